What follows belongs to an exercise in optimizing a design on an open flow for small area; a production flow would make more cautious choices. Where RTL was checked, it was by simulation tests only, not by an equivalence proof against the original. The runs stand in the order in which they began. Some may have run side by side, so a run need not build on the results above it, and the first need not be the original design. The series may have gaps, and a smaller design here may also do less where the tests do not look. No functional check of the RTL was part of runs 4, 9 and 17. In runs 12 to 19 the design's own scripts or RTL, not TritonCTS, make the clock network. The clock input has no modelled driver; a real chip could not lean on it and would need a root buffer or a full tree. No activity file was given, so power comes from the tool's default toggle rates.

--- flow/design.v ---
`timescale 1ns / 1ps
module display(
    input   wire        clk,         
    input   wire        rstn,        
    input   wire[31:0]  vga_pos,     
    output   wire       hsync,       
    output   wire       vsync,       
    output   wire[3:0]  red,         
    output   wire[3:0]  green,       
    output   wire[3:0]  blue         
    );
    reg reg_h;
    reg reg_v;
    reg[3:0] reg_red;
    reg[3:0] reg_green;
    reg[3:0] reg_blue;
    assign hsync = reg_h;
    assign vsync = reg_v;
    assign red = reg_red;
    assign green = reg_green;
    assign blue = reg_blue;
    reg[9:0] h_count;
    reg[9:0] v_count;
    always @(posedge clk) begin
        if (!rstn) begin
            h_count <= 10'b0;
            v_count <= 10'b0;
        end
        else begin
            if (h_count == 10'd800 - 1) begin
                h_count <= 10'b0;
                if (v_count == 10'd525 - 1) begin
                    v_count <= 10'b0;
                end
                else begin
                    v_count <= v_count + 1'b1;
                end
            end
            else begin
                h_count <= h_count + 1'b1;
            end
        end
    end
    always @(posedge clk) begin
        if (h_count < 10'd96) begin
            reg_h <= 1'b0;
        end
        else begin
            reg_h <= 1'b1;
        end
    end
    always @(posedge clk) begin
        if (v_count < 10'd2) begin
            reg_v <= 1'b0;
        end
        else begin
            reg_v <= 1'b1;
        end
    end
    wire[9:0] x, y;
    assign x = vga_pos % 10'd800;
    assign y = vga_pos / 10'd800;
    wire[9:0] top = y - 10'd15;
    wire[9:0] bottom = y + 10'd15;
    wire[9:0] left = x - 10'd15;
    wire[9:0] right = x + 10'd15;
    always @(posedge clk) begin
        if (h_count>left && h_count<right && v_count>top && v_count<bottom) begin
            if(v_count>top+10'd6 && v_count<top+10'd12) begin
                if((h_count>left+10'd3 && h_count<left+10'd12) || (h_count>right-10'd12 && h_count<right-10'd3)) begin   
                    reg_red   <= 4'b0;
                    reg_green <= 4'b0;
                    reg_blue  <= 4'b0;
                end
                else begin    
                    reg_red   <= 4'b0100;
                    reg_green <= 4'b0010;
                    reg_blue  <= 4'b0001;
                end
            end
            else if(h_count>left+10'd10 && h_count<right-10'd10 && v_count>bottom-10'd10 && v_count<bottom-10'd4) begin  
                reg_red     <= 4'b1000;
                reg_green   <= 4'b0001;
                reg_blue    <= 4'b0001;
            end
            else begin   
                reg_red   <= 4'b0100;
                reg_green <= 4'b0010;
                reg_blue  <= 4'b0001;
            end
        end
        else begin   
                reg_red   <= 4'b0;
                reg_green <= 4'b0;
                reg_blue  <= 4'b0;
        end
    end
endmodule
--- flow/run.sh ---
#!/bin/bash
# synth_recipe.tcl (not shown) runs the flow's synth.tcl, then flattens the netlist and writes it again
# the make line also repeats each setting of config.mk as NAME=value (left out here)
make -C /OpenROAD-flow-scripts/flow DESIGN_CONFIG=/design/flow/config.mk WORK_HOME=/design/flow/orfs CLKGATE_MAP_FILE= SYNTH_SCRIPT=/design/flow/synth_recipe.tcl finish
--- flow/config.mk ---
export PLATFORM = sky130hd
export DESIGN_NAME = display
export DESIGN_NICKNAME = display
export VERILOG_FILES = /design/flow/design.v
export SDC_FILE = /design/flow/constraint.sdc
export NUM_CORES = 4
export LEC_CHECK = 0
export CAP_MARGIN = 20
export CORE_MARGIN = 2
export CORE_UTILIZATION = 40
export SLEW_MARGIN = 20
--- flow/constraint.sdc ---
create_clock -name core_clock -period 40.0 [get_ports {clk}]
set_input_delay 8.0000 -clock core_clock [delete_from_list [all_inputs] [get_ports {clk}]]
set_output_delay 8.0000 -clock core_clock [all_outputs]
set_load 0.01 [all_outputs]
==> key figures, run 1 <==
Outcome
  • Status: no timing/DRC/antenna violations

Global routing
  • First-pass GRT wire length: between 50,000 and 60,000 um
  • Gr usage total: 0.210
  • Vias in the first global route: between 10,000 and 15,000
  • Initial antenna violation count: 0
  • Pin count of the biggest net entering global routing: 26
  • Total grt overflow: 0

Route
  • Total wire length: 34,200 um
  • Routed WL per cell: 16.9 um
  • Initial DRT Pass Iterations: 5
  • Vias/cell: approximately 6.2
  • Iteration-0 DRC Markers: a little under 800
  • Via count: roughly 13,000
  • Residual DRC: 0
  • Remaining antenna violation count: 0

Die
  • Die Area: ~0.032 mm2
  • Die Ht: roughly 180 um
  • Core Area: slightly above 0.03 mm2
  • Rows: between 60 and 70
  • Initial Util: 0.404
  • Die span in x: around 180 um
  • Num ports: between 40 and 50

Critical path
  • Reg-to-reg setup timing slack: around 37 ns
  • CP max stage cell: clkdlybuf4s50_1
  • Req. time, crit path: around 40 ns
  • Crit end category: flip-flop
  • CP arrival: ~28 ns
  • CP peak stage delay: between 0.9 and 1 ns
  • Top cell by count, worst path: o2111ai_1
  • Critical path launch point type: primary input
  • Crit path kind: primary input to flip-flop
  • Worst Path Max Fanout: 25

Synth
  • Synth area leaders: ha_1 15%, xnor2_1 5.7%, dfxtp_1 4.1%
  • Post-synth top area cell: ha_1
  • Synth Area per Inst: between 7 and 8 um2
  • Cell Area, Synth: about 0.012 mm2
  • Synth top area share: 0.153
  • EDFF count, synth: 0
  • Synth top cells by count: 150 x ha_1, 130 x nor2_1, 96 x nand2_1, 95 x a21oi_1, 80 x xnor2_1
  • Synth Instances: 1,648
  • Ys Warns: 1
  • Number of synthesized register bits: 25
  • Ys async rst share: 0
  • Synth cell types: 129
  • Sequential share of the synthesized area: 0.0408
  • Most frequent cell after synthesis: ha_1
  • Primary FF master, synth: dfxtp_1

CTS
  • Maximum clock insertion buffer count: 2
  • Clock-pin slew on the worst setup and hold paths: around 0.060 ns
  • CTS root buf: clkbuf_16
  • CTS tree: built
  • Hold-fix buffers, CTS: 0
  • CTS HTree Levels: 1
  • Clock latency (worst-skew pair): approximately 0.26 ns
  • PostCTS Resize Cnt: 0
  • CTS sink count: 25
  • Setup bufs post-CTS: 0
  • CTS buffer count: 3

Timing
  • Worst Clk Skew: about 0.0038 ns
  • Fin crit period: roughly 28 ns
  • Unrepaired setup endpoints after global routing: false
  • Fmax: 35.8 MHz
  • Final hold violations: 0
  • Final Cycle Share: 0.699
  • Max-slew headroom: 0.279
  • Final setup TNS: 0 ns
  • Worst slew pin tran: between 1 and 1.5 ns
  • Slack of the critical path: between 10 and 15 ns
  • Final Max Slew Viols: 0
  • # setup viols final: 0

Cells and area
  • Multi-input gate area: ~0.011 mm2
  • # diodes: 0
  • Net count, final: between 1,500 and 2,000
  • Area Overhead vs Synth: 5.60%
  • Layout cell share with drive strength beyond 1: 0.0829
  • # fillers: approximately 3,100
  • Sequential cell area: 500 um2

Placed design
  • Gpl congestion: 0.926
  • Pre-CTS setup slack: ~12 ns
  • DPL Wire Length: approximately 27,000 um
  • Port bufs: 40

Hold path
  • Tightest Hold Check Type: flip-flop to flip-flop

Run
  • Max cap viols: 0
layer usage:
| metal | global-route usage | share of wire |
|---|---|---|
| met1 | 0.286 | 0.47 |
| met2 | 0.367 | 0.47 |
| met3 | 0.0144 | 0.046 |
| met4 | 0.0318 | 0.011 |
| met5 | 0 | 0 |
cell usage in the layout (no fill, tap or decap), types with 34 or more instances in the layout:
| cell type | synthesis | final |
|---|---|---|
| ha_1 | 150 | 150 |
| nor2_1 | 130 | 130 |
| nand2_1 | 96 | 96 |
| a21oi_1 | 95 | 94 |
| xnor2_1 | 80 | 80 |
| inv_1 | 72 | 72 |
| o21ai_0 | 69 | 69 |
| nand3_1 | 49 | 49 |
| nor3_1 | 46 | 46 |
| clkdlybuf4s50_1 | 0 | 40 |
| xor2_1 | 38 | 38 |
| a21o_1 | 36 | 36 |
| a31oi_1 | 34 | 34 |
critical path, delay by kind of cell:
kind,cells,cell delay (ns)
AOI/OAI and AO/OA,33,10.49
and+or+nand+nor,21,5.99
buffers and inverters,3,1.39
xor gates and xnor gates,3,0.86
adders and majority gates,3,0.76
muxes,1,0.58
cells by family after synthesis:
family                   count (synthesis)  share of synthesized area
AO/OA/AOI/OAI                          576                      0.361
XOR/XNOR                               130                      0.102
adder cells (fa/ha/maj)                157                      0.159
buffers and inverters                  151                     0.0519
flip-flops                              25                     0.0408
multiplexers                            37                     0.0325
other                                    1                   0.000306
AND/OR/NAND/NOR                        571                      0.252
through the flow:
| stage | utilization | std cells | cell area [um2] | hold WS [ns] |
|---|---|---|---|---|
| after detailed placement | 0.424 | 2021 | 12900 | 0.471 |
| final | 0.426 | 2025 | 12900 | 0.484 |
| after CTS | 0.426 | 2025 | 12900 | 0.483 |
| after global routing | 0.426 | 2025 | 12900 | 0.499 |
| after floorplan | - | 1654 | 12300 | 0.441 |
| after global placement | 0.424 | 2021 | 12900 | 0.460 |
worst paths after layout:
check                                  from      endpoint  cells after the start
worst max-delay path            vga_pos[31]    reg_red[3]                     64
worst min-delay path             h_count[0]    h_count[0]                      1
worst max register to register   v_count[1]  reg_green[1]                     14
worst min register to register   h_count[0]    h_count[0]                      1
registers in the layout, indices dropped and copies added, names as in the netlist:
register   cells
reg_red        1
reg_h          1
v_count       10
h_count       10
reg_blue       1
reg_green      1
reg_v          1
area by class of cell:
| cell class | instances | share of cell area |
|---|---|---|
| Clock inverter | 1 | 0.000387 |
| Timing Repair Buffer | 43 | 0.0327 |
| Tap cell | 396 | 0.0383 |
| Inverter | 79 | 0.0229 |
| Multi-Input combinational cell | 1478 | 0.861 |
| Sequential cell | 25 | 0.0387 |
| Clock buffer | 3 | 0.00580 |
Power of run 1 is not shown: default switching activity piles up to over one toggle a cycle in this logic, so the estimate is an artifact.
==> run 2: changes to the inputs <==
==> flow/design.v (replaced) <==
`timescale 1ns / 1ps
module display(
    input   wire        clk,         
    input   wire        rstn,        
    input   wire[31:0]  vga_pos,     
    output   wire       hsync,       
    output   wire       vsync,       
    output   wire[3:0]  red,         
    output   wire[3:0]  green,       
    output   wire[3:0]  blue         
    );
    function [9:0] add10(input [9:0] a, input [9:0] b, input cin);
        integer i;
        reg c;
        begin
            c = cin;
            for (i = 0; i < 10; i = i + 1) begin
                add10[i] = a[i] ^ b[i] ^ c;
                c = (a[i] & b[i]) | (a[i] & c) | (b[i] & c);
            end
        end
    endfunction
    function [9:0] inc10(input [9:0] a);
        integer i;
        reg c;
        begin
            c = 1'b1;
            for (i = 0; i < 10; i = i + 1) begin
                inc10[i] = a[i] ^ c;
                c = a[i] & c;
            end
        end
    endfunction
    reg [9:0] hx;
    reg [9:0] vy;
    wire h_wrap = (hx == 10'd800 + 10'd14);
    wire v_wrap = (vy == 10'd525 + 10'd14);
    always @(posedge clk) begin
        if (!rstn) begin
            hx <= 10'd14;
            vy <= 10'd15;
        end
        else begin
            if (h_wrap) begin
                hx <= 10'd15;
                if (v_wrap)
                    vy <= 10'd15;
                else
                    vy <= inc10(vy);
            end
            else begin
                hx <= inc10(hx);
            end
        end
    end
    assign hsync = hx >= 10'd96 + 10'd15;
    assign vsync = vy >= 10'd2 + 10'd15;
    wire [4:0] s = hx[4:0];
    wire [31:0] pbits = {vga_pos[5], vga_pos[5], vga_pos[5], vga_pos[5], vga_pos[5],
                         vga_pos[5], vga_pos[6], vga_pos[7], vga_pos[8], vga_pos[9],
                         vga_pos[10], vga_pos[11], vga_pos[12], vga_pos[13], vga_pos[14],
                         vga_pos[15], vga_pos[16], vga_pos[17], vga_pos[18], vga_pos[19],
                         vga_pos[20], vga_pos[21], vga_pos[22], vga_pos[23], vga_pos[24],
                         vga_pos[25], vga_pos[26], vga_pos[27], vga_pos[28], vga_pos[29],
                         vga_pos[30], vga_pos[31]};
    wire pbit = pbits[s];
    reg [4:0] r_w;       
    reg [4:0] r_q;       
    wire [4:0] r_in = (s == 5'd0) ? 5'd0 : r_w;
    wire [5:0] t = {r_in, pbit};
    wire t_ge = (t >= 6'd25);
    wire [5:0] t_sub = t - 6'd25;
    always @(posedge clk) begin
        r_w <= t_ge ? t_sub[4:0] : t[4:0];
        if (s == 5'd27)
            r_q <= r_w;
    end
    wire [9:0] x = {r_q, vga_pos[4:0]};
    wire [9:0] d = add10(vga_pos[14:5], {5'b11111, ~r_q}, 1'b1);    
    wire [9:0] y = add10(add10(d, {d[6:0], 3'b000}, 1'b0), {d[4:0], 5'b00000}, 1'b0);
    wire [9:0] dh = add10(hx, ~x, 1'b1);
    wire [9:0] dv = add10(vy, ~y, 1'b1);
    wire in_h = (dh[9:5] == 5'd0) && (dh[4:0] != 5'd0) && (dh[4:0] <= 5'd29) && (x >= 10'd15);
    wire in_v = (dv[9:5] == 5'd0) && (dv[4:0] != 5'd0) && (dv[4:0] <= 5'd29) &&
                (y >= 10'd15) && (y <= 10'd1008);
    wire [4:0] ch = dh[4:0];
    wire [4:0] cv = dv[4:0];
    wire eye_row = (cv >= 5'd7) && (cv <= 5'd11);
    wire eye_col = ((ch >= 5'd4) && (ch <= 5'd11)) || ((ch >= 5'd19) && (ch <= 5'd26));
    wire mouth_row = (cv >= 5'd21) && (cv <= 5'd25);
    wire mouth_col = (ch >= 5'd11) && (ch <= 5'd19);
    wire inbox = in_h && in_v;
    wire mouth = inbox && mouth_row && mouth_col;
    wire face = inbox && !(eye_row && eye_col) && !mouth;
    assign red = {mouth, face, 2'b00};
    assign green = {2'b00, face, mouth};
    assign blue = {3'b000, face | mouth};
endmodule
==> key figures, run 2 <==
Timing
  • Worst Clk Skew: 0.00802 ns (+0.00419 ns)
  • Max-slew headroom: 0.459 (+0.179)
  • Slack of the critical path: 16.91 ns (+4.88 ns)
  • Final Max Slew Viols: 0 (unchanged)
  • Fin crit period: 23.09 ns (-4.88 ns)
  • Unrepaired setup endpoints after global routing: false
  • Worst slew pin tran: 0.811 ns (-0.256 ns)
  • Final hold violations: 0 (unchanged)
  • Final setup TNS: 0 ns (unchanged)
  • # setup viols final: 0 (unchanged)
  • Final Cycle Share: 0.577 (-0.122)
  • Fmax: 43.3 MHz (+21%)

Critical path
  • Crit Reg-Reg Startpoint: hx[1]
  • Crit-path cells: clkdlybuf4s50_1 > inv_1 > ha_1 > inv_1 > fa_1 > fa_1 > fa_1 > inv_1 > fa_1 > inv_1 > maj3_1 > a21oi_1 > fa_1 > fa_1 > fa_1 > fa_1 > fa_1 > nor4bb_1 > nand4_1 > a2111oi_4 > o2111ai_1 > a21boi_0 > clkdlybuf4s50_1
  • Top cell by count, worst path: fa_1
  • Critical path launch point type: primary input
  • Req. time, crit path: 32.00 ns (-8.16 ns)
  • CP Launch Point: vga_pos[5]
  • Crit path kind: primary input to output port
  • Worst Path Max Fanout: 4 (-84%)
  • Crit end category: output port
  • CP max stage cell: fa_1
  • CP peak stage delay: 0.60 ns (-0.37 ns)
  • CP arrival: 15.09 ns (-13.03 ns)

Route
  • Vias/cell: 5.12 (-18%)
  • Iteration-0 DRC Markers: 51 (-93%)
  • Total wire length: 6670 um (-81%)
  • Initial DRT Pass Iterations: 4 (-1)
  • Routed WL per cell: 14.8 um (-13%)
  • Via count: 2,311 (-82%)
  • Remaining antenna violation count: 0 (unchanged)
  • Residual DRC: 0 (unchanged)

Cells and area
  • Top flop regs: hx: 10 flops, vy: 10 flops
  • Layout cell share with drive strength beyond 1: 0.0625 (-0.0204)
  • Net count, final: 442 (-76%)
  • Non-filler cells, final: 451 (-78%)
  • # diodes: 0 (unchanged)
  • Area Overhead vs Synth: 17.4%
  • Most common cell after layout, fill and taps aside: inv_1
  • Commonest cells after routing, fill and taps aside: 42 x inv_1, 40 x clkdlybuf4s50_1, 33 x ha_1, 25 x dfxtp_1, 24 x fa_1

Synth
  • Synth top cells by count: 42 x inv_1, 33 x ha_1, 25 x dfxtp_1, 24 x fa_1, 17 x nor2_1
  • Most frequent cell after synthesis: inv_1
  • Cell Area, Synth: 0.00305 mm2 (-75%)
  • Ys async rst share: 0 (unchanged)
  • Ys Warns: 1 (unchanged)
  • Synth top area share: 0.164 (+0.0109)
  • Sequential share of the synthesized area: 0.213 (+0.172)
  • Synth cell types: 63 (-51%)
  • Post-synth top area cell: dfxtp_1
  • Synth Area per Inst: 9.75 um2 (+31%)
  • Number of synthesized register bits: 30 (+20%)
  • Synth area leaders: dfxtp_1 16%, fa_1 16%, ha_1 14%
  • Synth Instances: 313 (-81%)
  • EDFF count, synth: 5 (+5)
  • Primary FF master, synth: dfxtp_1

CTS
  • CTS buffer count: 5 (+2)
  • Setup bufs post-CTS: 0 (unchanged)
  • PostCTS Resize Cnt: 0 (unchanged)
  • CTS tree: built
  • Maximum clock insertion buffer count: 2 (unchanged)
  • Clock latency (worst-skew pair): 0.28 ns (+0.02 ns)
  • CTS HTree Levels: 2 (+1)
  • Hold-fix buffers, CTS: 0 (unchanged)
  • Clock-pin slew on the worst setup and hold paths: 0.06 ns (about the same)
  • CTS root buf: clkbuf_8
  • CTS sink count: 30 (+20%)

Global routing
  • Top Usage Layer GRT: met2
  • M2 GR Usage: 0.277 (-0.0906)
  • Total grt overflow: 0 (unchanged)
  • Pin count of the biggest net entering global routing: 16 (-38%)
  • M3 GR Usage: 0.0199 (+0.00550)
  • First-pass GRT wire length: 11,500 um (-80%)
  • Initial antenna violation count: 0 (unchanged)
  • GR Util met1: 0.244 (-0.0422)
  • Vias in the first global route: 2,337 (-80%)
  • Gr usage total: 0.170 (-0.0395)

Placed design
  • DPL Wire Length: 5470 um (-80%)
  • Port bufs: 40 (unchanged)
  • Pre-CTS setup slack: 16.90 ns (+5.02 ns)
  • Gpl congestion: 0.787 (-15%)
  • Dpl cells: 443 (-78%)

Hold path
  • Hold_sp: r_w[0]
  • Tightest Hold Check Type: flip-flop to flip-flop

Die
  • Die span in x: 91.3 um (-49%)
  • Die Ht: 91.3 um (-49%)
  • Initial Util: 0.416 (+0.0123)
  • Core Area: 0.00733 mm2 (-76%)
  • Num ports: 48 (unchanged)
  • Die Area: 0.00834 mm2 (-74%)
  • Rows: 31 (-52%)

Run
  • Max cap viols: 0 (unchanged)

Power
  • Peak supply drop: 25.8 uV
  • Leak pwr: ~1.6 nW
  • P per Cell Area: approximately 35 mW/mm2

Outcome
  • Status: no timing/DRC/antenna violations
[run 2: cell count changes after synthesis, moves of 33 or more]
| cell | previous run | this run |
|---|---|---|
| nor3_1 | 46 | 6 |
| clkbuf_1 | 40 | 1 |
| xnor2_1 | 80 | 8 |
| a21o_1 | 36 | 2 |
| xor2_1 | 38 | 5 |
| ha_1 | 150 | 33 |
| nand2_1 | 96 | 13 |
| nand3_1 | 49 | 2 |
| nor2_1 | 130 | 17 |
| a21oi_1 | 95 | 10 |
| o21ai_0 | 69 | 11 |
[run 2: layer usage]
metal	part of all wire	vias to the layer above	routed length (um)
li1	-	1156	-
met5	0	-	0
met2	0.47	28	3160
met4	0.0085	0	57
met1	0.50	1122	3330
met3	0.019	5	124
[run 2: cells by family after synthesis]
group,Yosys count,share of synthesized area
AND/OR/NAND/NOR,87,0.168
buffers and inverters,59,0.0947
adder cells (fa/ha/maj),58,0.296
AO/OA/AOI/OAI,52,0.125
flip-flops,30,0.213
XOR/XNOR,15,0.0529
multiplexers,11,0.0484
other,1,0.00123
[run 2: path summary, 6_finish.rpt]
kind / endpoint / slack (ns) / cells past startpoint
hold / removal: r_q[0] / 0.52 / 0
hold reg to reg: r_q[0] / 0.52 / 0
setup / recovery: green[1] / 16.91 / 23
setup reg to reg: r_w[2] / 36.78 / 11
[run 2: critical path, delay by kind of cell]
family,cells,cell delay (ns)
adder cells (fa/ha/maj),11,4.38
AND/OR/NAND/NOR,2,0.45
AO/OA/AOI/OAI,4,0.93
buffers and inverters,6,1.32
[run 2: through the flow]
step | util | hold WS (ns) | total power, mW | cell area (um2)
finish | 0.488 | 0.517 | 0.126 | 3580
global route | 0.488 | 0.542 | 0.137 | 3580
detailed placement | 0.474 | 0.499 | 0.0996 | 3480
global placement | 0.474 | 0.498 | 0.0985 | 3480
CTS | 0.488 | 0.511 | 0.127 | 3580
floorplan | - | 0.453 | 0.0855 | 3070
[run 2: layout make-up]
class / count / area (um2)
repair buffers: 41 / 408
flip-flops and latches: 30 / 651
clock inverters: 2 / 10.0
fillers: 705 / 3750
inverters: 43 / 161
multi-input cells: 230 / 2130
well taps: 99 / 124
clock buffers: 6 / 93.8
[run 2: report_power, final]
part	switching (mW)	total (mW)	leakage (nW)	internal [mW]
clock network	0.0118	0.0276	0.0561	0.0158
logic	0.0288	0.0571	1.31	0.0283
registers	0.00652	0.0415	0.250	0.0350
==> run 3: changes to the inputs <==
==> flow/flow/run.sh (new file) <==
#!/bin/bash
# Standard ORFS layout, with two changes that only pick smaller cells:
#  - port buffers are buf_1 instead of the resizer's default choice;
#  - the clock tree uses small clock buffers and no dummy loads.
set -euo pipefail
bash standard.sh synth > synth.log 2>&1
bash standard.sh \
  "BUFFER_PORTS_ARGS=-buffer_cell sky130_fd_sc_hd__buf_1" \
  "CTS_ARGS=-sink_clustering_enable -repair_clock_nets -dont_use_dummy_load -buf_list sky130_fd_sc_hd__clkbuf_4 -root_buf sky130_fd_sc_hd__clkbuf_4" \
  finish > layout.log 2>&1
==> flow/standard.sh (new file) <==
#!/bin/bash
# synth_recipe.tcl (not shown) runs the flow's synth.tcl, then flattens the netlist and writes it again
# the make line also repeats each setting of config.mk as NAME=value (left out here)
make -C /OpenROAD-flow-scripts/flow DESIGN_CONFIG=/design/flow/config.mk WORK_HOME=/design/flow/orfs CLKGATE_MAP_FILE= SYNTH_SCRIPT=/design/flow/synth_recipe.tcl "${@:-finish}"
removed: flow/run.sh
==> key figures, run 3 <==
Outcome
  • Status: no timing/DRC/antenna violations

Cells and area
  • Layout cell share with drive strength beyond 1: 0.0544 (-0.00806)
  • Net count, final: 442 (unchanged)
  • Area Overhead vs Synth: 7.01%
  • Most common cell after layout, fill and taps aside: inv_1
  • Non-filler cells, final: 448 (-0.67%)
  • Post-route cell area: 0.00326 mm2 (-8.8%)
  • Commonest cells after routing, fill and taps aside: 42 x inv_1, 40 x buf_1, 33 x ha_1, 25 x dfxtp_1, 24 x fa_1
  • # fillers: 724 (+2.7%)
  • # diodes: 0 (unchanged)
  • Top flop regs: hx: 10 flops, vy: 10 flops

Timing
  • Worst slew pin tran: 0.709 ns (-0.101 ns)
  • Final hold violations: 0 (unchanged)
  • Final Cycle Share: 0.556 (-0.0213)
  • # setup viols final: 0 (unchanged)
  • Fmax: 45.0 MHz (+3.8%)
  • Final Max Slew Viols: 0 (unchanged)
  • Worst Clk Skew: 0.0200 ns (+0.0120 ns)
  • Final setup TNS: 0 ns (unchanged)
  • Fin crit period: 22.24 ns (-0.853 ns)
  • Max-slew headroom: 0.526 (+0.0677)
  • Unrepaired setup endpoints after global routing: false

Die
  • Die Area: 0.00834 mm2 (unchanged)
  • Num ports: 48 (unchanged)
  • Initial Util: 0.416 (unchanged)
  • Die Ht: 91.3 um (unchanged)
  • Rows: 31 (unchanged)
  • Core Area: 0.00733 mm2 (unchanged)
  • Die span in x: 91.3 um (unchanged)

CTS
  • CTS root buf: clkbuf_4
  • CTS tree: built
  • CTS sink count: 30 (unchanged)
  • Setup bufs post-CTS: 0 (unchanged)
  • Clock latency (worst-skew pair): 0.32 ns (+0.04 ns)
  • Hold-fix buffers, CTS: 0 (unchanged)
  • Maximum clock insertion buffer count: 2 (unchanged)
  • PostCTS Resize Cnt: 0 (unchanged)
  • Clock-pin slew on the worst setup and hold paths: 0.10 ns (+0.04 ns)
  • CTS buffer count: 5 (unchanged)
  • CTS HTree Levels: 2 (unchanged)

Synth
  • Synth top cells by count: 42 x inv_1, 33 x ha_1, 25 x dfxtp_1, 24 x fa_1, 17 x nor2_1
  • Synth cell types: 63 (unchanged)
  • Cell Area, Synth: 0.00305 mm2 (unchanged)
  • Most frequent cell after synthesis: inv_1
  • Number of synthesized register bits: 30 (unchanged)
  • Ys Warns: 1 (unchanged)
  • Synth area leaders: dfxtp_1 16%, fa_1 16%, ha_1 14%
  • Post-synth top area cell: dfxtp_1
  • Ys async rst share: 0 (unchanged)
  • EDFF count, synth: 5 (unchanged)
  • Sequential share of the synthesized area: 0.213 (unchanged)
  • Synth top area share: 0.164 (unchanged)
  • Synth Instances: 313 (unchanged)
  • Primary FF master, synth: dfxtp_1
  • Synth Area per Inst: 9.75 um2 (unchanged)

Global routing
  • Initial antenna violation count: 0 (unchanged)
  • Pin count of the biggest net entering global routing: 16 (unchanged)
  • Total grt overflow: 0 (unchanged)
  • First-pass GRT wire length: 10,900 um (-5.2%)
  • Gr usage total: 0.162 (-0.00797)
  • Vias in the first global route: 2,361 (+1.0%)

Critical path
  • Req. time, crit path: 32.00 ns (about the same)
  • CP max stage cell: fa_1
  • Crit end category: output port
  • Worst Path Max Fanout: 4 (unchanged)
  • Top delay family on crit path: adder cells
  • Crit path kind: primary input to output port
  • Crit-path cells: buf_1 > inv_1 > ha_1 > inv_1 > fa_1 > fa_1 > fa_1 > inv_1 > fa_1 > inv_1 > maj3_1 > a21oi_1 > fa_1 > fa_1 > fa_1 > fa_1 > fa_1 > nor4bb_1 > nand4_1 > a2111oi_4 > o2111ai_1 > a21boi_0 > buf_1
  • CP arrival: 14.24 ns (-0.85 ns)
  • Critical path launch point type: primary input
  • CP peak stage delay: 0.59 ns (about the same)
  • Crit Reg-Reg Startpoint: hx[0]
  • Reg-to-reg setup timing slack: 36.80 ns (+0.02 ns)
  • Top cell by count, worst path: fa_1
  • Worst path bufs/invs: 6 (unchanged)
  • CP Launch Point: vga_pos[5]

Hold path
  • Tightest Hold Check Type: flip-flop to flip-flop
  • Hold_sp: vy[0]

Power
  • Leak pwr: 1.48 nW (-8.6%)
  • P per Cell Area: 34.3 mW/mm2 (-2.6%)
  • Peak supply drop: 24.6 uV (-4.5%)

Placed design
  • Dpl cells: 443 (unchanged)
  • DPL Wire Length: 5330 um (-2.6%)
  • Gpl congestion: 0.789 (+0.27%)
  • Area post-placement: 0.00323 mm2 (-7.2%)
  • Port bufs: 40 (unchanged)

Route
  • Initial DRT Pass Iterations: 4 (unchanged)
  • Residual DRC: 0 (unchanged)
  • Iteration-0 DRC Markers: 69 (+35%)
  • Routed WL per cell: 14.3 um (-3.7%)
  • Total wire length: 6390 um (-4.3%)
  • Via count: 2,307 (-0.17%)
  • Vias/cell: 5.15 (+0.50%)
  • Remaining antenna violation count: 0 (unchanged)

Run
  • Max cap viols: 0 (unchanged)
-- run 3: cell types whose count changed in the layout (fill, tap and decap cells not counted), sizes merged --
cell	delta
buf	+40
clkbuf	-1
clkdlybuf4s50	-40
clkinv	-2
-- run 3: layout make-up --
type | instances | area (um2) | share of cell area
well taps | 99 | 124 | 0.0379
flip-flops and latches | 30 | 651 | 0.199
repair buffers | 41 | 158 | 0.0483
multi-input cells | 230 | 2130 | 0.654
inverters | 43 | 161 | 0.0494
clock buffers | 5 | 37.5 | 0.0115
-- run 3: per-layer routing --
| metal | GRT usage | routed length (um) | up-vias |
|---|---|---|---|
| met3 | 0.0307 | 148 | 11 |
| met4 | 0.0417 | 93 | 0 |
| met5 | 0 | 0 | - |
| met1 | 0.211 | 3040 | 1105 |
| met2 | 0.278 | 3110 | 27 |
| li1 | - | - | 1164 |
-- run 3: power breakdown --
part / internal [mW] / switching (mW)
clock: 0.00586 / 0.00946
sequential: 0.0350 / 0.00628
combinational: 0.0262 / 0.0293
total: 0.0670 / 0.0451
-- run 3: logic make-up (layout without fill, tap and decap cells) --
family / count (synthesis) / in the layout / share of synthesized area
adders and majority gates: 58 / 58 / 0.296
DFF: 30 / 30 / 0.213
AOI/OAI and AO/OA: 52 / 52 / 0.125
xor gates and xnor gates: 15 / 15 / 0.0529
muxes: 11 / 11 / 0.0484
other: 1 / 7 / 0.00123
and+or+nand+nor: 87 / 87 / 0.168
buffers and inverters: 59 / 89 / 0.0947
-- run 3: worst paths after layout --
check | cells past startpoint | end
max | 23 | red[2]
min | 1 | vy[0]
max reg2reg | 11 | r_w[2]
min reg2reg | 1 | vy[0]
-- run 3: stage by stage --
step | utilization | setup WS, ns | hold slack (ns) | power [mW]
2_1_floorplan | - | 18.16 | 0.453 | 0.0855
3_3_place_gp | 0.440 | 17.85 | 0.494 | 0.0963
3_5_place_dp | 0.440 | 17.73 | 0.496 | 0.0978
4_1_cts | 0.445 | 17.73 | 0.520 | 0.114
5_1_grt | 0.445 | 17.31 | 0.542 | 0.124
6_report | 0.445 | 17.77 | 0.516 | 0.112
==> run 4: changes to the inputs <==
--- a/flow/design.v
+++ b/flow/design.v
@@ -21,9 +21,9 @@
         end
     endfunction
-    function [9:0] inc10(input [9:0] a);
+    function [9:0] inc10(input [9:0] a, input cin);
         integer i;
         reg c;
         begin
-            c = 1'b1;
+            c = cin;
             for (i = 0; i < 10; i = i + 1) begin
                 inc10[i] = a[i] ^ c;
@@ -42,14 +42,6 @@
         end
         else begin
-            if (h_wrap) begin
-                hx <= 10'd15;
-                if (v_wrap)
-                    vy <= 10'd15;
-                else
-                    vy <= inc10(vy);
-            end
-            else begin
-                hx <= inc10(hx);
-            end
+            hx <= h_wrap ? 10'd15 : inc10(hx, 1'b1);
+            vy <= (h_wrap && v_wrap) ? 10'd15 : inc10(vy, h_wrap);
         end
     end
@@ -66,19 +58,24 @@
     wire pbit = pbits[s];
     reg [4:0] r_w;       
-    reg [4:0] r_q;       
+    reg [4:0] r_qn;      
+    reg [9:0] y_n;       
     wire [4:0] r_in = (s == 5'd0) ? 5'd0 : r_w;
     wire [5:0] t = {r_in, pbit};
-    wire t_ge = (t >= 6'd25);
+    wire q = (t >= 6'd25);
     wire [5:0] t_sub = t - 6'd25;
+    integer k;
     always @(posedge clk) begin
-        r_w <= t_ge ? t_sub[4:0] : t[4:0];
+        r_w <= q ? t_sub[4:0] : t[4:0];
         if (s == 5'd27)
-            r_q <= r_w;
+            r_qn <= ~r_w;
+        for (k = 0; k < 10; k = k + 1)
+            if (s == 5'd26 - k)
+                y_n[k] <= ~q;
     end
-    wire [9:0] x = {r_q, vga_pos[4:0]};
-    wire [9:0] d = add10(vga_pos[14:5], {5'b11111, ~r_q}, 1'b1);    
-    wire [9:0] y = add10(add10(d, {d[6:0], 3'b000}, 1'b0), {d[4:0], 5'b00000}, 1'b0);
-    wire [9:0] dh = add10(hx, ~x, 1'b1);
-    wire [9:0] dv = add10(vy, ~y, 1'b1);
+    wire [9:0] x_n = {r_qn, ~vga_pos[4:0]};
+    wire [9:0] x = ~x_n;
+    wire [9:0] y = ~y_n;
+    wire [9:0] dh = add10(hx, x_n, 1'b1);
+    wire [9:0] dv = add10(vy, y_n, 1'b1);
     wire in_h = (dh[9:5] == 5'd0) && (dh[4:0] != 5'd0) && (dh[4:0] <= 5'd29) && (x >= 10'd15);
     wire in_v = (dv[9:5] == 5'd0) && (dv[4:0] != 5'd0) && (dv[4:0] <= 5'd29) &&
==> flow/flow/run.sh (replaced) <==
#!/bin/bash
# The standard ORFS layout with changes that only pick smaller cells:
#  - synthesis: the same ORFS synthesis script, but the combinational logic is
#    mapped by ABC with an area-oriented script (flow/abc.script) and without
#    Yosys's separate full-adder extraction, so ABC sees all of the logic;
#    registers are mapped exactly as in the standard synthesis;
#  - port buffers are buf_1 instead of the resizer's default choice;
#  - the clock tree uses small clock buffers and no dummy loads.
set -euo pipefail
HERE=$(pwd)
rm -rf "$HERE/scripts_mod"
cp -r "$FLOW_HOME/scripts" "$HERE/scripts_mod"
cp "$HERE/flow/abc.script" "$HERE/scripts_mod/abc_speed.script"
bash standard.sh "SCRIPTS_DIR=$HERE/scripts_mod" "ADDER_MAP_FILE=" synth > synth.log 2>&1
bash standard.sh \
  "BUFFER_PORTS_ARGS=-buffer_cell sky130_fd_sc_hd__buf_1" \
  "CTS_ARGS=-sink_clustering_enable -repair_clock_nets -dont_use_dummy_load -buf_list {sky130_fd_sc_hd__clkbuf_4 sky130_fd_sc_hd__clkbuf_8} -root_buf sky130_fd_sc_hd__clkbuf_8" \
  finish > layout.log 2>&1
==> flow/flow/abc.script (new file) <==
strash
&get -n
&deepsyn -T 30
&dch -f
&nf -R 1000
&put
==> key figures, run 4 <==
Route
  • Remaining antenna violation count: 0 (unchanged)
  • Residual DRC: 0 (unchanged)
  • Vias/cell: 5.36 (+4.1%)
  • Iteration-0 DRC Markers: 140 (+100%)
  • Routed WL per cell: 13.6 um (-4.9%)
  • Initial DRT Pass Iterations: 4 (unchanged)
  • Total wire length: 5730 um (-10%)
  • Via count: 2,267 (-1.7%)

Die
  • Num ports: 48 (unchanged)
  • Initial Util: 0.415 (-0.00120)
  • Die span in x: 82.6 um (-9.6%)
  • Core Area: 0.00596 mm2 (-19%)
  • Die Ht: 82.6 um (-9.6%)
  • Die Area: 0.00682 mm2 (-18%)
  • Rows: 28 (-9.7%)

Power
  • Sw power: 0.0296 mW (-34%)
  • Share of power burned in registers: 0.531 (+0.163)
  • Clock network power share: 0.247 (+0.110)
  • Leak pwr: 0.925 nW (-38%)
  • Int Pwr: 0.0687 mW (+2.6%)
  • P per Cell Area: 36.1 mW/mm2 (+5.1%)
  • Peak supply drop: 23.4 uV (-4.9%)
  • Sw Share: 0.301 (-0.102)
  • Logic pwr share: 0.222 (-0.273)
  • Total power: 0.0983 mW (-12%)

Timing
  • Worst slew pin tran: 0.623 ns (-0.0862 ns)
  • Final hold violations: 0 (unchanged)
  • Worst Clk Skew: 0.0148 ns (-0.00526 ns)
  • Slack of the critical path: 22.08 ns (+4.31 ns)
  • Final Cycle Share: 0.448 (-0.108)
  • Fin crit period: 17.92 ns (-4.31 ns)
  • Unrepaired setup endpoints after global routing: false
  • Max-slew headroom: 0.579 (+0.0527)
  • # setup viols final: 0 (unchanged)
  • Fmax: 55.8 MHz (+24%)
  • Final Max Slew Viols: 0 (unchanged)
  • Final setup TNS: 0 ns (unchanged)

CTS
  • Maximum clock insertion buffer count: 2 (unchanged)
  • CTS HTree Levels: 2 (unchanged)
  • Hold-fix buffers, CTS: 0 (unchanged)
  • Setup bufs post-CTS: 0 (unchanged)
  • CTS sink count: 40 (+33%)
  • CTS buffer count: 5 (unchanged)
  • CTS tree: built
  • Clock latency (worst-skew pair): 0.29 ns (-0.03 ns)
  • PostCTS Resize Cnt: 0 (unchanged)
  • Clock-pin slew on the worst setup and hold paths: 0.08 ns (-0.02 ns)
  • CTS root buf: clkbuf_8

Cells and area
  • Non-filler cells, final: 423 (-5.6%)
  • Final Core Density: 0.457 (+0.0121)
  • Top flop regs: hx: 10 flops, vy: 10 flops, y_n: 10 flops
  • # fillers: 619 (-15%)
  • Layout cell share with drive strength beyond 1: 0.0144 (-0.0401)
  • Commonest cells after routing, fill and taps aside: 45 x nor2_1, 40 x buf_1, 26 x nand2_1, 25 x dfxtp_1, 21 x o21ai_0
  • Net count, final: 384 (-13%)
  • Most common cell after layout, fill and taps aside: nor2_1
  • Area Overhead vs Synth: 10.2%
  • # diodes: 0 (unchanged)

Hold path
  • Tightest Hold Check Type: flip-flop to flip-flop
  • Worst hold path depth: 2 (+1)

Synth
  • EDFF count, synth: 15 (+10)
  • Synth top area share: 0.203 (+0.0385)
  • Synth Area per Inst: 8.02 um2 (-18%)
  • Primary FF master, synth: dfxtp_1
  • Post-synth top area cell: dfxtp_1
  • Synth top cells by count: 45 x nor2_1, 26 x nand2_1, 25 x dfxtp_1, 21 x o21ai_0, 20 x xnor2_1
  • Synth cell types: 45 (-29%)
  • Number of synthesized register bits: 40 (+33%)
  • Synth area leaders: dfxtp_1 20%, edfxtp_1 18%, xnor2_1 7.1%
  • Most frequent cell after synthesis: nor2_1
  • Synth Instances: 308 (-1.6%)
  • Ys Warns: 1 (unchanged)
  • Cell Area, Synth: 0.00247 mm2 (-19%)
  • Sequential share of the synthesized area: 0.385 (+0.172)
  • Ys async rst share: 0 (unchanged)

Placed design
  • Port bufs: 40 (unchanged)
  • Pre-CTS setup slack: 22.12 ns (+4.40 ns)
  • DPL Wire Length: 4570 um (-14%)
  • Dpl cells: 418 (-5.6%)
  • Gpl congestion: 0.830 (+5.2%)

Global routing
  • Vias in the first global route: 2,002 (-15%)
  • Total grt overflow: 0 (unchanged)
  • Gr usage total: 0.182 (+0.0195)
  • Pin count of the biggest net entering global routing: 14 (-2)
  • Initial antenna violation count: 0 (unchanged)
  • First-pass GRT wire length: 9670 um (-11%)

Critical path
  • Worst Path Max Fanout: 4 (unchanged)
  • Req. time, crit path: 32.00 ns (about the same)
  • CP arrival: 9.92 ns (-4.32 ns)
  • Crit path kind: primary input to output port
  • Reg2reg path depth: 10 (-1)
  • Crit end category: output port
  • Critical path launch point type: primary input

Run
  • Max cap viols: 0 (unchanged)

Outcome
  • Status: no timing/DRC/antenna violations
run 4: changes by cell type in the layout (fill, tap and decap cells not counted), sizes merged, moves of 8 or more:
cell    before  now
inv         43    0
xnor2        8   20
clkinv       0   13
nor2        17   45
o21ai       11   21
ha          33    0
edfxtp       5   15
nand2       13   26
nand3        2   10
nor3         6   19
o22ai        0    8
fa          24    0
run 4: through the flow:
| step | area (um2) | hold WS, ns |
|---|---|---|
| global placement | 2660 | 0.443 |
| floorplan | 2490 | 0.425 |
| CTS | 2720 | 0.453 |
| global route | 2720 | 0.471 |
| finish | 2720 | 0.453 |
| detailed placement | 2660 | 0.441 |
run 4: cell families (layout without fill, tap and decap cells):
group | Yosys count | in the layout | synth area share
buffers and inverters | 24 | 58 | 0.0532
XOR/XNOR | 24 | 24 | 0.0851
flip-flops | 40 | 40 | 0.385
AO/OA/AOI/OAI | 74 | 74 | 0.190
multiplexers | 1 | 1 | 0.00405
AND/OR/NAND/NOR | 144 | 144 | 0.282
other | 1 | 7 | 0.00152
run 4: final timing paths:
| kind | start | to | slack [ns] |
|---|---|---|---|
| hold / removal | r_w[3] | r_w[4] | 0.45 |
| hold reg to reg | r_w[3] | r_w[4] | 0.45 |
| setup / recovery | vga_pos[2] | green[1] | 22.08 |
| setup reg to reg | hx[0] | y_n[2] | 36.98 |
run 4: power groups by stage:
stage	Combinational, mW	Clock [mW]	Sequential [mW]
after floorplan	0.0170	0	0.0522
after global placement	0.0213	0	0.0531
after detailed placement	0.0219	0	0.0531
after CTS	0.0220	0.0246	0.0521
after global routing	0.0250	0.0257	0.0527
final	0.0218	0.0243	0.0521
run 4: final cells by class:
class | instances | area (um2) | share of cell area
Inverter | 13 | 48.8 | 0.0179
Tap cell | 75 | 93.8 | 0.0345
Clock buffer | 5 | 68.8 | 0.0253
Multi-Input combinational cell | 250 | 1410 | 0.518
Timing Repair Buffer | 40 | 150 | 0.0551
Sequential cell | 40 | 951 | 0.349
run 4: routing by layer:
| layer | part of all wire | track usage |
|---|---|---|
| met1 | 0.50 | 0.259 |
| met2 | 0.44 | 0.288 |
| met3 | 0.051 | 0.0293 |
| met4 | 0.0085 | 0.0443 |
| met5 | 0 | 0 |
run 4: critical path: stages:
cell and delay (ns):
buf_1 0.14, nand2b_1 0.17, nand3_1 0.09, a311oi_1 0.30, a21oi_1 0.09, nor2_1 0.11, a21oi_1 0.05, nor4_1 0.18
nand4_1 0.17, a311oi_1 0.29, o21a_1 0.18, buf_1 0.15
==> run 5: changes to the inputs <==
--- a/flow/design.v
+++ b/flow/design.v
@@ -34,6 +34,6 @@
     reg [9:0] hx;
     reg [9:0] vy;
-    wire h_wrap = (hx == 10'd800 + 10'd14);
-    wire v_wrap = (vy == 10'd525 + 10'd14);
+    wire h_wrap = hx[9] & hx[8] & hx[5] & ~hx[4] & hx[3] & hx[2] & hx[1] & ~hx[0];   
+    wire v_wrap = vy[9] & vy[4] & vy[3] & vy[1] & vy[0];                            
     always @(posedge clk) begin
         if (!rstn) begin
--- a/flow/flow/run.sh
+++ b/flow/flow/run.sh
@@ -6,5 +6,5 @@
 #    registers are mapped exactly as in the standard synthesis;
 #  - port buffers are buf_1 instead of the resizer's default choice;
-#  - the clock tree uses small clock buffers and no dummy loads.
+#  - the clock tree uses clkbuf_8 buffers only and no dummy loads.
 set -euo pipefail
 HERE=$(pwd)
@@ -14,5 +14,5 @@
 bash standard.sh "SCRIPTS_DIR=$HERE/scripts_mod" "ADDER_MAP_FILE=" synth > synth.log 2>&1
 bash standard.sh \
-  "BUFFER_PORTS_ARGS=-buffer_cell sky130_fd_sc_hd__buf_1" \
-  "CTS_ARGS=-sink_clustering_enable -repair_clock_nets -dont_use_dummy_load -buf_list {sky130_fd_sc_hd__clkbuf_4 sky130_fd_sc_hd__clkbuf_8} -root_buf sky130_fd_sc_hd__clkbuf_8" \
+  "SKIP_REPAIR_TIE_FANOUT=1" "BUFFER_PORTS_ARGS=-buffer_cell sky130_fd_sc_hd__buf_1" \
+  "CTS_ARGS=-sink_clustering_enable -repair_clock_nets -dont_use_dummy_load -sink_clustering_size 50 -sink_clustering_max_diameter 300 -buf_list sky130_fd_sc_hd__clkbuf_16 -root_buf sky130_fd_sc_hd__clkbuf_16" \
   finish > layout.log 2>&1
==> flow/flow/abc.script (replaced) <==
strash
&get -n
&deepsyn -J 100 -T 100 -S 3
&dch -f
&nf -R 1000
&put
==> key figures, run 5 <==
Outcome
  • Status: no timing/DRC/antenna violations

Hold path
  • Hold_sp: r_w[1]
  • Tightest Hold Check Type: flip-flop to flip-flop
  • Worst hold path depth: 1 (-1)
  • Hold EP: r_qn[1]

Global routing
  • Initial antenna violation count: 0 (unchanged)
  • Vias in the first global route: 2,042 (+2.0%)
  • Total grt overflow: 0 (unchanged)
  • Gr usage total: 0.179 (-0.00296)
  • Pin count of the biggest net entering global routing: 17 (+3)
  • First-pass GRT wire length: 9290 um (-3.8%)

Critical path
  • Reg-to-reg setup timing slack: 37.16 ns (+0.18 ns)
  • Crit path kind: primary input to output port
  • Critical path launch point type: primary input
  • CP peak stage delay: 0.40 ns (+0.10 ns)
  • CP max stage cell: or3_1
  • CP arrival: 10.42 ns (+0.50 ns)
  • Top delay family on crit path: simple AND/OR/NAND/NOR gates
  • Worst Path Max Fanout: 5 (+1)
  • Reg2reg path depth: 15 (+5)
  • Worst path bufs/invs: 3 (+1)
  • Crit end category: output port
  • Crit Reg-Reg Startpoint: hx[0]
  • Reg2reg end: r_w[2]
  • Crit-path cells: buf_1 > nand2b_1 > a31oi_1 > nand2b_1 > o21ai_0 > xnor2_1 > clkinv_1 > or3_1 > and3_1 > a211oi_1 > a21boi_0 > and2_0 > buf_1
  • Req. time, crit path: 32.00 ns (about the same)

Synth
  • Synth cell types: 41 (-8.9%)
  • EDFF count, synth: 15 (unchanged)
  • Synth Area per Inst: 8.24 um2 (+2.7%)
  • Synth top cells by count: 41 x nor2_1, 27 x o21ai_0, 25 x dfxtp_1, 20 x a21oi_1, 18 x xnor2_1
  • Ys Warns: 1 (unchanged)
  • Sequential share of the synthesized area: 0.387 (+0.00255)
  • Cell Area, Synth: 0.00245 mm2 (-0.66%)
  • Most frequent cell after synthesis: nor2_1
  • Synth area leaders: dfxtp_1 20%, edfxtp_1 18%, xnor2_1 6.4%
  • Ys async rst share: 0 (unchanged)
  • Synth top area share: 0.204 (+0.00134)
  • Post-synth top area cell: dfxtp_1
  • Synth Instances: 298 (-3.2%)
  • Primary FF master, synth: dfxtp_1
  • Number of synthesized register bits: 40 (unchanged)

Cells and area
  • Sequential cell area: 951 um2 (unchanged)
  • Top flop regs: hx: 10 flops, vy: 10 flops, y_n: 10 flops
  • Most common cell after layout, fill and taps aside: nor2_1
  • Multi-input gate area: 0.00139 mm2 (-1.4%)
  • Layout cell share with drive strength beyond 1: 0.0210 (+0.00659)
  • Commonest cells after routing, fill and taps aside: 41 x nor2_1, 40 x buf_1, 27 x o21ai_0, 25 x dfxtp_1, 20 x a21oi_1
  • # fillers: 611 (-1.3%)
  • # diodes: 0 (unchanged)
  • Area Overhead vs Synth: 12.3%
  • Net count, final: 370 (-3.6%)

Die
  • Rows: 28 (unchanged)
  • Core Area: 0.00592 mm2 (-0.59%)
  • Die Ht: 82.3 um (-0.31%)
  • Die span in x: 82.3 um (-0.31%)
  • Die Area: 0.00678 mm2 (-0.63%)
  • Initial Util: 0.415 (about the same)
  • Num ports: 48 (unchanged)

CTS
  • Clock-pin slew on the worst setup and hold paths: 0.06 ns (-0.02 ns)
  • CTS tree: built
  • CTS buffer count: 5 (unchanged)
  • Clock latency (worst-skew pair): 0.28 ns (about the same)
  • CTS sink count: 40 (unchanged)
  • CTS root buf: clkbuf_16
  • Setup bufs post-CTS: 0 (unchanged)
  • PostCTS Resize Cnt: 0 (unchanged)
  • Hold-fix buffers, CTS: 0 (unchanged)
  • Maximum clock insertion buffer count: 2 (unchanged)
  • CTS HTree Levels: 2 (unchanged)

Timing
  • Final setup TNS: 0 ns (unchanged)
  • Max-slew headroom: 0.627 (+0.0475)
  • Final Cycle Share: 0.461 (+0.0125)
  • Worst slew pin tran: 0.559 ns (-0.0639 ns)
  • Unrepaired setup endpoints after global routing: false
  • # setup viols final: 0 (unchanged)
  • Worst Clk Skew: 0.0144 ns (-0.000327 ns)
  • Final Max Slew Viols: 0 (unchanged)
  • Final hold violations: 0 (unchanged)
  • Fmax: 54.3 MHz (-2.7%)
  • Slack of the critical path: 21.58 ns (-0.501 ns)
  • Fin crit period: 18.42 ns (+0.501 ns)

Power
  • Clock network power share: 0.320 (+0.073)
  • Logic pwr share: 0.212 (-0.010)
  • P per Cell Area: 40.5 mW/mm2 (+12%)
  • Leak pwr: 0.941 nW (+1.8%)
  • Sw Share: 0.280 (-0.0207)
  • Peak supply drop: 33.6 uV (+44%)
  • Int Pwr: 0.0803 mW (+17%)
  • Sw power: 0.0312 mW (+5.7%)
  • Share of power burned in registers: 0.468 (-0.063)

Placed design
  • Port bufs: 40 (unchanged)
  • Gpl congestion: 0.827 (-0.43%)
  • DPL Wire Length: 4130 um (-9.7%)
  • Pre-CTS setup slack: 21.55 ns (-0.576 ns)

Route
  • Routed WL per cell: 13.0 um (-3.8%)
  • Initial DRT Pass Iterations: 4 (unchanged)
  • Vias/cell: 5.30 (-1.1%)
  • Residual DRC: 0 (unchanged)
  • Total wire length: 5330 um (-7.0%)
  • Remaining antenna violation count: 0 (unchanged)
  • Iteration-0 DRC Markers: 80 (-43%)
  • Via count: 2,168 (-4.4%)

Run
  • Max cap viols: 0 (unchanged)
run 5: worst reg2reg max path, cell delays in order (launching register included):
cell and delay [ns]:
dfxtp_1 0.47, nand2b_1 0.46, o22ai_1 0.16, nor3_1 0.13
o21ai_0 0.10, o21ai_0 0.09, a21oi_1 0.09, o2bb2ai_1 0.19
nand3_1 0.13, nand2_1 0.09, nor2_1 0.12, o21ai_0 0.09
buf_4 0.19, nand2b_1 0.18, nor2_1 0.13, xnor2_1 0.13
run 5: routing by layer:
| metal | vias to the layer above | wire length, um | global-route usage |
|---|---|---|---|
| met5 | - | 0 | 0 |
| met4 | 0 | 25 | 0.0400 |
| met3 | 2 | 150 | 0.0435 |
| met2 | 28 | 2550 | 0.308 |
| met1 | 994 | 2610 | 0.226 |
| li1 | 1144 | - | - |
run 5: power groups by stage:
stage / registers, mW / logic (mW) / clock network (mW)
after floorplan: 0.0522 / 0.0180 / 0
after global placement: 0.0529 / 0.0235 / 0
after detailed placement: 0.0530 / 0.0238 / 0
after CTS: 0.0522 / 0.0240 / 0.0367
after global routing: 0.0529 / 0.0278 / 0.0382
final: 0.0522 / 0.0236 / 0.0357
run 5: cell families (layout without fill, tap and decap cells):
kind of cell	count (synthesis)	count (layout)	share of synthesized area
XOR/XNOR	31	31	0.111
buffers and inverters	19	55	0.0459
multiplexers	1	1	0.00408
AO/OA/AOI/OAI	75	75	0.179
other	1	1	0.00153
AND/OR/NAND/NOR	128	128	0.259
adder cells (fa/ha/maj)	3	3	0.0122
flip-flops	40	40	0.387
run 5: worst max path at each step:
stage | startpoint | end | slack, ns | depth (start not counted)
floorplan | vga_pos[1] | green[1] | 21.74 | 12
global placement | vga_pos[1] | red[2] | 21.64 | 13
detailed placement | vga_pos[1] | green[1] | 21.55 | 13
CTS | vga_pos[1] | green[1] | 21.55 | 13
global route | vga_pos[1] | red[2] | 21.09 | 13
finish | vga_pos[1] | green[1] | 21.58 | 13
run 5: cell type report:
type                    count  area share
clock buffers               5      0.0454
repair buffers             42      0.0599
inverters                   8      0.0109
flip-flops and latches     40       0.345
multi-input cells         239       0.505
well taps                  75      0.0340
run 5: metrics by stage:
step / util / hold WS, ns / cell area, um2 / power (mW) / cells
floorplan: - / 0.435 / 2450 / 0.0701 / 298
finish: 0.466 / 0.460 / 2760 / 0.112 / 409
detailed placement: 0.444 / 0.449 / 2630 / 0.0768 / 404
global placement: 0.444 / 0.446 / 2630 / 0.0764 / 404
global route: 0.466 / 0.473 / 2760 / 0.119 / 409
CTS: 0.466 / 0.462 / 2760 / 0.113 / 409
==> run 6: changes to the inputs <==
--- a/flow/flow/run.sh
+++ b/flow/flow/run.sh
@@ -14,5 +14,5 @@
 bash standard.sh "SCRIPTS_DIR=$HERE/scripts_mod" "ADDER_MAP_FILE=" synth > synth.log 2>&1
 bash standard.sh \
-  "SKIP_REPAIR_TIE_FANOUT=1" "BUFFER_PORTS_ARGS=-buffer_cell sky130_fd_sc_hd__buf_1" \
-  "CTS_ARGS=-sink_clustering_enable -repair_clock_nets -dont_use_dummy_load -sink_clustering_size 50 -sink_clustering_max_diameter 300 -buf_list sky130_fd_sc_hd__clkbuf_16 -root_buf sky130_fd_sc_hd__clkbuf_16" \
+  "BUFFER_PORTS_ARGS=-buffer_cell sky130_fd_sc_hd__buf_1" \
+  "CTS_ARGS=-sink_clustering_enable -repair_clock_nets -dont_use_dummy_load -buf_list sky130_fd_sc_hd__clkbuf_8 -root_buf sky130_fd_sc_hd__clkbuf_8" \
   finish > layout.log 2>&1
==> key figures, run 6 <==
Outcome
  • Status: no timing/DRC/antenna violations

Hold path
  • Worst hold path depth: 1 (unchanged)
  • Tightest Hold Check Type: flip-flop to flip-flop

CTS
  • Clock latency (worst-skew pair): 0.29 ns (about the same)
  • CTS HTree Levels: 2 (unchanged)
  • CTS buffer count: 5 (unchanged)
  • Hold-fix buffers, CTS: 0 (unchanged)
  • CTS root buf: clkbuf_8
  • CTS sink count: 40 (unchanged)
  • Setup bufs post-CTS: 0 (unchanged)
  • PostCTS Resize Cnt: 0 (unchanged)
  • CTS tree: built
  • Clock-pin slew on the worst setup and hold paths: 0.07 ns (about the same)
  • Maximum clock insertion buffer count: 2 (unchanged)

Critical path
  • Reg-to-reg setup timing slack: 37.11 ns (-0.05 ns)
  • Worst Path Max Fanout: 5 (unchanged)
  • Crit end category: output port
  • Reg2reg end: vy[8]
  • Req. time, crit path: 32.00 ns (about the same)
  • Crit path kind: primary input to output port
  • Critical path launch point type: primary input
  • CP arrival: 10.45 ns (+0.03 ns)
  • CP Launch Point: vga_pos[1]
  • Reg2reg path depth: 8 (-7)
  • Crit path to: green[1]
  • Crit Reg-Reg Startpoint: hx[2]

Timing
  • Hold WS: 0.460 ns (+0.000163 ns)
  • Max-slew headroom: 0.528 (-0.0985)
  • Final Cycle Share: 0.461 (+0.000655)
  • # setup viols final: 0 (unchanged)
  • Fmax: 54.2 MHz (-0.14%)
  • Slack of the critical path: 21.55 ns (-0.0262 ns)
  • Unrepaired setup endpoints after global routing: false
  • Worst Clk Skew: 0.0236 ns (+0.00917 ns)
  • Final Max Slew Viols: 0 (unchanged)
  • Final hold violations: 0 (unchanged)
  • Final setup TNS: 0 ns (unchanged)
  • Worst slew pin tran: 0.702 ns (+0.143 ns)
  • Fin crit period: 18.45 ns (+0.0262 ns)

Synth
  • Synth Area per Inst: 8.24 um2 (unchanged)
  • Synth cell types: 41 (unchanged)
  • Most frequent cell after synthesis: nor2_1
  • Synth top cells by count: 41 x nor2_1, 27 x o21ai_0, 25 x dfxtp_1, 20 x a21oi_1, 18 x xnor2_1
  • Synth area leaders: dfxtp_1 20%, edfxtp_1 18%, xnor2_1 6.4%
  • Number of synthesized register bits: 40 (unchanged)
  • Synth Instances: 298 (unchanged)
  • Ys async rst share: 0 (unchanged)
  • Synth top area share: 0.204 (unchanged)
  • Post-synth top area cell: dfxtp_1
  • Sequential share of the synthesized area: 0.387 (unchanged)
  • Ys Warns: 1 (unchanged)
  • EDFF count, synth: 15 (unchanged)
  • Cell Area, Synth: 0.00245 mm2 (unchanged)
  • Primary FF master, synth: dfxtp_1

Die
  • Die span in x: 82.3 um (unchanged)
  • Die Area: 0.00678 mm2 (unchanged)
  • Core Area: 0.00592 mm2 (unchanged)
  • Initial Util: 0.415 (unchanged)
  • Die Ht: 82.3 um (unchanged)
  • Num ports: 48 (unchanged)
  • Rows: 28 (unchanged)

Route
  • Via count: 2,183 (+0.69%)
  • Vias/cell: 5.27 (-0.52%)
  • Routed WL per cell: 13.1 um (+0.46%)
  • Initial DRT Pass Iterations: 4 (unchanged)
  • Remaining antenna violation count: 0 (unchanged)
  • Total wire length: 5420 um (+1.7%)
  • Residual DRC: 0 (unchanged)
  • Iteration-0 DRC Markers: 72 (-10%)

Cells and area
  • Top flop regs: hx: 10 flops, vy: 10 flops, y_n: 10 flops
  • Net count, final: 375 (+1.4%)
  • Final Core Density: 0.459 (-0.00697)
  • Non-filler cells, final: 414 (+1.2%)
  • Area Overhead vs Synth: 10.6%
  • Multi-input gate area: 0.00141 mm2 (+1.6%)
  • # fillers: 594 (-2.8%)
  • Layout cell share with drive strength beyond 1: 0.0177 (-0.00326)
  • Sequential cell area: 951 um2 (unchanged)
  • # diodes: 0 (unchanged)
  • Most common cell after layout, fill and taps aside: nor2_1
  • Commonest cells after routing, fill and taps aside: 41 x nor2_1, 40 x buf_1, 27 x o21ai_0, 25 x dfxtp_1, 20 x a21oi_1

Placed design
  • Pre-CTS setup slack: 21.55 ns (+0.00120 ns)
  • Dpl cells: 409 (+1.2%)
  • Gpl congestion: 0.799 (-3.3%)
  • DPL Wire Length: 4120 um (about the same)
  • Port bufs: 40 (unchanged)

Run
  • Max cap viols: 0 (unchanged)

Global routing
  • First-pass GRT wire length: 9140 um (-1.7%)
  • Pin count of the biggest net entering global routing: 17 (unchanged)
  • Gr usage total: 0.176 (-0.00316)
  • Vias in the first global route: 2,032 (-0.49%)
  • Total grt overflow: 0 (unchanged)
  • Initial antenna violation count: 0 (unchanged)

Power
  • P per Cell Area: 36.6 mW/mm2 (-9.5%)
  • Leak pwr: 0.930 nW (-1.2%)
  • Peak supply drop: 28.1 uV (-16%)
## run 6: cell counts after synthesis
No cell type changed its count.
## run 6: kinds of logic (layout without fill, tap and decap cells)
| logic type | Yosys count | count (layout) | synth area share |
|---|---|---|---|
| simple gates | 128 | 128 | 0.259 |
| flops | 40 | 40 | 0.387 |
| buf+inv | 19 | 54 | 0.0459 |
| other cells | 1 | 7 | 0.00153 |
| fa+ha+maj | 3 | 3 | 0.0122 |
| xor+xnor | 31 | 31 | 0.111 |
| compound gates | 75 | 75 | 0.179 |
| mux | 1 | 1 | 0.00408 |
## run 6: worst max-delay path: stages
cell,delay [ns]
buf_1,0.09
nand2b_1,0.20
a31oi_1,0.25
nand2b_1,0.13
o21ai_0,0.15
xnor2_1,0.25
clkinv_1,0.15
or3_1,0.40
and3_1,0.19
a211oi_1,0.20
a21boi_0,0.13
and2_0,0.19
buf_1,0.13
## run 6: metrics by stage
| step | power, mW | area [um2] |
|---|---|---|
| CTS | 0.100 | 2720 |
| global placement | 0.0763 | 2650 |
| finish | 0.0994 | 2720 |
| global route | 0.107 | 2720 |
| detailed placement | 0.0767 | 2650 |
| floorplan | 0.0701 | 2480 |
## run 6: how the worst min path moves through the flow
stage	slack, ns	start	endpoint
2_1_floorplan	0.43	r_w[4]	r_qn[4]
6_report	0.46	r_w[1]	r_qn[1]
4_1_cts	0.46	r_w[1]	r_qn[1]
3_3_place_gp	0.45	r_w[3]	r_qn[3]
3_5_place_dp	0.45	r_w[2]	r_qn[2]
5_1_grt	0.48	r_w[1]	r_qn[1]
## run 6: layout make-up
class                           count  share of cell area
Inverter                            8              0.0111
Multi-Input combinational cell    245               0.521
Clock buffer                        5              0.0253
Tap cell                           75              0.0346
Timing Repair Buffer               41              0.0581
Sequential cell                    40               0.350
## run 6: power breakdown
group	leakage (nW)	total, mW	internal [mW]	switching, mW
clock network	0.0359	0.0237	0.0112	0.0124
logic	0.554	0.0237	0.00964	0.0141
registers	0.340	0.0520	0.0486	0.00338
total	0.930	0.0994	0.0695	0.0299
## run 6: routing by layer
layer	share of wire	global-route usage	vias up	wire length, um
li1	-	-	1145	-
met1	0.49	0.215	1002	2640
met2	0.48	0.305	31	2590
met3	0.027	0.0500	5	149
met4	0.0074	0.0400	0	40
met5	0	0	-	0
==> run 7: changes to the inputs <==
--- a/flow/flow/run.sh
+++ b/flow/flow/run.sh
@@ -14,5 +14,5 @@
 bash standard.sh "SCRIPTS_DIR=$HERE/scripts_mod" "ADDER_MAP_FILE=" synth > synth.log 2>&1
 bash standard.sh \
-  "BUFFER_PORTS_ARGS=-buffer_cell sky130_fd_sc_hd__buf_1" \
-  "CTS_ARGS=-sink_clustering_enable -repair_clock_nets -dont_use_dummy_load -buf_list sky130_fd_sc_hd__clkbuf_8 -root_buf sky130_fd_sc_hd__clkbuf_8" \
+  "SKIP_REPAIR_TIE_FANOUT=1" "BUFFER_PORTS_ARGS=-buffer_cell sky130_fd_sc_hd__buf_1" \
+  "CTS_ARGS=-sink_clustering_enable -repair_clock_nets -dont_use_dummy_load -buf_list sky130_fd_sc_hd__clkbuf_4 -root_buf sky130_fd_sc_hd__clkbuf_4" \
   finish > layout.log 2>&1
--- a/flow/config.mk
+++ b/flow/config.mk
@@ -6,6 +6,6 @@
 export NUM_CORES = 4
 export LEC_CHECK = 0
-export CAP_MARGIN = 20
+export CAP_MARGIN = 0
 export CORE_MARGIN = 2
-export CORE_UTILIZATION = 40
-export SLEW_MARGIN = 20
+export CORE_UTILIZATION = 70
+export SLEW_MARGIN = 0
==> key figures, run 7 <==
Critical path
  • CP peak stage delay: 0.40 ns (about the same)
  • Crit-path cells: buf_1 > nand2b_1 > a31oi_1 > nand2b_1 > o21ai_0 > xnor2_1 > clkinv_1 > or3_1 > and3_1 > a211oi_1 > a21boi_0 > and2_0 > buf_1
  • Critical path launch point type: primary input
  • CP max stage cell: or3_1
  • Worst Path Max Fanout: 5 (unchanged)
  • Req. time, crit path: 32.00 ns (about the same)
  • CP arrival: 10.44 ns (about the same)
  • Reg-to-reg setup timing slack: 37.09 ns (-0.02 ns)
  • Crit end category: output port
  • Crit path kind: primary input to output port

Route
  • Routed WL per cell: 13.0 um (-0.72%)
  • Initial DRT Pass Iterations: 4 (unchanged)
  • Total wire length: 4930 um (-9.1%)
  • Vias/cell: 5.93 (+12%)
  • Remaining antenna violation count: 0 (unchanged)
  • Iteration-0 DRC Markers: 135 (+88%)
  • Residual DRC: 0 (unchanged)
  • Via count: 2,247 (+2.9%)

Die
  • Die Area: 0.00400 mm2 (-41%)
  • Core Area: 0.00336 mm2 (-43%)
  • Rows: 21 (-25%)
  • Initial Util: 0.730 (+0.315)
  • Die span in x: 63.2 um (-23%)
  • Die Ht: 63.2 um (-23%)
  • Num ports: 48 (unchanged)

Synth
  • Ys async rst share: 0 (unchanged)
  • Synth Area per Inst: 8.24 um2 (unchanged)
  • EDFF count, synth: 15 (unchanged)
  • Number of synthesized register bits: 40 (unchanged)
  • Synth area leaders: dfxtp_1 20%, edfxtp_1 18%, xnor2_1 6.4%
  • Synth Instances: 298 (unchanged)
  • Post-synth top area cell: dfxtp_1
  • Synth top cells by count: 41 x nor2_1, 27 x o21ai_0, 25 x dfxtp_1, 20 x a21oi_1, 18 x xnor2_1
  • Most frequent cell after synthesis: nor2_1
  • Synth top area share: 0.204 (unchanged)
  • Ys Warns: 1 (unchanged)
  • Cell Area, Synth: 0.00245 mm2 (unchanged)
  • Synth cell types: 41 (unchanged)
  • Sequential share of the synthesized area: 0.387 (unchanged)
  • Primary FF master, synth: dfxtp_1

CTS
  • Hold-fix buffers, CTS: 0 (unchanged)
  • CTS HTree Levels: 2 (unchanged)
  • CTS root buf: clkbuf_4
  • Clock-pin slew on the worst setup and hold paths: 0.12 ns (+0.05 ns)
  • PostCTS Resize Cnt: 0 (unchanged)
  • Maximum clock insertion buffer count: 2 (unchanged)
  • CTS buffer count: 5 (unchanged)
  • Setup bufs post-CTS: 0 (unchanged)
  • CTS sink count: 40 (unchanged)
  • CTS tree: built
  • Clock latency (worst-skew pair): 0.35 ns (+0.06 ns)

Cells and area
  • Top flop regs: hx: 10 flops, vy: 10 flops, y_n: 10 flops
  • Commonest cells after routing, fill and taps aside: 41 x nor2_1, 40 x buf_1, 27 x o21ai_0, 25 x dfxtp_1, 20 x a21oi_1
  • Layout cell share with drive strength beyond 1: 0.0180 (+0.000319)
  • # fillers: 263 (-56%)
  • # diodes: 0 (unchanged)
  • Area Overhead vs Synth: 6.93%
  • Most common cell after layout, fill and taps aside: nor2_1
  • Net count, final: 369 (-1.6%)
  • Post-route cell area: 0.00263 mm2 (-3.3%)

Placed design
  • Pre-CTS setup slack: 21.55 ns (-0.000300 ns)
  • Port bufs: 40 (unchanged)
  • DPL Wire Length: 3750 um (-9.1%)
  • Gpl congestion: 0.798 (-0.18%)
  • Area post-placement: 0.00259 mm2 (-2.2%)

Timing
  • Final hold violations: 0 (unchanged)
  • Fmax: 54.2 MHz (about the same)
  • Worst slew pin tran: 0.720 ns (+0.0179 ns)
  • Max-slew headroom: 0.516 (-0.0120)
  • Final setup TNS: 0 ns (unchanged)
  • Worst Clk Skew: 0.0310 ns (+0.00739 ns)
  • Fin crit period: 18.45 ns (-0.00230 ns)
  • Final Cycle Share: 0.461 (about the same)
  • Final Max Slew Viols: 0 (unchanged)
  • Unrepaired setup endpoints after global routing: false
  • Slack of the critical path: 21.56 ns (+0.00230 ns)
  • # setup viols final: 0 (unchanged)

Run
  • Max cap viols: 0 (unchanged)

Power
  • Sw power: 0.0287 mW (-4.1%)
  • Leak pwr: 0.897 nW (-3.5%)
  • Logic pwr share: 0.255 (+0.016)
  • Peak supply drop: 29.6 uV (+5.3%)
  • Share of power burned in registers: 0.560 (+0.037)
  • Clock network power share: 0.185 (-0.053)
  • Sw Share: 0.309 (+0.00834)
  • P per Cell Area: 35.3 mW/mm2 (-3.5%)
  • Int Pwr: 0.0641 mW (-7.8%)
  • Total power: 0.0928 mW (-6.7%)

Global routing
  • Vias in the first global route: 2,062 (+1.5%)
  • First-pass GRT wire length: 8820 um (-3.5%)
  • Pin count of the biggest net entering global routing: 17 (unchanged)
  • Gr usage total: 0.277 (+0.102)
  • Total grt overflow: 0 (unchanged)
  • Initial antenna violation count: 0 (unchanged)

Hold path
  • Tightest Hold Check Type: flip-flop to flip-flop

Outcome
  • Status: no timing/DRC/antenna violations
[run 7: cell counts after synthesis]
Identical to the previous run, type by type.
[run 7: cell type report]
cell class	count	area [um2]	share of cell area
Timing Repair Buffer	41	158	0.0601
Clock buffer	5	37.5	0.0143
Multi-Input combinational cell	239	1390	0.530
Sequential cell	40	951	0.362
Inverter	8	30.0	0.0114
Tap cell	46	57.6	0.0219
[run 7: worst max-delay path: cells and delay by family]
family	cells	cell delay [ns]
buffers and inverters	3	0.36
AOI/OAI and AO/OA	4	0.72
xor gates and xnor gates	1	0.25
and+or+nand+nor	5	1.12
[run 7: logic make-up after synthesis]
family | after synthesis | synth area share
xor+xnor | 31 | 0.111
buf+inv | 19 | 0.0459
flops | 40 | 0.387
other cells | 1 | 0.00153
fa+ha+maj | 3 | 0.0122
simple gates | 128 | 0.259
mux | 1 | 0.00408
compound gates | 75 | 0.179
[run 7: through the flow]
step | utilization | std cells | hold WS, ns
detailed placement | 0.769 | 374 | 0.445
floorplan | - | 298 | 0.435
CTS | 0.781 | 379 | 0.476
finish | 0.781 | 379 | 0.475
global route | 0.781 | 379 | 0.492
global placement | 0.769 | 374 | 0.445
[run 7: path summary, 6_finish.rpt]
path | start | end | cells after the start
max reg2reg | hx[2] | vy[9] | 9
min reg2reg | r_w[2] | r_qn[2] | 1
min | r_w[2] | r_qn[2] | 1
max | vga_pos[1] | green[1] | 13
[run 7: layer usage]
metal / global-route usage / up-vias / share of wire
met3: 0.0607 / 8 / 0.055
met1: 0.331 / 1028 / 0.43
met5: 0 / - / 0
met2: 0.493 / 66 / 0.50
li1: - / 1145 / -
met4: 0.0951 / 0 / 0.015
[run 7: power groups by stage]
stage               clock, mW  sequential [mW]  combinational (mW)
detailed placement          0           0.0528              0.0236
global placement            0           0.0528              0.0229
global route           0.0190           0.0525              0.0274
CTS                    0.0176           0.0519              0.0237
finish                 0.0171           0.0520              0.0236
floorplan                   0           0.0522              0.0180
==> run 8: changes to the inputs <==
--- a/flow/config.mk
+++ b/flow/config.mk
@@ -8,4 +8,4 @@
 export CAP_MARGIN = 0
 export CORE_MARGIN = 2
-export CORE_UTILIZATION = 70
+export CORE_UTILIZATION = 85
 export SLEW_MARGIN = 0
==> key figures, run 8 <==
Outcome
  • Status: aborted with a tool error
  • Fail Step: global placement without I/O
  • First Err: [ERROR GPL-0301] Utilization 100.971 % exceeds 100%.

Synth
  • Synth Instances: 298 (unchanged)
  • Number of synthesized register bits: 40 (unchanged)
  • Synth top area share: 0.204 (unchanged)
  • Post-synth top area cell: dfxtp_1
  • Synth area leaders: dfxtp_1 20%, edfxtp_1 18%, xnor2_1 6.4%
  • Ys async rst share: 0 (unchanged)
  • Cell Area, Synth: 0.00245 mm2 (unchanged)
  • Ys Warns: 1 (unchanged)
  • Synth Area per Inst: 8.24 um2 (unchanged)
  • Most frequent cell after synthesis: nor2_1
  • Synth top cells by count: 41 x nor2_1, 27 x o21ai_0, 25 x dfxtp_1, 20 x a21oi_1, 18 x xnor2_1
  • EDFF count, synth: 15 (unchanged)
  • Primary FF master, synth: dfxtp_1
  • Synth cell types: 41 (unchanged)
  • Sequential share of the synthesized area: 0.387 (unchanged)

Die
  • Die Ht: 57.7 um (-8.7%)
  • Die span in x: 57.7 um (-8.7%)
  • Initial Util: 0.890 (+0.160)
  • Rows: 19 (-9.5%)
-- run 8: cells by family after synthesis --
kind of cell               share of synthesized area
buffers and inverters                         0.0459
and+or+nand+nor                                0.259
AOI/OAI and AO/OA                              0.179
other                                        0.00153
DFF                                            0.387
muxes                                        0.00408
adders and majority gates                     0.0122
xor gates and xnor gates                       0.111
==> run 9: changes to the inputs <==
--- a/flow/design.v
+++ b/flow/design.v
@@ -76,6 +76,15 @@
     wire [9:0] x = ~x_n;
     wire [9:0] y = ~y_n;
-    wire [9:0] dh = add10(hx, x_n, 1'b1);
-    wire [9:0] dv = add10(vy, y_n, 1'b1);
+    wire [9:0] dh, dv;
+    wire [10:0] ch_c, cv_c;
+    assign ch_c[0] = 1'b1;
+    assign cv_c[0] = 1'b1;
+    genvar g;
+    generate
+        for (g = 0; g < 10; g = g + 1) begin : adders
+            display_fa fa_h (.a(hx[g]), .b(x_n[g]), .ci(ch_c[g]), .s(dh[g]), .co(ch_c[g + 1]));
+            display_fa fa_v (.a(vy[g]), .b(y_n[g]), .ci(cv_c[g]), .s(dv[g]), .co(cv_c[g + 1]));
+        end
+    endgenerate
     wire in_h = (dh[9:5] == 5'd0) && (dh[4:0] != 5'd0) && (dh[4:0] <= 5'd29) && (x >= 10'd15);
     wire in_v = (dv[9:5] == 5'd0) && (dv[4:0] != 5'd0) && (dv[4:0] <= 5'd29) &&
@@ -94,2 +103,12 @@
     assign blue = {3'b000, face | mouth};
 endmodule
+module display_fa(
+    input   wire    a,
+    input   wire    b,
+    input   wire    ci,
+    output  wire    s,
+    output  wire    co
+    );
+    assign s = a ^ b ^ ci;
+    assign co = (a & b) | (a & ci) | (b & ci);
+endmodule
==> flow/flow/run.sh (replaced) <==
#!/bin/bash
# The standard ORFS layout with changes that only pick smaller cells:
#  - synthesis: the standard flow's synthesis script (ORFS's synth.tcl, then flatten and
#    rename), with three changes: ABC maps the combinational logic with an
#    area-oriented script (flow/abc.script) instead of the speed script;
#    Yosys's separate full-adder extraction is off, so ABC sees all of that
#    logic; and the design's one-bit full-adder module display_fa is kept
#    whole through synthesis and then laid out as the library's fa_1 cell
#    (flow/fa_cell.v) before the design is flattened.  Registers are mapped
#    exactly as in the standard synthesis.
#  - port buffers are buf_1 instead of the resizer's default choice;
#  - the clock tree uses clkbuf_4 buffers and no dummy loads;
#  - one tie cell drives all constant outputs.
set -euo pipefail
HERE=$(pwd)
rm -rf "$HERE/scripts_mod"
cp -r "$FLOW_HOME/scripts" "$HERE/scripts_mod"
cp "$HERE/flow/abc.script" "$HERE/scripts_mod/abc_speed.script"
# synth_recipe.tcl with the full-adder cell swapped in before flattening
awk -v fa="$HERE/flow/fa_cell.v" '{print} /^source .*synth\.tcl/ {print "read_verilog -overwrite " fa}' \
  "$HERE/synth_recipe.tcl" > "$HERE/synth_fa.tcl"
grep -q "read_verilog -overwrite" "$HERE/synth_fa.tcl"
bash standard.sh "SCRIPTS_DIR=$HERE/scripts_mod" "ADDER_MAP_FILE=" \
  "SYNTH_KEEP_MODULES=display_fa" "SYNTH_SCRIPT=$HERE/synth_fa.tcl" synth > synth.log 2>&1
bash standard.sh \
  "SKIP_REPAIR_TIE_FANOUT=1" "BUFFER_PORTS_ARGS=-buffer_cell sky130_fd_sc_hd__buf_1" \
  "CTS_ARGS=-sink_clustering_enable -repair_clock_nets -dont_use_dummy_load -buf_list sky130_fd_sc_hd__clkbuf_4 -root_buf sky130_fd_sc_hd__clkbuf_4" \
  finish > layout.log 2>&1
==> flow/flow/fa_cell.v (new file) <==
// The full-adder bit of the design, as the library's full-adder cell.
module display_fa(input a, input b, input ci, output s, output co);
    sky130_fd_sc_hd__fa_1 u (.A(a), .B(b), .CIN(ci), .SUM(s), .COUT(co));
endmodule
--- a/flow/config.mk
+++ b/flow/config.mk
@@ -8,4 +8,4 @@
 export CAP_MARGIN = 0
 export CORE_MARGIN = 2
-export CORE_UTILIZATION = 85
+export CORE_UTILIZATION = 70
 export SLEW_MARGIN = 0
==> key figures, run 9 <==
Outcome
  • Status: no timing/DRC/antenna violations

Critical path
  • Worst path bufs/invs: 3
  • Crit end category: output port
  • CP arrival: approximately 13 ns
  • Reg-to-reg setup timing slack: ~37 ns
  • CP peak stage delay: ~0.49 ns
  • Crit Reg-Reg Startpoint: hx[3]
  • Req. time, crit path: 32.00 ns
  • Top cell by count, worst path: fa_1
  • Top delay family on crit path: adder cells
  • CP max stage cell: or4_1
  • Crit-path cells: buf_1 > clkinv_1 > fa_1 > fa_1 > fa_1 > fa_1 > fa_1 > fa_1 > fa_1 > fa_1 > fa_1 > or4_1 > nor4_1 > nand3_1 > a21oi_1 > and2_0 > buf_1
  • Critical path launch point type: primary input
  • Worst Path Max Fanout: 2
  • Reg2reg end: r_w[2]
  • Crit path kind: primary input to output port
  • Reg2reg path depth: 12

Route
  • Iteration-0 DRC Markers: 166
  • Total wire length: between 4000 and 5000 um
  • Initial DRT Pass Iterations: 7
  • Routed WL per cell: around 14 um
  • Remaining antenna violation count: 0
  • Via count: approximately 1,900
  • Vias/cell: a little under 6
  • Residual DRC: 0

Cells and area
  • Area Overhead vs Synth: 7.04%
  • Top flop regs: hx: 10 flops, vy: 10 flops, y_n: 10 flops
  • # diodes: 0
  • Sequential cell area: approximately 950 um2
  • Final Core Density: 0.776
  • Commonest cells after routing, fill and taps aside: 40 x buf_1, 26 x nor2_1, 25 x dfxtp_1, 20 x fa_1
  • Layout cell share with drive strength beyond 1: 0.0209
  • # fillers: 262
  • Net count, final: 343
  • Most common cell after layout, fill and taps aside: buf_1
  • Non-filler cells, final: between 300 and 400
  • Post-route cell area: 0.00259 mm2
  • Multi-input gate area: approximately 0.0013 mm2

Timing
  • Max-slew headroom: 0.655
  • Final Cycle Share: 0.528
  • Unrepaired setup endpoints after global routing: false
  • Hold WS: between 0.4 and 0.5 ns
  • Fmax: around 47 MHz
  • Slack of the critical path: 18.88 ns
  • Final Max Slew Viols: 0
  • Final hold violations: 0
  • Worst Clk Skew: around 0.021 ns
  • Worst slew pin tran: 0.516 ns
  • # setup viols final: 0
  • Final setup TNS: 0 ns
  • Fin crit period: roughly 21 ns

CTS
  • CTS tree: built
  • CTS HTree Levels: 2
  • Maximum clock insertion buffer count: 2
  • Clock latency (worst-skew pair): around 0.33 ns
  • PostCTS Resize Cnt: 0
  • Hold-fix buffers, CTS: 0
  • Clock-pin slew on the worst setup and hold paths: 0.11 ns
  • Setup bufs post-CTS: 0
  • CTS root buf: clkbuf_4
  • CTS sink count: 40
  • CTS buffer count: 5

Die
  • Die Ht: 62.8 um (+8.7%)
  • Die span in x: 62.8 um (+8.7%)
  • Initial Util: 0.725 (-0.165)
  • Core Area: roughly 0.0033 mm2
  • Die Area: ~0.0039 mm2
  • Rows: 21 (+2)
  • Num ports: 48

Placed design
  • Pre-CTS setup slack: 18.92 ns
  • DPL Wire Length: roughly 3700 um
  • Dpl cells: 328
  • Gpl congestion: slightly above 0.8
  • Area post-placement: roughly 0.0026 mm2
  • Port bufs: 40

Hold path
  • Hold EP: r_w[4]
  • Worst hold path depth: 2
  • Tightest Hold Check Type: flip-flop to flip-flop
  • Hold_sp: r_w[3]

Global routing
  • Gr usage total: 0.266
  • Total grt overflow: 0
  • Initial antenna violation count: 0
  • First-pass GRT wire length: 8270 um
  • Pin count of the biggest net entering global routing: 14
  • Vias in the first global route: approximately 1,900

Power
  • Peak supply drop: 33.5 uV
  • P per Cell Area: ~36 mW/mm2
  • Total power: a little over 0.09 mW
  • Leak pwr: slightly below 0.9 nW

Synth
  • Synth Area per Inst: 9.60 um2 (+17%)
  • Synth Instances: 252 (-15%)
  • Cell Area, Synth: 0.00242 mm2 (-1.5%)
  • Ys Warns: 1 (unchanged)

Run
  • Max cap viols: 0
[run 9: how the worst max path moves through the flow]
stage	from	to	depth (start not counted)
finish	vga_pos[0]	green[1]	17
detailed placement	vga_pos[0]	green[1]	17
global placement	vga_pos[0]	red[2]	17
floorplan	vga_pos[0]	green[1]	16
CTS	vga_pos[0]	green[1]	17
global route	vga_pos[0]	green[1]	17
[run 9: where the power goes]
part / switching (mW) / internal, mW / total [mW]
Sequential: 0.00417 / 0.0487 / 0.0529
Clock: 0.0108 / 0.00588 / 0.0167
Combinational: 0.0130 / 0.00975 / 0.0228
[run 9: cell type report]
class	instances	area share
well taps	46	0.0222
repair buffers	41	0.0609
flip-flops and latches	40	0.367
inverters	12	0.0174
multi-input cells	189	0.518
clock buffers	5	0.0145
[run 9: routing by layer]
metal,up-vias,GRT usage,wire (um)
li1,974,-,-
met1,892,0.365,2100
met2,70,0.437,2240
met3,4,0.0523,250
met4,0,0.0722,36
met5,-,0,0
[run 9: worst min-delay path: cells and delay by family (launching register included)]
family                 cells  cell delay (ns)
AO/OA/AOI/OAI              1             0.05
flip-flops                 1             0.33
buffers and inverters      1             0.05
==> run 10: changes to the inputs <==
==> flow/design.v (replaced) <==
`timescale 1ns / 1ps
module display(
    input   wire        clk,         
    input   wire        rstn,        
    input   wire[31:0]  vga_pos,     
    output   wire       hsync,       
    output   wire       vsync,       
    output   wire[3:0]  red,         
    output   wire[3:0]  green,       
    output   wire[3:0]  blue         
    );
    function [9:0] inc10(input [9:0] a, input cin);
        integer i;
        reg c;
        begin
            c = cin;
            for (i = 0; i < 10; i = i + 1) begin
                inc10[i] = a[i] ^ c;
                c = a[i] & c;
            end
        end
    endfunction
    reg [9:0] hx_n;
    reg [9:0] vy_n;
    wire [9:0] hx = ~hx_n;
    wire [9:0] vy = ~vy_n;
    wire h_wrap = hx[9] & hx[8] & hx[5] & ~hx[4] & hx[3] & hx[2] & hx[1] & ~hx[0];   
    wire v_wrap = vy[9] & vy[4] & vy[3] & vy[1] & vy[0];                            
    always @(posedge clk) begin
        if (!rstn) begin
            hx_n <= ~10'd14;
            vy_n <= ~10'd15;
        end
        else begin
            hx_n <= ~(h_wrap ? 10'd15 : inc10(hx, 1'b1));
            vy_n <= ~((h_wrap && v_wrap) ? 10'd15 : inc10(vy, h_wrap));
        end
    end
    assign hsync = hx >= 10'd96 + 10'd15;
    assign vsync = vy >= 10'd2 + 10'd15;
    wire [4:0] s = hx[4:0];
    wire [31:0] pbits = {vga_pos[5], vga_pos[5], vga_pos[5], vga_pos[5], vga_pos[5],
                         vga_pos[5], vga_pos[6], vga_pos[7], vga_pos[8], vga_pos[9],
                         vga_pos[10], vga_pos[11], vga_pos[12], vga_pos[13], vga_pos[14],
                         vga_pos[15], vga_pos[16], vga_pos[17], vga_pos[18], vga_pos[19],
                         vga_pos[20], vga_pos[21], vga_pos[22], vga_pos[23], vga_pos[24],
                         vga_pos[25], vga_pos[26], vga_pos[27], vga_pos[28], vga_pos[29],
                         vga_pos[30], vga_pos[31]};
    wire pbit = pbits[s];
    reg [4:0] r_w;       
    reg [4:0] r_q;       
    reg [9:0] y;         
    wire [4:0] r_in = (s == 5'd0) ? 5'd0 : r_w;
    wire [5:0] t = {r_in, pbit};
    wire q = (t >= 6'd25);
    wire [5:0] t_sub = t - 6'd25;
    integer k;
    always @(posedge clk) begin
        r_w <= q ? t_sub[4:0] : t[4:0];
        if (s == 5'd27)
            r_q <= r_w;
        for (k = 0; k < 10; k = k + 1)
            if (s == 5'd26 - k)
                y[k] <= q;
    end
    wire [9:0] x = {r_q, vga_pos[4:0]};
    wire [9:0] sh, sv;
    wire [10:0] ch, cv;
    assign ch[0] = 1'b0;
    assign cv[0] = 1'b0;
    genvar g;
    generate
        for (g = 0; g < 10; g = g + 1) begin : adders
            display_fa fa_h (.a(hx_n[g]), .b(x[g]), .ci(ch[g]), .s(sh[g]), .co(ch[g + 1]));
            display_fa fa_v (.a(vy_n[g]), .b(y[g]), .ci(cv[g]), .s(sv[g]), .co(cv[g + 1]));
        end
    endgenerate
    wire [9:0] dh = ~sh;
    wire [9:0] dv = ~sv;
    wire [4:0] col = dh[4:0];
    wire [4:0] row = dv[4:0];
    wire in_h = (dh[9:5] == 5'd0) && (col != 5'd0) && (col <= 5'd29) && (x >= 10'd15);
    wire in_v = (dv[9:5] == 5'd0) && (row != 5'd0) && (row <= 5'd29) &&
                (y >= 10'd15) && (y <= 10'd1008);
    wire eye_row = (row >= 5'd7) && (row <= 5'd11);
    wire eye_col = ((col >= 5'd4) && (col <= 5'd11)) || ((col >= 5'd19) && (col <= 5'd26));
    wire mouth_row = (row >= 5'd21) && (row <= 5'd25);
    wire mouth_col = (col >= 5'd11) && (col <= 5'd19);
    wire inbox = in_h && in_v;
    wire mouth = inbox && mouth_row && mouth_col;
    wire face = inbox && !(eye_row && eye_col) && !mouth;
    assign red = {mouth, face, 2'b00};
    assign green = {2'b00, face, mouth};
    assign blue = {3'b000, face | mouth};
endmodule
module display_fa(
    input   wire    a,
    input   wire    b,
    input   wire    ci,
    output  wire    s,
    output  wire    co
    );
    assign s = a ^ b ^ ci;
    assign co = (a & b) | (a & ci) | (b & ci);
endmodule
==> key figures, run 10 <==
Critical path
  • CP peak stage delay: 0.49 ns (about the same)
  • Reg2reg path depth: 7 (-5)
  • CP Launch Point: vga_pos[0]
  • Req. time, crit path: 32.00 ns (about the same)
  • Reg-to-reg setup timing slack: 36.85 ns (-0.21 ns)
  • Crit Reg-Reg Startpoint: hx_n[0]
  • Top cell by count, worst path: fa_1
  • Crit end category: output port
  • Critical path launch point type: primary input
  • Crit path kind: primary input to output port
  • Crit-path cells: buf_1 > fa_1 > fa_1 > fa_1 > fa_1 > fa_1 > fa_1 > fa_1 > fa_1 > fa_1 > fa_1 > nand4_1 > nor2_1 > o21ai_0 > a311oi_1 > o21a_1 > nor2b_1 > buf_1
  • Reg2reg end: vy_n[9]
  • CP max stage cell: fa_1
  • Worst Path Max Fanout: 2 (unchanged)
  • CP arrival: 13.29 ns (+0.17 ns)

Timing
  • Unrepaired setup endpoints after global routing: false
  • Worst slew pin tran: 0.665 ns (+0.149 ns)
  • Fin crit period: 21.29 ns (+0.172 ns)
  • Worst Clk Skew: 0.0208 ns (+0.000186 ns)
  • Final setup TNS: 0 ns (unchanged)
  • Max-slew headroom: 0.551 (-0.105)
  • Final hold violations: 0 (unchanged)
  • Final Max Slew Viols: 0 (unchanged)
  • Slack of the critical path: 18.71 ns (-0.172 ns)
  • Final Cycle Share: 0.532 (+0.00429)
  • Fmax: 47.0 MHz (-0.81%)
  • # setup viols final: 0 (unchanged)

CTS
  • CTS sink count: 40 (unchanged)
  • CTS tree: built
  • Clock latency (worst-skew pair): 0.34 ns (about the same)
  • Setup bufs post-CTS: 0 (unchanged)
  • Hold-fix buffers, CTS: 0 (unchanged)
  • CTS buffer count: 5 (unchanged)
  • CTS root buf: clkbuf_4
  • PostCTS Resize Cnt: 0 (unchanged)
  • Maximum clock insertion buffer count: 2 (unchanged)
  • Clock-pin slew on the worst setup and hold paths: 0.10 ns (about the same)
  • CTS HTree Levels: 2 (unchanged)

Die
  • Initial Util: 0.724 (about the same)
  • Num ports: 48 (unchanged)
  • Rows: 21 (unchanged)
  • Core Area: 0.00331 mm2 (-0.79%)
  • Die Area: 0.00391 mm2 (-0.83%)
  • Die Ht: 62.5 um (-0.41%)
  • Die span in x: 62.5 um (-0.41%)

Power
  • Total power: 0.0917 mW (-0.63%)
  • P per Cell Area: 35.7 mW/mm2 (+0.20%)
  • Peak supply drop: 26.5 uV (-21%)
  • Leak pwr: 0.826 nW (-5.7%)

Route
  • Remaining antenna violation count: 0 (unchanged)
  • Vias/cell: 6.11 (+4.8%)
  • Routed WL per cell: 14.7 um (+5.8%)
  • Iteration-0 DRC Markers: 191 (+15%)
  • Total wire length: 4740 um (+2.6%)
  • Via count: 1,973 (+1.7%)
  • Residual DRC: 0 (unchanged)
  • Initial DRT Pass Iterations: 5 (-2)

Global routing
  • Vias in the first global route: 1,827 (-3.7%)
  • Total grt overflow: 0 (unchanged)
  • First-pass GRT wire length: 8410 um (+1.8%)
  • Initial antenna violation count: 0 (unchanged)
  • Gr usage total: 0.276 (+0.00996)
  • Pin count of the biggest net entering global routing: 15 (+1)

Placed design
  • Port bufs: 40 (unchanged)
  • Dpl cells: 318 (-3.0%)
  • DPL Wire Length: 3690 um (-1.0%)
  • Gpl congestion: 0.871 (+6.8%)
  • Pre-CTS setup slack: 18.74 ns (-0.175 ns)

Cells and area
  • Top flop regs: hx_n: 10 flops, vy_n: 10 flops, y: 10 flops
  • Sequential cell area: 951 um2 (unchanged)
  • Layout cell share with drive strength beyond 1: 0.0217 (+0.000755)
  • Net count, final: 333 (-2.9%)
  • # diodes: 0 (unchanged)
  • Most common cell after layout, fill and taps aside: buf_1
  • Commonest cells after routing, fill and taps aside: 40 x buf_1, 29 x nor2_1, 25 x dfxtp_1, 20 x fa_1, 19 x nand2_1
  • Multi-input gate area: 0.00136 mm2 (+1.5%)
  • Non-filler cells, final: 323 (-3.0%)
  • # fillers: 238 (-9.2%)
  • Area Overhead vs Synth: 7.10% (about the same)

Synth
  • Synth Area per Inst: 9.91 um2 (+3.2%)
  • Cell Area, Synth: 0.00240 mm2 (-0.88%)
  • Synth Instances: 242 (-4.0%)
  • Ys Warns: 1 (unchanged)

Outcome
  • Status: no timing/DRC/antenna violations

Hold path
  • Tightest Hold Check Type: flip-flop to flip-flop
  • Worst hold path depth: 0 (-2)
  • Hold EP: r_q[4]
  • Hold_sp: r_w[4]

Run
  • Max cap viols: 0 (unchanged)
## run 10: cell count changes in the layout (fill, tap and decap cells not counted), moves of 4 or more
cell / previous run / this run
o22ai_1: 7 / 3
clkinv_1: 12 / 1
nor3_1: 15 / 3
or3_1: 2 / 8
## run 10: critical path, delay by kind of cell
family	cells	cell delay [ns]
AOI/OAI and AO/OA	3	0.60
buffers and inverters	2	0.26
adders and majority gates	10	4.08
and+or+nand+nor	3	0.36
## run 10: layer usage
metal	part of all wire	global-route usage	wire [um]	vias up
li1	-	-	-	951
met1	0.44	0.375	2080	923
met2	0.49	0.464	2300	91
met3	0.066	0.0468	311	8
met4	0.010	0.0722	49	0
met5	0	0	0	-
## run 10: final cells by class
type,count,share of cell area
multi-input cells,190,0.530
well taps,46,0.0224
repair buffers,41,0.0614
inverters,1,0.00146
clock buffers,5,0.0146
flip-flops and latches,40,0.370
## run 10: report_power, final
part	switching [mW]	internal, mW
Sequential	0.00382	0.0486
Combinational	0.0123	0.00925
Clock	0.0119	0.00589
## run 10: how the worst max path moves through the flow
stage                    end  slack (ns)  cells after the start
detailed placement  green[1]       18.74                     18
global placement    green[1]       18.88                     18
finish              green[1]       18.71                     18
floorplan           green[1]       19.08                     17
CTS                 green[1]       18.73                     18
global route        green[1]       18.49                     18
## run 10: per-stage QoR
stage | utilization | hold WS, ns | cell area (um2)
2_1_floorplan | - | 0.409 | 2400
3_3_place_gp | 0.764 | 0.415 | 2530
3_5_place_dp | 0.764 | 0.419 | 2530
4_1_cts | 0.776 | 0.444 | 2570
5_1_grt | 0.776 | 0.477 | 2570
6_report | 0.776 | 0.443 | 2570
==> run 11: changes to the inputs <==
==> flow/flow/run.sh (replaced) <==
#!/bin/bash
# The standard ORFS layout with changes that only pick smaller cells:
#  - synthesis: the standard flow's synthesis script (ORFS's synth.tcl, then flatten and
#    rename), with three changes: ABC maps the combinational logic with an
#    area-oriented script (flow/abc.script.in) instead of the speed script;
#    Yosys's separate full-adder extraction is off, so ABC sees all of that
#    logic; and the design's one-bit full-adder module display_fa is kept
#    whole through synthesis and then laid out as the library's fa_1 cell
#    (flow/fa_cell.v) before the design is flattened.  Registers are mapped
#    exactly as in the standard synthesis.  The ABC script's random seed is
#    chosen by synthesizing with seeds 1..8 first and keeping the smallest.
#  - port buffers are buf_1 instead of the resizer's default choice;
#  - the clock tree uses clkbuf_4 buffers and no dummy loads;
#  - one tie cell drives all constant outputs.
# Each tool's output goes to a log file here: trial_<seed>.log, synth.log,
# layout.log (ORFS's own per-step logs are under orfs/logs/).
set -euo pipefail
HERE=$(pwd)

# synth_recipe.tcl with the full-adder cell swapped in before flattening
awk -v fa="$HERE/flow/fa_cell.v" '{print} /^source .*synth\.tcl/ {print "read_verilog -overwrite " fa}' \
  "$HERE/synth_recipe.tcl" > "$HERE/synth_fa.tcl"
grep -q "read_verilog -overwrite" "$HERE/synth_fa.tcl"

scripts_for() {  # scripts_for SEED: an ORFS scripts folder whose ABC script uses SEED
  local d="$HERE/scripts_$1"
  rm -rf "$d"
  cp -r "$FLOW_HOME/scripts" "$d"
  sed "s/@SEED@/$1/" "$HERE/flow/abc.script.in" > "$d/abc_speed.script"
}

SYNTH_VARS=("ADDER_MAP_FILE=" "SYNTH_KEEP_MODULES=display_fa" "SYNTH_SCRIPT=$HERE/synth_fa.tcl")

# trial syntheses, four at a time
trial() {
  local seed=$1
  scripts_for "$seed"
  make -C "$FLOW_HOME" DESIGN_CONFIG="$HERE/config.mk" WORK_HOME="$HERE/trial_$seed" \
    CLKGATE_MAP_FILE= "SCRIPTS_DIR=$HERE/scripts_$seed" "${SYNTH_VARS[@]}" synth \
    > "$HERE/trial_$seed.log" 2>&1 || true
}
for seed in 1 2 3 4; do trial $seed & done; wait
for seed in 5 6 7 8; do trial $seed & done; wait
best=3
best_area=1e30
for seed in 1 2 3 4 5 6 7 8; do
  f=$(ls "$HERE"/trial_$seed/reports/*/*/*/synth_stat.txt 2>/dev/null | head -1 || true)
  [[ -n "$f" ]] || continue
  a=$(sed -n "s/.*Chip area for module '\\\\display': \([0-9.]*\).*/\1/p" "$f" | head -1)
  [[ -n "$a" ]] || continue
  echo "seed $seed area $a" >> "$HERE/trials.txt"
  if awk -v a="$a" -v b="$best_area" 'BEGIN{exit !(a < b)}'; then best=$seed; best_area=$a; fi
done
echo "chosen seed $best" >> "$HERE/trials.txt"
for seed in 1 2 3 4 5 6 7 8; do [[ $seed == "$best" ]] || rm -rf "$HERE/trial_$seed" "$HERE/scripts_$seed"; done

bash standard.sh "SCRIPTS_DIR=$HERE/scripts_$best" "${SYNTH_VARS[@]}" synth > synth.log 2>&1
bash standard.sh \
  "SKIP_REPAIR_TIE_FANOUT=1" "BUFFER_PORTS_ARGS=-buffer_cell sky130_fd_sc_hd__buf_1" \
  "CTS_ARGS=-sink_clustering_enable -repair_clock_nets -dont_use_dummy_load -buf_list sky130_fd_sc_hd__clkbuf_4 -root_buf sky130_fd_sc_hd__clkbuf_4" \
  finish > layout.log 2>&1
==> flow/flow/abc.script.in (new file) <==
strash
&get -n
&deepsyn -J 100 -T 100 -S @SEED@
&dch -f
&nf -R 1000
&put
removed: flow/flow/abc.script
==> key figures, run 11 <==
Die
  • Initial Util: 0.720 (-0.00449)
  • Rows: 21 (unchanged)
  • Num ports: 48 (unchanged)
  • Core Area: 0.00328 mm2 (-0.79%)
  • Die Ht: 62.1 um (-0.66%)
  • Die Area: 0.00386 mm2 (-1.3%)
  • Die span in x: 62.1 um (-0.66%)

CTS
  • CTS root buf: clkbuf_4
  • Maximum clock insertion buffer count: 2 (unchanged)
  • CTS tree: built
  • Clock-pin slew on the worst setup and hold paths: 0.10 ns (about the same)
  • CTS sink count: 40 (unchanged)
  • CTS buffer count: 5 (unchanged)
  • CTS HTree Levels: 2 (unchanged)
  • Hold-fix buffers, CTS: 0 (unchanged)
  • Setup bufs post-CTS: 0 (unchanged)
  • Clock latency (worst-skew pair): 0.35 ns (about the same)
  • PostCTS Resize Cnt: 0 (unchanged)

Placed design
  • Gpl congestion: 0.831 (-4.6%)
  • Pre-CTS setup slack: 18.81 ns (+0.0644 ns)
  • Port bufs: 40 (unchanged)
  • DPL Wire Length: 3600 um (-2.4%)
  • Area post-placement: 0.00250 mm2 (-1.3%)

Timing
  • # setup viols final: 0 (unchanged)
  • Unrepaired setup endpoints after global routing: false
  • Final setup TNS: 0 ns (unchanged)
  • Final hold violations: 0 (unchanged)
  • Fin crit period: 21.19 ns (-0.0980 ns)
  • Worst slew pin tran: 0.755 ns (+0.0900 ns)
  • Final Cycle Share: 0.530 (-0.00245)
  • Max-slew headroom: 0.490 (-0.0608)
  • Worst Clk Skew: 0.0166 ns (-0.00412 ns)
  • Fmax: 47.2 MHz (+0.46%)
  • Final Max Slew Viols: 0 (unchanged)
  • Slack of the critical path: 18.81 ns (+0.0980 ns)

Cells and area
  • Final Core Density: 0.771 (-0.00408)
  • Post-route cell area: 0.00253 mm2 (-1.3%)
  • Layout cell share with drive strength beyond 1: 0.0220 (+0.000317)
  • Area Overhead vs Synth: 7.20% (about the same)
  • Commonest cells after routing, fill and taps aside: 40 x buf_1, 26 x nor2_1, 25 x dfxtp_1, 20 x fa_1, 18 x o21ai_0
  • Most common cell after layout, fill and taps aside: buf_1
  • Top flop regs: hx_n: 10 flops, vy_n: 10 flops, y: 10 flops
  • Net count, final: 329 (-1.2%)
  • # diodes: 0 (unchanged)

Route
  • Routed WL per cell: 14.1 um (-3.8%)
  • Remaining antenna violation count: 0 (unchanged)
  • Vias/cell: 5.86 (-4.1%)
  • Via count: 1,868 (-5.3%)
  • Initial DRT Pass Iterations: 4 (-1)
  • Total wire length: 4510 um (-5.0%)
  • Residual DRC: 0 (unchanged)
  • Iteration-0 DRC Markers: 87 (-54%)

Critical path
  • Crit end category: output port
  • Crit path kind: primary input to output port
  • CP arrival: 13.19 ns (-0.10 ns)
  • Critical path launch point type: primary input
  • Req. time, crit path: 32.00 ns (about the same)
  • Worst Path Max Fanout: 2 (unchanged)
  • Reg2reg path depth: 12 (+5)

Run
  • Max cap viols: 0 (unchanged)

Outcome
  • Status: no timing/DRC/antenna violations

Global routing
  • Total grt overflow: 0 (unchanged)
  • Initial antenna violation count: 0 (unchanged)
  • Vias in the first global route: 1,779 (-2.6%)
  • First-pass GRT wire length: 8110 um (-3.5%)
  • Gr usage total: 0.267 (-0.00893)
  • Pin count of the biggest net entering global routing: 16 (+1)

Synth
  • Synth Instances: 238 (-1.7%)
  • Synth Area per Inst: 9.93 um2 (+0.25%)
  • Ys Warns: 1 (unchanged)
  • Cell Area, Synth: 0.00236 mm2 (-1.4%)

Power
  • Peak supply drop: 38.1 uV (+44%)
  • Leak pwr: 0.816 nW (-1.2%)
  • P per Cell Area: 36.0 mW/mm2 (+0.72%)

Hold path
  • Tightest Hold Check Type: flip-flop to flip-flop
  • Worst hold path depth: 0 (unchanged)
==> run 11: area by class of cell <==
type,count,area (um2)
Tap cell,46,57.6
Clock buffer,5,37.5
Timing Repair Buffer,41,158
Fill cell,242,751
Multi-Input combinational cell,183,1320
Sequential cell,40,951
Inverter,4,15.0
==> run 11: metrics by stage <==
step	instances	total power, mW	hold slack (ns)
after floorplan	238	0.0687	0.409
after global placement	314	0.0734	0.421
after detailed placement	314	0.0741	0.422
after CTS	319	0.0912	0.444
after global routing	319	0.0972	0.478
final	319	0.0912	0.450
==> run 11: where the power goes <==
| part | internal [mW] | switching, mW | leakage [nW] |
|---|---|---|---|
| Clock | 0.00588 | 0.0118 | 0.0230 |
| Combinational | 0.00883 | 0.0123 | 0.454 |
| Sequential | 0.0486 | 0.00380 | 0.339 |
==> run 11: final timing paths <==
kind | from | end | slack, ns
setup / recovery | vga_pos[0] | red[2] | 18.81
hold reg to reg | r_w[4] | r_q[4] | 0.45
hold / removal | r_w[4] | r_q[4] | 0.45
setup reg to reg | hx_n[0] | r_w[2] | 36.89
==> run 11: worst max-delay path, cell delays in order <==
cell and delay (ns):
buf_1 0.10, fa_1 0.40, fa_1 0.39, fa_1 0.39
fa_1 0.38, fa_1 0.40, fa_1 0.40, fa_1 0.40
fa_1 0.41, fa_1 0.39, fa_1 0.50, nand4_1 0.09
nor2_1 0.11, o21ai_0 0.12, nor4_1 0.33, nor2b_1 0.20
buf_1 0.17
==> run 11: layer usage <==
metal,global-route usage,vias to the layer above,wire [um],share of wire
li1,-,944,-,-
met2,0.458,56,2250,0.50
met3,0.0507,9,224,0.050
met4,0.0806,0,73,0.016
met1,0.348,859,1960,0.43
met5,0,-,0,0
==> run 12: changes to the inputs <==
--- a/flow/flow/run.sh
+++ b/flow/flow/run.sh
@@ -11,5 +11,7 @@
 #    chosen by synthesizing with seeds 1..8 first and keeping the smallest.
 #  - port buffers are buf_1 instead of the resizer's default choice;
-#  - the clock tree uses clkbuf_4 buffers and no dummy loads;
+#  - the clock tree is two clkbuf_8 buffers fed by the clock port, each driving
+#    the registers of one half of the layout (flow/split_clock.tcl), in place
+#    of ORFS's clock tree synthesis;
 #  - one tie cell drives all constant outputs.
 # Each tool's output goes to a log file here: trial_<seed>.log, synth.log,
@@ -56,6 +58,16 @@
 
 bash standard.sh "SCRIPTS_DIR=$HERE/scripts_$best" "${SYNTH_VARS[@]}" synth > synth.log 2>&1
-bash standard.sh \
+# the clock tree step with the two-buffer clock tree
+cts="$HERE/scripts_$best/cts.tcl"
+python3 - "$cts" "$HERE/flow/split_clock.tcl" <<'PY'
+import sys
+path, split = sys.argv[1], sys.argv[2]
+s = open(path).read()
+old = "log_cmd clock_tree_synthesis {*}$cts_args"
+assert s.count(old) == 1
+s = s.replace(old, "source %s\nsplit_clock sky130_fd_sc_hd__clkbuf_8 2\nset_propagated_clock [all_clocks]" % split)
+open(path, "w").write(s)
+PY
+bash standard.sh "SCRIPTS_DIR=$HERE/scripts_$best" \
   "SKIP_REPAIR_TIE_FANOUT=1" "BUFFER_PORTS_ARGS=-buffer_cell sky130_fd_sc_hd__buf_1" \
-  "CTS_ARGS=-sink_clustering_enable -repair_clock_nets -dont_use_dummy_load -buf_list sky130_fd_sc_hd__clkbuf_4 -root_buf sky130_fd_sc_hd__clkbuf_4" \
   finish > layout.log 2>&1
==> flow/flow/split_clock.tcl (new file) <==
# Drive the clock's sinks through NG buffers of type CELL placed next to them:
# the sinks are sorted by x and split into NG groups of equal size, and each
# group gets one buffer at the centre of its sinks, fed by the clock port.
proc split_clock { cell ng } {
  set block [ord::get_db_block]
  set net [$block findNet clk]
  set sinks {}
  foreach it [$net getITerms] {
    set inst [$it getInst]
    set box [$inst getBBox]
    set x [expr ([$box xMin] + [$box xMax]) / 2]
    set y [expr ([$box yMin] + [$box yMax]) / 2]
    lappend sinks [list $x $y "[$inst getName]/[[$it getMTerm] getName]"]
  }
  set sinks [lsort -integer -index 0 $sinks]
  set n [llength $sinks]
  set dbu [$block getDbUnitsPerMicron]
  for {set g 0} {$g < $ng} {incr g} {
    set lo [expr $g * $n / $ng]
    set hi [expr ($g + 1) * $n / $ng - 1]
    set grp [lrange $sinks $lo $hi]
    set sx 0; set sy 0; set pins {}
    foreach s $grp {
      set sx [expr $sx + [lindex $s 0]]; set sy [expr $sy + [lindex $s 1]]
      lappend pins [get_pins [lindex $s 2]]
    }
    set cx [expr double($sx) / [llength $grp] / $dbu]
    set cy [expr double($sy) / [llength $grp] / $dbu]
    insert_buffer -buffer_cell $cell -net clk -load_pins $pins -location [list $cx $cy] \
      -buffer_name clkbuf_$g -net_name clknet_$g
  }
}
==> key figures, run 12 <==
Outcome
  • Status: no timing/DRC/antenna violations

Die
  • Core Area: 0.00328 mm2 (unchanged)
  • Num ports: 48 (unchanged)
  • Die Ht: 62.1 um (unchanged)
  • Die span in x: 62.1 um (unchanged)
  • Die Area: 0.00386 mm2 (unchanged)
  • Rows: 21 (unchanged)
  • Initial Util: 0.720 (unchanged)

Global routing
  • Gr usage total: 0.253 (-0.0140)
  • First-pass GRT wire length: 8130 um (+0.17%)
  • Initial antenna violation count: 0 (unchanged)
  • Vias in the first global route: 1,794 (+0.84%)
  • Total grt overflow: 0 (unchanged)
  • Pin count of the biggest net entering global routing: 21 (+5)

Route
  • Routed WL per cell: 14.3 um (+0.90%)
  • Via count: 1,848 (-1.1%)
  • Residual DRC: 0 (unchanged)
  • Total wire length: 4500 um (about the same)
  • Iteration-0 DRC Markers: 116 (+33%)
  • Vias/cell: 5.85 (-0.13%)
  • Initial DRT Pass Iterations: 4 (unchanged)
  • Remaining antenna violation count: 0 (unchanged)

Synth
  • Ys Warns: 1 (unchanged)
  • Synth Area per Inst: 9.93 um2 (unchanged)
  • Cell Area, Synth: 0.00236 mm2 (unchanged)
  • Synth Instances: 238 (unchanged)

Cells and area
  • Final Core Density: 0.768 (-0.00305)
  • Top flop regs: hx_n: 10 flops, vy_n: 10 flops, y: 10 flops
  • # diodes: 0 (unchanged)
  • Most common cell after layout, fill and taps aside: buf_1
  • Net count, final: 326 (-0.91%)
  • Layout cell share with drive strength beyond 1: 0.0111 (-0.0109)
  • Commonest cells after routing, fill and taps aside: 40 x buf_1, 26 x nor2_1, 25 x dfxtp_1, 20 x fa_1, 18 x o21ai_0
  • Post-route cell area: 0.00252 mm2 (-0.40%)
  • Area Overhead vs Synth: 6.78%

Timing
  • Final Cycle Share: 0.530 (about the same)
  • Max-slew headroom: 0.492 (+0.00247)
  • Fmax: 47.1 MHz (about the same)
  • # setup viols final: 0 (unchanged)
  • Fin crit period: 21.21 ns (+0.0183 ns)
  • Final hold violations: 0 (unchanged)
  • Final Max Slew Viols: 0 (unchanged)
  • Unrepaired setup endpoints after global routing: false
  • Final setup TNS: 0 ns (unchanged)
  • Worst slew pin tran: 0.752 ns (-0.00365 ns)
  • Worst Clk Skew: 0.00504 ns (-0.0116 ns)

CTS
  • Hold-fix buffers, CTS: 0 (unchanged)
  • Clock-pin slew on the worst setup and hold paths: 0.11 ns (about the same)
  • Clock latency (worst-skew pair): 0.17 ns (-0.18 ns)
  • PostCTS Resize Cnt: 0 (unchanged)
  • Setup bufs post-CTS: 0 (unchanged)

Placed design
  • Port bufs: 40 (unchanged)
  • Area post-placement: 0.00250 mm2 (unchanged)
  • DPL Wire Length: 3600 um (unchanged)
  • Gpl congestion: 0.831 (unchanged)

Critical path
  • Crit end category: output port
  • Crit path kind: primary input to output port
  • Req. time, crit path: 32.00 ns (about the same)
  • Critical path launch point type: primary input
  • CP arrival: 13.21 ns (+0.02 ns)
  • Worst Path Max Fanout: 2 (unchanged)

Power
  • Leak pwr: 0.807 nW (-1.1%)
  • Peak supply drop: 33.2 uV (-13%)
  • P per Cell Area: 34.9 mW/mm2 (-3.1%)

Hold path
  • Tightest Hold Check Type: flip-flop to flip-flop

Run
  • Max cap viols: 0 (unchanged)
[run 12: final timing paths]
path	cells past startpoint	endpoint	slack, ns	startpoint
worst max register to register	8	vy_n[9]	36.89	hx_n[0]
worst min-delay path	0	r_q[4]	0.45	r_w[4]
worst max-delay path	17	red[2]	18.79	vga_pos[0]
worst min register to register	0	r_q[4]	0.45	r_w[4]
[run 12: layout make-up, clock buffers not listed]
class | instances | area [um2]
fill | 241 | 761
timing repair buffer | 41 | 158
sequential | 40 | 951
inverter | 4 | 15.0
tap | 46 | 57.6
multi-input combinational | 183 | 1320
[run 12: where the power goes]
group / total, mW / switching [mW] / internal, mW
clock: 0.0146 / 0.00995 / 0.00470
combinational: 0.0209 / 0.0121 / 0.00883
sequential: 0.0524 / 0.00381 / 0.0486
[run 12: stage by stage]
step | hold slack, ns | cells | setup WS, ns | power (mW)
floorplan | 0.409 | 238 | 18.99 | 0.0687
global placement | 0.421 | 314 | 18.96 | 0.0734
detailed placement | 0.422 | 314 | 18.81 | 0.0741
CTS | 0.447 | 316 | 18.80 | 0.0879
global route | 0.481 | 316 | 18.51 | 0.0936
finish | 0.454 | 316 | 18.79 | 0.0880
[run 12: routing by layer]
layer  share of wire  wire [um]  GRT usage
met1            0.43       1940      0.343
met2            0.52       2330      0.477
met3           0.045        201     0.0109
met4          0.0076         34     0.0167
met5               0          0          0
[run 12: critical path: stages]
cell,delay [ns]
buf_1,0.10
fa_1,0.40
fa_1,0.39
fa_1,0.39
fa_1,0.38
fa_1,0.40
fa_1,0.40
fa_1,0.40
fa_1,0.41
fa_1,0.39
fa_1,0.50
nand4_1,0.09
nor2_1,0.11
o21ai_0,0.12
nor4_1,0.34
nor2b_1,0.20
buf_1,0.17
==> run 13: changes to the inputs <==
--- a/flow/design.v
+++ b/flow/design.v
@@ -25,18 +25,18 @@
     wire [9:0] hx = ~hx_n;
     wire [9:0] vy = ~vy_n;
-    wire h_wrap = hx[9] & hx[8] & hx[5] & ~hx[4] & hx[3] & hx[2] & hx[1] & ~hx[0];   
-    wire v_wrap = vy[9] & vy[4] & vy[3] & vy[1] & vy[0];                            
+    wire h_wrap = hx[9] & hx[8] & hx[5] & hx[3] & hx[2] & hx[0];   
+    wire v_wrap = vy[9] & vy[4] & vy[3] & vy[2];   
     always @(posedge clk) begin
         if (!rstn) begin
-            hx_n <= ~10'd14;
-            vy_n <= ~10'd15;
+            hx_n <= ~10'd13;
+            vy_n <= ~10'd16;
         end
         else begin
-            hx_n <= ~(h_wrap ? 10'd15 : inc10(hx, 1'b1));
-            vy_n <= ~((h_wrap && v_wrap) ? 10'd15 : inc10(vy, h_wrap));
+            hx_n <= ~(h_wrap ? 10'd14 : inc10(hx, 1'b1));
+            vy_n <= ~((h_wrap && v_wrap) ? 10'd16 : inc10(vy, h_wrap));
         end
     end
-    assign hsync = hx >= 10'd96 + 10'd15;
-    assign vsync = vy >= 10'd2 + 10'd15;
+    assign hsync = hx >= 10'd96 + 10'd14;
+    assign vsync = vy >= 10'd2 + 10'd16;
     wire [4:0] s = hx[4:0];
     wire [31:0] pbits = {vga_pos[5], vga_pos[5], vga_pos[5], vga_pos[5], vga_pos[5],
@@ -80,11 +80,11 @@
     wire [4:0] col = dh[4:0];
     wire [4:0] row = dv[4:0];
-    wire in_h = (dh[9:5] == 5'd0) && (col != 5'd0) && (col <= 5'd29) && (x >= 10'd15);
-    wire in_v = (dv[9:5] == 5'd0) && (row != 5'd0) && (row <= 5'd29) &&
+    wire in_h = (dh[9:5] == 5'd0) && (col <= 5'd28) && (x >= 10'd15);
+    wire in_v = (dv[9:5] == 5'd0) && (row >= 5'd2) && (row <= 5'd30) &&
                 (y >= 10'd15) && (y <= 10'd1008);
-    wire eye_row = (row >= 5'd7) && (row <= 5'd11);
-    wire eye_col = ((col >= 5'd4) && (col <= 5'd11)) || ((col >= 5'd19) && (col <= 5'd26));
-    wire mouth_row = (row >= 5'd21) && (row <= 5'd25);
-    wire mouth_col = (col >= 5'd11) && (col <= 5'd19);
+    wire eye_row = (row >= 5'd8) && (row <= 5'd12);
+    wire eye_col = ((col >= 5'd3) && (col <= 5'd10)) || ((col >= 5'd18) && (col <= 5'd25));
+    wire mouth_row = (row >= 5'd22) && (row <= 5'd26);
+    wire mouth_col = (col >= 5'd10) && (col <= 5'd18);
     wire inbox = in_h && in_v;
     wire mouth = inbox && mouth_row && mouth_col;
--- a/flow/flow/run.sh
+++ b/flow/flow/run.sh
@@ -11,10 +11,8 @@
 #    chosen by synthesizing with seeds 1..8 first and keeping the smallest.
 #  - port buffers are buf_1 instead of the resizer's default choice;
-#  - the clock tree is two clkbuf_8 buffers fed by the clock port, each driving
-#    the registers of one half of the layout (flow/split_clock.tcl), in place
-#    of ORFS's clock tree synthesis;
 #  - one tie cell drives all constant outputs.
 # Each tool's output goes to a log file here: trial_<seed>.log, synth.log,
-# layout.log (ORFS's own per-step logs are under orfs/logs/).
+# place.log, clock_trials.log, layout.log (ORFS's own per-step logs are under
+# orfs/logs/).
 set -euo pipefail
 HERE=$(pwd)
@@ -58,13 +56,31 @@
 
 bash standard.sh "SCRIPTS_DIR=$HERE/scripts_$best" "${SYNTH_VARS[@]}" synth > synth.log 2>&1
-# the clock tree step with the two-buffer clock tree
+bash standard.sh "SCRIPTS_DIR=$HERE/scripts_$best" \
+  "SKIP_REPAIR_TIE_FANOUT=1" "BUFFER_PORTS_ARGS=-buffer_cell sky130_fd_sc_hd__buf_1" \
+  place > place.log 2>&1
+RES="$HERE/orfs/results/sky130hd/display/base"
+choice=""
+for cfg in "sky130_fd_sc_hd__clkbuf_8 2 1" "sky130_fd_sc_hd__clkbuf_8 1 2" \
+           "sky130_fd_sc_hd__clkbuf_4 2 2" "sky130_fd_sc_hd__clkbuf_8 3 1" \
+           "sky130_fd_sc_hd__clkbuf_8 2 2"; do
+  set -- $cfg
+  slew=$(LIB="$FLOW_HOME/platforms/sky130hd/lib/sky130_fd_sc_hd__tt_025C_1v80.lib" \
+    PLATFORM_DIR="$FLOW_HOME/platforms/sky130hd" PLACED_ODB="$RES/3_place.odb" \
+    PLACED_SDC="$RES/3_place.sdc" SPLIT_TCL="$HERE/flow/split_clock.tcl" CB=$1 NX=$2 NY=$3 \
+    openroad -no_init -exit "$HERE/flow/clock_trial.tcl" 2>&1 | tee -a "$HERE/clock_trials.log" \
+    | sed -n 's/^TRIAL_SLEW //p' | tail -1)
+  echo "$cfg: $slew" >> "$HERE/clock_trials.txt"
+  if [[ -n "$slew" ]] && awk -v s="$slew" 'BEGIN{exit !(s <= 0.110)}'; then choice="$cfg"; break; fi
+done
+[[ -n "$choice" ]] || choice="sky130_fd_sc_hd__clkbuf_8 2 2"
+echo "chosen: $choice" >> "$HERE/clock_trials.txt"
 cts="$HERE/scripts_$best/cts.tcl"
-python3 - "$cts" "$HERE/flow/split_clock.tcl" <<'PY'
+python3 - "$cts" "$HERE/flow/split_clock.tcl" "$choice" <<'PY'
 import sys
-path, split = sys.argv[1], sys.argv[2]
+path, split, choice = sys.argv[1], sys.argv[2], sys.argv[3]
 s = open(path).read()
 old = "log_cmd clock_tree_synthesis {*}$cts_args"
 assert s.count(old) == 1
-s = s.replace(old, "source %s\nsplit_clock sky130_fd_sc_hd__clkbuf_8 2\nset_propagated_clock [all_clocks]" % split)
+s = s.replace(old, "source %s\nsplit_clock %s\nset_propagated_clock [all_clocks]" % (split, choice))
 open(path, "w").write(s)
 PY
==> flow/flow/clock_trial.tcl (new file) <==
# Trial of one clock buffering on the placed design: prints the worst
# flip-flop clock-pin slew (ns) with the clock driven as split_clock does.
read_liberty $::env(LIB)
read_db $::env(PLACED_ODB)
read_sdc $::env(PLACED_SDC)
source $::env(PLATFORM_DIR)/setRC.tcl
source $::env(SPLIT_TCL)
split_clock $::env(CB) $::env(NX) $::env(NY)
detailed_placement
set_propagated_clock [all_clocks]
estimate_parasitics -placement
set worst 0
foreach pin [get_pins -hierarchical */CLK] {
  set worst [expr max($worst, [get_property $pin slew_max_rise], [get_property $pin slew_max_fall])]
}
puts "TRIAL_SLEW $worst"
==> flow/flow/split_clock.tcl (replaced) <==
# Drive the clock's sinks through buffers of type CELL placed next to them,
# fed straight from the clock port.  The sinks are split into groups of
# about equal size by position: NX columns by x, and each column into NY
# rows by y.  Each group gets one buffer at the centre of its sinks.
proc split_clock { cell nx ny } {
  set block [ord::get_db_block]
  set net [$block findNet clk]
  set sinks {}
  foreach it [$net getITerms] {
    set inst [$it getInst]
    set box [$inst getBBox]
    set x [expr ([$box xMin] + [$box xMax]) / 2]
    set y [expr ([$box yMin] + [$box yMax]) / 2]
    lappend sinks [list $x $y "[$inst getName]/[[$it getMTerm] getName]"]
  }
  set sinks [lsort -integer -index 0 $sinks]
  set n [llength $sinks]
  set dbu [$block getDbUnitsPerMicron]
  set g 0
  for {set i 0} {$i < $nx} {incr i} {
    set col [lrange $sinks [expr $i * $n / $nx] [expr ($i + 1) * $n / $nx - 1]]
    set col [lsort -integer -index 1 $col]
    set m [llength $col]
    for {set j 0} {$j < $ny} {incr j} {
      set grp [lrange $col [expr $j * $m / $ny] [expr ($j + 1) * $m / $ny - 1]]
      set sx 0; set sy 0; set pins {}
      foreach s $grp {
        set sx [expr $sx + [lindex $s 0]]; set sy [expr $sy + [lindex $s 1]]
        lappend pins [get_pins [lindex $s 2]]
      }
      set cx [expr double($sx) / [llength $grp] / $dbu]
      set cy [expr double($sy) / [llength $grp] / $dbu]
      insert_buffer -buffer_cell $cell -net clk -load_pins $pins -location [list $cx $cy] \
        -buffer_name clkbuf_$g -net_name clknet_$g
      incr g
    }
  }
}
==> key figures, run 13 <==
Outcome
  • Status: no timing/DRC/antenna violations

Timing
  • Slack of the critical path: 18.62 ns (-0.168 ns)
  • # setup viols final: 0 (unchanged)
  • Final Max Slew Viols: 0 (unchanged)
  • Final setup TNS: 0 ns (unchanged)
  • Final Cycle Share: 0.534 (+0.00420)
  • Fmax: 46.8 MHz (-0.79%)
  • Unrepaired setup endpoints after global routing: false
  • Worst slew pin tran: 1.15 ns (+0.401 ns)
  • Max-slew headroom: 0.225 (-0.267)
  • Final hold violations: 0 (unchanged)
  • Fin crit period: 21.38 ns (+0.168 ns)
  • Worst Clk Skew: 0.00809 ns (+0.00305 ns)

Critical path
  • Crit end category: output port
  • CP arrival: 13.38 ns (+0.17 ns)
  • CP Launch Point: vga_pos[0]
  • Req. time, crit path: 32.00 ns (about the same)
  • Crit path kind: primary input to output port
  • Crit Reg-Reg Startpoint: hx_n[0]
  • Reg-to-reg setup timing slack: 36.31 ns (-0.58 ns)
  • Worst Path Max Fanout: 2 (unchanged)
  • Critical path launch point type: primary input

Placed design
  • Dpl cells: 313 (-0.32%)
  • Pre-CTS setup slack: 18.62 ns (-0.187 ns)
  • Port bufs: 40 (unchanged)
  • DPL Wire Length: 3660 um (+1.8%)
  • Gpl congestion: 0.765 (-7.9%)

Die
  • Core Area: 0.00328 mm2 (unchanged)
  • Num ports: 48 (unchanged)
  • Die Ht: 61.8 um (-0.42%)
  • Rows: 21 (unchanged)
  • Die Area: 0.00382 mm2 (-0.84%)
  • Die span in x: 61.8 um (-0.42%)
  • Initial Util: 0.713 (-0.00648)

Global routing
  • Vias in the first global route: 1,768 (-1.4%)
  • Initial antenna violation count: 0 (unchanged)
  • Gr usage total: 0.267 (+0.0137)
  • Pin count of the biggest net entering global routing: 15 (-29%)
  • Total grt overflow: 0 (unchanged)
  • First-pass GRT wire length: 7600 um (-6.5%)

Route
  • Total wire length: 4660 um (+3.5%)
  • Routed WL per cell: 14.8 um (+3.5%)
  • Residual DRC: 0 (unchanged)
  • Vias/cell: 5.81 (-0.60%)
  • Initial DRT Pass Iterations: 4 (unchanged)
  • Via count: 1,837 (-0.60%)
  • Remaining antenna violation count: 0 (unchanged)
  • Iteration-0 DRC Markers: 113 (-2.6%)

Cells and area
  • Net count, final: 326 (unchanged)
  • Commonest cells after routing, fill and taps aside: 40 x buf_1, 26 x nor2_1, 25 x dfxtp_1, 23 x nand2_1
  • Layout cell share with drive strength beyond 1: 0.0111 (unchanged)
  • # diodes: 0 (unchanged)
  • Area Overhead vs Synth: 7.10%
  • Most common cell after layout, fill and taps aside: buf_1
  • Top flop regs: hx_n: 10 flops, vy_n: 10 flops, y: 10 flops
  • Non-filler cells, final: 316 (unchanged)

Power
  • Leak pwr: 0.812 nW (+0.57%)
  • Logic pwr share: 0.223 (-0.015)
  • Clock network power share: 0.193 (+0.027)
  • Peak supply drop: 34.5 uV (+3.9%)
  • Sw Share: 0.297 (+0.00259)
  • P per Cell Area: 36.3 mW/mm2 (+4.1%)
  • Share of power burned in registers: 0.584 (-0.012)
  • Sw power: 0.0270 mW (+4.4%)
  • Int Pwr: 0.0640 mW (+3.1%)

Synth
  • Ys Warns: 1 (unchanged)
  • Synth Instances: 238 (unchanged)
  • Cell Area, Synth: 0.00234 mm2 (-0.90%)
  • Synth Area per Inst: 9.84 um2 (-0.90%)

Hold path
  • Tightest Hold Check Type: flip-flop to flip-flop
  • Hold_sp: r_w[1]

CTS
  • Clock latency (worst-skew pair): 0.15 ns (-0.02 ns)
  • Hold-fix buffers, CTS: 0 (unchanged)
  • Clock-pin slew on the worst setup and hold paths: 0.09 ns (-0.02 ns)
  • Setup bufs post-CTS: 0 (unchanged)
  • PostCTS Resize Cnt: 0 (unchanged)

Run
  • Max cap viols: 0 (unchanged)
## run 13: layout make-up, clock buffers not listed
type	count	area, um2
fill	248	776
inverter	4	15.0
multi-input combinational	183	1290
sequential	40	951
tap	46	57.6
timing repair buffer	40	150
## run 13: path summary, 6_finish.rpt
path / cells past startpoint / endpoint
setup reg to reg: 12 / r_w[2]
hold / removal: 0 / r_q[1]
hold reg to reg: 0 / r_q[1]
setup / recovery: 18 / green[1]
## run 13: power by group through the flow
stage	combinational (mW)	sequential [mW]	clock [mW]
global route	0.0233	0.0539	0.0185
global placement	0.0197	0.0539	0
finish	0.0203	0.0531	0.0176
detailed placement	0.0202	0.0540	0
CTS	0.0203	0.0531	0.0174
floorplan	0.0160	0.0526	0
## run 13: stage by stage
stage / utilization / power (mW) / hold slack [ns] / instance area [um2]
4_1_cts: 0.764 / 0.0908 / 0.472 / 2510
3_3_place_gp: 0.751 / 0.0736 / 0.453 / 2470
2_1_floorplan: - / 0.0686 / 0.430 / 2340
5_1_grt: 0.764 / 0.0958 / 0.500 / 2510
3_5_place_dp: 0.751 / 0.0742 / 0.452 / 2470
6_report: 0.764 / 0.0910 / 0.475 / 2510
## run 13: worst max-delay path: stages
cell and delay (ns):
buf_1 0.11, fa_1 0.42, fa_1 0.40, fa_1 0.40
fa_1 0.39, fa_1 0.39, fa_1 0.39, fa_1 0.39
fa_1 0.40, fa_1 0.39, fa_1 0.49, and4_1 0.18
nand4_1 0.09, nor4_1 0.30, clkinv_1 0.13, a31oi_1 0.18
and2_0 0.18, buf_1 0.16
## run 13: layer usage
metal / global-route usage / part of all wire / vias to the layer above
li1: - / - / 920
met1: 0.329 / 0.43 / 848
met2: 0.522 / 0.51 / 62
met3: 0.0166 / 0.047 / 7
met4: 0.0365 / 0.015 / 0
met5: 0 / 0 / -
==> run 14: changes to the inputs <==
--- a/flow/flow/run.sh
+++ b/flow/flow/run.sh
@@ -69,7 +69,7 @@
     PLACED_SDC="$RES/3_place.sdc" SPLIT_TCL="$HERE/flow/split_clock.tcl" CB=$1 NX=$2 NY=$3 \
     openroad -no_init -exit "$HERE/flow/clock_trial.tcl" 2>&1 | tee -a "$HERE/clock_trials.log" \
-    | sed -n 's/^TRIAL_SLEW //p' | tail -1)
+    | sed -n 's/^TRIAL_SLEW //p' | tail -1 || true)
   echo "$cfg: $slew" >> "$HERE/clock_trials.txt"
-  if [[ -n "$slew" ]] && awk -v s="$slew" 'BEGIN{exit !(s <= 0.110)}'; then choice="$cfg"; break; fi
+  if [[ -n "$slew" ]] && awk -v s="$slew" 'BEGIN{exit !(s <= 0.115)}'; then choice="$cfg"; break; fi
 done
 [[ -n "$choice" ]] || choice="sky130_fd_sc_hd__clkbuf_8 2 2"
==> key figures, run 14 <==
Run
  • Max cap viols: 0 (unchanged)

Power
  • Share of power burned in registers: 0.597 (+0.013)
  • Leak pwr: 0.809 nW (-0.39%)
  • Peak supply drop: 33.7 uV (-2.3%)
  • Sw Share: 0.303 (+0.00681)
  • P per Cell Area: 35.6 mW/mm2 (-1.9%)
  • Logic pwr share: 0.230 (+0.007)
  • Int Pwr: 0.0619 mW (-3.3%)
  • Sw power: 0.0270 mW (about the same)
  • Total power: 0.0889 mW (-2.3%)
  • Clock network power share: 0.173 (-0.020)

Critical path
  • CP Launch Point: vga_pos[0]
  • Top delay family on crit path: adder cells
  • CP arrival: 13.39 ns (about the same)
  • CP peak stage delay: 0.49 ns (about the same)
  • Req. time, crit path: 32.00 ns (about the same)
  • Top cell by count, worst path: fa_1
  • Crit Reg-Reg Startpoint: hx_n[0]
  • CP max stage cell: fa_1
  • Crit path kind: primary input to output port
  • Crit end category: output port
  • Worst path bufs/invs: 3 (unchanged)
  • Crit-path cells: buf_1 > fa_1 > fa_1 > fa_1 > fa_1 > fa_1 > fa_1 > fa_1 > fa_1 > fa_1 > fa_1 > and4_1 > nand4_1 > nor4_1 > clkinv_1 > a31oi_1 > and2_0 > buf_1
  • Critical path launch point type: primary input
  • Worst Path Max Fanout: 2 (unchanged)

Placed design
  • DPL Wire Length: 3660 um (unchanged)
  • Dpl cells: 313 (unchanged)
  • Gpl congestion: 0.765 (unchanged)
  • Port bufs: 40 (unchanged)

Synth
  • Cell Area, Synth: 0.00234 mm2 (unchanged)
  • Synth Instances: 238 (unchanged)
  • Synth Area per Inst: 9.84 um2 (unchanged)
  • Ys Warns: 1 (unchanged)

Timing
  • Max-slew headroom: 0.193 (-0.0315)
  • Worst Clk Skew: 0.0156 ns (+0.00751 ns)
  • Final hold violations: 0 (unchanged)
  • Hold WS: 0.480 ns (+0.00458 ns)
  • Fin crit period: 21.39 ns (+0.0128 ns)
  • Unrepaired setup endpoints after global routing: false
  • Worst slew pin tran: 1.20 ns (+0.0468 ns)
  • Fmax: 46.7 MHz (about the same)
  • Final Cycle Share: 0.535 (about the same)
  • # setup viols final: 0 (unchanged)
  • Final Max Slew Viols: 0 (unchanged)
  • Final setup TNS: 0 ns (unchanged)

Outcome
  • Status: no timing/DRC/antenna violations

Hold path
  • Tightest Hold Check Type: flip-flop to flip-flop
  • Hold_sp: r_w[3]

CTS
  • Setup bufs post-CTS: 0 (unchanged)
  • Clock-pin slew on the worst setup and hold paths: 0.10 ns (about the same)
  • PostCTS Resize Cnt: 0 (unchanged)
  • Hold-fix buffers, CTS: 0 (unchanged)
  • Clock latency (worst-skew pair): 0.17 ns (+0.02 ns)

Global routing
  • First-pass GRT wire length: 7590 um (-0.17%)
  • Initial antenna violation count: 0 (unchanged)
  • Pin count of the biggest net entering global routing: 14 (-1)
  • Total grt overflow: 0 (unchanged)
  • Gr usage total: 0.264 (-0.00220)
  • Vias in the first global route: 1,761 (-0.40%)

Route
  • Initial DRT Pass Iterations: 4 (unchanged)
  • Residual DRC: 0 (unchanged)
  • Vias/cell: 5.90 (+1.5%)
  • Via count: 1,871 (+1.9%)
  • Iteration-0 DRC Markers: 144 (+27%)
  • Total wire length: 4650 um (-0.36%)
  • Routed WL per cell: 14.7 um (-0.68%)
  • Remaining antenna violation count: 0 (unchanged)

Die
  • Die span in x: 61.8 um (unchanged)
  • Num ports: 48 (unchanged)
  • Initial Util: 0.713 (unchanged)
  • Die Ht: 61.8 um (unchanged)
  • Core Area: 0.00328 mm2 (unchanged)
  • Die Area: 0.00382 mm2 (unchanged)
  • Rows: 21 (unchanged)

Cells and area
  • Non-filler cells, final: 317 (+0.32%)
  • Most common cell after layout, fill and taps aside: buf_1
  • # fillers: 255 (+2.8%)
  • Multi-input gate area: 0.00129 mm2 (unchanged)
  • Top flop regs: hx_n: 10 flops, vy_n: 10 flops, y: 10 flops
  • Layout cell share with drive strength beyond 1: 0.0148 (+0.00365)
  • Commonest cells after routing, fill and taps aside: 40 x buf_1, 26 x nor2_1, 25 x dfxtp_1, 23 x nand2_1
  • # diodes: 0 (unchanged)
  • Sequential cell area: 951 um2 (unchanged)
  • Area Overhead vs Synth: 6.62%
  • Net count, final: 327 (+0.31%)
## run 14: routing by layer
layer	global-route usage	wire length, um	up-vias
li1	-	-	921
met1	0.348	2020	873
met2	0.489	2330	71
met3	0.0166	232	6
met4	0.0456	63	0
met5	0	0	-
## run 14: power by group through the flow
stage,Combinational (mW),Sequential [mW],Clock [mW]
6_report,0.0205,0.0531,0.0153
5_1_grt,0.0233,0.0539,0.0165
4_1_cts,0.0203,0.0531,0.0151
3_5_place_dp,0.0202,0.0540,0
3_3_place_gp,0.0197,0.0539,0
2_1_floorplan,0.0160,0.0526,0
## run 14: stage by stage
step,instance area (um2),utilization,setup WS (ns)
floorplan,2340,-,18.86
detailed placement,2470,0.751,18.62
CTS,2500,0.760,18.61
finish,2500,0.760,18.61
global placement,2470,0.751,18.76
global route,2500,0.760,18.20
## run 14: path summary, 6_finish.rpt
check | depth (start not counted) | slack, ns | to
worst max-delay path | 18 | 18.61 | green[1]
worst min-delay path | 0 | 0.48 | r_q[3]
worst min register to register | 0 | 0.48 | r_q[3]
worst max register to register | 12 | 36.25 | r_w[2]
## run 14: cell type report, clock buffers not listed
cell class	instances	area share
tap	46	0.0230
multi-input combinational	183	0.518
sequential	40	0.381
inverter	4	0.00601
timing repair buffer	40	0.0601
==> run 15: changes to the inputs <==
--- a/flow/flow/run.sh
+++ b/flow/flow/run.sh
@@ -9,5 +9,5 @@
 #    (flow/fa_cell.v) before the design is flattened.  Registers are mapped
 #    exactly as in the standard synthesis.  The ABC script's random seed is
-#    chosen by synthesizing with seeds 1..8 first and keeping the smallest.
+#    chosen by synthesizing with seeds 1..16 first and keeping the smallest.
 #  - port buffers are buf_1 instead of the resizer's default choice;
 #  - one tie cell drives all constant outputs.
@@ -40,9 +40,11 @@
     > "$HERE/trial_$seed.log" 2>&1 || true
 }
-for seed in 1 2 3 4; do trial $seed & done; wait
-for seed in 5 6 7 8; do trial $seed & done; wait
+SEEDS="1 2 3 4 5 6 7 8 9 10 11 12 13 14 15 16"
+for round in "1 2 3 4" "5 6 7 8" "9 10 11 12" "13 14 15 16"; do
+  for seed in $round; do trial $seed & done; wait
+done
 best=3
 best_area=1e30
-for seed in 1 2 3 4 5 6 7 8; do
+for seed in $SEEDS; do
   f=$(ls "$HERE"/trial_$seed/reports/*/*/*/synth_stat.txt 2>/dev/null | head -1 || true)
   [[ -n "$f" ]] || continue
@@ -53,5 +55,5 @@
 done
 echo "chosen seed $best" >> "$HERE/trials.txt"
-for seed in 1 2 3 4 5 6 7 8; do [[ $seed == "$best" ]] || rm -rf "$HERE/trial_$seed" "$HERE/scripts_$seed"; done
+for seed in $SEEDS; do [[ $seed == "$best" ]] || rm -rf "$HERE/trial_$seed" "$HERE/scripts_$seed"; done
 
 bash standard.sh "SCRIPTS_DIR=$HERE/scripts_$best" "${SYNTH_VARS[@]}" synth > synth.log 2>&1
==> key figures, run 15 <==
Outcome
  • Status: no timing/DRC/antenna violations

Critical path
  • Crit path kind: primary input to output port
  • CP arrival: 13.41 ns (+0.02 ns)
  • Worst path bufs/invs: 2 (-1)
  • Req. time, crit path: 32.00 ns (about the same)
  • CP Launch Point: vga_pos[0]
  • CP peak stage delay: 0.50 ns (about the same)
  • Crit Reg-Reg Startpoint: hx_n[1]
  • Top delay family on crit path: adder cells
  • Top cell by count, worst path: fa_1
  • Critical path launch point type: primary input
  • CP max stage cell: fa_1
  • Worst Path Max Fanout: 2 (unchanged)
  • Crit-path cells: buf_1 > fa_1 > fa_1 > fa_1 > fa_1 > fa_1 > fa_1 > fa_1 > fa_1 > fa_1 > fa_1 > and4_1 > nand4_1 > a221oi_1 > o311ai_0 > a41oi_1 > and2_0 > buf_1
  • Crit end category: output port

Global routing
  • Total grt overflow: 0 (unchanged)
  • Initial antenna violation count: 0 (unchanged)
  • Pin count of the biggest net entering global routing: 15 (+1)
  • First-pass GRT wire length: 7800 um (+2.8%)
  • Gr usage total: 0.276 (+0.0116)
  • Vias in the first global route: 1,746 (-0.85%)

CTS
  • Setup bufs post-CTS: 0 (unchanged)
  • Clock latency (worst-skew pair): 0.17 ns (about the same)
  • Hold-fix buffers, CTS: 0 (unchanged)
  • Clock-pin slew on the worst setup and hold paths: 0.09 ns (about the same)
  • PostCTS Resize Cnt: 0 (unchanged)

Synth
  • Synth Instances: 235 (-1.3%)
  • Synth Area per Inst: 9.94 um2 (+0.95%)
  • Cell Area, Synth: 0.00233 mm2 (-0.32%)
  • Ys Warns: 1 (unchanged)

Placed design
  • Pre-CTS setup slack: 18.57 ns (-0.0445 ns)
  • Gpl congestion: 0.858 (+12%)
  • Area post-placement: 0.00246 mm2 (-0.41%)
  • Dpl cells: 308 (-1.6%)
  • DPL Wire Length: 3730 um (+1.7%)
  • Port bufs: 40 (unchanged)

Timing
  • Worst slew pin tran: 0.806 ns (-0.393 ns)
  • Hold WS: 0.461 ns (-0.0192 ns)
  • Unrepaired setup endpoints after global routing: false
  • Final Max Slew Viols: 0 (unchanged)
  • Final setup TNS: 0 ns (unchanged)
  • Fmax: 46.7 MHz (-0.11%)
  • Worst Clk Skew: 0.0157 ns (+0.000119 ns)
  • Max-slew headroom: 0.460 (+0.267)
  • Final Cycle Share: 0.535 (+0.000562)
  • Final hold violations: 0 (unchanged)
  • # setup viols final: 0 (unchanged)
  • Slack of the critical path: 18.59 ns (-0.0225 ns)
  • Fin crit period: 21.41 ns (+0.0225 ns)

Route
  • Routed WL per cell: 15.1 um (+3.2%)
  • Total wire length: 4720 um (+1.6%)
  • Remaining antenna violation count: 0 (unchanged)
  • Initial DRT Pass Iterations: 4 (unchanged)
  • Vias/cell: 6.04 (+2.3%)
  • Iteration-0 DRC Markers: 97 (-33%)
  • Residual DRC: 0 (unchanged)
  • Via count: 1,884 (+0.69%)

Power
  • P per Cell Area: 35.8 mW/mm2 (+0.63%)
  • Leak pwr: 0.826 nW (+2.1%)
  • Total power: 0.0891 mW (+0.23%)
  • Peak supply drop: 36.9 uV (+9.3%)

Die
  • Die span in x: 61.8 um (-0.15%)
  • Initial Util: 0.752 (+0.0393)
  • Die Area: 0.00381 mm2 (-0.31%)
  • Rows: 20 (-4.8%)
  • Num ports: 48 (unchanged)
  • Die Ht: 61.8 um (-0.15%)
  • Core Area: 0.00310 mm2 (-5.5%)

Cells and area
  • # diodes: 0 (unchanged)
  • Commonest cells after routing, fill and taps aside: 40 x buf_1, 25 x dfxtp_1, 23 x nor2_1, 21 x o21ai_0
  • Area Overhead vs Synth: 6.54% (about the same)
  • Net count, final: 324 (-0.92%)
  • Layout cell share with drive strength beyond 1: 0.0149 (+0.000165)
  • Sequential cell area: 951 um2 (unchanged)
  • # fillers: 217 (-15%)
  • Non-filler cells, final: 312 (-1.6%)
  • Top flop regs: hx_n: 10 flops, vy_n: 10 flops, y: 10 flops
  • Most common cell after layout, fill and taps aside: buf_1
  • Final Core Density: 0.802 (+0.0412)
  • Post-route cell area: 0.00249 mm2 (-0.40%)
  • Multi-input gate area: 0.00129 mm2 (-0.29%)

Hold path
  • Hold_sp: r_w[3]
  • Tightest Hold Check Type: flip-flop to flip-flop

Run
  • Max cap viols: 0 (unchanged)
-- run 15: final cells by class, clock buffers not listed --
class	count	area share
Inverter	3	0.00453
Multi-Input combinational cell	181	0.519
Sequential cell	40	0.382
Tap cell	44	0.0221
Timing Repair Buffer	40	0.0604
-- run 15: power by group --
part | internal [mW] | leakage [nW] | total, mW | switching (mW)
clock | 0.00480 | 0.0184 | 0.0144 | 0.00964
sequential | 0.0487 | 0.340 | 0.0528 | 0.00415
combinational | 0.00906 | 0.468 | 0.0218 | 0.0128
-- run 15: path summary, 6_finish.rpt --
| check | depth (start not counted) | slack (ns) | end |
|---|---|---|---|
| worst max-delay path | 18 | 18.59 | red[2] |
| worst min-delay path | 0 | 0.46 | r_q[3] |
| worst max register to register | 13 | 36.41 | r_w[2] |
| worst min register to register | 0 | 0.46 | r_q[3] |
-- run 15: worst reg2reg max path: stages (launching register included) --
cell      delay (ns)
dfxtp_1         0.52
or2_0           0.65
o22ai_1         0.17
o21ai_0         0.18
o21ai_0         0.11
nor4bb_1        0.25
a31oi_1         0.13
nand2_1         0.16
and3_1          0.22
nor2_1          0.05
nor2_1          0.61
nand2_1         0.18
nor2_1          0.15
xnor2_1         0.13
-- run 15: routing by layer --
| metal | global-route usage | part of all wire | vias to the layer above |
|---|---|---|---|
| li1 | - | - | 928 |
| met1 | 0.404 | 0.42 | 859 |
| met2 | 0.447 | 0.47 | 82 |
| met3 | 0.0186 | 0.070 | 15 |
| met4 | 0.0881 | 0.032 | 0 |
| met5 | 0 | 0 | - |
==> run 16: changes to the inputs <==
--- a/flow/design.v
+++ b/flow/design.v
@@ -40,18 +40,17 @@
     assign vsync = vy >= 10'd2 + 10'd16;
     wire [4:0] s = hx[4:0];
-    wire [31:0] pbits = {vga_pos[5], vga_pos[5], vga_pos[5], vga_pos[5], vga_pos[5],
-                         vga_pos[5], vga_pos[6], vga_pos[7], vga_pos[8], vga_pos[9],
-                         vga_pos[10], vga_pos[11], vga_pos[12], vga_pos[13], vga_pos[14],
-                         vga_pos[15], vga_pos[16], vga_pos[17], vga_pos[18], vga_pos[19],
-                         vga_pos[20], vga_pos[21], vga_pos[22], vga_pos[23], vga_pos[24],
-                         vga_pos[25], vga_pos[26], vga_pos[27], vga_pos[28], vga_pos[29],
-                         vga_pos[30], vga_pos[31]};
+    wire [31:0] pbits = {5'b00000, vga_pos[5], vga_pos[6], vga_pos[7], vga_pos[8],
+                         vga_pos[9], vga_pos[10], vga_pos[11], vga_pos[12], vga_pos[13],
+                         vga_pos[14], vga_pos[15], vga_pos[16], vga_pos[17], vga_pos[18],
+                         vga_pos[19], vga_pos[20], vga_pos[21], vga_pos[22], vga_pos[23],
+                         vga_pos[24], vga_pos[25], vga_pos[26], vga_pos[27], vga_pos[28],
+                         vga_pos[29], vga_pos[30], vga_pos[31]};
     wire pbit = pbits[s];
     reg [4:0] r_w;       
     reg [4:0] r_q;       
     reg [9:0] y;         
-    wire [4:0] r_in = (s == 5'd0) ? 5'd0 : r_w;
-    wire [5:0] t = {r_in, pbit};
-    wire q = (t >= 6'd25);
+    wire active = (s <= 5'd26);
+    wire [5:0] t = {r_w, pbit};
+    wire q = active && (t >= 6'd25);
     wire [5:0] t_sub = t - 6'd25;
     integer k;
==> key figures, run 16 <==
Cells and area
  • Layout cell share with drive strength beyond 1: 0.0148 (-0.000111)
  • Post-route cell area: 0.00246 mm2 (-0.91%)
  • # diodes: 0 (unchanged)
  • Net count, final: 326 (+0.62%)
  • Commonest cells after routing, fill and taps aside: 40 x buf_1, 33 x nor2_1, 26 x nand2_1, 25 x dfxtp_1
  • Most common cell after layout, fill and taps aside: buf_1
  • Top flop regs: hx_n: 10 flops, vy_n: 10 flops, y: 10 flops
  • Area Overhead vs Synth: 6.60% (about the same)
  • # fillers: 220 (+1.4%)
  • Non-filler cells, final: 314 (+0.64%)

Route
  • Remaining antenna violation count: 0 (unchanged)
  • Routed WL per cell: 14.7 um (-3.0%)
  • Total wire length: 4610 um (-2.4%)
  • Initial DRT Pass Iterations: 4 (unchanged)
  • Iteration-0 DRC Markers: 197 (+100%)
  • Vias/cell: 5.97 (-1.2%)
  • Via count: 1,874 (-0.53%)
  • Residual DRC: 0 (unchanged)

Die
  • Rows: 20 (unchanged)
  • Initial Util: 0.745 (-0.00726)
  • Num ports: 48 (unchanged)
  • Die Ht: 61.5 um (-0.45%)
  • Die Area: 0.00378 mm2 (-0.89%)
  • Die span in x: 61.5 um (-0.45%)
  • Core Area: 0.00310 mm2 (unchanged)

Global routing
  • Total grt overflow: 0 (unchanged)
  • Gr usage total: 0.269 (-0.00664)
  • First-pass GRT wire length: 7750 um (-0.70%)
  • Vias in the first global route: 1,767 (+1.2%)
  • Initial antenna violation count: 0 (unchanged)
  • Pin count of the biggest net entering global routing: 14 (-1)

Synth
  • Synth Area per Inst: 9.76 um2 (-1.8%)
  • Cell Area, Synth: 0.00231 mm2 (-0.96%)
  • Ys Warns: 1 (unchanged)
  • Synth Instances: 237 (+0.85%)

CTS
  • Clock-pin slew on the worst setup and hold paths: 0.09 ns (about the same)
  • Setup bufs post-CTS: 0 (unchanged)
  • PostCTS Resize Cnt: 0 (unchanged)
  • Hold-fix buffers, CTS: 0 (unchanged)
  • Clock latency (worst-skew pair): 0.18 ns (about the same)

Timing
  • # setup viols final: 0 (unchanged)
  • Unrepaired setup endpoints after global routing: false
  • Final hold violations: 0 (unchanged)
  • Worst Clk Skew: 0.0256 ns (+0.00989 ns)
  • Fmax: 47.4 MHz (+1.5%)
  • Final setup TNS: 0 ns (unchanged)
  • Hold WS: 0.472 ns (+0.0119 ns)
  • Final Max Slew Viols: 0 (unchanged)
  • Fin crit period: 21.09 ns (-0.324 ns)
  • Worst slew pin tran: 0.687 ns (-0.119 ns)
  • Max-slew headroom: 0.542 (+0.0816)
  • Final Cycle Share: 0.527 (-0.00810)

Power
  • Peak supply drop: 34.6 uV (-6.1%)
  • Total power: 0.0886 mW (-0.55%)
  • Leak pwr: 0.800 nW (-3.2%)
  • P per Cell Area: 35.9 mW/mm2 (+0.36%)

Critical path
  • Crit path kind: primary input to output port
  • Worst Path Max Fanout: 2 (unchanged)
  • CP Launch Point: vga_pos[0]
  • Critical path launch point type: primary input
  • Req. time, crit path: 32.00 ns (about the same)
  • CP arrival: 13.09 ns (-0.32 ns)
  • Crit Reg-Reg Startpoint: hx_n[1]
  • Crit end category: output port

Placed design
  • Dpl cells: 310 (+0.65%)
  • Port bufs: 40 (unchanged)
  • DPL Wire Length: 3660 um (-1.8%)
  • Gpl congestion: 0.878 (+2.4%)
  • Area post-placement: 0.00243 mm2 (-0.92%)

Run
  • Max cap viols: 0 (unchanged)

Hold path
  • Tightest Hold Check Type: flip-flop to flip-flop
  • Hold_sp: r_w[4]

Outcome
  • Status: no timing/DRC/antenna violations
run 16: layer usage:
layer,share of wire,vias up,global-route usage,wire [um]
met4,0.018,0,0.0486,82
met3,0.057,8,0.0147,264
met5,0,-,0,0
met2,0.49,79,0.483,2250
met1,0.44,869,0.369,2010
li1,-,918,-,-
run 16: critical path, cell delays in order:
cell,delay (ns)
buf_1,0.10
fa_1,0.41
fa_1,0.39
fa_1,0.39
fa_1,0.40
fa_1,0.39
fa_1,0.39
fa_1,0.39
fa_1,0.40
fa_1,0.40
fa_1,0.49
nand4_1,0.10
nor3_1,0.19
nand4_1,0.13
a31oi_1,0.19
and2_0,0.17
buf_1,0.16
run 16: area by class of cell, clock buffers not listed:
class | count | area [um2] | area share
flip-flops and latches | 40 | 951 | 0.386
well taps | 44 | 55.1 | 0.0223
repair buffers | 40 | 150 | 0.0609
multi-input cells | 186 | 1280 | 0.519
run 16: power breakdown:
group          switching, mW  internal, mW  leakage, nW
sequential           0.00385        0.0488        0.340
combinational         0.0120       0.00870        0.442
clock                 0.0105       0.00481       0.0184
total                 0.0264        0.0623        0.800
run 16: path summary, 6_finish.rpt:
check                           cells past startpoint     end  slack, ns
worst max-delay path                               17  red[2]      18.91
worst min register to register                      0  r_q[4]       0.47
worst min-delay path                                0  r_q[4]       0.47
worst max register to register                     13  r_w[2]      36.70
run 16: per-stage QoR:
step	util	setup slack [ns]
after CTS	0.794	18.93
after floorplan	-	19.15
after detailed placement	0.785	18.93
after global placement	0.785	19.08
final	0.794	18.91
after global routing	0.794	18.62
==> run 17: changes to the inputs <==
--- a/flow/design.v
+++ b/flow/design.v
@@ -48,5 +48,4 @@
     wire pbit = pbits[s];
     reg [4:0] r_w;       
-    reg [4:0] r_q;       
     reg [9:0] y;         
     wire active = (s <= 5'd26);
@@ -57,11 +56,19 @@
     always @(posedge clk) begin
         r_w <= q ? t_sub[4:0] : t[4:0];
-        if (s == 5'd27)
-            r_q <= r_w;
         for (k = 0; k < 10; k = k + 1)
             if (s == 5'd26 - k)
                 y[k] <= q;
     end
-    wire [9:0] x = {r_q, vga_pos[4:0]};
+    wire [4:0] m = {y[4] ^ y[1] ^ y[0] ^ (y[3] & y[0]), y[3] ^ y[0], y[2:0]};    
+    wire [4:0] r_x;
+    wire [5:0] cr;
+    assign cr[0] = 1'b1;
+    genvar gr;
+    generate
+        for (gr = 0; gr < 5; gr = gr + 1) begin : rsub
+            display_fa fa_r (.a(vga_pos[5 + gr]), .b(~m[gr]), .ci(cr[gr]), .s(r_x[gr]), .co(cr[gr + 1]));
+        end
+    endgenerate
+    wire [9:0] x = {r_x, vga_pos[4:0]};
     wire [9:0] sh, sv;
     wire [10:0] ch, cv;
==> key figures, run 17 <==
Critical path
  • Crit-path cells: buf_1 > fa_1 > fa_1 > fa_1 > fa_1 > fa_1 > fa_1 > fa_1 > fa_1 > fa_1 > fa_1 > nand4_1 > or3_1 > nor2_1 > o311ai_0 > a21oi_1 > and2_0 > buf_1
  • Levels on crit path: 18 (+1)
  • Reg2reg path depth: 11 (-2)
  • Reg2reg end: r_w[2]
  • Req. time, crit path: 32.00 ns (about the same)
  • CP peak stage delay: 0.49 ns (about the same)
  • Critical path launch point type: primary input
  • Crit end category: output port
  • Crit Reg-Reg Startpoint: hx_n[0]
  • Worst path bufs/invs: 2 (unchanged)
  • Top delay family on crit path: adder cells
  • Crit path kind: primary input to output port
  • Reg-to-reg setup timing slack: 36.97 ns (+0.27 ns)
  • CP max stage cell: fa_1
  • Top cell by count, worst path: fa_1
  • CP arrival: 13.40 ns (+0.31 ns)
  • Worst Path Max Fanout: 2 (unchanged)

Synth
  • Synth Area per Inst: 9.53 um2 (-2.4%)
  • Ys Warns: 1 (unchanged)
  • Cell Area, Synth: 0.00231 mm2 (+0.11%)
  • Synth Instances: 243 (+2.5%)

CTS
  • PostCTS Resize Cnt: 0 (unchanged)
  • Hold-fix buffers, CTS: 0 (unchanged)
  • Setup bufs post-CTS: 0 (unchanged)
  • Clock-pin slew on the worst setup and hold paths: 0.10 ns (about the same)
  • Clock latency (worst-skew pair): 0.17 ns (about the same)

Die
  • Core Area: 0.00310 mm2 (unchanged)
  • Die Ht: 61.5 um (about the same)
  • Initial Util: 0.746 (+0.000806)
  • Num ports: 48 (unchanged)
  • Rows: 20 (unchanged)
  • Die Area: 0.00378 mm2 (about the same)
  • Die span in x: 61.5 um (about the same)

Power
  • Peak supply drop: 33.6 uV (-3.1%)
  • P per Cell Area: 33.4 mW/mm2 (-7.2%)
  • Leak pwr: 0.807 nW (+0.93%)

Timing
  • # setup viols final: 0 (unchanged)
  • Final hold violations: 0 (unchanged)
  • Slack of the critical path: 18.60 ns (-0.309 ns)
  • Worst slew pin tran: 0.668 ns (-0.0185 ns)
  • Fin crit period: 21.40 ns (+0.309 ns)
  • Unrepaired setup endpoints after global routing: false
  • Worst Clk Skew: 0.0205 ns (-0.00507 ns)
  • Final Cycle Share: 0.535 (+0.00773)
  • Final Max Slew Viols: 0 (unchanged)
  • Max-slew headroom: 0.554 (+0.0123)
  • Hold WS: 0.481 ns (+0.00815 ns)
  • Fmax: 46.7 MHz (-1.4%)
  • Final setup TNS: 0 ns (unchanged)

Cells and area
  • # fillers: 242 (+10%)
  • Most common cell after layout, fill and taps aside: buf_1
  • Non-filler cells, final: 318 (+1.3%)
  • Net count, final: 335 (+2.8%)
  • Commonest cells after routing, fill and taps aside: 40 x buf_1, 29 x nor2_1, 25 x fa_1, 25 x dfxtp_1, 23 x o21ai_0
  • Layout cell share with drive strength beyond 1: 0.00730 (-0.00752)
  • Post-route cell area: 0.00246 mm2 (unchanged)
  • Top flop regs: hx_n: 10 flops, vy_n: 10 flops, y: 10 flops
  • Area Overhead vs Synth: 6.49%
  • # diodes: 0 (unchanged)

Global routing
  • Total grt overflow: 0 (unchanged)
  • Vias in the first global route: 1,719 (-2.7%)
  • Pin count of the biggest net entering global routing: 19 (+5)
  • Initial antenna violation count: 0 (unchanged)
  • Gr usage total: 0.285 (+0.0162)
  • First-pass GRT wire length: 7920 um (+2.2%)

Placed design
  • Pre-CTS setup slack: 18.67 ns (-0.255 ns)
  • Area post-placement: 0.00244 mm2 (+0.10%)
  • Port bufs: 40 (unchanged)
  • Dpl cells: 316 (+1.9%)
  • Gpl congestion: 0.819 (-6.7%)
  • DPL Wire Length: 3940 um (+7.8%)

Route
  • Routed WL per cell: 15.5 um (+6.0%)
  • Remaining antenna violation count: 0 (unchanged)
  • Total wire length: 4940 um (+7.3%)
  • Residual DRC: 0 (unchanged)
  • Via count: 1,926 (+2.8%)
  • Vias/cell: 6.06 (+1.5%)
  • Initial DRT Pass Iterations: 4 (unchanged)
  • Iteration-0 DRC Markers: 109 (-45%)

Run
  • Max cap viols: 0 (unchanged)

Hold path
  • Worst hold path depth: 1 (+1)
  • Tightest Hold Check Type: flip-flop to flip-flop
  • Hold EP: r_w[1]
  • Hold_sp: r_w[0]

Outcome
  • Status: no timing/DRC/antenna violations
## run 17: cell type report, clock buffers not listed
class	count	area, um2	share of cell area
Timing Repair Buffer	40	150	0.0609
Multi-Input combinational cell	192	1410	0.573
Tap cell	44	55.1	0.0223
Sequential cell	35	801	0.325
Inverter	5	18.8	0.00761
## run 17: metal layers
layer | track usage | wire, um
met5 | 0 | 0
met2 | 0.523 | 2430
met3 | 0.0336 | 405
met4 | 0.0456 | 88
met1 | 0.369 | 2020
## run 17: where the power goes
group,switching (mW),internal [mW]
logic,0.0134,0.00953
clock network,0.00945,0.00468
registers,0.00314,0.0421
total,0.0260,0.0563
## run 17: how the worst max path moves through the flow
stage / slack, ns / to / start
2_1_floorplan: 18.94 / green[1] / vga_pos[0]
3_3_place_gp: 18.77 / green[1] / vga_pos[0]
3_5_place_dp: 18.67 / green[1] / vga_pos[0]
4_1_cts: 18.67 / green[1] / vga_pos[0]
5_1_grt: 18.30 / red[2] / vga_pos[0]
6_report: 18.60 / green[1] / vga_pos[0]
## run 17: worst reg2reg max path, cell delays in order, from the launching register on
cell and delay (ns):
dfxtp_1 0.50, or2_0 0.58, o221ai_1 0.23, o21ai_0 0.16, o21ai_0 0.08, o21ai_0 0.36, or3_1 0.20, nand4_1 0.16
a21oi_1 0.27, clkinv_1 0.09, o21ai_0 0.16, o21ai_0 0.11
## run 17: stage by stage
| step | util | power (mW) |
|---|---|---|
| 3_5_place_dp | 0.785 | 0.0688 |
| 4_1_cts | 0.794 | 0.0817 |
| 3_3_place_gp | 0.785 | 0.0681 |
| 6_report | 0.794 | 0.0822 |
| 2_1_floorplan | - | 0.0626 |
| 5_1_grt | 0.794 | 0.0864 |
==> run 18: changes to the inputs <==
--- a/flow/design.v
+++ b/flow/design.v
@@ -25,18 +25,18 @@
     wire [9:0] hx = ~hx_n;
     wire [9:0] vy = ~vy_n;
-    wire h_wrap = hx[9] & hx[8] & hx[5] & hx[3] & hx[2] & hx[0];   
-    wire v_wrap = vy[9] & vy[4] & vy[3] & vy[2];   
+    wire h_wrap = hx[9] & hx[8] & hx[5] & hx[3] & hx[2] & hx[1];   
+    wire v_wrap = vy[9] & vy[4] & vy[3] & vy[1];   
     always @(posedge clk) begin
         if (!rstn) begin
-            hx_n <= ~10'd13;
-            vy_n <= ~10'd16;
+            hx_n <= ~10'd14;
+            vy_n <= ~10'd14;
         end
         else begin
-            hx_n <= ~(h_wrap ? 10'd14 : inc10(hx, 1'b1));
-            vy_n <= ~((h_wrap && v_wrap) ? 10'd16 : inc10(vy, h_wrap));
+            hx_n <= ~(h_wrap ? 10'd15 : inc10(hx, 1'b1));
+            vy_n <= ~((h_wrap && v_wrap) ? 10'd14 : inc10(vy, h_wrap));
         end
     end
-    assign hsync = hx >= 10'd96 + 10'd14;
-    assign vsync = vy >= 10'd2 + 10'd16;
+    assign hsync = hx >= 10'd96 + 10'd15;
+    assign vsync = vy >= 10'd2 + 10'd14;
     wire [4:0] s = hx[4:0];
     wire [31:0] pbits = {5'b00000, vga_pos[5], vga_pos[6], vga_pos[7], vga_pos[8],
@@ -48,4 +48,5 @@
     wire pbit = pbits[s];
     reg [4:0] r_w;       
+    reg [4:0] r_q;       
     reg [9:0] y;         
     wire active = (s <= 5'd26);
@@ -56,19 +57,11 @@
     always @(posedge clk) begin
         r_w <= q ? t_sub[4:0] : t[4:0];
+        if (s == 5'd27)
+            r_q <= r_w;
         for (k = 0; k < 10; k = k + 1)
             if (s == 5'd26 - k)
                 y[k] <= q;
     end
-    wire [4:0] m = {y[4] ^ y[1] ^ y[0] ^ (y[3] & y[0]), y[3] ^ y[0], y[2:0]};    
-    wire [4:0] r_x;
-    wire [5:0] cr;
-    assign cr[0] = 1'b1;
-    genvar gr;
-    generate
-        for (gr = 0; gr < 5; gr = gr + 1) begin : rsub
-            display_fa fa_r (.a(vga_pos[5 + gr]), .b(~m[gr]), .ci(cr[gr]), .s(r_x[gr]), .co(cr[gr + 1]));
-        end
-    endgenerate
-    wire [9:0] x = {r_x, vga_pos[4:0]};
+    wire [9:0] x = {r_q, vga_pos[4:0]};
     wire [9:0] sh, sv;
     wire [10:0] ch, cv;
@@ -86,11 +79,11 @@
     wire [4:0] col = dh[4:0];
     wire [4:0] row = dv[4:0];
-    wire in_h = (dh[9:5] == 5'd0) && (col <= 5'd28) && (x >= 10'd15);
-    wire in_v = (dv[9:5] == 5'd0) && (row >= 5'd2) && (row <= 5'd30) &&
+    wire in_h = (dh[9:5] == 5'd0) && (col >= 5'd1) && (col <= 5'd29) && (x >= 10'd15);
+    wire in_v = (dv[9:5] == 5'd0) && (row <= 5'd28) &&
                 (y >= 10'd15) && (y <= 10'd1008);
-    wire eye_row = (row >= 5'd8) && (row <= 5'd12);
-    wire eye_col = ((col >= 5'd3) && (col <= 5'd10)) || ((col >= 5'd18) && (col <= 5'd25));
-    wire mouth_row = (row >= 5'd22) && (row <= 5'd26);
-    wire mouth_col = (col >= 5'd10) && (col <= 5'd18);
+    wire eye_row = (row >= 5'd6) && (row <= 5'd10);
+    wire eye_col = ((col >= 5'd4) && (col <= 5'd11)) || ((col >= 5'd19) && (col <= 5'd26));
+    wire mouth_row = (row >= 5'd20) && (row <= 5'd24);
+    wire mouth_col = (col >= 5'd11) && (col <= 5'd19);
     wire inbox = in_h && in_v;
     wire mouth = inbox && mouth_row && mouth_col;
--- a/flow/flow/run.sh
+++ b/flow/flow/run.sh
@@ -63,7 +63,8 @@
 RES="$HERE/orfs/results/sky130hd/display/base"
 choice=""
-for cfg in "sky130_fd_sc_hd__clkbuf_8 2 1" "sky130_fd_sc_hd__clkbuf_8 1 2" \
+for cfg in "sky130_fd_sc_hd__clkbuf_4 3 1" "sky130_fd_sc_hd__clkbuf_4 1 3" \
+           "sky130_fd_sc_hd__clkbuf_8 2 1" "sky130_fd_sc_hd__clkbuf_8 1 2" \
            "sky130_fd_sc_hd__clkbuf_4 2 2" "sky130_fd_sc_hd__clkbuf_8 3 1" \
-           "sky130_fd_sc_hd__clkbuf_8 2 2"; do
+           "sky130_fd_sc_hd__clkbuf_8 1 3" "sky130_fd_sc_hd__clkbuf_8 2 2"; do
   set -- $cfg
   slew=$(LIB="$FLOW_HOME/platforms/sky130hd/lib/sky130_fd_sc_hd__tt_025C_1v80.lib" \
@@ -73,5 +74,5 @@
     | sed -n 's/^TRIAL_SLEW //p' | tail -1 || true)
   echo "$cfg: $slew" >> "$HERE/clock_trials.txt"
-  if [[ -n "$slew" ]] && awk -v s="$slew" 'BEGIN{exit !(s <= 0.115)}'; then choice="$cfg"; break; fi
+  if [[ -n "$slew" ]] && awk -v s="$slew" 'BEGIN{exit !(s <= 0.108)}'; then choice="$cfg"; break; fi
 done
 [[ -n "$choice" ]] || choice="sky130_fd_sc_hd__clkbuf_8 2 2"
==> key figures, run 18 <==
Outcome
  • Status: no timing/DRC/antenna violations

Global routing
  • Vias in the first global route: 1,811 (+5.4%)
  • Gr usage total: 0.278 (-0.00763)
  • Pin count of the biggest net entering global routing: 15 (-4)
  • Initial antenna violation count: 0 (unchanged)
  • First-pass GRT wire length: 7980 um (+0.78%)
  • Total grt overflow: 0 (unchanged)

Cells and area
  • Net count, final: 322 (-3.9%)
  • Post-route cell area: 0.00247 mm2 (+0.15%)
  • Final Core Density: 0.796 (+0.00121)
  • Most common cell after layout, fill and taps aside: buf_1
  • Commonest cells after routing, fill and taps aside: 40 x buf_1, 28 x nor2_1, 25 x dfxtp_1, 22 x nand2_1, 20 x fa_1
  • Area Overhead vs Synth: 7.11%
  • Layout cell share with drive strength beyond 1: 0.0113 (+0.00398)
  • Top flop regs: hx_n: 10 flops, vy_n: 10 flops, y: 10 flops
  • # diodes: 0 (unchanged)

CTS
  • Clock-pin slew on the worst setup and hold paths: 0.09 ns (about the same)
  • Clock latency (worst-skew pair): 0.15 ns (-0.02 ns)
  • PostCTS Resize Cnt: 0 (unchanged)
  • Hold-fix buffers, CTS: 0 (unchanged)
  • Setup bufs post-CTS: 0 (unchanged)

Power
  • Total power: 0.0903 mW (+9.8%)
  • P per Cell Area: 36.6 mW/mm2 (+9.6%)
  • Int Pwr: 0.0636 mW (+13%)
  • Peak supply drop: 37.9 uV (+13%)
  • Sw power: 0.0267 mW (+2.9%)
  • Leak pwr: 0.806 nW (-0.13%)
  • Logic pwr share: 0.224 (-0.055)
  • Clock network power share: 0.195 (+0.023)
  • Share of power burned in registers: 0.580 (+0.030)
  • Sw Share: 0.296 (-0.0200)

Critical path
  • Top cell by count, worst path: fa_1
  • Top delay family on crit path: adder cells
  • Req. time, crit path: 32.00 ns (about the same)
  • Crit-path cells: buf_1 > fa_1 > fa_1 > fa_1 > fa_1 > fa_1 > fa_1 > fa_1 > fa_1 > fa_1 > fa_1 > nand4_1 > nor4_1 > nand4_1 > a41oi_1 > and2_0 > buf_1
  • Crit path kind: primary input to output port
  • CP arrival: 13.18 ns (-0.22 ns)
  • CP peak stage delay: 0.49 ns (about the same)
  • Crit end category: output port
  • Worst Path Max Fanout: 2 (unchanged)
  • Worst path bufs/invs: 2 (unchanged)
  • Critical path launch point type: primary input
  • CP max stage cell: fa_1

Timing
  • Fmax: 47.2 MHz (+1.0%)
  • Final setup TNS: 0 ns (unchanged)
  • Unrepaired setup endpoints after global routing: false
  • # setup viols final: 0 (unchanged)
  • Worst Clk Skew: 0.0130 ns (-0.00756 ns)
  • Fin crit period: 21.18 ns (-0.216 ns)
  • Final Max Slew Viols: 0 (unchanged)
  • Final hold violations: 0 (unchanged)
  • Final Cycle Share: 0.530 (-0.00540)
  • Max-slew headroom: 0.589 (+0.0343)
  • Hold WS: 0.465 ns (-0.0152 ns)
  • Worst slew pin tran: 0.617 ns (-0.0514 ns)

Route
  • Remaining antenna violation count: 0 (unchanged)
  • Max Used Layer: met4
  • Total wire length: 4670 um (-5.5%)
  • Iteration-0 DRC Markers: 123 (+13%)
  • Routed WL per cell: 15.1 um (-3.0%)
  • Met3 WL: 251 um (-38%)
  • Via count: 1,868 (-3.0%)
  • Initial DRT Pass Iterations: 4 (unchanged)
  • Met1 wire length: 2100 um (+3.9%)
  • Residual DRC: 0 (unchanged)
  • Vias/cell: 6.03 (-0.51%)
  • Met2 routed WL: 2260 um (-7.1%)

Synth
  • Cell Area, Synth: 0.00230 mm2 (-0.43%)
  • Synth Area per Inst: 9.85 um2 (+3.4%)
  • Ys Warns: 1 (unchanged)
  • Synth Instances: 234 (-3.7%)

Die
  • Core Area: 0.00310 mm2 (unchanged)
  • Num ports: 48 (unchanged)
  • Die Ht: 61.4 um (-0.20%)
  • Die Area: 0.00377 mm2 (-0.41%)
  • Rows: 20 (unchanged)
  • Die span in x: 61.4 um (-0.20%)
  • Initial Util: 0.743 (-0.00323)

Placed design
  • DPL Wire Length: 3650 um (-7.4%)
  • Area post-placement: 0.00243 mm2 (-0.41%)
  • Port bufs: 40 (unchanged)
  • Gpl congestion: 0.812 (-0.87%)

Hold path
  • Tightest Hold Check Type: flip-flop to flip-flop

Run
  • Max cap viols: 0 (unchanged)
-- run 18: path summary, 6_finish.rpt --
path,startpoint,end,slack [ns],cells after the start
hold reg to reg,r_w[4],r_q[4],0.47,0
hold / removal,r_w[4],r_q[4],0.47,0
setup / recovery,vga_pos[0],green[1],18.82,17
setup reg to reg,hx_n[0],y[3],36.53,12
-- run 18: through the flow --
step                worst slack [ns]  instances
finish                         18.82        310
floorplan                      19.02        234
global placement               18.93        307
CTS                            18.82        310
global route                   18.50        310
detailed placement             18.82        307
-- run 18: metal layers --
metal / vias up / global-route usage
met2: 75 / 0.509
met1: 881 / 0.381
li1: 905 / -
met3: 7 / 0.0189
met5: - / 0
met4: 0 / 0.0243
-- run 18: area by class of cell, clock buffers not listed --
cell class	instances	area (um2)
fillers	222	634
inverters	4	15.0
multi-input cells	179	1260
well taps	44	55.1
repair buffers	40	150
flip-flops and latches	40	951
-- run 18: power by group through the flow --
stage	clock network (mW)	registers (mW)	logic (mW)
3_3_place_gp	0	0.0529	0.0190
3_5_place_dp	0	0.0532	0.0199
6_report	0.0176	0.0524	0.0203
5_1_grt	0.0190	0.0529	0.0227
2_1_floorplan	0	0.0520	0.0155
4_1_cts	0.0179	0.0522	0.0201
==> run 19: changes to the inputs <==
--- a/flow/flow/run.sh
+++ b/flow/flow/run.sh
@@ -74,5 +74,5 @@
     | sed -n 's/^TRIAL_SLEW //p' | tail -1 || true)
   echo "$cfg: $slew" >> "$HERE/clock_trials.txt"
-  if [[ -n "$slew" ]] && awk -v s="$slew" 'BEGIN{exit !(s <= 0.108)}'; then choice="$cfg"; break; fi
+  if [[ -n "$slew" ]] && awk -v s="$slew" 'BEGIN{exit !(s <= 0.115)}'; then choice="$cfg"; break; fi
 done
 [[ -n "$choice" ]] || choice="sky130_fd_sc_hd__clkbuf_8 2 2"
==> key figures, run 19 <==
Global routing
  • Pin count of the biggest net entering global routing: 12 (-3)
  • Initial antenna violation count: 0 (unchanged)
  • Gr usage total: 0.280 (+0.00223)
  • Total grt overflow: 0 (unchanged)
  • First-pass GRT wire length: 8000 um (+0.18%)
  • Vias in the first global route: 1,838 (+1.5%)

Hold path
  • Tightest Hold Check Type: flip-flop to flip-flop
  • Worst hold path depth: 1 (+1)

Route
  • Iteration-0 DRC Markers: 107 (-13%)
  • Total wire length: 4710 um (+0.88%)
  • Remaining antenna violation count: 0 (unchanged)
  • Initial DRT Pass Iterations: 4 (unchanged)
  • Vias/cell: 6.06 (+0.59%)
  • Via count: 1,885 (+0.91%)
  • Routed WL per cell: 15.2 um (+0.55%)
  • Residual DRC: 0 (unchanged)

Power
  • Total power: 0.0881 mW (-2.5%)
  • Leak pwr: 0.803 nW (-0.39%)
  • Peak supply drop: 44.8 uV (+18%)
  • P per Cell Area: 35.8 mW/mm2 (-2.0%)

Critical path
  • Req. time, crit path: 32.00 ns (about the same)
  • Worst Path Max Fanout: 2 (unchanged)
  • Reg2reg path depth: 12 (unchanged)
  • Critical path launch point type: primary input
  • Crit end category: output port
  • CP arrival: 13.18 ns (about the same)
  • Crit path kind: primary input to output port

Placed design
  • Dpl cells: 307 (unchanged)
  • DPL Wire Length: 3650 um (unchanged)
  • Port bufs: 40 (unchanged)
  • Gpl congestion: 0.812 (unchanged)

Timing
  • Final Cycle Share: 0.530 (about the same)
  • Worst Clk Skew: 0.00950 ns (-0.00348 ns)
  • Max-slew headroom: 0.601 (+0.0120)
  • Final setup TNS: 0 ns (unchanged)
  • Unrepaired setup endpoints after global routing: false
  • Worst slew pin tran: 0.599 ns (-0.0180 ns)
  • Final Max Slew Viols: 0 (unchanged)
  • Final hold violations: 0 (unchanged)
  • Fin crit period: 21.18 ns (-0.00220 ns)
  • Fmax: 47.2 MHz (about the same)
  • # setup viols final: 0 (unchanged)

Synth
  • Ys Warns: 1 (unchanged)
  • Synth Area per Inst: 9.85 um2 (unchanged)
  • Synth Instances: 234 (unchanged)
  • Cell Area, Synth: 0.00230 mm2 (unchanged)

Run
  • Max cap viols: 0 (unchanged)

CTS
  • Hold-fix buffers, CTS: 0 (unchanged)
  • Clock-pin slew on the worst setup and hold paths: 0.10 ns (about the same)
  • PostCTS Resize Cnt: 0 (unchanged)
  • Setup bufs post-CTS: 0 (unchanged)
  • Clock latency (worst-skew pair): 0.17 ns (+0.02 ns)

Die
  • Die Ht: 61.4 um (unchanged)
  • Die Area: 0.00377 mm2 (unchanged)
  • Rows: 20 (unchanged)
  • Die span in x: 61.4 um (unchanged)
  • Initial Util: 0.743 (unchanged)
  • Core Area: 0.00310 mm2 (unchanged)
  • Num ports: 48 (unchanged)

Outcome
  • Status: no timing/DRC/antenna violations

Cells and area
  • # fillers: 222 (unchanged)
  • # diodes: 0 (unchanged)
  • Top flop regs: hx_n: 10 flops, vy_n: 10 flops, y: 10 flops
  • Net count, final: 323 (+0.31%)
  • Non-filler cells, final: 311 (+0.32%)
  • Area Overhead vs Synth: 6.62%
  • Commonest cells after routing, fill and taps aside: 40 x buf_1, 28 x nor2_1, 25 x dfxtp_1, 22 x nand2_1, 20 x fa_1
  • Most common cell after layout, fill and taps aside: buf_1
  • Layout cell share with drive strength beyond 1: 0.0150 (+0.00370)
## run 19: area by class of cell, clock buffers not listed
cell class              instances  area, um2  share of cell area
multi-input cells             179       1260               0.511
flip-flops and latches         40        951               0.387
repair buffers                 40        150              0.0611
well taps                      44       55.1              0.0224
inverters                       4       15.0             0.00611
## run 19: final timing paths
path	start	slack, ns	to
worst max-delay path	vga_pos[0]	18.82	green[1]
worst min-delay path	r_w[2]	0.48	r_w[3]
worst max register to register	hx_n[0]	36.47	y[4]
worst min register to register	r_w[2]	0.48	r_w[3]
## run 19: critical path, cell delays in order
cell and delay, ns:
buf_1 0.10, fa_1 0.41, fa_1 0.39, fa_1 0.39
fa_1 0.39, fa_1 0.38, fa_1 0.39, fa_1 0.39
fa_1 0.39, fa_1 0.39, fa_1 0.49, nand4_1 0.09
nor4_1 0.26, nand4_1 0.16, a41oi_1 0.22, and2_0 0.17
buf_1 0.15
## run 19: through the flow
step,utilization,setup WS [ns],area (um2),hold WS [ns]
after detailed placement,0.782,18.82,2430,0.442
after global placement,0.782,18.93,2430,0.438
after CTS,0.792,18.82,2460,0.480
after floorplan,-,19.02,2300,0.424
final,0.792,18.82,2460,0.480
after global routing,0.792,18.50,2460,0.499
## run 19: metal layers
layer / GRT usage / wire (um) / vias to the layer above
met4: 0.0486 / 58 / 0
met2: 0.495 / 2260 / 99
met1: 0.380 / 2020 / 870
met5: 0 / 0 / -
met3: 0.0336 / 371 / 5
li1: - / - / 911
## run 19: where the power goes
group          internal, mW  switching [mW]  total (mW)
Combinational       0.00798          0.0123      0.0203
Clock               0.00481          0.0104      0.0152
Sequential           0.0487         0.00383      0.0525
Total                0.0615          0.0266      0.0881

[port drivers added, routing unchanged]
In the flow no input, the clock included, has a driving cell. The finished layouts below were timed again as built, in two steps.
Step 1 sets driving cells, clkbuf_16 on the clock port and buf_2 on the other inputs (assumed; they add their load-dependent delay and slew).
Step 2 adds t to the input delays and takes it off the output delays; t is the mean of the earliest and latest rising clock arrival at the registers after step 1. Input paths then give back, and output paths get back, about the clock's delay inside the block.
Slacks: ideal / step 1 / step 2; pairs: ideal / step 1.
run	t (ns)	slack for setup (ns)	worst setup path after step 2	latest minus earliest clock arrival (ns)
run 1	0.287	12.037 / 12.041 / 11.754	input to register	0.004 / 0.004
run 2	0.305	16.912 / 16.883 / 16.883	input to output	0.009 / 0.009
run 3	0.338	17.765 / 17.736 / 17.736	input to output	0.020 / 0.021
run 4	0.311	22.080 / 22.053 / 22.053	input to output	0.014 / 0.015
run 5	0.303	21.579 / 21.557 / 21.557	input to output	0.014 / 0.015
run 6	0.310	21.553 / 21.528 / 21.528	input to output	0.023 / 0.024
run 7	0.359	21.555 / 21.535 / 21.535	input to output	0.031 / 0.031
run 9	0.344	18.882 / 18.858 / 18.858	input to output	0.021 / 0.021
run 10	0.356	18.710 / 18.690 / 18.690	input to output	0.020 / 0.021
run 11	0.361	18.808 / 18.786 / 18.786	input to output	0.016 / 0.017
run 12	0.205	18.790 / 18.767 / 18.767	input to output	0.006 / 0.006
run 13	0.194	18.622 / 18.602 / 18.602	input to output	0.008 / 0.008
run 14	0.212	18.609 / 18.589 / 18.589	input to output	0.016 / 0.015
run 15	0.200	18.586 / 18.565 / 18.565	input to output	0.016 / 0.016
run 16	0.203	18.910 / 18.891 / 18.891	input to output	0.025 / 0.025
run 17	0.201	18.601 / 18.571 / 18.571	input to output	0.021 / 0.021
run 18	0.190	18.817 / 18.795 / 18.795	input to output	0.013 / 0.013
run 19	0.209	18.820 / 18.798 / 18.798	input to output	0.010 / 0.010
After both steps every run listed still meets setup and hold. For run 1, which loses most, drivers alone change the setup slack by +0.004 ns; drivers and shift together by -0.283 ns.
